From an optimization exercise on the open Yosys and OpenROAD flow, aimed at small area and a short achievable clock period; shortcuts taken in it are not production practice.
The RTL was checked by simulation tests, not by an equivalence proof against the original design.
Runs are listed by start time; runs that overlapped did not see each other's results, and the first one shown may already differ from the original design.
The series may have gaps, and a smaller design here may also do less where the tests do not look.

<file path="flow/design.v">
package defines;
parameter FLOAT32_EXP_WIDTH = 8;
parameter FLOAT32_SIG_WIDTH = 23;
typedef struct packed {
    logic sign;
    logic[FLOAT32_EXP_WIDTH - 1:0] exponent;
    logic[FLOAT32_SIG_WIDTH - 1:0] significand;
} float32_t;
parameter NUM_VECTOR_LANES = 2;
parameter NUM_REGISTERS = 32;
parameter TOTAL_THREADS = 4 * 1;
typedef logic[31:0] scalar_t;
typedef scalar_t[NUM_VECTOR_LANES - 1:0] vector_t;
typedef logic[$clog2(4) - 1:0] local_thread_idx_t;
typedef logic[4 - 1:0] local_thread_bitmap_t;  
typedef logic[4:0] register_idx_t;
typedef logic[(NUM_VECTOR_LANES > 1 ? $clog2(NUM_VECTOR_LANES) : 1) - 1:0] subcycle_t;
typedef logic[NUM_VECTOR_LANES - 1:0] vector_mask_t;
typedef logic[14:0] syscall_index_t;
parameter CORE_ID_WIDTH = $clog2(1);
typedef logic[3:0] core_id_t;
parameter CORE_PERF_EVENTS = 14;
parameter L2_PERF_EVENTS = 3;
parameter INSTRUCTION_NOP = 32'd0;
parameter REG_RA = register_idx_t'(31);
typedef enum logic[5:0] {
    OP_OR                   = 6'b000000,     
    OP_AND                  = 6'b000001,     
    OP_SYSCALL              = 6'b000010,     
    OP_XOR                  = 6'b000011,     
    OP_ADD_I                = 6'b000101,     
    OP_SUB_I                = 6'b000110,     
    OP_MULL_I               = 6'b000111,     
    OP_MULH_U               = 6'b001000,     
    OP_ASHR                 = 6'b001001,     
    OP_SHR                  = 6'b001010,     
    OP_SHL                  = 6'b001011,     
    OP_CLZ                  = 6'b001100,     
    OP_SHUFFLE              = 6'b001101,     
    OP_CTZ                  = 6'b001110,     
    OP_MOVE                 = 6'b001111,
    OP_CMPEQ_I              = 6'b010000,     
    OP_CMPNE_I              = 6'b010001,     
    OP_CMPGT_I              = 6'b010010,     
    OP_CMPGE_I              = 6'b010011,     
    OP_CMPLT_I              = 6'b010100,     
    OP_CMPLE_I              = 6'b010101,     
    OP_CMPGT_U              = 6'b010110,     
    OP_CMPGE_U              = 6'b010111,     
    OP_CMPLT_U              = 6'b011000,     
    OP_CMPLE_U              = 6'b011001,     
    OP_GETLANE              = 6'b011010,     
    OP_FTOI                 = 6'b011011,     
    OP_RECIPROCAL           = 6'b011100,     
    OP_SEXT8                = 6'b011101,     
    OP_SEXT16               = 6'b011110,     
    OP_MULH_I               = 6'b011111,     
    OP_ADD_F                = 6'b100000,     
    OP_SUB_F                = 6'b100001,     
    OP_MUL_F                = 6'b100010,     
    OP_ITOF                 = 6'b101010,     
    OP_CMPGT_F              = 6'b101100,     
    OP_CMPLT_F              = 6'b101110,     
    OP_CMPGE_F              = 6'b101101,     
    OP_CMPLE_F              = 6'b101111,     
    OP_CMPEQ_F              = 6'b110000,     
    OP_CMPNE_F              = 6'b110001,     
    OP_BREAKPOINT           = 6'b111110
} alu_op_t;
typedef enum logic[3:0] {
    MEM_B                   = 4'b0000,   
    MEM_BX                  = 4'b0001,   
    MEM_S                   = 4'b0010,   
    MEM_SX                  = 4'b0011,   
    MEM_L                   = 4'b0100,   
    MEM_SYNC                = 4'b0101,   
    MEM_CONTROL_REG         = 4'b0110,   
    MEM_BLOCK               = 4'b0111,   
    MEM_BLOCK_M             = 4'b1000,
    MEM_SCGATH              = 4'b1101,   
    MEM_SCGATH_M            = 4'b1110
} memory_op_t;
typedef enum logic[2:0] {
    CACHE_DTLB_INSERT       = 3'b000,
    CACHE_DINVALIDATE       = 3'b001,
    CACHE_DFLUSH            = 3'b010,
    CACHE_IINVALIDATE       = 3'b011,
    CACHE_MEMBAR            = 3'b100,
    CACHE_TLB_INVAL         = 3'b101,
    CACHE_TLB_INVAL_ALL     = 3'b110,
    CACHE_ITLB_INSERT       = 3'b111
} cache_op_t;
typedef enum logic[2:0] {
    BRANCH_REGISTER         = 3'b000,
    BRANCH_ZERO             = 3'b001,
    BRANCH_NOT_ZERO         = 3'b010,
    BRANCH_ALWAYS           = 3'b011,
    BRANCH_CALL_OFFSET      = 3'b100,
    BRANCH_CALL_REGISTER    = 3'b110,
    BRANCH_ERET             = 3'b111
} branch_type_t;
typedef enum logic [4:0] {
    CR_THREAD_ID            = 5'd0,
    CR_TRAP_HANDLER         = 5'd1,
    CR_TRAP_PC              = 5'd2,
    CR_TRAP_CAUSE           = 5'd3,
    CR_FLAGS                = 5'd4,
    CR_TRAP_ADDRESS         = 5'd5,
    CR_CYCLE_COUNT          = 5'd6,
    CR_TLB_MISS_HANDLER     = 5'd7,
    CR_SAVED_FLAGS          = 5'd8,
    CR_CURRENT_ASID         = 5'd9,
    CR_PAGE_DIR             = 5'd10,
    CR_SCRATCHPAD0          = 5'd11,
    CR_SCRATCHPAD1          = 5'd12,
    CR_SUBCYCLE             = 5'd13,
    CR_INTERRUPT_ENABLE     = 5'd14,
    CR_INTERRUPT_ACK        = 5'd15,
    CR_INTERRUPT_PENDING    = 5'd16,
    CR_INTERRUPT_TRIGGER    = 5'd17,
    CR_JTAG_DATA            = 5'd18,
    CR_SYSCALL_INDEX        = 5'd19,
    CR_SUSPEND_THREAD       = 5'd20,
    CR_RESUME_THREAD        = 5'd21,
    CR_PERF_EVENT_SELECT0   = 5'd22,
    CR_PERF_EVENT_SELECT1   = 5'd23,
    CR_PERF_EVENT_COUNT0_L  = 5'd24,
    CR_PERF_EVENT_COUNT0_H  = 5'd25,
    CR_PERF_EVENT_COUNT1_L  = 5'd26,
    CR_PERF_EVENT_COUNT1_H  = 5'd27
} control_register_t;
typedef enum logic[3:0] {
    TT_RESET                = 4'd0,
    TT_ILLEGAL_INSTRUCTION  = 4'd1,
    TT_PRIVILEGED_OP        = 4'd2,
    TT_INTERRUPT            = 4'd3,
    TT_SYSCALL              = 4'd4,
    TT_UNALIGNED_ACCESS     = 4'd5,
    TT_PAGE_FAULT           = 4'd6,
    TT_TLB_MISS             = 4'd7,
    TT_ILLEGAL_STORE        = 4'd8,
    TT_SUPERVISOR_ACCESS    = 4'd9,
    TT_NOT_EXECUTABLE       = 4'd10,
    TT_BREAKPOINT           = 4'd11
} trap_type_t;
typedef enum logic [1:0] {
    MASK_SRC_SCALAR1,
    MASK_SRC_SCALAR2,
    MASK_SRC_ALL_ONES
} mask_src_t;
typedef enum logic {
    OP1_SRC_VECTOR1,
    OP1_SRC_SCALAR1
} op1_src_t;
typedef enum logic [1:0] {
    OP2_SRC_SCALAR2,
    OP2_SRC_VECTOR2,
    OP2_SRC_IMMEDIATE
} op2_src_t;
typedef enum logic [1:0] {
    PIPE_MEM,
    PIPE_INT_ARITH,
    PIPE_FLOAT_ARITH
} pipeline_sel_t;
typedef struct packed {
    logic dcache;
    logic store;
    trap_type_t trap_type;
} trap_cause_t;
typedef logic[3:0] interrupt_id_t;
typedef struct packed {
    scalar_t pc;
    logic injected;
    logic has_trap;
    trap_cause_t trap_cause;
    logic has_scalar1;
    register_idx_t scalar_sel1;
    logic has_scalar2;
    register_idx_t scalar_sel2;
    logic has_vector1;
    register_idx_t vector_sel1;
    logic has_vector2;
    register_idx_t vector_sel2;
    logic has_dest;
    logic dest_vector;
    register_idx_t dest_reg;
    alu_op_t alu_op;
    mask_src_t mask_src;
    op1_src_t op1_src;
    op2_src_t op2_src;
    logic store_value_vector;
    scalar_t immediate_value;
    logic branch;
    branch_type_t branch_type;
    logic call;
    pipeline_sel_t pipeline_sel;
    logic memory_access;
    memory_op_t memory_access_type;
    logic load;
    logic compare;
    subcycle_t last_subcycle;  
    control_register_t creg_index;
    logic cache_control;
    cache_op_t cache_control_op;
} decoded_instruction_t;
parameter PAGE_SIZE = 'h1000;
parameter PAGE_NUM_BITS  = 32 - $clog2(PAGE_SIZE);
parameter ASID_WIDTH = 8;
parameter CACHE_LINE_BYTES = NUM_VECTOR_LANES * 4;  
parameter CACHE_LINE_BITS = CACHE_LINE_BYTES * 8;
parameter CACHE_LINE_WORDS = CACHE_LINE_BYTES / 4;
parameter CACHE_LINE_OFFSET_WIDTH = $clog2(CACHE_LINE_BYTES);     
parameter ICACHE_TAG_BITS = 32 - (CACHE_LINE_OFFSET_WIDTH + $clog2(64));
parameter DCACHE_TAG_BITS = 32 - (CACHE_LINE_OFFSET_WIDTH + $clog2(64));
typedef logic[CACHE_LINE_BITS - 1:0] cache_line_data_t;
typedef logic[PAGE_NUM_BITS - 1:0] page_index_t;
typedef struct packed {
    logic[PAGE_NUM_BITS - 1:0] ppage_idx;
    logic[32 - (PAGE_NUM_BITS + 5) - 1:0] unused;
    logic global_map;
    logic supervisor;
    logic executable;
    logic writable;
    logic present;
} tlb_entry_t;
typedef logic[$clog2(4) - 1:0] l1d_way_idx_t;
typedef logic[$clog2(64) - 1:0] l1d_set_idx_t;
typedef logic[DCACHE_TAG_BITS - 1:0] l1d_tag_t;
typedef struct packed {
    l1d_tag_t tag;
    l1d_set_idx_t set_idx;
    logic[CACHE_LINE_OFFSET_WIDTH - 1:0] offset;
} l1d_addr_t;
typedef logic[$clog2(4) - 1:0] l1i_way_idx_t;
typedef logic[$clog2(64) - 1:0] l1i_set_idx_t;
typedef logic[ICACHE_TAG_BITS - 1:0] l1i_tag_t;
typedef struct packed {
    l1i_tag_t tag;
    l1i_set_idx_t set_idx;
    logic[CACHE_LINE_OFFSET_WIDTH - 1:0] offset;
} l1i_addr_t;
typedef logic[$clog2(8) - 1:0] l2_way_idx_t;
typedef logic[$clog2(256) - 1:0] l2_set_idx_t;
typedef logic[(31 - (CACHE_LINE_OFFSET_WIDTH + $clog2(256))):0] l2_tag_t;
typedef struct packed {
    l2_tag_t tag;
    l2_set_idx_t set_idx;
} l2_addr_t;
typedef logic[31 - CACHE_LINE_OFFSET_WIDTH:0] cache_line_index_t;
typedef enum logic {
    CT_ICACHE,
    CT_DCACHE
} cache_type_t;
typedef logic[$clog2(4) - 1:0] l1_miss_entry_idx_t;
typedef enum logic[2:0] {
    L2REQ_LOAD,
    L2REQ_LOAD_SYNC,
    L2REQ_STORE,
    L2REQ_STORE_SYNC,
    L2REQ_FLUSH,
    L2REQ_IINVALIDATE,
    L2REQ_DINVALIDATE
} l2req_packet_type_t;
typedef struct packed {
    core_id_t core;
    l1_miss_entry_idx_t id;
    l2req_packet_type_t packet_type;
    cache_type_t cache_type;
    l2_addr_t address;
    logic[CACHE_LINE_BYTES - 1:0] store_mask;
    cache_line_data_t data;
} l2req_packet_t;
typedef enum logic[2:0] {
    L2RSP_LOAD_ACK,
    L2RSP_STORE_ACK,
    L2RSP_FLUSH_ACK,
    L2RSP_IINVALIDATE_ACK,
    L2RSP_DINVALIDATE_ACK
} l2rsp_packet_type_t;
typedef struct packed {
    logic status;
    core_id_t core;
    l1_miss_entry_idx_t id;
    l2rsp_packet_type_t packet_type;
    cache_type_t cache_type;
    l2_addr_t address;
    cache_line_data_t data;
} l2rsp_packet_t;
typedef struct packed {
    logic store;
    local_thread_idx_t thread_idx;
    scalar_t address;
    scalar_t value;
} ioreq_packet_t;
typedef struct packed {
    core_id_t core;
    local_thread_idx_t thread_idx;
    scalar_t read_value;
} iorsp_packet_t;
parameter AXI_ADDR_WIDTH = 32;
endpackage : defines
module fp_execute_stage1(
    input                                           clk,
    input                                           reset,
    input logic                                     wb_rollback_en,
    input defines::local_thread_idx_t                        wb_rollback_thread_idx,
    input defines::scalar_t[defines::NUM_VECTOR_LANES - 1:0]                                  of_operand1,
    input defines::scalar_t[defines::NUM_VECTOR_LANES - 1:0]                                  of_operand2,
    input defines::vector_mask_t                             of_mask_value,
    input                                           of_instruction_valid,
    input defines::decoded_instruction_t                     of_instruction,
    input defines::local_thread_idx_t                        of_thread_idx,
    input defines::subcycle_t                                of_subcycle,
    output logic                                    fx1_instruction_valid,
    output defines::decoded_instruction_t                    fx1_instruction,
    output defines::vector_mask_t                            fx1_mask_value,
    output defines::local_thread_idx_t                       fx1_thread_idx,
    output defines::subcycle_t                               fx1_subcycle,
    output logic[defines::NUM_VECTOR_LANES - 1:0]            fx1_result_inf,
    output logic[defines::NUM_VECTOR_LANES - 1:0]            fx1_result_nan,
    output logic[defines::NUM_VECTOR_LANES - 1:0]            fx1_equal,
    output logic[defines::NUM_VECTOR_LANES - 1:0][5:0]       fx1_ftoi_lshift,
    output defines::scalar_t[defines::NUM_VECTOR_LANES - 1:0]         fx1_significand_le,   
    output defines::scalar_t[defines::NUM_VECTOR_LANES - 1:0]         fx1_significand_se,   
    output logic[defines::NUM_VECTOR_LANES - 1:0][5:0]       fx1_se_align_shift,
    output logic[defines::NUM_VECTOR_LANES - 1:0][7:0]       fx1_add_exponent,
    output logic[defines::NUM_VECTOR_LANES - 1:0]            fx1_logical_subtract,
    output logic[defines::NUM_VECTOR_LANES - 1:0]            fx1_add_result_sign,
    output logic[defines::NUM_VECTOR_LANES - 1:0][31:0]      fx1_multiplicand,
    output logic[defines::NUM_VECTOR_LANES - 1:0][31:0]      fx1_multiplier,
    output logic[defines::NUM_VECTOR_LANES - 1:0][7:0]       fx1_mul_exponent,
    output logic[defines::NUM_VECTOR_LANES - 1:0]            fx1_mul_underflow,
    output logic[defines::NUM_VECTOR_LANES - 1:0]            fx1_mul_sign);
    logic fmul;
    logic imul;
    logic ftoi;
    logic itof;
    logic compare;
    assign fmul = of_instruction.alu_op == defines::OP_MUL_F;
    assign imul = of_instruction.alu_op == defines::OP_MULL_I || of_instruction.alu_op == defines::OP_MULH_U
        || of_instruction.alu_op == defines::OP_MULH_I;
    assign ftoi = of_instruction.alu_op == defines::OP_FTOI;
    assign itof = of_instruction.alu_op == defines::OP_ITOF;
    assign compare = of_instruction.alu_op == defines::OP_CMPGT_F
        || of_instruction.alu_op == defines::OP_CMPLT_F
        || of_instruction.alu_op == defines::OP_CMPGE_F
        || of_instruction.alu_op == defines::OP_CMPLE_F
        || of_instruction.alu_op == defines::OP_CMPEQ_F
        || of_instruction.alu_op == defines::OP_CMPNE_F;
    genvar lane_idx;
    generate
        for (lane_idx = 0; lane_idx < defines::NUM_VECTOR_LANES; lane_idx++)
        begin : lane_logic_gen
            defines::float32_t fop1;
            defines::float32_t fop2;
            logic[defines::FLOAT32_SIG_WIDTH:0] full_significand1;     
            logic[defines::FLOAT32_SIG_WIDTH:0] full_significand2;
            logic op1_hidden_bit;
            logic op2_hidden_bit;
            logic op1_larger;
            logic[defines::FLOAT32_EXP_WIDTH - 1:0] exp_difference;
            logic subtract;
            logic[defines::FLOAT32_EXP_WIDTH - 1:0] mul_exponent;
            logic fop1_inf;
            logic fop1_nan;
            logic fop2_inf;
            logic fop2_nan;
            logic logical_subtract;
            logic result_nan;
            logic equal;
            logic mul_exponent_underflow;
            logic mul_exponent_carry;
            logic[5:0] ftoi_rshift;
            logic[5:0] ftoi_lshift_nxt;
            assign fop1 = of_operand1[lane_idx];
            assign fop2 = of_operand2[lane_idx];
            assign op1_hidden_bit = fop1.exponent != 0;     
            assign op2_hidden_bit = fop2.exponent != 0;
            assign full_significand1 = {op1_hidden_bit, fop1.significand};
            assign full_significand2 = {op2_hidden_bit, fop2.significand};
            assign subtract = of_instruction.alu_op != defines::OP_ADD_F;     
            assign fop1_inf = fop1.exponent == 8'hff && fop1.significand == 0;
            assign fop1_nan = fop1.exponent == 8'hff && fop1.significand != 0;
            assign fop2_inf = fop2.exponent == 8'hff && fop2.significand == 0;
            assign fop2_nan = fop2.exponent == 8'hff && fop2.significand != 0;
            always_comb
            begin
                if (fop2.exponent < 8'd118)
                begin
                    ftoi_rshift = 6'd32;     
                    ftoi_lshift_nxt = 0;
                end
                else if (fop2.exponent < 8'd150)
                begin
                    ftoi_rshift = 6'(8'd150 - fop2.exponent);   
                    ftoi_lshift_nxt = 0;
                end
                else
                begin
                    ftoi_rshift = 6'd0;     
                    ftoi_lshift_nxt = 6'(fop2.exponent - 8'd150);
                end
            end
            always_comb
            begin
                if (itof)
                    logical_subtract = of_operand2[lane_idx][31];  
                else if (ftoi)
                    logical_subtract = fop2.sign;  
                else
                    logical_subtract = fop1.sign ^ fop2.sign ^ subtract;
            end
            always_comb
            begin
                if (itof)
                    result_nan = 0;
                else if (fmul)
                    result_nan = fop1_nan || fop2_nan || (fop1_inf && of_operand2[lane_idx] == 0)
                        || (fop2_inf && of_operand1[lane_idx] == 0);
                else if (ftoi)
                    result_nan = fop2_nan || fop2_inf || fop2.exponent >= 8'd159;
                else if (compare)
                    result_nan = fop1_nan || fop2_nan;
                else
                    result_nan = fop1_nan || fop2_nan || (fop1_inf && fop2_inf && logical_subtract);
            end
            assign equal = (fop1_inf && fop2_inf && fop1.sign == fop2.sign)
                || (!fop1_inf && !fop2_inf && fop1 == fop2);
            assign {mul_exponent_underflow, mul_exponent_carry, mul_exponent}
                =  {2'd0, fop1.exponent} + {2'd0, fop2.exponent} - 10'd127;
            assign op1_larger = fop1.exponent > fop2.exponent
                    || (fop1.exponent == fop2.exponent && full_significand1 >= full_significand2);
            assign exp_difference = op1_larger ? fop1.exponent - fop2.exponent
                : fop2.exponent - fop1.exponent;
            always_ff @(posedge clk)
            begin
                fx1_result_nan[lane_idx] <= result_nan;
                fx1_result_inf[lane_idx] <= !itof && !result_nan && (fop1_inf || fop2_inf
                    || (fmul && mul_exponent_carry && !mul_exponent_underflow));
                fx1_equal[lane_idx] <= equal;
                fx1_mul_underflow[lane_idx] <= mul_exponent_underflow;
                if (op1_larger || ftoi || itof)
                begin
                    if (ftoi || itof)
                        fx1_significand_le[lane_idx] <= 0;
                    else
                        fx1_significand_le[lane_idx] <= defines::scalar_t'(full_significand1);
                    if (itof)
                    begin
                        fx1_significand_se[lane_idx] <= of_operand2[lane_idx];
                        fx1_add_exponent[lane_idx] <= 8'd127 + 8'd23;
                        fx1_add_result_sign[lane_idx] <= of_operand2[lane_idx][31];
                    end
                    else
                    begin
                        fx1_significand_se[lane_idx] <= defines::scalar_t'(full_significand2);
                        fx1_add_exponent[lane_idx] <= fop1.exponent;
                        fx1_add_result_sign[lane_idx] <= fop1.sign;     
                    end
                end
                else
                begin
                    fx1_significand_le[lane_idx] <= defines::scalar_t'(full_significand2);
                    fx1_significand_se[lane_idx] <= defines::scalar_t'(full_significand1);
                    fx1_add_exponent[lane_idx] <= fop2.exponent;
                    fx1_add_result_sign[lane_idx] <= fop2.sign ^ subtract;
                end
                fx1_logical_subtract[lane_idx] <= logical_subtract;
                if (itof)
                    fx1_se_align_shift[lane_idx] <= 0;
                else if (ftoi)
                begin
                    fx1_se_align_shift[lane_idx] <= ftoi_rshift[5:0];
                end
                else
                begin
                    fx1_se_align_shift[lane_idx] <= exp_difference < 8'd27 ? 6'(exp_difference) : 6'd27;
                end
                fx1_ftoi_lshift[lane_idx] <= ftoi_lshift_nxt;
                if (imul)
                begin
                    fx1_multiplicand[lane_idx] <= of_operand1[lane_idx];
                    fx1_multiplier[lane_idx] <= of_operand2[lane_idx];
                end
                else
                begin
                    fx1_multiplicand[lane_idx] <= defines::scalar_t'(full_significand1);
                    fx1_multiplier[lane_idx] <= defines::scalar_t'(full_significand2);
                end
                fx1_mul_exponent[lane_idx] <= mul_exponent;
                fx1_mul_sign[lane_idx] <= fop1.sign ^ fop2.sign;
            end
        end
    endgenerate
    always_ff @(posedge clk)
    begin
        fx1_instruction <= of_instruction;
        fx1_mask_value <= of_mask_value;
        fx1_thread_idx <= of_thread_idx;
        fx1_subcycle <= of_subcycle;
    end
    always_ff @(posedge clk, posedge reset)
    begin
        if (reset)
            fx1_instruction_valid <= '0;
        else
        begin
            fx1_instruction_valid <= of_instruction_valid
                && (!wb_rollback_en || wb_rollback_thread_idx != of_thread_idx)
                && of_instruction.pipeline_sel == defines::PIPE_FLOAT_ARITH;
        end
    end
endmodule
module fp_execute_stage2(
    input                                       clk,
    input                                       reset,
    input logic                                 wb_rollback_en,
    input defines::local_thread_idx_t                    wb_rollback_thread_idx,
    input defines::pipeline_sel_t                        wb_rollback_pipeline,
    input defines::vector_mask_t                         fx1_mask_value,
    input                                       fx1_instruction_valid,
    input defines::decoded_instruction_t                 fx1_instruction,
    input defines::local_thread_idx_t                    fx1_thread_idx,
    input defines::subcycle_t                            fx1_subcycle,
    input [defines::NUM_VECTOR_LANES - 1:0]              fx1_result_inf,
    input [defines::NUM_VECTOR_LANES - 1:0]              fx1_result_nan,
    input [defines::NUM_VECTOR_LANES - 1:0]              fx1_equal,
    input [defines::NUM_VECTOR_LANES - 1:0][5:0]         fx1_ftoi_lshift,
    input defines::scalar_t[defines::NUM_VECTOR_LANES - 1:0]      fx1_significand_le,
    input defines::scalar_t[defines::NUM_VECTOR_LANES - 1:0]      fx1_significand_se,
    input [defines::NUM_VECTOR_LANES - 1:0]              fx1_logical_subtract,
    input [defines::NUM_VECTOR_LANES - 1:0][5:0]         fx1_se_align_shift,
    input [defines::NUM_VECTOR_LANES - 1:0][7:0]         fx1_add_exponent,
    input [defines::NUM_VECTOR_LANES - 1:0]              fx1_add_result_sign,
    input [defines::NUM_VECTOR_LANES - 1:0][7:0]         fx1_mul_exponent,
    input [defines::NUM_VECTOR_LANES - 1:0]              fx1_mul_sign,
    input [defines::NUM_VECTOR_LANES - 1:0][31:0]        fx1_multiplicand,
    input [defines::NUM_VECTOR_LANES - 1:0][31:0]        fx1_multiplier,
    input [defines::NUM_VECTOR_LANES - 1:0]              fx1_mul_underflow,
    output logic                                fx2_instruction_valid,
    output defines::decoded_instruction_t                fx2_instruction,
    output defines::vector_mask_t                        fx2_mask_value,
    output defines::local_thread_idx_t                   fx2_thread_idx,
    output defines::subcycle_t                           fx2_subcycle,
    output logic[defines::NUM_VECTOR_LANES - 1:0]        fx2_result_inf,
    output logic[defines::NUM_VECTOR_LANES - 1:0]        fx2_result_nan,
    output logic[defines::NUM_VECTOR_LANES - 1:0]        fx2_equal,
    output logic[defines::NUM_VECTOR_LANES - 1:0][5:0]   fx2_ftoi_lshift,
    output logic[defines::NUM_VECTOR_LANES - 1:0]        fx2_logical_subtract,
    output logic[defines::NUM_VECTOR_LANES - 1:0]        fx2_add_result_sign,
    output defines::scalar_t[defines::NUM_VECTOR_LANES - 1:0]     fx2_significand_le,
    output defines::scalar_t[defines::NUM_VECTOR_LANES - 1:0]     fx2_significand_se,
    output logic[defines::NUM_VECTOR_LANES - 1:0][7:0]   fx2_add_exponent,
    output logic[defines::NUM_VECTOR_LANES - 1:0]        fx2_guard,
    output logic[defines::NUM_VECTOR_LANES - 1:0]        fx2_round,
    output logic[defines::NUM_VECTOR_LANES - 1:0]        fx2_sticky,
    output logic[defines::NUM_VECTOR_LANES - 1:0][63:0]  fx2_significand_product,
    output logic[defines::NUM_VECTOR_LANES - 1:0][7:0]   fx2_mul_exponent,
    output logic[defines::NUM_VECTOR_LANES - 1:0]        fx2_mul_underflow,
    output logic[defines::NUM_VECTOR_LANES - 1:0]        fx2_mul_sign);
    logic imulhs;
    assign imulhs = fx1_instruction.alu_op == defines::OP_MULH_I;
    genvar lane_idx;
    generate
        for (lane_idx = 0; lane_idx < defines::NUM_VECTOR_LANES; lane_idx++)
        begin : lane_logic_gen
            defines::scalar_t aligned_significand;
            logic guard;
            logic round;
            logic[24:0] sticky_bits;
            logic sticky;
            logic[63:0] sext_multiplicand;
            logic[63:0] sext_multiplier;
            assign {aligned_significand, guard, round, sticky_bits} = {fx1_significand_se[lane_idx], 27'd0} >>
                fx1_se_align_shift[lane_idx];
            assign sticky = |sticky_bits;
            assign sext_multiplicand = {{32{fx1_multiplicand[lane_idx][31] && imulhs}},
                fx1_multiplicand[lane_idx]};
            assign sext_multiplier = {{32{fx1_multiplier[lane_idx][31] && imulhs}},
                fx1_multiplier[lane_idx]};
            always_ff @(posedge clk)
            begin
                fx2_significand_le[lane_idx] <= fx1_significand_le[lane_idx];
                fx2_significand_se[lane_idx] <= aligned_significand;
                fx2_add_exponent[lane_idx] <= fx1_add_exponent[lane_idx];
                fx2_logical_subtract[lane_idx] <= fx1_logical_subtract[lane_idx];
                fx2_add_result_sign[lane_idx] <= fx1_add_result_sign[lane_idx];
                fx2_guard[lane_idx] <= guard;
                fx2_round[lane_idx] <= round;
                fx2_sticky[lane_idx] <= sticky;
                fx2_mul_exponent[lane_idx] <= fx1_mul_exponent[lane_idx];
                fx2_mul_underflow[lane_idx] <= fx1_mul_underflow[lane_idx];
                fx2_mul_sign[lane_idx] <= fx1_mul_sign[lane_idx];
                fx2_result_inf[lane_idx] <= fx1_result_inf[lane_idx];
                fx2_result_nan[lane_idx] <= fx1_result_nan[lane_idx];
                fx2_equal[lane_idx] <= fx1_equal[lane_idx];
                fx2_ftoi_lshift[lane_idx] <= fx1_ftoi_lshift[lane_idx];
                fx2_significand_product[lane_idx] <= sext_multiplicand * sext_multiplier;
            end
        end
    endgenerate
    always_ff @(posedge clk)
    begin
        fx2_instruction <= fx1_instruction;
        fx2_mask_value <= fx1_mask_value;
        fx2_thread_idx <= fx1_thread_idx;
        fx2_subcycle <= fx1_subcycle;
    end
    always_ff @(posedge clk, posedge reset)
    begin
        if (reset)
            fx2_instruction_valid <= '0;
        else
        begin
            fx2_instruction_valid <= fx1_instruction_valid
                && (!wb_rollback_en || wb_rollback_thread_idx != fx1_thread_idx
                || wb_rollback_pipeline != defines::PIPE_MEM);
        end
    end
endmodule
module fp_execute_stage3(
    input                                       clk,
    input                                       reset,
    input defines::vector_mask_t                         fx2_mask_value,
    input                                       fx2_instruction_valid,
    input defines::decoded_instruction_t                 fx2_instruction,
    input defines::local_thread_idx_t                    fx2_thread_idx,
    input defines::subcycle_t                            fx2_subcycle,
    input [defines::NUM_VECTOR_LANES - 1:0]              fx2_result_inf,
    input [defines::NUM_VECTOR_LANES - 1:0]              fx2_result_nan,
    input [defines::NUM_VECTOR_LANES - 1:0]              fx2_equal,
    input [defines::NUM_VECTOR_LANES - 1:0][5:0]         fx2_ftoi_lshift,
    input defines::scalar_t[defines::NUM_VECTOR_LANES - 1:0]      fx2_significand_le,
    input defines::scalar_t[defines::NUM_VECTOR_LANES - 1:0]      fx2_significand_se,
    input[defines::NUM_VECTOR_LANES - 1:0]               fx2_logical_subtract,
    input[defines::NUM_VECTOR_LANES - 1:0][7:0]          fx2_add_exponent,
    input[defines::NUM_VECTOR_LANES - 1:0]               fx2_add_result_sign,
    input[defines::NUM_VECTOR_LANES - 1:0]               fx2_guard,
    input[defines::NUM_VECTOR_LANES - 1:0]               fx2_round,
    input[defines::NUM_VECTOR_LANES - 1:0]               fx2_sticky,
    input [defines::NUM_VECTOR_LANES - 1:0][63:0]        fx2_significand_product,
    input [defines::NUM_VECTOR_LANES - 1:0][7:0]         fx2_mul_exponent,
    input [defines::NUM_VECTOR_LANES - 1:0]              fx2_mul_underflow,
    input [defines::NUM_VECTOR_LANES - 1:0]              fx2_mul_sign,
    output logic                                fx3_instruction_valid,
    output defines::decoded_instruction_t                fx3_instruction,
    output defines::vector_mask_t                        fx3_mask_value,
    output defines::local_thread_idx_t                   fx3_thread_idx,
    output defines::subcycle_t                           fx3_subcycle,
    output logic[defines::NUM_VECTOR_LANES - 1:0]        fx3_result_inf,
    output logic[defines::NUM_VECTOR_LANES - 1:0]        fx3_result_nan,
    output logic[defines::NUM_VECTOR_LANES - 1:0]        fx3_equal,
    output logic[defines::NUM_VECTOR_LANES - 1:0][5:0]   fx3_ftoi_lshift,
    output defines::scalar_t[defines::NUM_VECTOR_LANES - 1:0]     fx3_add_significand,
    output logic[defines::NUM_VECTOR_LANES - 1:0][7:0]   fx3_add_exponent,
    output logic[defines::NUM_VECTOR_LANES - 1:0]        fx3_add_result_sign,
    output logic[defines::NUM_VECTOR_LANES - 1:0]        fx3_logical_subtract,
    output logic[defines::NUM_VECTOR_LANES - 1:0][63:0]  fx3_significand_product,
    output logic[defines::NUM_VECTOR_LANES - 1:0][7:0]   fx3_mul_exponent,
    output logic[defines::NUM_VECTOR_LANES - 1:0]        fx3_mul_underflow,
    output logic[defines::NUM_VECTOR_LANES - 1:0]        fx3_mul_sign);
    logic ftoi;
    assign ftoi = fx2_instruction.alu_op == defines::OP_FTOI;
    genvar lane_idx;
    generate
        for (lane_idx = 0; lane_idx < defines::NUM_VECTOR_LANES; lane_idx++)
        begin : lane_logic_gen
            logic carry_in;
            defines::scalar_t unnormalized_sum;
            logic sum_odd;
            logic round_up;
            logic round_tie;
            logic do_round;
            logic _unused;
            assign sum_odd = fx2_significand_le[lane_idx][0] ^ fx2_significand_se[lane_idx][0];
            assign round_tie = (fx2_guard[lane_idx] && !(fx2_round[lane_idx] || fx2_sticky[lane_idx]));
            assign round_up = (fx2_guard[lane_idx] && (fx2_round[lane_idx] || fx2_sticky[lane_idx]));
            assign do_round = (round_up || (sum_odd && round_tie));
            assign carry_in = fx2_logical_subtract[lane_idx] ^ (do_round && !ftoi);
            assign {unnormalized_sum, _unused} = {fx2_significand_le[lane_idx], 1'b1}
                + {(fx2_significand_se[lane_idx] ^ {32{fx2_logical_subtract[lane_idx]}}), carry_in};
            always_ff @(posedge clk)
            begin
                fx3_result_inf[lane_idx] <= fx2_result_inf[lane_idx];
                fx3_result_nan[lane_idx] <= fx2_result_nan[lane_idx];
                fx3_equal[lane_idx] <= fx2_equal[lane_idx];
                fx3_equal[lane_idx] <= fx2_equal[lane_idx];
                fx3_ftoi_lshift[lane_idx] <= fx2_ftoi_lshift[lane_idx];
                fx3_add_significand[lane_idx] <= unnormalized_sum;
                fx3_add_exponent[lane_idx] <= fx2_add_exponent[lane_idx];
                fx3_logical_subtract[lane_idx] <= fx2_logical_subtract[lane_idx];
                fx3_add_result_sign[lane_idx] <= fx2_add_result_sign[lane_idx];
                fx3_significand_product[lane_idx] <= fx2_significand_product[lane_idx];
                fx3_mul_exponent[lane_idx] <= fx2_mul_exponent[lane_idx];
                fx3_mul_underflow[lane_idx] <= fx2_mul_underflow[lane_idx];
                fx3_mul_sign[lane_idx] <= fx2_mul_sign[lane_idx];
            end
        end
    endgenerate
    always_ff @(posedge clk)
    begin
        fx3_instruction <= fx2_instruction;
        fx3_mask_value <= fx2_mask_value;
        fx3_thread_idx <= fx2_thread_idx;
        fx3_subcycle <= fx2_subcycle;
    end
    always_ff @(posedge clk, posedge reset)
    begin
        if (reset)
            fx3_instruction_valid <= '0;
        else
            fx3_instruction_valid <= fx2_instruction_valid;
    end
endmodule
module fp_execute_stage4(
    input                                       clk,
    input                                       reset,
    input defines::vector_mask_t                         fx3_mask_value,
    input                                       fx3_instruction_valid,
    input defines::decoded_instruction_t                 fx3_instruction,
    input defines::local_thread_idx_t                    fx3_thread_idx,
    input defines::subcycle_t                            fx3_subcycle,
    input [defines::NUM_VECTOR_LANES - 1:0]              fx3_result_inf,
    input [defines::NUM_VECTOR_LANES - 1:0]              fx3_result_nan,
    input [defines::NUM_VECTOR_LANES - 1:0]              fx3_equal,
    input [defines::NUM_VECTOR_LANES - 1:0][5:0]         fx3_ftoi_lshift,
    input defines::scalar_t[defines::NUM_VECTOR_LANES - 1:0]      fx3_add_significand,
    input[defines::NUM_VECTOR_LANES - 1:0][7:0]          fx3_add_exponent,
    input[defines::NUM_VECTOR_LANES - 1:0]               fx3_add_result_sign,
    input[defines::NUM_VECTOR_LANES - 1:0]               fx3_logical_subtract,
    input [defines::NUM_VECTOR_LANES - 1:0][63:0]        fx3_significand_product,
    input [defines::NUM_VECTOR_LANES - 1:0][7:0]         fx3_mul_exponent,
    input [defines::NUM_VECTOR_LANES - 1:0]              fx3_mul_underflow,
    input [defines::NUM_VECTOR_LANES - 1:0]              fx3_mul_sign,
    output logic                                fx4_instruction_valid,
    output defines::decoded_instruction_t                fx4_instruction,
    output defines::vector_mask_t                        fx4_mask_value,
    output defines::local_thread_idx_t                   fx4_thread_idx,
    output defines::subcycle_t                           fx4_subcycle,
    output logic [defines::NUM_VECTOR_LANES - 1:0]       fx4_result_inf,
    output logic [defines::NUM_VECTOR_LANES - 1:0]       fx4_result_nan,
    output logic [defines::NUM_VECTOR_LANES - 1:0]       fx4_equal,
    output logic[defines::NUM_VECTOR_LANES - 1:0][7:0]   fx4_add_exponent,
    output logic[defines::NUM_VECTOR_LANES - 1:0][31:0]  fx4_add_significand,
    output logic[defines::NUM_VECTOR_LANES - 1:0]        fx4_add_result_sign,
    output logic[defines::NUM_VECTOR_LANES - 1:0]        fx4_logical_subtract,
    output logic[defines::NUM_VECTOR_LANES - 1:0][5:0]   fx4_norm_shift,
    output logic[defines::NUM_VECTOR_LANES - 1:0][63:0]  fx4_significand_product,
    output logic[defines::NUM_VECTOR_LANES - 1:0][7:0]   fx4_mul_exponent,
    output logic[defines::NUM_VECTOR_LANES - 1:0]        fx4_mul_underflow,
    output logic[defines::NUM_VECTOR_LANES - 1:0]        fx4_mul_sign);
    logic ftoi;
    assign ftoi = fx3_instruction.alu_op == defines::OP_FTOI;
    genvar lane_idx;
    generate
        for (lane_idx = 0; lane_idx < defines::NUM_VECTOR_LANES; lane_idx++)
        begin : lane_logic_gen
            logic[5:0] leading_zeroes;
            always_comb
            begin
                leading_zeroes = 0;
                unique casez (fx3_add_significand[lane_idx])
                    32'b1???????????????????????????????: leading_zeroes = 0;
                    32'b01??????????????????????????????: leading_zeroes = 1;
                    32'b001?????????????????????????????: leading_zeroes = 2;
                    32'b0001????????????????????????????: leading_zeroes = 3;
                    32'b00001???????????????????????????: leading_zeroes = 4;
                    32'b000001??????????????????????????: leading_zeroes = 5;
                    32'b0000001?????????????????????????: leading_zeroes = 6;
                    32'b00000001????????????????????????: leading_zeroes = 7;
                    32'b000000001???????????????????????: leading_zeroes = 8;
                    32'b0000000001??????????????????????: leading_zeroes = 9;
                    32'b00000000001?????????????????????: leading_zeroes = 10;
                    32'b000000000001????????????????????: leading_zeroes = 11;
                    32'b0000000000001???????????????????: leading_zeroes = 12;
                    32'b00000000000001??????????????????: leading_zeroes = 13;
                    32'b000000000000001?????????????????: leading_zeroes = 14;
                    32'b0000000000000001????????????????: leading_zeroes = 15;
                    32'b00000000000000001???????????????: leading_zeroes = 16;
                    32'b000000000000000001??????????????: leading_zeroes = 17;
                    32'b0000000000000000001?????????????: leading_zeroes = 18;
                    32'b00000000000000000001????????????: leading_zeroes = 19;
                    32'b000000000000000000001???????????: leading_zeroes = 20;
                    32'b0000000000000000000001??????????: leading_zeroes = 21;
                    32'b00000000000000000000001?????????: leading_zeroes = 22;
                    32'b000000000000000000000001????????: leading_zeroes = 23;
                    32'b0000000000000000000000001???????: leading_zeroes = 24;
                    32'b00000000000000000000000001??????: leading_zeroes = 25;
                    32'b000000000000000000000000001?????: leading_zeroes = 26;
                    32'b0000000000000000000000000001????: leading_zeroes = 27;
                    32'b00000000000000000000000000001???: leading_zeroes = 28;
                    32'b000000000000000000000000000001??: leading_zeroes = 29;
                    32'b0000000000000000000000000000001?: leading_zeroes = 30;
                    32'b00000000000000000000000000000001: leading_zeroes = 31;
                    32'b00000000000000000000000000000000: leading_zeroes = 32;
                    default: leading_zeroes = 0;
                endcase
            end
            always_ff @(posedge clk)
            begin
                fx4_add_significand[lane_idx] <= fx3_add_significand[lane_idx];
                fx4_norm_shift[lane_idx] <= ftoi ? fx3_ftoi_lshift[lane_idx] : leading_zeroes;
                fx4_add_exponent[lane_idx] <= fx3_add_exponent[lane_idx];
                fx4_add_result_sign[lane_idx] <= fx3_add_result_sign[lane_idx];
                fx4_logical_subtract[lane_idx] <= fx3_logical_subtract[lane_idx];
                fx4_significand_product[lane_idx] <= fx3_significand_product[lane_idx];
                fx4_mul_exponent[lane_idx] <= fx3_mul_exponent[lane_idx];
                fx4_mul_underflow[lane_idx] <= fx3_mul_underflow[lane_idx];
                fx4_mul_sign[lane_idx] <= fx3_mul_sign[lane_idx];
                fx4_result_inf[lane_idx] <= fx3_result_inf[lane_idx];
                fx4_result_nan[lane_idx] <= fx3_result_nan[lane_idx];
                fx4_equal[lane_idx] <= fx3_equal[lane_idx];
            end
        end
    endgenerate
    always_ff @(posedge clk)
    begin
        fx4_instruction <= fx3_instruction;
        fx4_mask_value <= fx3_mask_value;
        fx4_thread_idx <= fx3_thread_idx;
        fx4_subcycle <= fx3_subcycle;
    end
    always_ff @(posedge clk, posedge reset)
    begin
        if (reset)
            fx4_instruction_valid <= '0;
        else
            fx4_instruction_valid <= fx3_instruction_valid;
    end
endmodule
module fp_execute_stage5(
    input                                   clk,
    input                                   reset,
    input defines::vector_mask_t                     fx4_mask_value,
    input                                   fx4_instruction_valid,
    input defines::decoded_instruction_t             fx4_instruction,
    input defines::local_thread_idx_t                fx4_thread_idx,
    input defines::subcycle_t                        fx4_subcycle,
    input [defines::NUM_VECTOR_LANES - 1:0]          fx4_result_inf,
    input [defines::NUM_VECTOR_LANES - 1:0]          fx4_result_nan,
    input [defines::NUM_VECTOR_LANES - 1:0]          fx4_equal,
    input [defines::NUM_VECTOR_LANES - 1:0][7:0]     fx4_add_exponent,
    input defines::scalar_t[defines::NUM_VECTOR_LANES - 1:0]  fx4_add_significand,
    input [defines::NUM_VECTOR_LANES - 1:0]          fx4_add_result_sign,
    input [defines::NUM_VECTOR_LANES - 1:0]          fx4_logical_subtract,
    input [defines::NUM_VECTOR_LANES - 1:0][5:0]     fx4_norm_shift,
    input [defines::NUM_VECTOR_LANES - 1:0][63:0]    fx4_significand_product,
    input [defines::NUM_VECTOR_LANES - 1:0][7:0]     fx4_mul_exponent,
    input [defines::NUM_VECTOR_LANES - 1:0]          fx4_mul_underflow,
    input [defines::NUM_VECTOR_LANES - 1:0]          fx4_mul_sign,
    output logic                            fx5_instruction_valid,
    output defines::decoded_instruction_t            fx5_instruction,
    output defines::vector_mask_t                    fx5_mask_value,
    output defines::local_thread_idx_t               fx5_thread_idx,
    output defines::subcycle_t                       fx5_subcycle,
    output defines::scalar_t[defines::NUM_VECTOR_LANES - 1:0]                         fx5_result);
    logic fmul;
    logic imull;
    logic imulh;
    logic ftoi;
    assign fmul = fx4_instruction.alu_op == defines::OP_MUL_F;
    assign imull = fx4_instruction.alu_op == defines::OP_MULL_I;
    assign imulh = fx4_instruction.alu_op == defines::OP_MULH_U || fx4_instruction.alu_op == defines::OP_MULH_I;
    assign ftoi = fx4_instruction.alu_op == defines::OP_FTOI;
    genvar lane_idx;
    generate
        for (lane_idx = 0; lane_idx < defines::NUM_VECTOR_LANES; lane_idx++)
        begin : lane_logic_gen
            logic[22:0] add_result_significand;
            logic[7:0] add_result_exponent;
            logic[7:0] adjusted_add_exponent;
            defines::scalar_t shifted_significand;
            logic add_subnormal;
            defines::scalar_t add_result;
            logic add_round;
            logic add_overflow;
            logic mul_normalize_shift;
            logic[22:0] mul_normalized_significand;
            logic[22:0] mul_rounded_significand;
            defines::scalar_t fmul_result;
            logic[7:0] mul_exponent;
            logic mul_guard;
            logic mul_round;
            logic[21:0] mul_sticky_bits;
            logic mul_sticky;
            logic mul_round_tie;
            logic mul_round_up;
            logic mul_do_round;
            logic compare_result;
            logic sum_zero;
            logic mul_hidden_bit;
            logic mul_round_overflow;
            assign adjusted_add_exponent = fx4_add_exponent[lane_idx]
                - defines::FLOAT32_EXP_WIDTH'(fx4_norm_shift[lane_idx]) + defines::FLOAT32_EXP_WIDTH'(8);
            assign add_subnormal = fx4_add_exponent[lane_idx] == 0 || fx4_add_significand[lane_idx] == 0;
            assign shifted_significand = fx4_add_significand[lane_idx] << fx4_norm_shift[lane_idx];
            assign add_round = shifted_significand[7] && shifted_significand[8] && !fx4_logical_subtract[lane_idx];
            assign add_result_significand = add_subnormal ? fx4_add_significand[lane_idx][22:0]
                : (shifted_significand[30:8] + defines::FLOAT32_SIG_WIDTH'(add_round));     
            assign add_result_exponent = add_subnormal ? '0 : adjusted_add_exponent;
            assign add_overflow = add_result_exponent == 8'hFF && !fx4_result_nan[lane_idx];
            always_comb
            begin
                if (fx4_result_inf[lane_idx] || add_overflow)
                    add_result = {fx4_add_result_sign[lane_idx], 8'hff, 23'd0};
                else if (fx4_result_nan[lane_idx])
                    add_result = {32'h7fffffff};
                else if (add_result_significand == 0 && add_subnormal)
                begin
                    add_result = 0;
                end
                else
                    add_result = {fx4_add_result_sign[lane_idx], add_result_exponent, add_result_significand};
            end
            assign sum_zero = add_subnormal && add_result_significand == 0;
            always_comb
            begin
                unique case (fx4_instruction.alu_op)
                    defines::OP_CMPGT_F: compare_result = !fx4_add_result_sign[lane_idx] && !fx4_equal[lane_idx] && !fx4_result_nan[lane_idx];
                    defines::OP_CMPGE_F: compare_result = (!fx4_add_result_sign[lane_idx] || fx4_equal[lane_idx]) && !fx4_result_nan[lane_idx];
                    defines::OP_CMPLT_F: compare_result = fx4_add_result_sign[lane_idx] && !fx4_equal[lane_idx] && !fx4_result_nan[lane_idx];
                    defines::OP_CMPLE_F: compare_result = (fx4_add_result_sign[lane_idx] || fx4_equal[lane_idx]) && !fx4_result_nan[lane_idx];
                    defines::OP_CMPEQ_F: compare_result = fx4_equal[lane_idx] && !fx4_result_nan[lane_idx];
                    defines::OP_CMPNE_F: compare_result = !fx4_equal[lane_idx] || fx4_result_nan[lane_idx];
                    default: compare_result = 0;
                endcase
            end
            assign mul_normalize_shift = !fx4_significand_product[lane_idx][47];
            assign {mul_normalized_significand, mul_guard, mul_round, mul_sticky_bits} = mul_normalize_shift
                ? {fx4_significand_product[lane_idx][45:0], 1'b0}
                : fx4_significand_product[lane_idx][46:0];
            assign mul_sticky = |mul_sticky_bits;
            assign mul_round_tie = mul_guard && !(mul_round || mul_sticky);
            assign mul_round_up = mul_guard && (mul_round || mul_sticky);
            assign mul_do_round = mul_round_up || (mul_round_tie && mul_normalized_significand[0]);
            assign mul_rounded_significand = mul_normalized_significand + defines::FLOAT32_SIG_WIDTH'(mul_do_round);
            assign mul_hidden_bit = mul_normalize_shift ? fx4_significand_product[lane_idx][46] : 1'b1;
            assign mul_round_overflow = mul_do_round && mul_rounded_significand == 0;
            always_comb
            begin
                if (!mul_hidden_bit)
                    mul_exponent = 0;     
                else if (mul_normalize_shift && !mul_round_overflow)
                    mul_exponent = fx4_mul_exponent[lane_idx];
                else
                    mul_exponent = fx4_mul_exponent[lane_idx] + defines::FLOAT32_EXP_WIDTH'(1);
            end
            always_comb
            begin
                if (fx4_result_inf[lane_idx])
                    fmul_result = {fx4_mul_sign[lane_idx], 8'hff, 23'd0};
                else if (fx4_result_nan[lane_idx])
                    fmul_result = {32'h7fffffff};
                else
                    fmul_result = {fx4_mul_sign[lane_idx], mul_exponent, mul_rounded_significand};
            end
            always_ff @(posedge clk)
            begin
                if (ftoi)
                begin
                    if (fx4_result_nan[lane_idx])
                        fx5_result[lane_idx] <= 32'h80000000;     
                    else
                        fx5_result[lane_idx] <= shifted_significand;
                end
                else if (fx4_instruction.compare)
                    fx5_result[lane_idx] <= defines::scalar_t'(compare_result);
                else if (imull)
                    fx5_result[lane_idx] <= fx4_significand_product[lane_idx][31:0];
                else if (imulh)
                    fx5_result[lane_idx] <= fx4_significand_product[lane_idx][63:32];
                else if (fmul)
                    fx5_result[lane_idx] <= fx4_mul_underflow[lane_idx] ? 32'h00000000 : fmul_result;
                else
                    fx5_result[lane_idx] <= add_result;
            end
        end
    endgenerate
    always_ff @(posedge clk)
    begin
        fx5_instruction <= fx4_instruction;
        fx5_mask_value <= fx4_mask_value;
        fx5_thread_idx <= fx4_thread_idx;
        fx5_subcycle <= fx4_subcycle;
    end
    always_ff @(posedge clk, posedge reset)
    begin
        if (reset)
            fx5_instruction_valid <= '0;
        else
            fx5_instruction_valid <= fx4_instruction_valid;
    end
endmodule
module fp_pipeline(
    input                                   clk,
    input                                   reset,
    input                                   in_valid,
    input [5:0]                             in_op,
    input [defines::NUM_VECTOR_LANES * 32 - 1:0]     in_a,
    input [defines::NUM_VECTOR_LANES * 32 - 1:0]     in_b,
    output logic                            out_valid,
    output logic [defines::NUM_VECTOR_LANES * 32 - 1:0] out_result);
    defines::decoded_instruction_t of_instruction;
    defines::scalar_t[defines::NUM_VECTOR_LANES - 1:0] of_operand1;
    defines::scalar_t[defines::NUM_VECTOR_LANES - 1:0] of_operand2;
    defines::alu_op_t op;
    assign op = defines::alu_op_t'(in_op);
    assign of_operand1 = in_a;
    assign of_operand2 = in_b;
    always_comb
    begin
        of_instruction = '0;
        of_instruction.alu_op = op;
        of_instruction.pipeline_sel = defines::PIPE_FLOAT_ARITH;
        of_instruction.compare = op == defines::OP_CMPGT_F || op == defines::OP_CMPLT_F || op == defines::OP_CMPGE_F
            || op == defines::OP_CMPLE_F || op == defines::OP_CMPEQ_F || op == defines::OP_CMPNE_F;
    end
    logic fx1_instruction_valid;
    defines::decoded_instruction_t fx1_instruction;
    defines::vector_mask_t fx1_mask_value;
    defines::local_thread_idx_t fx1_thread_idx;
    defines::subcycle_t fx1_subcycle;
    logic[defines::NUM_VECTOR_LANES - 1:0] fx1_result_inf;
    logic[defines::NUM_VECTOR_LANES - 1:0] fx1_result_nan;
    logic[defines::NUM_VECTOR_LANES - 1:0] fx1_equal;
    logic[defines::NUM_VECTOR_LANES - 1:0][5:0] fx1_ftoi_lshift;
    defines::scalar_t[defines::NUM_VECTOR_LANES - 1:0] fx1_significand_le;
    defines::scalar_t[defines::NUM_VECTOR_LANES - 1:0] fx1_significand_se;
    logic[defines::NUM_VECTOR_LANES - 1:0][5:0] fx1_se_align_shift;
    logic[defines::NUM_VECTOR_LANES - 1:0][7:0] fx1_add_exponent;
    logic[defines::NUM_VECTOR_LANES - 1:0] fx1_logical_subtract;
    logic[defines::NUM_VECTOR_LANES - 1:0] fx1_add_result_sign;
    logic[defines::NUM_VECTOR_LANES - 1:0][31:0] fx1_multiplicand;
    logic[defines::NUM_VECTOR_LANES - 1:0][31:0] fx1_multiplier;
    logic[defines::NUM_VECTOR_LANES - 1:0][7:0] fx1_mul_exponent;
    logic[defines::NUM_VECTOR_LANES - 1:0] fx1_mul_underflow;
    logic[defines::NUM_VECTOR_LANES - 1:0] fx1_mul_sign;
    logic fx2_instruction_valid;
    defines::decoded_instruction_t fx2_instruction;
    defines::vector_mask_t fx2_mask_value;
    defines::local_thread_idx_t fx2_thread_idx;
    defines::subcycle_t fx2_subcycle;
    logic[defines::NUM_VECTOR_LANES - 1:0] fx2_result_inf;
    logic[defines::NUM_VECTOR_LANES - 1:0] fx2_result_nan;
    logic[defines::NUM_VECTOR_LANES - 1:0] fx2_equal;
    logic[defines::NUM_VECTOR_LANES - 1:0][5:0] fx2_ftoi_lshift;
    logic[defines::NUM_VECTOR_LANES - 1:0] fx2_logical_subtract;
    logic[defines::NUM_VECTOR_LANES - 1:0] fx2_add_result_sign;
    defines::scalar_t[defines::NUM_VECTOR_LANES - 1:0] fx2_significand_le;
    defines::scalar_t[defines::NUM_VECTOR_LANES - 1:0] fx2_significand_se;
    logic[defines::NUM_VECTOR_LANES - 1:0][7:0] fx2_add_exponent;
    logic[defines::NUM_VECTOR_LANES - 1:0] fx2_guard;
    logic[defines::NUM_VECTOR_LANES - 1:0] fx2_round;
    logic[defines::NUM_VECTOR_LANES - 1:0] fx2_sticky;
    logic[defines::NUM_VECTOR_LANES - 1:0][63:0] fx2_significand_product;
    logic[defines::NUM_VECTOR_LANES - 1:0][7:0] fx2_mul_exponent;
    logic[defines::NUM_VECTOR_LANES - 1:0] fx2_mul_underflow;
    logic[defines::NUM_VECTOR_LANES - 1:0] fx2_mul_sign;
    logic fx3_instruction_valid;
    defines::decoded_instruction_t fx3_instruction;
    defines::vector_mask_t fx3_mask_value;
    defines::local_thread_idx_t fx3_thread_idx;
    defines::subcycle_t fx3_subcycle;
    logic[defines::NUM_VECTOR_LANES - 1:0] fx3_result_inf;
    logic[defines::NUM_VECTOR_LANES - 1:0] fx3_result_nan;
    logic[defines::NUM_VECTOR_LANES - 1:0] fx3_equal;
    logic[defines::NUM_VECTOR_LANES - 1:0][5:0] fx3_ftoi_lshift;
    defines::scalar_t[defines::NUM_VECTOR_LANES - 1:0] fx3_add_significand;
    logic[defines::NUM_VECTOR_LANES - 1:0][7:0] fx3_add_exponent;
    logic[defines::NUM_VECTOR_LANES - 1:0] fx3_add_result_sign;
    logic[defines::NUM_VECTOR_LANES - 1:0] fx3_logical_subtract;
    logic[defines::NUM_VECTOR_LANES - 1:0][63:0] fx3_significand_product;
    logic[defines::NUM_VECTOR_LANES - 1:0][7:0] fx3_mul_exponent;
    logic[defines::NUM_VECTOR_LANES - 1:0] fx3_mul_underflow;
    logic[defines::NUM_VECTOR_LANES - 1:0] fx3_mul_sign;
    logic fx4_instruction_valid;
    defines::decoded_instruction_t fx4_instruction;
    defines::vector_mask_t fx4_mask_value;
    defines::local_thread_idx_t fx4_thread_idx;
    defines::subcycle_t fx4_subcycle;
    logic[defines::NUM_VECTOR_LANES - 1:0] fx4_result_inf;
    logic[defines::NUM_VECTOR_LANES - 1:0] fx4_result_nan;
    logic[defines::NUM_VECTOR_LANES - 1:0] fx4_equal;
    logic[defines::NUM_VECTOR_LANES - 1:0][7:0] fx4_add_exponent;
    logic[defines::NUM_VECTOR_LANES - 1:0][31:0] fx4_add_significand;
    logic[defines::NUM_VECTOR_LANES - 1:0] fx4_add_result_sign;
    logic[defines::NUM_VECTOR_LANES - 1:0] fx4_logical_subtract;
    logic[defines::NUM_VECTOR_LANES - 1:0][5:0] fx4_norm_shift;
    logic[defines::NUM_VECTOR_LANES - 1:0][63:0] fx4_significand_product;
    logic[defines::NUM_VECTOR_LANES - 1:0][7:0] fx4_mul_exponent;
    logic[defines::NUM_VECTOR_LANES - 1:0] fx4_mul_underflow;
    logic[defines::NUM_VECTOR_LANES - 1:0] fx4_mul_sign;
    defines::decoded_instruction_t fx5_instruction;
    defines::vector_mask_t fx5_mask_value;
    defines::local_thread_idx_t fx5_thread_idx;
    defines::subcycle_t fx5_subcycle;
    defines::scalar_t[defines::NUM_VECTOR_LANES - 1:0] fx5_result;
    fp_execute_stage1 fp_execute_stage1(
        .clk(clk),
        .reset(reset),
        .wb_rollback_en(1'b0),
        .wb_rollback_thread_idx('0),
        .of_operand1(of_operand1),
        .of_operand2(of_operand2),
        .of_mask_value('0),
        .of_instruction_valid(in_valid),
        .of_instruction(of_instruction),
        .of_thread_idx('0),
        .of_subcycle('0),
        .fx1_instruction_valid(fx1_instruction_valid),
        .fx1_instruction(fx1_instruction),
        .fx1_mask_value(fx1_mask_value),
        .fx1_thread_idx(fx1_thread_idx),
        .fx1_subcycle(fx1_subcycle),
        .fx1_result_inf(fx1_result_inf),
        .fx1_result_nan(fx1_result_nan),
        .fx1_equal(fx1_equal),
        .fx1_ftoi_lshift(fx1_ftoi_lshift),
        .fx1_significand_le(fx1_significand_le),
        .fx1_significand_se(fx1_significand_se),
        .fx1_se_align_shift(fx1_se_align_shift),
        .fx1_add_exponent(fx1_add_exponent),
        .fx1_logical_subtract(fx1_logical_subtract),
        .fx1_add_result_sign(fx1_add_result_sign),
        .fx1_multiplicand(fx1_multiplicand),
        .fx1_multiplier(fx1_multiplier),
        .fx1_mul_exponent(fx1_mul_exponent),
        .fx1_mul_underflow(fx1_mul_underflow),
        .fx1_mul_sign(fx1_mul_sign));
    fp_execute_stage2 fp_execute_stage2(
        .clk(clk),
        .reset(reset),
        .wb_rollback_en(1'b0),
        .wb_rollback_thread_idx('0),
        .wb_rollback_pipeline(defines::PIPE_MEM),
        .fx1_mask_value(fx1_mask_value),
        .fx1_instruction_valid(fx1_instruction_valid),
        .fx1_instruction(fx1_instruction),
        .fx1_thread_idx(fx1_thread_idx),
        .fx1_subcycle(fx1_subcycle),
        .fx1_result_inf(fx1_result_inf),
        .fx1_result_nan(fx1_result_nan),
        .fx1_equal(fx1_equal),
        .fx1_ftoi_lshift(fx1_ftoi_lshift),
        .fx1_significand_le(fx1_significand_le),
        .fx1_significand_se(fx1_significand_se),
        .fx1_logical_subtract(fx1_logical_subtract),
        .fx1_se_align_shift(fx1_se_align_shift),
        .fx1_add_exponent(fx1_add_exponent),
        .fx1_add_result_sign(fx1_add_result_sign),
        .fx1_mul_exponent(fx1_mul_exponent),
        .fx1_mul_sign(fx1_mul_sign),
        .fx1_multiplicand(fx1_multiplicand),
        .fx1_multiplier(fx1_multiplier),
        .fx1_mul_underflow(fx1_mul_underflow),
        .fx2_instruction_valid(fx2_instruction_valid),
        .fx2_instruction(fx2_instruction),
        .fx2_mask_value(fx2_mask_value),
        .fx2_thread_idx(fx2_thread_idx),
        .fx2_subcycle(fx2_subcycle),
        .fx2_result_inf(fx2_result_inf),
        .fx2_result_nan(fx2_result_nan),
        .fx2_equal(fx2_equal),
        .fx2_ftoi_lshift(fx2_ftoi_lshift),
        .fx2_logical_subtract(fx2_logical_subtract),
        .fx2_add_result_sign(fx2_add_result_sign),
        .fx2_significand_le(fx2_significand_le),
        .fx2_significand_se(fx2_significand_se),
        .fx2_add_exponent(fx2_add_exponent),
        .fx2_guard(fx2_guard),
        .fx2_round(fx2_round),
        .fx2_sticky(fx2_sticky),
        .fx2_significand_product(fx2_significand_product),
        .fx2_mul_exponent(fx2_mul_exponent),
        .fx2_mul_underflow(fx2_mul_underflow),
        .fx2_mul_sign(fx2_mul_sign));
    fp_execute_stage3 fp_execute_stage3(
        .clk(clk),
        .reset(reset),
        .fx2_mask_value(fx2_mask_value),
        .fx2_instruction_valid(fx2_instruction_valid),
        .fx2_instruction(fx2_instruction),
        .fx2_thread_idx(fx2_thread_idx),
        .fx2_subcycle(fx2_subcycle),
        .fx2_result_inf(fx2_result_inf),
        .fx2_result_nan(fx2_result_nan),
        .fx2_equal(fx2_equal),
        .fx2_ftoi_lshift(fx2_ftoi_lshift),
        .fx2_significand_le(fx2_significand_le),
        .fx2_significand_se(fx2_significand_se),
        .fx2_logical_subtract(fx2_logical_subtract),
        .fx2_add_exponent(fx2_add_exponent),
        .fx2_add_result_sign(fx2_add_result_sign),
        .fx2_guard(fx2_guard),
        .fx2_round(fx2_round),
        .fx2_sticky(fx2_sticky),
        .fx2_significand_product(fx2_significand_product),
        .fx2_mul_exponent(fx2_mul_exponent),
        .fx2_mul_underflow(fx2_mul_underflow),
        .fx2_mul_sign(fx2_mul_sign),
        .fx3_instruction_valid(fx3_instruction_valid),
        .fx3_instruction(fx3_instruction),
        .fx3_mask_value(fx3_mask_value),
        .fx3_thread_idx(fx3_thread_idx),
        .fx3_subcycle(fx3_subcycle),
        .fx3_result_inf(fx3_result_inf),
        .fx3_result_nan(fx3_result_nan),
        .fx3_equal(fx3_equal),
        .fx3_ftoi_lshift(fx3_ftoi_lshift),
        .fx3_add_significand(fx3_add_significand),
        .fx3_add_exponent(fx3_add_exponent),
        .fx3_add_result_sign(fx3_add_result_sign),
        .fx3_logical_subtract(fx3_logical_subtract),
        .fx3_significand_product(fx3_significand_product),
        .fx3_mul_exponent(fx3_mul_exponent),
        .fx3_mul_underflow(fx3_mul_underflow),
        .fx3_mul_sign(fx3_mul_sign));
    fp_execute_stage4 fp_execute_stage4(
        .clk(clk),
        .reset(reset),
        .fx3_mask_value(fx3_mask_value),
        .fx3_instruction_valid(fx3_instruction_valid),
        .fx3_instruction(fx3_instruction),
        .fx3_thread_idx(fx3_thread_idx),
        .fx3_subcycle(fx3_subcycle),
        .fx3_result_inf(fx3_result_inf),
        .fx3_result_nan(fx3_result_nan),
        .fx3_equal(fx3_equal),
        .fx3_ftoi_lshift(fx3_ftoi_lshift),
        .fx3_add_significand(fx3_add_significand),
        .fx3_add_exponent(fx3_add_exponent),
        .fx3_add_result_sign(fx3_add_result_sign),
        .fx3_logical_subtract(fx3_logical_subtract),
        .fx3_significand_product(fx3_significand_product),
        .fx3_mul_exponent(fx3_mul_exponent),
        .fx3_mul_underflow(fx3_mul_underflow),
        .fx3_mul_sign(fx3_mul_sign),
        .fx4_instruction_valid(fx4_instruction_valid),
        .fx4_instruction(fx4_instruction),
        .fx4_mask_value(fx4_mask_value),
        .fx4_thread_idx(fx4_thread_idx),
        .fx4_subcycle(fx4_subcycle),
        .fx4_result_inf(fx4_result_inf),
        .fx4_result_nan(fx4_result_nan),
        .fx4_equal(fx4_equal),
        .fx4_add_exponent(fx4_add_exponent),
        .fx4_add_significand(fx4_add_significand),
        .fx4_add_result_sign(fx4_add_result_sign),
        .fx4_logical_subtract(fx4_logical_subtract),
        .fx4_norm_shift(fx4_norm_shift),
        .fx4_significand_product(fx4_significand_product),
        .fx4_mul_exponent(fx4_mul_exponent),
        .fx4_mul_underflow(fx4_mul_underflow),
        .fx4_mul_sign(fx4_mul_sign));
    fp_execute_stage5 fp_execute_stage5(
        .clk(clk),
        .reset(reset),
        .fx4_mask_value(fx4_mask_value),
        .fx4_instruction_valid(fx4_instruction_valid),
        .fx4_instruction(fx4_instruction),
        .fx4_thread_idx(fx4_thread_idx),
        .fx4_subcycle(fx4_subcycle),
        .fx4_result_inf(fx4_result_inf),
        .fx4_result_nan(fx4_result_nan),
        .fx4_equal(fx4_equal),
        .fx4_add_exponent(fx4_add_exponent),
        .fx4_add_significand(fx4_add_significand),
        .fx4_add_result_sign(fx4_add_result_sign),
        .fx4_logical_subtract(fx4_logical_subtract),
        .fx4_norm_shift(fx4_norm_shift),
        .fx4_significand_product(fx4_significand_product),
        .fx4_mul_exponent(fx4_mul_exponent),
        .fx4_mul_underflow(fx4_mul_underflow),
        .fx4_mul_sign(fx4_mul_sign),
        .fx5_instruction_valid(out_valid),
        .fx5_instruction(fx5_instruction),
        .fx5_mask_value(fx5_mask_value),
        .fx5_thread_idx(fx5_thread_idx),
        .fx5_subcycle(fx5_subcycle),
        .fx5_result(fx5_result));
    assign out_result = fx5_result;
endmodule
</file>
<file path="flow/run.sh">
#!/bin/bash
# synth_recipe.tcl (not shown) runs the flow's synth.tcl, then flattens the netlist and writes it again
# the make line also repeats each setting of config.mk as NAME=value (left out here)
make -C /OpenROAD-flow-scripts/flow DESIGN_CONFIG=/design/flow/config.mk WORK_HOME=/design/flow/orfs CLKGATE_MAP_FILE= SYNTH_SCRIPT=/design/flow/synth_recipe.tcl finish
</file>
<file path="flow/config.mk">
export PLATFORM = sky130hd
export DESIGN_NAME = fp_pipeline
export DESIGN_NICKNAME = fp_pipeline
export VERILOG_FILES = /design/flow/design.v
export SDC_FILE = /design/flow/constraint.sdc
export NUM_CORES = 4
export LEC_CHECK = 0
export CAP_MARGIN = 20
export CORE_MARGIN = 2
export CORE_UTILIZATION = 45
export PLACE_DENSITY = 0.6
export SLEW_MARGIN = 20
</file>
<file path="flow/constraint.sdc">
create_clock -name core_clock -period 10.0 [get_ports {clk}]
set_input_delay 2.0000 -clock core_clock [delete_from_list [all_inputs] [get_ports {clk}]]
set_output_delay 2.0000 -clock core_clock [all_outputs]
set_load 0.01 [all_outputs]
</file>
==> results.py, run 1 <==
metrics = {
    "sta": {
        "setup_viol": 0,
        "maxSlewViolCount": 0,
        "hold_viol": 0,
        "fmax_mhz": 108,
        "slew_headroom_pct": 26.4,
        "fin_skew_ns": 0.0517,
        "grt_setup_unrepaired": "false",
        "worst_slew_pin_slew_ns": 1.10,
        "min_period_over_period_pct": 92.8,
        "setup_tns_ns": 0,
        "min_period_ns": 9.28,
    },
    "synth": {
        "synthCells": 13600,
        "synth-seq-cells": 1211,
        "yosysTopAreaCell": "fa_1",
        "yosys_warnings": 6,
        "async_flop_share_pct": 0.413,
        "yosys-top-cells-area": "fa_1, dfxtp_1, inv_1",
        "syn_area_um2": 127000,
        "ys_seq_area_share_pct": 19.2,
        "synth-edff-count": 0,
        "synth_most_common_cell": "inv_1",
        "yosysTopAreaCellShare_pct": 35.8,
        "ys.flop_type": "dfxtp_1",
        "syn_area_per_cell_um2": 9.31,
        "synth_commonest_cells": "inv_1, fa_1, nand2_1, dfxtp_1, and2_1",
        "ys_types": 122,
        "syn_nets": 16600,
    },
    "run": {
        "cap_violations": 0,
    },
    "final_layout": {
        "finalInstanceArea_um2": 136000,
        "syn_to_final_growth_pct": 7.67,
        "nets": 16500,
        "drive_gt1_share_pct": 5.41,
        "post-route-util_pct": 48.8,
    },
    "global_route": {
        "grt_pass1_wl_mm": 583,
        "antenna_found_initial": 46,
        "first_global_vias": 94600,
        "grtUsageTotal_pct": 26.5,
        "grt.overflow.total": 0,
        "grt_start_max_net_pins": 61,
    },
    "floorplanning": {
        "io-pin-count": 202,
        "fp.coreArea_um2": 279000,
        "core.rowCount": 194,
        "initial_core_util_pct": 45.3,
        "die_height_um": 534,
        "die-area_um2": 285000,
        "die_w_um": 534,
    },
    "critical_path": {
        "cpMostUsedCell": "fa_1",
        "cp_num_buf_inv": 4,
        "worstPathRequired_ns": 10.63,
        "worstRegToRegCells": 26,
        "critPathSlowestCell": "dfxtp_1",
        "worstPathMaxFanout": 19,
        "cpPeakStageDelay_ns": 1.01,
        "crit_family": "adder cells",
        "worstSetupPathType": "reg2reg",
        "cp_num_cells": 26,
        "start_kind": "flip-flop",
        "crit_path_end_kind": "flip-flop",
        "critPathArrivalTime_ns": 9.91,
    },
    "placement": {
        "place_area_um2": 132000,
        "gp_congestion": 0.980,
        "hpwl_mm": 308,
        "portBuffers": 201,
    },
    "cts": {
        "cts_tree": "yes",
        "clk_latency_ns": 0.77,
        "cts_resized": 0,
        "cts_inserted_buffers": 110,
        "cts_setup_buffers": 0,
        "clockBufferDepth": 3,
        "htreeDepth": 3,
        "clk_pin_slew_ns": 0.08,
        "cts_root_buf": "clkbuf_16",
        "clock-sinks": 1211,
        "holdBufCountCts": 0,
    },
    "route": {
        "wl_mm": 373,
        "ant_nets": 0,
        "drtIter0Drc": 7807,
        "wire_per_inst_um": 21.6,
        "drt_pass1_iterations": 6,
        "vias_per_cell": 5.37,
        "vias": 92800,
        "drc": 0,
    },
    "worst_hold_path": {
        "hold_path_depth": 0,
        "hold_path_class": "reg2reg",
    },
    "outcome": {
        "outcome": "complete, no violations",
    },
}
[metal layers]
| layer | up-vias | global-route usage, % | part of all wire (%) |
|---|---|---|---|
| met2 | 3331 | 40.4 | 44 |
| met1 | 46900 | 38.1 | 45 |
| met5 | - | 0 | 0.027 |
| met3 | 636 | 3.40 | 6.7 |
| met4 | 10 | 10.6 | 4.5 |
| li1 | 41900 | - | - |
[worst paths after layout]
| kind | from | to | slack (ns) |
|---|---|---|---|
| max in group asynchronous | reset | fp_execute_stage1.fx1_instruction_valid | 8.39 |
| min in group asynchronous | reset | fp_execute_stage4.fx4_instruction_valid | 1.44 |
| worst min register to register | fp_execute_stage2.fx2_result_nan[0] | fp_execute_stage3.fx3_result_nan[0] | 0.30 |
| worst max register to register | fp_execute_stage1.fx1_multiplicand[9] | fp_execute_stage2.fx2_significand_product[60] | 0.72 |
| worst min-delay path | fp_execute_stage2.fx2_result_nan[0] | fp_execute_stage3.fx3_result_nan[0] | 0.30 |
| worst max-delay path | fp_execute_stage1.fx1_multiplicand[9] | fp_execute_stage2.fx2_significand_product[60] | 0.72 |
[sequential cells by signal, summed over array words and instances (netlist names), 16 cells and up]
name                                       count
fp_execute_stage2.fx2_significand_product    128
fp_execute_stage3.fx3_significand_product    128
fp_execute_stage4.fx4_significand_product    128
fp_execute_stage1.fx1_multiplicand            64
fp_execute_stage1.fx1_multiplier              64
fp_execute_stage1.fx1_significand_se          64
fp_execute_stage2.fx2_significand_se          64
fp_execute_stage3.fx3_add_significand         64
fp_execute_stage4.fx4_add_significand         64
fp_execute_stage5.fx5_result                  64
fp_execute_stage1.fx1_significand_le          48
fp_execute_stage2.fx2_significand_le          48
fp_execute_stage1.fx1_add_exponent            16
fp_execute_stage1.fx1_mul_exponent            16
fp_execute_stage2.fx2_add_exponent            16
fp_execute_stage2.fx2_mul_exponent            16
fp_execute_stage3.fx3_add_exponent            16
fp_execute_stage3.fx3_mul_exponent            16
fp_execute_stage4.fx4_add_exponent            16
fp_execute_stage4.fx4_mul_exponent            16
[placed cells by master (no fill, tap or decap), types with 26 or more instances in the layout]
cell / synthesis / layout
inv_1: 2453 / 2453
fa_1: 2260 / 2260
nand2_1: 2051 / 2050
dfxtp_1: 1206 / 1190
and2_1: 652 / 652
ha_1: 614 / 614
nor2_1: 533 / 531
a21oi_1: 448 / 447
o21ai_0: 342 / 340
xnor2_1: 262 / 262
buf_4: 10 / 251
clkdlybuf4s50_1: 0 / 201
mux2i_1: 168 / 168
a21o_1: 166 / 166
xor2_1: 150 / 150
nand3_1: 125 / 125
clkbuf_16: 0 / 111
nor3_1: 105 / 105
mux4_2: 87 / 87
and3_1: 86 / 86
nor4_1: 85 / 82
mux2_2: 76 / 76
nor2b_1: 76 / 75
a211oi_1: 72 / 72
nand4_1: 70 / 70
nand2b_1: 51 / 51
a31oi_1: 48 / 47
o22ai_1: 41 / 41
o21a_1: 41 / 40
or2_2: 38 / 38
o21bai_1: 36 / 36
o211ai_1: 33 / 33
a221oi_1: 32 / 32
or3_1: 26 / 26
[stage by stage]
step / cells / hold slack [ns] / worst slack, ns
after detailed placement: 17100 / 0.312 / 0.862
after global routing: 17300 / 0.301 / 0.267
after floorplan: 13600 / 0.310 / 1.39
after global placement: 17100 / 0.310 / 0.877
after CTS: 17300 / 0.285 / 0.828
final: 17300 / 0.297 / 0.718
[cell type report]
type / instances / area (µm²)
tap: 3724 / 4660
clock buffer: 144 / 3050
sequential: 1211 / 24300
inverter: 2463 / 9250
antenna: 23 / 57.6
fill: 26300 / 143000
timing repair buffer: 453 / 3920
clock inverter: 58 / 800
multi-input combinational: 9209 / 90200
[worst register-to-register path, delay by kind of cell, from the launching register on]
kind,cells,cell delay [ns]
AND/OR/NAND/NOR,5,1.31
XOR/XNOR,1,0.17
flip-flops,1,1.01
adder cells (fa/ha/maj),9,4.44
AO/OA/AOI/OAI,7,1.68
buffers and inverters,4,0.57
[kinds of logic after synthesis]
logic type | count (synthesis) | share of synthesized area, %
xor gates and xnor gates | 412 | 2.85
and+or+nand+nor | 4005 | 14.7
muxes | 344 | 3.80
adders and majority gates | 2874 | 41.8
AOI/OAI and AO/OA | 1574 | 8.02
buffers and inverters | 3162 | 9.58
DFF | 1211 | 19.2
Power of run 1 is not shown: the default activity estimate is doubtful for this run.
--- run 2: outline of the changes from run 1 ---
flow/design.v: 1282 -> 2296 lines; modules unchanged: 0
  booth_tree33: new, 1621 lines, shown in part
  fp_pipeline: edited, 289 -> 374 lines
  removed: fp_execute_stage1, fp_execute_stage2, fp_execute_stage3, fp_execute_stage4, fp_execute_stage5
==> module booth_tree33 as of run 2, first 64 of 1621 lines <==
module booth_tree33(
    input  [32:0] x,
    input  [16:0] bneg,
    input  [16:0] bone,
    input  [16:0] btwo,
    output [63:0] s,
    output [63:0] c,
    output [63:0] t,
    output [63:0] u);
    wire [34:0] xe = {x[32], x, 1'b0};
    wire neg0 = bneg[0];
    wire one0 = bone[0];
    wire two0 = btwo[0];
    wire [33:0] pp0;
    genvar j0;
    for (j0 = 0; j0 < 34; j0++) begin : g0
        assign pp0[j0] = ((one0 & xe[j0+1]) | (two0 & xe[j0])) ^ neg0;
    end
    wire neg1 = bneg[1];
    wire one1 = bone[1];
    wire two1 = btwo[1];
    wire [33:0] pp1;
    genvar j1;
    for (j1 = 0; j1 < 34; j1++) begin : g1
        assign pp1[j1] = ((one1 & xe[j1+1]) | (two1 & xe[j1])) ^ neg1;
    end
    wire neg2 = bneg[2];
    wire one2 = bone[2];
    wire two2 = btwo[2];
    wire [33:0] pp2;
    genvar j2;
    for (j2 = 0; j2 < 34; j2++) begin : g2
        assign pp2[j2] = ((one2 & xe[j2+1]) | (two2 & xe[j2])) ^ neg2;
    end
    wire neg3 = bneg[3];
    wire one3 = bone[3];
    wire two3 = btwo[3];
    wire [33:0] pp3;
    genvar j3;
    for (j3 = 0; j3 < 34; j3++) begin : g3
        assign pp3[j3] = ((one3 & xe[j3+1]) | (two3 & xe[j3])) ^ neg3;
    end
    wire neg4 = bneg[4];
    wire one4 = bone[4];
    wire two4 = btwo[4];
    wire [33:0] pp4;
    genvar j4;
    for (j4 = 0; j4 < 34; j4++) begin : g4
        assign pp4[j4] = ((one4 & xe[j4+1]) | (two4 & xe[j4])) ^ neg4;
    end
    wire neg5 = bneg[5];
    wire one5 = bone[5];
    wire two5 = btwo[5];
    wire [33:0] pp5;
    genvar j5;
    for (j5 = 0; j5 < 34; j5++) begin : g5
        assign pp5[j5] = ((one5 & xe[j5+1]) | (two5 & xe[j5])) ^ neg5;
    end
    wire neg6 = bneg[6];
    wire one6 = bone[6];
    wire two6 = btwo[6];
    wire [33:0] pp6;
    genvar j6;
    for (j6 = 0; j6 < 34; j6++) begin : g6
==> module fp_pipeline as of run 2 <==
module fp_pipeline(
    input                   clk,
    input                   reset,
    input                   in_valid,
    input [5:0]             in_op,
    input [63:0]            in_a,
    input [63:0]            in_b,
    output logic            out_valid,
    output logic [63:0]     out_result);
    localparam logic[5:0] OP_ADD_F = 6'b100000;
    localparam logic[5:0] OP_SUB_F = 6'b100001;
    localparam logic[5:0] OP_MUL_F = 6'b100010;
    localparam logic[5:0] OP_ITOF = 6'b101010;
    localparam logic[5:0] OP_FTOI = 6'b011011;
    localparam logic[5:0] OP_CMPGT_F = 6'b101100;
    localparam logic[5:0] OP_CMPLT_F = 6'b101110;
    localparam logic[5:0] OP_CMPGE_F = 6'b101101;
    localparam logic[5:0] OP_CMPLE_F = 6'b101111;
    localparam logic[5:0] OP_CMPEQ_F = 6'b110000;
    localparam logic[5:0] OP_CMPNE_F = 6'b110001;
    localparam logic[5:0] OP_MULL_I = 6'b000111;
    localparam logic[5:0] OP_MULH_U = 6'b001000;
    localparam logic[5:0] OP_MULH_I = 6'b011111;
    function automatic logic[5:0] clz32(input logic[31:0] v);
        logic[1:0] c2[16];
        logic z2a[16];
        logic[2:0] c4[8];
        logic z4[8];
        logic[3:0] c8[4];
        logic z8[4];
        logic[4:0] c16[2];
        logic z16[2];
        for (int i = 0; i < 16; i++)
        begin
            z2a[i] = !v[2 * i + 1] && !v[2 * i];
            c2[i] = {1'b0, !v[2 * i + 1]};
        end
        for (int i = 0; i < 8; i++)
        begin
            z4[i] = z2a[2 * i + 1] && z2a[2 * i];
            c4[i] = z2a[2 * i + 1] ? {1'b1, c2[2 * i][0]} : {1'b0, c2[2 * i + 1][0]};
        end
        for (int i = 0; i < 4; i++)
        begin
            z8[i] = z4[2 * i + 1] && z4[2 * i];
            c8[i] = z4[2 * i + 1] ? {1'b1, c4[2 * i][1:0]} : {1'b0, c4[2 * i + 1][1:0]};
        end
        for (int i = 0; i < 2; i++)
        begin
            z16[i] = z8[2 * i + 1] && z8[2 * i];
            c16[i] = z8[2 * i + 1] ? {2'b01, c8[2 * i][2:0]} : {2'b00, c8[2 * i + 1][2:0]};
        end
        if (z16[1] && z16[0])
            clz32 = 6'd32;
        else if (z16[1])
            clz32 = {2'b01, c16[0][3:0]};
        else
            clz32 = {2'b00, c16[1][3:0]};
    endfunction
    logic s0_itof, s0_ftoi, s0_imul, s0_mulhs;
    assign s0_itof = in_op == OP_ITOF;
    assign s0_ftoi = in_op == OP_FTOI;
    assign s0_imul = in_op == OP_MULL_I || in_op == OP_MULH_U || in_op == OP_MULH_I;
    assign s0_mulhs = in_op == OP_MULH_I;
    logic r1_valid, r2_valid, r3_valid;
    logic r1_add, r1_fmul, r1_itof, r1_ftoi, r1_cmp;
    logic r1_cmpgt, r1_cmplt, r1_cmpge, r1_cmple, r1_cmpeq, r1_cmpne;
    logic r1_mull, r1_mulh, r1_addres;
    logic r2_fmul, r2_ftoi, r2_cmp, r2_mull, r2_mulh, r2_addres;
    logic r3_fmul, r3_ftoi, r3_cmp, r3_mull, r3_mulh, r3_addres;
    always_ff @(posedge clk)
    begin
        r1_add <= in_op == OP_ADD_F;
        r1_fmul <= in_op == OP_MUL_F;
        r1_itof <= s0_itof;
        r1_ftoi <= s0_ftoi;
        r1_mull <= in_op == OP_MULL_I;
        r1_mulh <= in_op == OP_MULH_U || in_op == OP_MULH_I;
        r1_addres <= in_op == OP_ADD_F || in_op == OP_SUB_F || in_op == OP_ITOF;
        r1_cmpgt <= in_op == OP_CMPGT_F;
        r1_cmplt <= in_op == OP_CMPLT_F;
        r1_cmpge <= in_op == OP_CMPGE_F;
        r1_cmple <= in_op == OP_CMPLE_F;
        r1_cmpeq <= in_op == OP_CMPEQ_F;
        r1_cmpne <= in_op == OP_CMPNE_F;
        r1_cmp <= in_op == OP_CMPGT_F || in_op == OP_CMPLT_F || in_op == OP_CMPGE_F
            || in_op == OP_CMPLE_F || in_op == OP_CMPEQ_F || in_op == OP_CMPNE_F;
        r2_fmul <= r1_fmul;
        r2_ftoi <= r1_ftoi;
        r2_cmp <= r1_cmp;
        r2_mull <= r1_mull;
        r2_mulh <= r1_mulh;
        r2_addres <= r1_addres;
        r3_fmul <= r2_fmul;
        r3_ftoi <= r2_ftoi;
        r3_cmp <= r2_cmp;
        r3_mull <= r2_mull;
        r3_mulh <= r2_mulh;
        r3_addres <= r2_addres;
    end
    always_ff @(posedge clk, posedge reset)
    begin
        if (reset)
        begin
            r1_valid <= 1'b0;
            r2_valid <= 1'b0;
            r3_valid <= 1'b0;
            out_valid <= 1'b0;
        end
        else
        begin
            r1_valid <= in_valid;
            r2_valid <= r1_valid;
            r3_valid <= r2_valid;
            out_valid <= r3_valid;
        end
    end
    genvar lane;
    generate
        for (lane = 0; lane < 2; lane++)
        begin : lane_gen
            logic[31:0] a, b;
            logic[7:0] ea, eb;
            logic[8:0] dab, dba;
            logic[32:0] mx, my;
            logic[34:0] ye;
            logic[16:0] bneg, bone, btwo;
            assign a = in_a[lane * 32+:32];
            assign b = in_b[lane * 32+:32];
            assign ea = a[30:23];
            assign eb = b[30:23];
            assign dab = {1'b0, ea} - {1'b0, eb};
            assign dba = {1'b0, eb} - {1'b0, ea};
            assign mx = s0_imul ? {s0_mulhs && a[31], a} : {9'd0, ea != 0, a[22:0]};
            assign my = s0_imul ? {s0_mulhs && b[31], b} : {9'd0, eb != 0, b[22:0]};
            assign ye = {my[32], my, 1'b0};
            for (genvar i = 0; i < 17; i++)
            begin : booth_gen
                assign bneg[i] = ye[2 * i + 2];
                assign bone[i] = ye[2 * i + 1] ^ ye[2 * i];
                assign btwo[i] = (ye[2 * i + 2] && !ye[2 * i + 1] && !ye[2 * i])
                    || (!ye[2 * i + 2] && ye[2 * i + 1] && ye[2 * i]);
            end
            logic[31:0] r1_a, r1_b;
            logic r1_swap;
            logic[7:0] r1_diff;
            logic[9:0] r1_mxh;
            logic[16:0] r1_bneg, r1_bone, r1_btwo;
            always_ff @(posedge clk)
            begin
                r1_a <= a;
                r1_b <= b;
                r1_swap <= !(s0_itof || s0_ftoi) && a[30:0] < b[30:0];
                r1_diff <= dab[8] ? dba[7:0] : dab[7:0];
                r1_mxh <= mx[32:23];
                r1_bneg <= bneg;
                r1_bone <= bone;
                r1_btwo <= btwo;
            end
            logic[31:0] l, s;
            logic[7:0] el, es;
            logic hid_l, hid_s;
            logic l_inf, l_nan, s_inf, s_nan;
            logic sub;
            logic ls;
            logic res_sign;
            logic[7:0] add_exp;
            logic[5:0] ftoi_rshift;
            logic[5:0] shamt;
            logic[23:0] le;
            logic[31:0] se;
            logic[31:0] aligned;
            logic guard, round;
            logic[24:0] sticky_bits;
            logic[9:0] mexp_full;
            logic munder, mcarry;
            logic nan, inf, equal, cmp_res;
            logic[63:0] ms, mc, mt, mu;
            assign l = r1_swap ? r1_b : r1_a;
            assign s = r1_swap ? r1_a : r1_b;
            assign el = l[30:23];
            assign es = s[30:23];
            assign hid_l = el != 0;
            assign hid_s = es != 0;
            assign l_inf = el == 8'hff && l[22:0] == 0;
            assign l_nan = el == 8'hff && l[22:0] != 0;
            assign s_inf = es == 8'hff && s[22:0] == 0;
            assign s_nan = es == 8'hff && s[22:0] != 0;
            assign sub = !r1_add;
            assign ls = (r1_itof || r1_ftoi) ? s[31] : l[31] ^ s[31] ^ sub;
            assign res_sign = r1_itof ? s[31] : (r1_swap ? l[31] ^ sub : l[31]);
            assign add_exp = r1_itof ? 8'd150 : el;
            always_comb
            begin
                if (es < 8'd118)
                    ftoi_rshift = 6'd32;
                else if (es < 8'd150)
                    ftoi_rshift = 6'(8'd150 - es);
                else
                    ftoi_rshift = 6'd0;
                if (r1_itof)
                    shamt = 6'd0;
                else if (r1_ftoi)
                    shamt = ftoi_rshift;
                else
                    shamt = r1_diff < 8'd27 ? 6'(r1_diff) : 6'd27;
            end
            assign le = (r1_itof || r1_ftoi) ? 24'd0 : {hid_l, l[22:0]};
            assign se = r1_itof ? s : {8'd0, hid_s, s[22:0]};
            assign {aligned, guard, round, sticky_bits} = {se, 27'd0} >> shamt;
            assign mexp_full = {2'd0, el} + {2'd0, es} - 10'd127;
            assign munder = mexp_full[9];
            assign mcarry = mexp_full[8];
            always_comb
            begin
                if (r1_itof)
                    nan = 1'b0;
                else if (r1_fmul)
                    nan = l_nan || s_nan || (l_inf && s == 0) || (s_inf && l == 0);
                else if (r1_ftoi)
                    nan = s_nan || s_inf || es >= 8'd159;
                else if (r1_cmp)
                    nan = l_nan || s_nan;
                else
                    nan = l_nan || s_nan || (l_inf && s_inf && ls);
            end
            assign inf = !r1_itof && !nan && (l_inf || s_inf || (r1_fmul && mcarry && !munder));
            assign equal = (l_inf && s_inf && l[31] == s[31])
                || (!l_inf && !s_inf && r1_a == r1_b);
            assign cmp_res = (r1_cmpgt && !res_sign && !equal && !nan)
                || (r1_cmpge && (!res_sign || equal) && !nan)
                || (r1_cmplt && res_sign && !equal && !nan)
                || (r1_cmple && (res_sign || equal) && !nan)
                || (r1_cmpeq && equal && !nan)
                || (r1_cmpne && (!equal || nan));
            booth_tree33 mul(
                .x({r1_mxh, r1_a[22:0]}),
                .bneg(r1_bneg),
                .bone(r1_bone),
                .btwo(r1_btwo),
                .s(ms),
                .c(mc),
                .t(mt),
                .u(mu));
            logic[63:0] r2_ms, r2_mc, r2_mt, r2_mu;
            logic[31:0] r2_aligned;
            logic[23:0] r2_le;
            logic r2_guard, r2_rs;
            logic[7:0] r2_exp;
            logic r2_sign, r2_ls, r2_nan, r2_inf, r2_under;
            always_ff @(posedge clk)
            begin
                r2_ms <= ms;
                r2_mc <= mc;
                r2_mt <= mt;
                r2_mu <= mu;
                r2_aligned <= aligned;
                r2_le <= le;
                r2_guard <= guard;
                r2_rs <= round || |sticky_bits;
                r2_exp <= r1_fmul ? mexp_full[7:0] : (r1_ftoi ? (es >= 8'd150 ? es - 8'd150 : 8'd0) : add_exp);
                r2_sign <= r1_fmul ? l[31] ^ s[31] : res_sign;
                r2_ls <= r1_cmp ? cmp_res : ls;
                r2_nan <= nan;
                r2_inf <= inf;
                r2_under <= munder;
            end
            logic[63:0] p;
            logic do_round, carry_in;
            logic[31:0] sum;
            logic sum_unused;
            logic[21:0] zlow;
            logic[63:0] qs, qc, ps, pc;
            assign qs = r2_ms ^ r2_mc ^ r2_mt;
            assign qc = {(r2_ms[62:0] & r2_mc[62:0]) | (r2_ms[62:0] & r2_mt[62:0]) | (r2_mc[62:0] & r2_mt[62:0]), 1'b0};
            assign ps = qs ^ qc ^ r2_mu;
            assign pc = {(qs[62:0] & qc[62:0]) | (qs[62:0] & r2_mu[62:0]) | (qc[62:0] & r2_mu[62:0]), 1'b0};
            assign p = ps + pc;
            assign do_round = r2_guard && (r2_rs || (r2_le[0] ^ r2_aligned[0]));
            assign carry_in = r2_ls ^ (do_round && !r2_ftoi);
            assign {sum, sum_unused} = {8'd0, r2_le, 1'b1} + {r2_aligned ^ {32{r2_ls}}, carry_in};
            assign zlow[0] = !(ps[0] ^ pc[0]);
            for (genvar k = 1; k < 22; k++)
            begin : zlow_gen
                assign zlow[k] = (ps[k] ^ pc[k]) == (ps[k - 1] | pc[k - 1]);
            end
            logic[5:0] lz;
            assign lz = clz32(sum);
            logic[63:0] r3_p;
            logic[5:0] r3_nshift;
            logic[7:0] r3_exp;
            logic r3_subn;
            logic r3_sign, r3_ls, r3_nan, r3_inf, r3_under, r3_z21, r3_z22;
            always_ff @(posedge clk)
            begin
                r3_p <= {p[63:32], (r2_fmul || r2_mull || r2_mulh) ? p[31:0] : sum};
                r3_nshift <= r2_ftoi ? r2_exp[5:0] : lz;
                r3_exp <= r2_exp;
                r3_subn <= r2_exp == 0 || lz[5];
                r3_sign <= r2_sign;
                r3_ls <= r2_ls;
                r3_nan <= r2_nan;
                r3_inf <= r2_inf;
                r3_under <= r2_under;
                r3_z21 <= &zlow[20:0];
                r3_z22 <= &zlow[21:0];
            end
            logic mnorm;
            logic[22:0] msig, msig_r, msig_inc0, msig_inc1;
            logic mguard, mround, msticky, mdo_round, mhidden, movf;
            logic[21:0] msticky_bits;
            logic[7:0] mexp;
            logic[31:0] fmul_res;
            logic[31:0] asum;
            logic[31:0] shifted;
            logic[7:0] rexp;
            logic subn, around;
            logic[22:0] rsig;
            logic[31:0] add_res;
            logic[31:0] result;
            assign mnorm = !r3_p[47];
            assign {msig, mguard, mround, msticky_bits} = mnorm ? {r3_p[45:0], 1'b0} : r3_p[46:0];
            assign msticky = mnorm ? !r3_z21 : !r3_z22;
            assign mdo_round = mguard && (mround || msticky || msig[0]);
            assign msig_inc0 = r3_p[45:23] + 23'd1;
            assign msig_inc1 = r3_p[46:24] + 23'd1;
            assign msig_r = mdo_round ? (mnorm ? msig_inc0 : msig_inc1) : msig;
            assign mhidden = mnorm ? r3_p[46] : 1'b1;
            assign movf = mdo_round && (mnorm ? &r3_p[45:23] : &r3_p[46:24]);
            always_comb
            begin
                if (!mhidden)
                    mexp = 8'd0;
                else if (mnorm && !movf)
                    mexp = r3_exp;
                else
                    mexp = r3_exp + 8'd1;
                if (r3_under)
                    fmul_res = 32'd0;
                else if (r3_inf)
                    fmul_res = {r3_sign, 8'hff, 23'd0};
                else if (r3_nan)
                    fmul_res = 32'h7fffffff;
                else
                    fmul_res = {r3_sign, mexp, msig_r};
            end
            assign asum = r3_p[31:0];
            assign shifted = asum << r3_nshift;
            assign subn = r3_subn;
            assign around = shifted[7] && shifted[8] && !r3_ls;
            assign rsig = subn ? asum[22:0] : shifted[30:8] + 23'(around);
            assign rexp = subn ? 8'd0 : r3_exp - {2'd0, r3_nshift} + 8'd8;
            always_comb
            begin
                if (r3_inf || (rexp == 8'hff && !r3_nan))
                    add_res = {r3_sign, 8'hff, 23'd0};
                else if (r3_nan)
                    add_res = 32'h7fffffff;
                else if (rsig == 0 && subn)
                    add_res = 32'd0;
                else
                    add_res = {r3_sign, rexp, rsig};
            end
            assign result = ({32{r3_ftoi}} & (r3_nan ? 32'h80000000 : shifted))
                | ({32{r3_cmp}} & {31'd0, r3_ls})
                | ({32{r3_mull}} & r3_p[31:0])
                | ({32{r3_mulh}} & r3_p[63:32])
                | ({32{r3_fmul}} & fmul_res)
                | ({32{r3_addres}} & add_res);
            always_ff @(posedge clk)
                out_result[lane * 32+:32] <= result;
        end
    endgenerate
endmodule
removed: flow/run.sh
==> flow/flow/run.sh (new file) <==
#!/bin/bash
set -e
export SETUP_SLACK_MARGIN=6
bash standard.sh > standard.log 2>&1
==> flow/standard.sh (new file) <==
#!/bin/bash
# synth_recipe.tcl (not shown) runs the flow's synth.tcl, then flattens the netlist and writes it again
# the make line also repeats each setting of config.mk as NAME=value (left out here)
make -C /OpenROAD-flow-scripts/flow DESIGN_CONFIG=/design/flow/config.mk WORK_HOME=/design/flow/orfs CLKGATE_MAP_FILE= SYNTH_SCRIPT=/design/flow/synth_recipe.tcl "${@:-finish}"
--- a/flow/config.mk
+++ b/flow/config.mk
@@ -5,6 +5,7 @@
 export SDC_FILE = /design/flow/constraint.sdc
 export NUM_CORES = 4
 export LEC_CHECK = 0
+export ABC_AREA = 1
 export CAP_MARGIN = 20
 export CORE_MARGIN = 2
 export CORE_UTILIZATION = 45
==> run 2 against run 1 <==
Effect of this change: still clean; sequential share of layout area grew 2.3 points; non-clock buffer count grew 84; area after synthesis shrank 20%; first-iteration DRC count grew 56%; synthesized cell count shrank 5.0%; largest cell class unchanged.
==> results.py, run 2 <==
metrics = {
    "cts": {
        "holdBufCountCts": 0,
        "clk_pin_slew_ns": 0.06,
        "htreeDepth": 4,
        "clockBufferDepth": 3,
        "cts_tree": "yes",
        "cts_inserted_buffers": 139,
        "clock-sinks": 1134,
        "clk_latency_ns": 0.87,
        "cts_root_buf": "clkbuf_16",
    },
    "synth": {
        "synthMuxAreaShare_pct": 0.268,
        "yosysTopAreaCell": "dfxtp_1",
        "ys.flop_type": "dfxtp_1",
        "synth_xor_xnor_area_share_pct": 12.4,
        "synth-compound-area-share_pct": 14.5,
        "yosysTopAreaCellShare_pct": 22.3,
        "yosys_warnings": 17,
        "synth-simple-area-share_pct": 16.6,
        "syn_nets": 14400,
        "synth_commonest_cells": "nand2_1, inv_1, xor2_1, dfxtp_1, o22ai_1",
        "ys_types": 81,
        "syn_area_um2": 101000,
        "synthCells": 12900,
        "async_flop_share_pct": 0.353,
        "synth_top_family_by_area": "adder cells",
        "synth-seq-cells": 1134,
        "syn_area_per_cell_um2": 7.86,
        "yosys.area_share.adder_pct": 24.2,
        "ys_seq_area_share_pct": 22.4,
        "synth_most_common_cell": "nand2_1",
        "yosys-top-cells-area": "dfxtp_1, fa_1, xor2_1",
        "synth-edff-count": 0,
    },
    "critical_path": {
        "worstRegToRegCells": 9,
        "worstPathRequired_ns": 10.71,
        "start_kind": "flip-flop",
        "crit_path_end_kind": "flip-flop",
        "worstSetupPathType": "reg2reg",
        "critPathArrivalTime_ns": 4.70,
        "rrSetupSlack_ns": 6.01,
        "worstPathMaxFanout": 32,
    },
    "route": {
        "wire_per_inst_um": 28.2,
        "drtIter0Drc": 12200,
        "met3_length_mm": 66.1,
        "drt_pass1_iterations": 9,
        "routed.top_layer": "met5",
        "drc": 0,
        "wl_mm": 449,
        "drt-met1-wl_mm": 186,
        "vias_per_cell": 6.05,
        "met2_wirelength_mm": 175,
        "ant_nets": 0,
        "vias": 96400,
    },
    "run": {
        "cap_violations": 0,
    },
    "global_route": {
        "first_global_vias": 94600,
        "grt.overflow.total": 0,
        "grt_pass1_wl_mm": 644,
        "antenna_found_initial": 42,
        "grtUsageTotal_pct": 38.0,
        "grt_start_max_net_pins": 108,
    },
    "final_layout": {
        "nets": 14400,
        "finalNonFillerCells": 15900,
        "largestRegisters": "lane_gen.r2_ms (128), lane_gen.r3_p (128), lane_gen.r2_mc (126)",
        "final_common_cell": "nand2_1",
        "syn_to_final_growth_pct": 11.6,
        "drive_gt1_share_pct": 8.28,
        "layout_common_cells": "nand2_1, inv_1, xor2_1, dfxtp_1, o22ai_1",
        "post-route-util_pct": 50.4,
    },
    "worst_hold_path": {
        "hold_path_depth": 0,
        "hold_path_class": "reg2reg",
    },
    "sta": {
        "min_period_over_period_pct": 39.9,
        "slew_headroom_pct": 8.64,
        "setup_tns_ns": 0,
        "holdWs_ns": 0.328,
        "maxSlewViolCount": 0,
        "fin_skew_ns": 0.0486,
        "grt_setup_unrepaired": "true",
        "min_period_ns": 3.99,
        "hold_viol": 0,
        "worst_slew_pin_slew_ns": 1.37,
        "fmax_mhz": 251,
        "setup_viol": 0,
    },
    "placement": {
        "hpwl_mm": 338,
        "portBuffers": 201,
        "gp_congestion": 1.03,
        "dp_cells": 15600,
    },
    "floorplanning": {
        "die_height_um": 478,
        "fp.coreArea_um2": 224000,
        "die-area_um2": 229000,
        "io-pin-count": 202,
        "die_w_um": 478,
        "initial_core_util_pct": 45.2,
        "core.rowCount": 174,
    },
    "outcome": {
        "outcome": "complete, no violations",
    },
}
run 2: changes by cell type in the layout (fill, tap and decap cells not counted), moves of 647 or more:
| cell | before | now |
|---|---|---|
| and2_1 | 652 | 5 |
| o22ai_1 | 41 | 1067 |
| fa_1 | 2260 | 913 |
| xor2_1 | 150 | 1326 |
| nand3_1 | 125 | 816 |
| inv_1 | 2453 | 1630 |
run 2: routing by layer:
layer  track usage [%]  vias to the layer above
li1                  -                    42100
met2              51.5                     6582
met5             0.483                        -
met1              52.1                    46400
met4              15.9                       38
met3              16.6                     1313
run 2: kinds of logic after synthesis:
logic type / after synthesis
buffers and inverters: 2504
adders and majority gates: 1404
and+or+nand+nor: 3924
DFF: 1134
muxes: 26
xor gates and xnor gates: 1429
AOI/OAI and AO/OA: 2476
run 2: final timing paths:
check / from / to
min reg2reg: r1_addres / r2_addres
max: lane_gen[0].r1_a[11] / lane_gen[0].r2_ms[34]
max in group asynchronous: reset / out_valid
min: r1_addres / r2_addres
max reg2reg: lane_gen[0].r1_a[11] / lane_gen[0].r2_ms[34]
min in group asynchronous: reset / r3_valid
run 2: layout make-up:
cell class	count	area [µm²]
antenna	15	37.5
clock buffer	176	3830
sequential	1134	22800
tap	2992	3740
clock inverter	77	1040
inverter	1754	6720
timing repair inverter	3	23.8
multi-input combinational	9260	70100
timing repair buffer	537	4770
fill	21700	111000
run 2: repair_timing:
| item | CTS | global route |
|---|---|---|
| pin swaps | 35 | 54 |
| cloned | 2 | 6 |
| gates resized for setup | 170 | 222 |
| buffers inserted | 30 | 65 |
| endpoints found under the setup margin | 188 | 161 |
run 2: metrics by stage:
step	setup WS (ns)	area (µm²)
finish	6.01	113000
global route	5.95	113000
CTS	5.96	111000
detailed placement	4.75	106000
global placement	4.71	106000
floorplan	6.03	101000
run 2: worst max-delay path, cell delays in order (launching register included):
cell,delay [ns]
dfxtp_1,0.52
inv_1,0.16
buf_4,0.47
o22ai_1,0.22
xor2_1,0.21
fa_1,0.51
fa_1,0.52
fa_1,0.60
inv_1,0.08
fa_1,0.48
Power of run 2 is not shown: the default activity estimate is doubtful for this run.
==> run 3: changes to the inputs <==
--- a/flow/design.v
+++ b/flow/design.v
@@ -1979,6 +1979,47 @@
         else
             clz32 = {2'b00, c16[1][3:0]};
     endfunction
+    function automatic logic[32:0] add32c(input logic[31:0] x, input logic[31:0] y, input logic cin);
+        logic[31:0] g, p, gg, pp, c0, c1;
+        g = x & y;
+        p = x ^ y;
+        gg = g;
+        pp = p;
+        for (int l = 0; l < 5; l++)
+            for (int i = 0; i < 32; i++)
+                if (((i >> l) & 1) != 0)
+                begin
+                    gg[i] = gg[i] | (pp[i] & gg[((i >> l) << l) - 1]);
+                    pp[i] = pp[i] & pp[((i >> l) << l) - 1];
+                end
+        c0 = {gg[30:0], 1'b0};
+        c1 = {gg[30:0] | pp[30:0], 1'b1};
+        add32c = cin ? {gg[31] | pp[31], p ^ c1} : {gg[31], p ^ c0};
+    endfunction
+    function automatic logic[63:0] add64(input logic[63:0] x, input logic[63:0] y);
+        logic[63:0] g, p, gg, pp;
+        g = x & y;
+        p = x ^ y;
+        gg = g;
+        pp = p;
+        for (int l = 0; l < 6; l++)
+            for (int i = 0; i < 64; i++)
+                if (((i >> l) & 1) != 0)
+                begin
+                    gg[i] = gg[i] | (pp[i] & gg[((i >> l) << l) - 1]);
+                    pp[i] = pp[i] & pp[((i >> l) << l) - 1];
+                end
+        add64 = p ^ {gg[62:0], 1'b0};
+    endfunction
+    function automatic logic[22:0] inc23(input logic[22:0] x);
+        logic[22:0] pp;
+        pp = x;
+        for (int l = 0; l < 5; l++)
+            for (int i = 0; i < 23; i++)
+                if (((i >> l) & 1) != 0)
+                    pp[i] = pp[i] & pp[((i >> l) << l) - 1];
+        inc23 = x ^ {pp[21:0], 1'b1};
+    endfunction
     logic s0_itof, s0_ftoi, s0_imul, s0_mulhs;
     assign s0_itof = in_op == OP_ITOF;
     assign s0_ftoi = in_op == OP_FTOI;
@@ -2045,39 +2086,47 @@
             logic[7:0] ea, eb;
             logic[8:0] dab, dba;
             logic[32:0] mx, my;
-            logic[34:0] ye;
-            logic[16:0] bneg, bone, btwo;
             assign a = in_a[lane * 32+:32];
             assign b = in_b[lane * 32+:32];
             assign ea = a[30:23];
             assign eb = b[30:23];
             assign dab = {1'b0, ea} - {1'b0, eb};
             assign dba = {1'b0, eb} - {1'b0, ea};
+            logic[7:0] diff;
+            logic[5:0] ftoi_rshift;
+            logic[5:0] shamt0;
+            assign diff = dab[8] ? dba[7:0] : dab[7:0];
+            always_comb
+            begin
+                if (eb < 8'd118)
+                    ftoi_rshift = 6'd32;
+                else if (eb < 8'd150)
+                    ftoi_rshift = 6'(8'd150 - eb);
+                else
+                    ftoi_rshift = 6'd0;
+                if (s0_itof)
+                    shamt0 = 6'd0;
+                else if (s0_ftoi)
+                    shamt0 = ftoi_rshift;
+                else
+                    shamt0 = diff < 8'd27 ? 6'(diff) : 6'd27;
+            end
             assign mx = s0_imul ? {s0_mulhs && a[31], a} : {9'd0, ea != 0, a[22:0]};
             assign my = s0_imul ? {s0_mulhs && b[31], b} : {9'd0, eb != 0, b[22:0]};
-            assign ye = {my[32], my, 1'b0};
-            for (genvar i = 0; i < 17; i++)
-            begin : booth_gen
-                assign bneg[i] = ye[2 * i + 2];
-                assign bone[i] = ye[2 * i + 1] ^ ye[2 * i];
-                assign btwo[i] = (ye[2 * i + 2] && !ye[2 * i + 1] && !ye[2 * i])
-                    || (!ye[2 * i + 2] && ye[2 * i + 1] && ye[2 * i]);
-            end
             logic[31:0] r1_a, r1_b;
             logic r1_swap;
-            logic[7:0] r1_diff;
-            logic[9:0] r1_mxh;
-            logic[16:0] r1_bneg, r1_bone, r1_btwo;
+            logic[5:0] r1_shamt;
+            logic[9:0] r1_mxh, r1_myh;
+            logic r1_eq;
             always_ff @(posedge clk)
             begin
                 r1_a <= a;
                 r1_b <= b;
                 r1_swap <= !(s0_itof || s0_ftoi) && a[30:0] < b[30:0];
-                r1_diff <= dab[8] ? dba[7:0] : dab[7:0];
+                r1_shamt <= shamt0;
                 r1_mxh <= mx[32:23];
-                r1_bneg <= bneg;
-                r1_bone <= bone;
-                r1_btwo <= btwo;
+                r1_myh <= my[32:23];
+                r1_eq <= a == b;
             end
             logic[31:0] l, s;
             logic[7:0] el, es;
@@ -2087,13 +2136,11 @@
             logic ls;
             logic res_sign;
             logic[7:0] add_exp;
-            logic[5:0] ftoi_rshift;
             logic[5:0] shamt;
             logic[23:0] le;
             logic[31:0] se;
             logic[31:0] aligned;
             logic guard, round;
-            logic[24:0] sticky_bits;
             logic[9:0] mexp_full;
             logic munder, mcarry;
             logic nan, inf, equal, cmp_res;
@@ -2112,24 +2159,15 @@
             assign ls = (r1_itof || r1_ftoi) ? s[31] : l[31] ^ s[31] ^ sub;
             assign res_sign = r1_itof ? s[31] : (r1_swap ? l[31] ^ sub : l[31]);
             assign add_exp = r1_itof ? 8'd150 : el;
-            always_comb
-            begin
-                if (es < 8'd118)
-                    ftoi_rshift = 6'd32;
-                else if (es < 8'd150)
-                    ftoi_rshift = 6'(8'd150 - es);
-                else
-                    ftoi_rshift = 6'd0;
-                if (r1_itof)
-                    shamt = 6'd0;
-                else if (r1_ftoi)
-                    shamt = ftoi_rshift;
-                else
-                    shamt = r1_diff < 8'd27 ? 6'(r1_diff) : 6'd27;
-            end
+            assign shamt = r1_shamt;
             assign le = (r1_itof || r1_ftoi) ? 24'd0 : {hid_l, l[22:0]};
             assign se = r1_itof ? s : {8'd0, hid_s, s[22:0]};
-            assign {aligned, guard, round, sticky_bits} = {se, 27'd0} >> shamt;
+            logic[31:0] sticky_mask;
+            assign {aligned, guard, round} = {se, 2'd0} >> shamt;
+            for (genvar k = 0; k < 32; k++)
+            begin : sticky_mask_gen
+                assign sticky_mask[k] = shamt >= 6'(k + 3);
+            end
             assign mexp_full = {2'd0, el} + {2'd0, es} - 10'd127;
             assign munder = mexp_full[9];
             assign mcarry = mexp_full[8];
@@ -2148,18 +2186,28 @@
             end
             assign inf = !r1_itof && !nan && (l_inf || s_inf || (r1_fmul && mcarry && !munder));
             assign equal = (l_inf && s_inf && l[31] == s[31])
-                || (!l_inf && !s_inf && r1_a == r1_b);
+                || (!l_inf && !s_inf && r1_eq);
             assign cmp_res = (r1_cmpgt && !res_sign && !equal && !nan)
                 || (r1_cmpge && (!res_sign || equal) && !nan)
                 || (r1_cmplt && res_sign && !equal && !nan)
                 || (r1_cmple && (res_sign || equal) && !nan)
                 || (r1_cmpeq && equal && !nan)
                 || (r1_cmpne && (!equal || nan));
+            logic[34:0] ye;
+            logic[16:0] bneg, bone, btwo;
+            assign ye = {r1_myh[9], r1_myh, r1_b[22:0], 1'b0};
+            for (genvar i = 0; i < 17; i++)
+            begin : booth_gen
+                assign bneg[i] = ye[2 * i + 2];
+                assign bone[i] = ye[2 * i + 1] ^ ye[2 * i];
+                assign btwo[i] = (ye[2 * i + 2] && !ye[2 * i + 1] && !ye[2 * i])
+                    || (!ye[2 * i + 2] && ye[2 * i + 1] && ye[2 * i]);
+            end
             booth_tree33 mul(
                 .x({r1_mxh, r1_a[22:0]}),
-                .bneg(r1_bneg),
-                .bone(r1_bone),
-                .btwo(r1_btwo),
+                .bneg(bneg),
+                .bone(bone),
+                .btwo(btwo),
                 .s(ms),
                 .c(mc),
                 .t(mt),
@@ -2179,7 +2227,7 @@
                 r2_aligned <= aligned;
                 r2_le <= le;
                 r2_guard <= guard;
-                r2_rs <= round || |sticky_bits;
+                r2_rs <= round || |(se & sticky_mask);
                 r2_exp <= r1_fmul ? mexp_full[7:0] : (r1_ftoi ? (es >= 8'd150 ? es - 8'd150 : 8'd0) : add_exp);
                 r2_sign <= r1_fmul ? l[31] ^ s[31] : res_sign;
                 r2_ls <= r1_cmp ? cmp_res : ls;
@@ -2197,10 +2245,10 @@
             assign qc = {(r2_ms[62:0] & r2_mc[62:0]) | (r2_ms[62:0] & r2_mt[62:0]) | (r2_mc[62:0] & r2_mt[62:0]), 1'b0};
             assign ps = qs ^ qc ^ r2_mu;
             assign pc = {(qs[62:0] & qc[62:0]) | (qs[62:0] & r2_mu[62:0]) | (qc[62:0] & r2_mu[62:0]), 1'b0};
-            assign p = ps + pc;
+            assign p = add64(ps, pc);
             assign do_round = r2_guard && (r2_rs || (r2_le[0] ^ r2_aligned[0]));
             assign carry_in = r2_ls ^ (do_round && !r2_ftoi);
-            assign {sum, sum_unused} = {8'd0, r2_le, 1'b1} + {r2_aligned ^ {32{r2_ls}}, carry_in};
+            assign {sum_unused, sum} = add32c({8'd0, r2_le}, r2_aligned ^ {32{r2_ls}}, carry_in);
             assign zlow[0] = !(ps[0] ^ pc[0]);
             for (genvar k = 1; k < 22; k++)
             begin : zlow_gen
@@ -2228,7 +2276,7 @@
                 r3_z22 <= &zlow[21:0];
             end
             logic mnorm;
-            logic[22:0] msig, msig_r, msig_inc0, msig_inc1;
+            logic[22:0] msig, msig_r;
             logic mguard, mround, msticky, mdo_round, mhidden, movf;
             logic[21:0] msticky_bits;
             logic[7:0] mexp;
@@ -2244,9 +2292,7 @@
             assign {msig, mguard, mround, msticky_bits} = mnorm ? {r3_p[45:0], 1'b0} : r3_p[46:0];
             assign msticky = mnorm ? !r3_z21 : !r3_z22;
             assign mdo_round = mguard && (mround || msticky || msig[0]);
-            assign msig_inc0 = r3_p[45:23] + 23'd1;
-            assign msig_inc1 = r3_p[46:24] + 23'd1;
-            assign msig_r = mdo_round ? (mnorm ? msig_inc0 : msig_inc1) : msig;
+            assign msig_r = mdo_round ? inc23(msig) : msig;
             assign mhidden = mnorm ? r3_p[46] : 1'b1;
             assign movf = mdo_round && (mnorm ? &r3_p[45:23] : &r3_p[46:24]);
             always_comb
@@ -2270,7 +2316,7 @@
             assign shifted = asum << r3_nshift;
             assign subn = r3_subn;
             assign around = shifted[7] && shifted[8] && !r3_ls;
-            assign rsig = subn ? asum[22:0] : shifted[30:8] + 23'(around);
+            assign rsig = subn ? asum[22:0] : (around ? inc23(shifted[30:8]) : shifted[30:8]);
             assign rexp = subn ? 8'd0 : r3_exp - {2'd0, r3_nshift} + 8'd8;
             always_comb
             begin
@@ -2278,7 +2324,7 @@
                     add_res = {r3_sign, 8'hff, 23'd0};
                 else if (r3_nan)
                     add_res = 32'h7fffffff;
-                else if (rsig == 0 && subn)
+                else if (subn && asum[22:0] == 0)
                     add_res = 32'd0;
                 else
                     add_res = {r3_sign, rexp, rsig};
==> run 3 against run 2 <==
Effect of this change: still clean; area after synthesis fell by 2.6%; global-route usage is 1.3 points lower; via count decreased by 1.4%; die area is 2.5% lower; critical path type unchanged; critical endpoint is now lane_gen[0].r3_p[38].
==> results.py, run 3 <==
metrics = {
    "outcome": {
        "outcome": "complete, no violations",
    },
    "critical_path": {
        "cpPeakStageDelay_ns": 0.52,
        "worstPathRequired_ns": 10.65,
        "worstSetupPathType": "reg2reg",
        "critPathArrivalTime_ns": 4.68,
        "cp-startpoint": "lane_gen[0].r2_ms[4]",
        "crit_family": "adder cells",
        "crit_path_end_kind": "flip-flop",
        "cp_num_cells": 19,
        "worstPathMaxFanout": 6,
        "r2r_start": "lane_gen[0].r2_ms[4]",
        "worstRegToRegCells": 19,
        "start_kind": "flip-flop",
        "endpoint": "lane_gen[0].r3_p[38]",
        "r2r_end": "lane_gen[0].r3_p[38]",
        "critPathSlowestCell": "fa_1",
        "cpMostUsedCell": "nand2_2",
        "crit_chain": "fa_1, inv_1, fa_1, ha_1, nand3_2, nand2_1, nand2_2, nand2_2, nand2_2, nand2_2, a21oi_4, o21ai_4, a21o_1, nand2_2, nand2_4, buf_12, nand3_2, o211ai_1, xor2_2",
        "cp_num_buf_inv": 2,
        "rrSetupSlack_ns": 5.97,
    },
    "final_layout": {
        "post-route-util_pct": 51.6,
        "largestRegisters": "lane_gen.r2_ms (128), lane_gen.r3_p (128), lane_gen.r2_mc (126)",
        "finalNonFillerCells": 15600,
        "drive_gt1_share_pct": 8.43,
        "nets": 14200,
        "syn_to_final_growth_pct": 13.7,
        "layout_common_cells": "nand2_1, inv_1, xor2_1, o22ai_1, dfxtp_1",
        "final_common_cell": "nand2_1",
    },
    "floorplanning": {
        "initial_core_util_pct": 45.4,
        "die-area_um2": 223000,
        "die_w_um": 472,
        "die_height_um": 472,
        "fp.coreArea_um2": 218000,
        "io-pin-count": 202,
        "core.rowCount": 171,
    },
    "cts": {
        "clock-sinks": 1076,
        "clockBufferDepth": 3,
        "cts_tree": "yes",
        "clk_latency_ns": 0.84,
        "clk_pin_slew_ns": 0.06,
        "cts_inserted_buffers": 132,
        "htreeDepth": 4,
        "cts_root_buf": "clkbuf_16",
    },
    "global_route": {
        "grt_pass1_wl_mm": 611,
        "grt.overflow.total": 0,
        "grt_start_max_net_pins": 120,
        "first_global_vias": 92600,
        "grtUsageTotal_pct": 36.8,
        "antenna_found_initial": 36,
    },
    "synth": {
        "yosysTopAreaCell": "dfxtp_1",
        "syn_nets": 14200,
        "synthMuxAreaShare_pct": 0.368,
        "yosys_warnings": 17,
        "yosys-top-cells-area": "dfxtp_1, fa_1, xor2_1",
        "synth-simple-area-share_pct": 16.2,
        "synth-edff-count": 0,
        "yosys.area_share.adder_pct": 25.1,
        "syn_area_um2": 98700,
        "synth_xor_xnor_area_share_pct": 10.9,
        "ys_types": 81,
        "ys.flop_type": "dfxtp_1",
        "synth_most_common_cell": "nand2_1",
        "synthCells": 12600,
        "ys_seq_area_share_pct": 21.8,
        "synth-compound-area-share_pct": 15.8,
        "synth_commonest_cells": "nand2_1, inv_1, xor2_1, dfxtp_1, o22ai_1",
        "async_flop_share_pct": 0.372,
        "syn_area_per_cell_um2": 7.80,
        "yosysTopAreaCellShare_pct": 21.7,
        "synth_top_family_by_area": "adder cells",
        "synth-seq-cells": 1076,
    },
    "sta": {
        "min_period_ns": 4.03,
        "setup_viol": 0,
        "grt_setup_unrepaired": "true",
        "slew_headroom_pct": 14.5,
        "hold_viol": 0,
        "maxSlewViolCount": 0,
        "worst_slew_pin_slew_ns": 1.27,
        "setup_tns_ns": 0,
        "fin_skew_ns": 0.0447,
        "fmax_mhz": 248,
        "min_period_over_period_pct": 40.3,
    },
    "placement": {
        "hpwl_mm": 302,
        "dp_cells": 15100,
        "gp_congestion": 0.999,
        "portBuffers": 201,
    },
    "route": {
        "wire_per_inst_um": 27.7,
        "drc": 0,
        "wl_mm": 431,
        "drtIter0Drc": 13000,
        "drt_pass1_iterations": 12,
        "vias_per_cell": 6.10,
        "ant_nets": 0,
        "vias": 95100,
    },
    "worst_hold_path": {
        "hold_path_class": "reg2reg",
    },
    "run": {
        "cap_violations": 0,
    },
}
run 3: repair_timing:
action	in CTS	in global routing
hold buffers	0	0
endpoints found under the hold margin	0	0
gates cloned	12	26
pin swaps	28	68
gates resized for setup	308	371
endpoints found under the setup margin	358	219
setup buffers	62	77
run 3: worst register-to-register path, delay by kind of cell (launching register included):
family,cells,cell delay (ns)
fa+ha+maj,3,1.38
simple gates,9,0.78
compound gates,4,0.71
xor+xnor,1,0.45
flops,1,0.32
buf+inv,2,0.22
run 3: cells by family (layout without fill, tap and decap cells):
| family | Yosys count | in the layout |
|---|---|---|
| simple gates | 3762 | 3765 |
| compound gates | 2628 | 2635 |
| buf+inv | 2494 | 2545 |
| fa+ha+maj | 1422 | 1422 |
| xor+xnor | 1230 | 1230 |
| flops | 1076 | 1076 |
| mux | 36 | 36 |
| other cells | 0 | 15 |
run 3: worst min path at each step:
stage,startpoint,slack [ns],depth (start not counted),end
floorplan,lane_gen[0].r2_inf,0.31,0,lane_gen[0].r3_inf
global placement,lane_gen[0].r2_sign,0.32,0,lane_gen[0].r3_sign
detailed placement,lane_gen[1].r2_sign,0.32,0,lane_gen[1].r3_sign
CTS,lane_gen[0].r2_nan,0.33,0,lane_gen[0].r3_nan
global route,lane_gen[1].r2_under,0.34,0,lane_gen[1].r3_under
finish,lane_gen[0].r2_nan,0.33,0,lane_gen[0].r3_nan
run 3: cell type report:
type,instances,area [µm²]
well taps,2854,3570
repair inverters,1,5.00
inverters,1707,6600
multi-input cells,9088,69100
clock inverters,77,1050
fillers,20600,105000
clock buffers,165,3660
diodes,15,37.5
flip-flops and latches,1076,21600
repair buffers,595,6550
run 3: routing by layer:
| layer | track usage (%) | vias to the layer above | wire length [µm] | share of wire, % |
|---|---|---|---|---|
| li1 | - | 41400 | - | - |
| met1 | 50.1 | 45300 | 175000 | 40 |
| met2 | 49.6 | 6718 | 164000 | 38 |
| met3 | 16.1 | 1583 | 67800 | 16 |
| met4 | 16.2 | 30 | 23800 | 5.5 |
| met5 | 0.541 | - | 1030 | 0.24 |
run 3: stage by stage:
step / cell area, µm² / hold slack, ns / setup WS, ns
after CTS: 110000 / 0.332 / 5.96
after global placement: 103000 / 0.315 / 4.86
final: 112000 / 0.330 / 5.97
after global routing: 112000 / 0.337 / 5.90
after detailed placement: 103000 / 0.316 / 4.87
after floorplan: 98700 / 0.310 / 6.04
Power of run 3 is not shown: the default activity estimate is doubtful for this run.
==> run 4: changes to the inputs <==
--- a/flow/design.v
+++ b/flow/design.v
@@ -1979,47 +1979,6 @@
         else
             clz32 = {2'b00, c16[1][3:0]};
     endfunction
-    function automatic logic[32:0] add32c(input logic[31:0] x, input logic[31:0] y, input logic cin);
-        logic[31:0] g, p, gg, pp, c0, c1;
-        g = x & y;
-        p = x ^ y;
-        gg = g;
-        pp = p;
-        for (int l = 0; l < 5; l++)
-            for (int i = 0; i < 32; i++)
-                if (((i >> l) & 1) != 0)
-                begin
-                    gg[i] = gg[i] | (pp[i] & gg[((i >> l) << l) - 1]);
-                    pp[i] = pp[i] & pp[((i >> l) << l) - 1];
-                end
-        c0 = {gg[30:0], 1'b0};
-        c1 = {gg[30:0] | pp[30:0], 1'b1};
-        add32c = cin ? {gg[31] | pp[31], p ^ c1} : {gg[31], p ^ c0};
-    endfunction
-    function automatic logic[63:0] add64(input logic[63:0] x, input logic[63:0] y);
-        logic[63:0] g, p, gg, pp;
-        g = x & y;
-        p = x ^ y;
-        gg = g;
-        pp = p;
-        for (int l = 0; l < 6; l++)
-            for (int i = 0; i < 64; i++)
-                if (((i >> l) & 1) != 0)
-                begin
-                    gg[i] = gg[i] | (pp[i] & gg[((i >> l) << l) - 1]);
-                    pp[i] = pp[i] & pp[((i >> l) << l) - 1];
-                end
-        add64 = p ^ {gg[62:0], 1'b0};
-    endfunction
-    function automatic logic[22:0] inc23(input logic[22:0] x);
-        logic[22:0] pp;
-        pp = x;
-        for (int l = 0; l < 5; l++)
-            for (int i = 0; i < 23; i++)
-                if (((i >> l) & 1) != 0)
-                    pp[i] = pp[i] & pp[((i >> l) << l) - 1];
-        inc23 = x ^ {pp[21:0], 1'b1};
-    endfunction
     logic s0_itof, s0_ftoi, s0_imul, s0_mulhs;
     assign s0_itof = in_op == OP_ITOF;
     assign s0_ftoi = in_op == OP_FTOI;
@@ -2086,47 +2045,39 @@
             logic[7:0] ea, eb;
             logic[8:0] dab, dba;
             logic[32:0] mx, my;
+            logic[34:0] ye;
+            logic[16:0] bneg, bone, btwo;
             assign a = in_a[lane * 32+:32];
             assign b = in_b[lane * 32+:32];
             assign ea = a[30:23];
             assign eb = b[30:23];
             assign dab = {1'b0, ea} - {1'b0, eb};
             assign dba = {1'b0, eb} - {1'b0, ea};
-            logic[7:0] diff;
-            logic[5:0] ftoi_rshift;
-            logic[5:0] shamt0;
-            assign diff = dab[8] ? dba[7:0] : dab[7:0];
-            always_comb
-            begin
-                if (eb < 8'd118)
-                    ftoi_rshift = 6'd32;
-                else if (eb < 8'd150)
-                    ftoi_rshift = 6'(8'd150 - eb);
-                else
-                    ftoi_rshift = 6'd0;
-                if (s0_itof)
-                    shamt0 = 6'd0;
-                else if (s0_ftoi)
-                    shamt0 = ftoi_rshift;
-                else
-                    shamt0 = diff < 8'd27 ? 6'(diff) : 6'd27;
-            end
             assign mx = s0_imul ? {s0_mulhs && a[31], a} : {9'd0, ea != 0, a[22:0]};
             assign my = s0_imul ? {s0_mulhs && b[31], b} : {9'd0, eb != 0, b[22:0]};
+            assign ye = {my[32], my, 1'b0};
+            for (genvar i = 0; i < 17; i++)
+            begin : booth_gen
+                assign bneg[i] = ye[2 * i + 2];
+                assign bone[i] = ye[2 * i + 1] ^ ye[2 * i];
+                assign btwo[i] = (ye[2 * i + 2] && !ye[2 * i + 1] && !ye[2 * i])
+                    || (!ye[2 * i + 2] && ye[2 * i + 1] && ye[2 * i]);
+            end
             logic[31:0] r1_a, r1_b;
             logic r1_swap;
-            logic[5:0] r1_shamt;
-            logic[9:0] r1_mxh, r1_myh;
-            logic r1_eq;
+            logic[7:0] r1_diff;
+            logic[9:0] r1_mxh;
+            logic[16:0] r1_bneg, r1_bone, r1_btwo;
             always_ff @(posedge clk)
             begin
                 r1_a <= a;
                 r1_b <= b;
                 r1_swap <= !(s0_itof || s0_ftoi) && a[30:0] < b[30:0];
-                r1_shamt <= shamt0;
+                r1_diff <= dab[8] ? dba[7:0] : dab[7:0];
                 r1_mxh <= mx[32:23];
-                r1_myh <= my[32:23];
-                r1_eq <= a == b;
+                r1_bneg <= bneg;
+                r1_bone <= bone;
+                r1_btwo <= btwo;
             end
             logic[31:0] l, s;
             logic[7:0] el, es;
@@ -2136,11 +2087,13 @@
             logic ls;
             logic res_sign;
             logic[7:0] add_exp;
+            logic[5:0] ftoi_rshift;
             logic[5:0] shamt;
             logic[23:0] le;
             logic[31:0] se;
             logic[31:0] aligned;
             logic guard, round;
+            logic[24:0] sticky_bits;
             logic[9:0] mexp_full;
             logic munder, mcarry;
             logic nan, inf, equal, cmp_res;
@@ -2159,15 +2112,24 @@
             assign ls = (r1_itof || r1_ftoi) ? s[31] : l[31] ^ s[31] ^ sub;
             assign res_sign = r1_itof ? s[31] : (r1_swap ? l[31] ^ sub : l[31]);
             assign add_exp = r1_itof ? 8'd150 : el;
-            assign shamt = r1_shamt;
+            always_comb
+            begin
+                if (es < 8'd118)
+                    ftoi_rshift = 6'd32;
+                else if (es < 8'd150)
+                    ftoi_rshift = 6'(8'd150 - es);
+                else
+                    ftoi_rshift = 6'd0;
+                if (r1_itof)
+                    shamt = 6'd0;
+                else if (r1_ftoi)
+                    shamt = ftoi_rshift;
+                else
+                    shamt = r1_diff < 8'd27 ? 6'(r1_diff) : 6'd27;
+            end
             assign le = (r1_itof || r1_ftoi) ? 24'd0 : {hid_l, l[22:0]};
             assign se = r1_itof ? s : {8'd0, hid_s, s[22:0]};
-            logic[31:0] sticky_mask;
-            assign {aligned, guard, round} = {se, 2'd0} >> shamt;
-            for (genvar k = 0; k < 32; k++)
-            begin : sticky_mask_gen
-                assign sticky_mask[k] = shamt >= 6'(k + 3);
-            end
+            assign {aligned, guard, round, sticky_bits} = {se, 27'd0} >> shamt;
             assign mexp_full = {2'd0, el} + {2'd0, es} - 10'd127;
             assign munder = mexp_full[9];
             assign mcarry = mexp_full[8];
@@ -2186,28 +2148,18 @@
             end
             assign inf = !r1_itof && !nan && (l_inf || s_inf || (r1_fmul && mcarry && !munder));
             assign equal = (l_inf && s_inf && l[31] == s[31])
-                || (!l_inf && !s_inf && r1_eq);
+                || (!l_inf && !s_inf && r1_a == r1_b);
             assign cmp_res = (r1_cmpgt && !res_sign && !equal && !nan)
                 || (r1_cmpge && (!res_sign || equal) && !nan)
                 || (r1_cmplt && res_sign && !equal && !nan)
                 || (r1_cmple && (res_sign || equal) && !nan)
                 || (r1_cmpeq && equal && !nan)
                 || (r1_cmpne && (!equal || nan));
-            logic[34:0] ye;
-            logic[16:0] bneg, bone, btwo;
-            assign ye = {r1_myh[9], r1_myh, r1_b[22:0], 1'b0};
-            for (genvar i = 0; i < 17; i++)
-            begin : booth_gen
-                assign bneg[i] = ye[2 * i + 2];
-                assign bone[i] = ye[2 * i + 1] ^ ye[2 * i];
-                assign btwo[i] = (ye[2 * i + 2] && !ye[2 * i + 1] && !ye[2 * i])
-                    || (!ye[2 * i + 2] && ye[2 * i + 1] && ye[2 * i]);
-            end
             booth_tree33 mul(
                 .x({r1_mxh, r1_a[22:0]}),
-                .bneg(bneg),
-                .bone(bone),
-                .btwo(btwo),
+                .bneg(r1_bneg),
+                .bone(r1_bone),
+                .btwo(r1_btwo),
                 .s(ms),
                 .c(mc),
                 .t(mt),
@@ -2227,7 +2179,7 @@
                 r2_aligned <= aligned;
                 r2_le <= le;
                 r2_guard <= guard;
-                r2_rs <= round || |(se & sticky_mask);
+                r2_rs <= round || |sticky_bits;
                 r2_exp <= r1_fmul ? mexp_full[7:0] : (r1_ftoi ? (es >= 8'd150 ? es - 8'd150 : 8'd0) : add_exp);
                 r2_sign <= r1_fmul ? l[31] ^ s[31] : res_sign;
                 r2_ls <= r1_cmp ? cmp_res : ls;
@@ -2245,10 +2197,10 @@
             assign qc = {(r2_ms[62:0] & r2_mc[62:0]) | (r2_ms[62:0] & r2_mt[62:0]) | (r2_mc[62:0] & r2_mt[62:0]), 1'b0};
             assign ps = qs ^ qc ^ r2_mu;
             assign pc = {(qs[62:0] & qc[62:0]) | (qs[62:0] & r2_mu[62:0]) | (qc[62:0] & r2_mu[62:0]), 1'b0};
-            assign p = add64(ps, pc);
+            assign p = ps + pc;
             assign do_round = r2_guard && (r2_rs || (r2_le[0] ^ r2_aligned[0]));
             assign carry_in = r2_ls ^ (do_round && !r2_ftoi);
-            assign {sum_unused, sum} = add32c({8'd0, r2_le}, r2_aligned ^ {32{r2_ls}}, carry_in);
+            assign {sum, sum_unused} = {8'd0, r2_le, 1'b1} + {r2_aligned ^ {32{r2_ls}}, carry_in};
             assign zlow[0] = !(ps[0] ^ pc[0]);
             for (genvar k = 1; k < 22; k++)
             begin : zlow_gen
@@ -2276,7 +2228,7 @@
                 r3_z22 <= &zlow[21:0];
             end
             logic mnorm;
-            logic[22:0] msig, msig_r;
+            logic[22:0] msig, msig_r, msig_inc0, msig_inc1;
             logic mguard, mround, msticky, mdo_round, mhidden, movf;
             logic[21:0] msticky_bits;
             logic[7:0] mexp;
@@ -2292,7 +2244,9 @@
             assign {msig, mguard, mround, msticky_bits} = mnorm ? {r3_p[45:0], 1'b0} : r3_p[46:0];
             assign msticky = mnorm ? !r3_z21 : !r3_z22;
             assign mdo_round = mguard && (mround || msticky || msig[0]);
-            assign msig_r = mdo_round ? inc23(msig) : msig;
+            assign msig_inc0 = r3_p[45:23] + 23'd1;
+            assign msig_inc1 = r3_p[46:24] + 23'd1;
+            assign msig_r = mdo_round ? (mnorm ? msig_inc0 : msig_inc1) : msig;
             assign mhidden = mnorm ? r3_p[46] : 1'b1;
             assign movf = mdo_round && (mnorm ? &r3_p[45:23] : &r3_p[46:24]);
             always_comb
@@ -2316,7 +2270,7 @@
             assign shifted = asum << r3_nshift;
             assign subn = r3_subn;
             assign around = shifted[7] && shifted[8] && !r3_ls;
-            assign rsig = subn ? asum[22:0] : (around ? inc23(shifted[30:8]) : shifted[30:8]);
+            assign rsig = subn ? asum[22:0] : shifted[30:8] + 23'(around);
             assign rexp = subn ? 8'd0 : r3_exp - {2'd0, r3_nshift} + 8'd8;
             always_comb
             begin
==> flow/flow/run.sh (replaced) <==
#!/bin/bash
set -e
export SETUP_SLACK_MARGIN=6
export BUFFER_PORTS_ARGS="-buffer_cell sky130_fd_sc_hd__buf_2"
bash standard.sh > standard.log 2>&1
--- a/flow/config.mk
+++ b/flow/config.mk
@@ -9,5 +9,7 @@
 export CAP_MARGIN = 20
 export CORE_MARGIN = 2
 export CORE_UTILIZATION = 45
+export CTS_CLUSTER_DIAMETER = 150
+export CTS_CLUSTER_SIZE = 18
 export PLACE_DENSITY = 0.6
 export SLEW_MARGIN = 20
==> run 4 against run 3 <==
Effect of this change: sequential share of layout area rose by 1.8 points; critical path type unchanged; hold slack barely moved; maximum frequency rose by 1.1%; first-iteration DRC count rose by 2.9%; global-route usage rose by 1.1 points; clock-buffer cell count fell by 84; die area rose by 2.7%; setup slack improved by 0.043 ns; critical path depth fell by 10; area after synthesis rose by 2.7%; cell area fell by 3.7%.
==> results.py, run 4 <==
metrics = {
    "outcome": {
        "outcome": "complete, no violations",
    },
    "synth": {
        "yosys-top-cells-area": "dfxtp_1, fa_1, xor2_1",
        "ys.flop_type": "dfxtp_1",
        "syn_nets": 14500,
        "yosysTopAreaCell": "dfxtp_1",
        "synth_commonest_cells": "nand2_1, inv_1, xor2_1, dfxtp_1, o22ai_1",
        "yosysTopAreaCellShare_pct": 22.3,
        "ys_types": 77,
        "synth_most_common_cell": "nand2_1",
        "synth-seq-cells": 1134,
        "synthCells": 12900,
        "async_flop_share_pct": 0.353,
        "synth-edff-count": 0,
        "syn_area_um2": 101000,
        "syn_area_per_cell_um2": 7.84,
        "ys_seq_area_share_pct": 22.4,
        "yosys_warnings": 17,
    },
    "critical_path": {
        "cp_num_buf_inv": 3,
        "worstPathMaxFanout": 24,
        "cpPeakStageDelay_ns": 0.61,
        "worstSetupPathType": "reg2reg",
        "critPathSlowestCell": "fa_1",
        "crit_path_end_kind": "flip-flop",
        "worstPathRequired_ns": 10.60,
        "crit_family": "adder cells",
        "critPathArrivalTime_ns": 4.59,
        "start_kind": "flip-flop",
        "crit_chain": "inv_2, buf_4, o22ai_1, xor2_1, fa_1, fa_1, fa_1, inv_1, fa_1",
        "cpMostUsedCell": "fa_1",
    },
    "cts": {
        "cts_inserted_buffers": 74,
        "clockBufferDepth": 3,
        "cts_tree": "yes",
        "clk_latency_ns": 0.79,
        "htreeDepth": 3,
        "clk_pin_slew_ns": 0.09,
        "clock-sinks": 1134,
        "cts_root_buf": "clkbuf_16",
    },
    "placement": {
        "gp_congestion": 1.09,
        "portBuffers": 201,
        "hpwl_mm": 333,
    },
    "sta": {
        "worst_slew_pin_slew_ns": 1.29,
        "fmax_mhz": 251,
        "hold_viol": 0,
        "maxSlewViolCount": 0,
        "grt_setup_unrepaired": "true",
        "slew_headroom_pct": 13.9,
        "fin_skew_ns": 0.0697,
        "setup_tns_ns": 0,
        "setup_viol": 0,
        "min_period_ns": 3.98,
        "min_period_over_period_pct": 39.8,
    },
    "global_route": {
        "grt_start_max_net_pins": 96,
        "antenna_found_initial": 37,
        "grt.overflow.total": 0,
        "grt_pass1_wl_mm": 642,
        "first_global_vias": 94100,
        "grtUsageTotal_pct": 37.9,
    },
    "final_layout": {
        "largestRegisters": "lane_gen.r2_ms (128), lane_gen.r3_p (128), lane_gen.r2_mc (126)",
        "fill_cells": 22200,
        "drive_gt1_share_pct": 7.09,
        "layout_common_cells": "nand2_1, inv_1, xor2_1, dfxtp_1, o22ai_1",
        "seq_area_um2": 22800,
        "syn_to_final_growth_pct": 6.51,
        "multiInputGateArea_um2": 69600,
        "final_common_cell": "nand2_1",
        "nets": 14300,
    },
    "route": {
        "vias_per_cell": 6.16,
        "drc": 0,
        "ant_nets": 0,
        "wl_mm": 450,
        "drtIter0Drc": 13300,
        "drt_pass1_iterations": 9,
        "vias": 97000,
        "wire_per_inst_um": 28.6,
    },
    "floorplanning": {
        "fp.coreArea_um2": 224000,
        "die_height_um": 479,
        "initial_core_util_pct": 45.2,
        "die_w_um": 479,
        "core.rowCount": 174,
        "io-pin-count": 202,
        "die-area_um2": 229000,
    },
    "run": {
        "cap_violations": 0,
    },
    "worst_hold_path": {
        "hold_path_class": "reg2reg",
    },
}
==> run 4: final timing paths <==
path / startpoint / to / slack [ns] / cells after the start
min in group asynchronous: reset / r1_valid / 1.13 / 2
setup reg to reg: lane_gen[0].r1_a[14] / lane_gen[0].r2_ms[30] / 6.02 / 9
hold / removal: lane_gen[0].r2_nan / lane_gen[0].r3_nan / 0.33 / 0
hold reg to reg: lane_gen[0].r2_nan / lane_gen[0].r3_nan / 0.33 / 0
setup / recovery: lane_gen[0].r1_a[14] / lane_gen[0].r2_ms[30] / 6.02 / 9
max in group asynchronous: reset / out_valid / 8.73 / 2
==> run 4: logic make-up after synthesis <==
logic type,Yosys count,synth area share [%]
mux,20,0.205
buf+inv,2528,9.60
flops,1134,22.4
simple gates,3747,15.7
compound gates,2661,15.4
fa+ha+maj,1404,24.2
xor+xnor,1438,12.4
==> run 4: stage by stage <==
stage	area [µm²]	util, %	cells	worst slack [ns]	hold WS (ns)
global route	108000	48.1	15700	5.85	0.326
global placement	105000	46.7	15600	5.20	0.313
detailed placement	105000	46.7	15600	5.19	0.322
floorplan	101000	-	12900	6.00	0.310
CTS	107000	47.8	15700	5.83	0.321
finish	108000	48.1	15700	6.02	0.330
==> run 4: what timing repair did <==
item / in CTS / in global routing
endpoints found under the setup margin: 179 / 180
cloned: 0 / 2
setup buffers: 16 / 18
gates resized for setup: 43 / 151
pin swaps: 5 / 13
hold buffers: 0 / 0
==> run 4: area by class of cell <==
cell class                 count  share of cell area [%]
inverter                    1771                    6.21
antenna                       19                  0.0440
clock buffer                  81                    1.80
clock inverter                 9                   0.123
sequential                  1134                    21.1
tap                         2992                    3.47
multi-input combinational   9270                    64.4
timing repair buffer         465                    2.88
timing repair inverter         1                 0.00695
==> run 4: worst reg2reg max path: cells and delay by family (launching register included) <==
kind,cells,cell delay (ns)
XOR/XNOR,1,0.20
buffers and inverters,3,0.91
flip-flops,1,0.32
AO/OA/AOI/OAI,1,0.19
adder cells (fa/ha/maj),4,2.20
==> run 4: metal layers <==
metal	wire [µm]	up-vias	GRT usage [%]
li1	-	41900	-
met2	169000	7094	49.9
met4	24400	28	16.6
met1	183000	46400	51.1
met5	303	-	0.331
met3	72900	1542	19.1
Power of run 4 is not shown: the default activity estimate is doubtful for this run.
==> run 5: changes to the inputs <==
--- a/flow/config.mk
+++ b/flow/config.mk
@@ -9,7 +9,5 @@
 export CAP_MARGIN = 20
 export CORE_MARGIN = 2
 export CORE_UTILIZATION = 45
-export CTS_CLUSTER_DIAMETER = 150
-export CTS_CLUSTER_SIZE = 18
 export PLACE_DENSITY = 0.6
 export SLEW_MARGIN = 20
==> run 5 against run 4 <==
Effect of this change: critical path type unchanged; cell count rose by 0.98%; maximum frequency fell by 0.94%; cell area rose by 2.6%; first-iteration DRC count rose by 1.6%; utilization rose by 1.2 points; via count rose by 0.69%; critical path depth did not move; sequential share of layout area fell by 0.53 points; hold slack improved by 0.0032 ns; register-to-register slack got worse by 0.04 ns.
==> results.py, run 5 <==
metrics = {
    "floorplanning": {
        "core.rowCount": 174,
        "io-pin-count": 202,
        "die_w_um": 479,
        "fp.coreArea_um2": 224000,
        "die_height_um": 479,
        "initial_core_util_pct": 45.2,
        "die-area_um2": 229000,
    },
    "cts": {
        "htreeDepth": 4,
        "clk_pin_slew_ns": 0.07,
        "holdBufCountCts": 0,
        "cts_root_buf": "clkbuf_16",
        "clock-sinks": 1134,
        "cts_inserted_buffers": 138,
        "clk_latency_ns": 0.84,
        "clockBufferDepth": 3,
        "cts_tree": "yes",
    },
    "global_route": {
        "grt_pass1_wl_mm": 644,
        "antenna_found_initial": 41,
        "grtUsageTotal_pct": 38.0,
        "grt.overflow.total": 0,
        "grt_start_max_net_pins": 96,
        "first_global_vias": 94700,
    },
    "critical_path": {
        "cp_num_buf_inv": 3,
        "crit_family": "adder cells",
        "worstSetupPathType": "reg2reg",
        "crit_chain": "clkinvlp_4, buf_4, o22ai_1, xor2_1, fa_1, fa_1, fa_1, inv_1, fa_1",
        "worstPathRequired_ns": 10.66,
        "worstRegToRegCells": 9,
        "critPathArrivalTime_ns": 4.68,
        "cp_num_cells": 9,
        "crit_path_end_kind": "flip-flop",
        "critPathSlowestCell": "fa_1",
        "rrSetupSlack_ns": 5.98,
        "cpPeakStageDelay_ns": 0.63,
        "start_kind": "flip-flop",
        "r2r_end": "lane_gen[0].r2_mu[29]",
        "cpMostUsedCell": "fa_1",
        "r2r_start": "lane_gen[0].r1_bone[5]",
        "worstPathMaxFanout": 20,
    },
    "worst_hold_path": {
        "hold_end": "lane_gen[0].r3_nan",
        "hold_start": "lane_gen[0].r2_nan",
        "hold_path_depth": 0,
        "hold_path_class": "reg2reg",
    },
    "synth": {
        "synth_most_common_cell": "nand2_1",
        "syn_area_per_cell_um2": 7.84,
        "ys.flop_type": "dfxtp_1",
        "syn_area_um2": 101000,
        "yosysTopAreaCellShare_pct": 22.3,
        "yosysTopAreaCell": "dfxtp_1",
        "async_flop_share_pct": 0.353,
        "synth_commonest_cells": "nand2_1, inv_1, xor2_1, dfxtp_1, o22ai_1",
        "ys_seq_area_share_pct": 22.4,
        "yosys-top-cells-area": "dfxtp_1, fa_1, xor2_1",
        "yosys_warnings": 17,
        "synth-edff-count": 0,
        "ys_types": 77,
        "synth-seq-cells": 1134,
        "syn_nets": 14500,
        "synthCells": 12900,
    },
    "route": {
        "drtIter0Drc": 13600,
        "drc": 0,
        "vias_per_cell": 6.14,
        "ant_nets": 0,
        "wire_per_inst_um": 28.4,
        "wl_mm": 451,
        "drt_pass1_iterations": 10,
        "vias": 97700,
    },
    "sta": {
        "min_period_over_period_pct": 40.2,
        "grt_setup_unrepaired": "true",
        "hold_viol": 0,
        "fin_skew_ns": 0.0465,
        "min_period_ns": 4.02,
        "setup_tns_ns": 0,
        "slew_headroom_pct": 11.5,
        "worst_slew_pin_slew_ns": 1.31,
        "maxSlewViolCount": 0,
        "setup_viol": 0,
        "fmax_mhz": 249,
        "setup_ws_ns": 5.98,
    },
    "final_layout": {
        "syn_to_final_growth_pct": 9.23,
        "layout_common_cells": "nand2_1, inv_1, xor2_1, dfxtp_1, o22ai_1",
        "drive_gt1_share_pct": 7.98,
        "nets": 14300,
        "final_common_cell": "nand2_1",
        "largestRegisters": "lane_gen.r2_ms (128), lane_gen.r3_p (128), lane_gen.r2_mc (126)",
    },
    "outcome": {
        "outcome": "complete, no violations",
    },
    "placement": {
        "gp_congestion": 1.09,
        "hpwl_mm": 333,
        "dp_slack_ns": 5.19,
        "portBuffers": 201,
    },
    "run": {
        "cap_violations": 0,
    },
}
-- run 5: worst reg2reg max path, delay by kind of cell (launching register included) --
kind / cells / cell delay, ns
buffers and inverters: 3 / 0.77
flip-flops: 1 / 0.56
adder cells (fa/ha/maj): 4 / 2.19
AO/OA/AOI/OAI: 1 / 0.21
XOR/XNOR: 1 / 0.12
-- run 5: what timing repair did --
action	in CTS	in global routing
resized for setup	42	150
gates cloned	0	2
buffers inserted	11	20
pin swaps	4	15
setup endpoints to repair	162	232
-- run 5: how the worst max path moves through the flow --
| stage | from | endpoint | slack (ns) |
|---|---|---|---|
| after floorplan | in_a[23] | lane_gen[0].r1_diff[7] | 6.00 |
| after global placement | in_op[1] | lane_gen[0].r1_btwo[11] | 5.20 |
| after detailed placement | in_op[1] | lane_gen[0].r1_btwo[11] | 5.19 |
| after CTS | lane_gen[1].r1_swap | lane_gen[1].r2_rs | 5.83 |
| after global routing | lane_gen[1].r1_swap | lane_gen[1].r2_rs | 5.85 |
| final | lane_gen[0].r1_bone[5] | lane_gen[0].r2_mu[29] | 5.98 |
-- run 5: through the flow --
step / std cells / instance area [µm²] / hold WS (ns) / util, %
floorplan: 12900 / 101000 / 0.310 / -
global placement: 15600 / 105000 / 0.313 / 46.7
detailed placement: 15600 / 105000 / 0.322 / 46.7
CTS: 15900 / 110000 / 0.334 / 49.0
global route: 15900 / 111000 / 0.341 / 49.3
finish: 15900 / 111000 / 0.333 / 49.3
-- run 5: final cells by class --
cell class / count / area (µm²)
multi-input combinational: 9270 / 69600
tap: 2992 / 3740
clock inverter: 63 / 997
timing repair buffer: 460 / 3070
clock buffer: 188 / 3880
timing repair inverter: 1 / 7.51
sequential: 1134 / 22800
inverter: 1771 / 6710
fill: 21900 / 114000
antenna: 17 / 42.5
-- run 5: layer usage --
layer | vias up | wire [µm] | global-route usage (%)
met5 | - | 283 | 0.518
met4 | 32 | 24900 | 17.1
met3 | 1573 | 72700 | 18.9
met2 | 7300 | 169000 | 49.8
met1 | 46700 | 184000 | 51.6
li1 | 42100 | - | -
-- run 5: kinds of logic after synthesis --
family | synth area share [%]
xor gates and xnor gates | 12.4
DFF | 22.4
muxes | 0.205
and+or+nand+nor | 15.7
AOI/OAI and AO/OA | 15.4
buffers and inverters | 9.60
adders and majority gates | 24.2
Power of run 5 is not shown: the default activity estimate is doubtful for this run.
==> run 6: changes to the inputs <==
==> flow/flow/run.sh (replaced) <==
#!/bin/bash
set -e
export SETUP_SLACK_MARGIN=6.1
export BUFFER_PORTS_ARGS="-buffer_cell sky130_fd_sc_hd__buf_2"
bash standard.sh > standard.log 2>&1
--- a/flow/config.mk
+++ b/flow/config.mk
@@ -9,5 +9,7 @@
 export CAP_MARGIN = 20
 export CORE_MARGIN = 2
 export CORE_UTILIZATION = 45
+export CTS_CLUSTER_DIAMETER = 150
+export CTS_CLUSTER_SIZE = 18
 export PLACE_DENSITY = 0.6
 export SLEW_MARGIN = 20
==> run 6 against run 5 <==
Effect of this change: register-to-register slack better by 0.07 ns; non-clock buffer count increased by 32; global-route usage rose by 1.1 points; flip-flop and latch count stayed put; maximum frequency is 1.7% higher; utilization down 0.94 points; clock skew is 0.0086 ns higher; synthesized cell count unchanged; setup slack better by 0.066 ns; still clean on timing, DRC and antenna; clock-buffer cell count is 106 lower; sequential share of layout area rose by 0.41 points; hold slack worse by 0.0026 ns.
==> results.py, run 6 <==
metrics = {
    "outcome": {
        "outcome": "complete, no violations",
    },
    "sta": {
        "fin_skew_ns": 0.0551,
        "slew_headroom_pct": 13.2,
        "worst_slew_pin_slew_ns": 1.30,
        "hold_viol": 0,
        "min_period_over_period_pct": 39.6,
        "maxSlewViolCount": 0,
        "min_period_ns": 3.96,
        "setup_ws_ns": 6.04,
        "fmax_mhz": 253,
        "setup_tns_ns": 0,
        "grt_setup_unrepaired": "true",
        "setup_viol": 0,
    },
    "critical_path": {
        "crit_path_end_kind": "flip-flop",
        "critPathArrivalTime_ns": 4.55,
        "worstPathRequired_ns": 10.60,
        "critPathSlowestCell": "a21oi_2",
        "crit_family": "adder cells",
        "cpMostUsedCell": "fa_1",
        "cp_num_buf_inv": 0,
        "cpPeakStageDelay_ns": 0.86,
        "worstPathMaxFanout": 4,
        "start_kind": "flip-flop",
        "crit_chain": "fa_1, fa_1, ha_1, a21oi_2, o221ai_1, a221oi_1, nand2_1, xor2_1",
        "worstSetupPathType": "reg2reg",
    },
    "synth": {
        "yosys-top-cells-area": "dfxtp_1, fa_1, xor2_1",
        "ys_seq_area_share_pct": 22.4,
        "syn_area_um2": 101000,
        "synthCells": 12900,
        "synth_most_common_cell": "nand2_1",
        "yosys_warnings": 17,
        "ys.flop_type": "dfxtp_1",
        "synth-seq-cells": 1134,
        "yosysTopAreaCell": "dfxtp_1",
        "syn_nets": 14500,
        "ys_types": 77,
        "yosysTopAreaCellShare_pct": 22.3,
        "async_flop_share_pct": 0.353,
        "syn_area_per_cell_um2": 7.84,
        "synth-edff-count": 0,
        "synth_commonest_cells": "nand2_1, inv_1, xor2_1, dfxtp_1, o22ai_1",
    },
    "final_layout": {
        "finalNonFillerCells": 15800,
        "drive_gt1_share_pct": 7.87,
        "nets": 14300,
        "syn_to_final_growth_pct": 7.16,
        "final_common_cell": "nand2_1",
        "layout_common_cells": "nand2_1, inv_1, xor2_1, dfxtp_1, o22ai_1",
        "largestRegisters": "lane_gen.r2_ms (128), lane_gen.r3_p (128), lane_gen.r2_mc (126)",
        "fill_cells": 22300,
    },
    "cts": {
        "clk_latency_ns": 0.77,
        "cts_root_buf": "clkbuf_16",
        "clockBufferDepth": 3,
        "cts_inserted_buffers": 75,
        "cts_tree": "yes",
        "htreeDepth": 3,
        "clock-sinks": 1134,
        "clk_pin_slew_ns": 0.08,
        "holdBufCountCts": 0,
    },
    "floorplanning": {
        "fp.coreArea_um2": 224000,
        "initial_core_util_pct": 45.2,
        "io-pin-count": 202,
        "die_height_um": 479,
        "die-area_um2": 229000,
        "core.rowCount": 174,
        "die_w_um": 479,
    },
    "placement": {
        "dp_slack_ns": 5.28,
        "dp_cells": 15600,
        "gp_congestion": 1.02,
        "hpwl_mm": 347,
        "portBuffers": 201,
    },
    "route": {
        "wl_mm": 464,
        "drt_pass1_iterations": 9,
        "wire_per_inst_um": 29.4,
        "vias": 96400,
        "vias_per_cell": 6.11,
        "drc": 0,
        "ant_nets": 0,
        "drtIter0Drc": 12200,
    },
    "global_route": {
        "antenna_found_initial": 31,
        "grtUsageTotal_pct": 39.2,
        "grt_pass1_wl_mm": 658,
        "grt.overflow.total": 0,
        "first_global_vias": 94400,
        "grt_start_max_net_pins": 87,
    },
    "run": {
        "cap_violations": 0,
    },
    "worst_hold_path": {
        "hold_path_class": "reg2reg",
    },
}
[run 6: cell counts after synthesis]
No cell type changed its count.
[run 6: worst reg2reg max path, delay by kind of cell, from the launching register on]
kind                     cells  cell delay, ns
AND/OR/NAND/NOR              1            0.15
AO/OA/AOI/OAI                3            1.47
adder cells (fa/ha/maj)      3            1.69
XOR/XNOR                     1            0.16
flip-flops                   1            0.32
[run 6: cell families (layout without fill, tap and decap cells)]
family	after synthesis	after routing	synth area share [%]
multiplexers	20	20	0.205
adder cells (fa/ha/maj)	1404	1404	24.2
AND/OR/NAND/NOR	3747	3747	15.7
AO/OA/AOI/OAI	2661	2661	15.4
flip-flops	1134	1134	22.4
XOR/XNOR	1438	1438	12.4
buffers and inverters	2528	2354	9.60
other	0	19	0
[run 6: worst paths after layout]
check,start,endpoint,slack [ns],cells after the start
min in group asynchronous,reset,r1_valid,1.13,2
min reg2reg,lane_gen[0].r2_nan,lane_gen[0].r3_nan,0.33,0
max in group asynchronous,reset,r2_valid,8.73,2
min,lane_gen[0].r2_nan,lane_gen[0].r3_nan,0.33,0
max,lane_gen[0].r2_ms[59],lane_gen[0].r3_p[62],6.04,8
max reg2reg,lane_gen[0].r2_ms[59],lane_gen[0].r3_p[62],6.04,8
[run 6: final cells by class]
class                      instances  area, µm²  share of cell area, %
clock buffer                      82       1980                   1.82
antenna                           19       47.5                 0.0438
multi-input combinational       9270      69900                   64.3
timing repair inverter             2       12.5                 0.0115
sequential                      1134      22800                   21.0
inverter                        1771       6750                   6.21
clock inverter                     7       86.3                 0.0794
tap                             2992       3740                   3.44
timing repair buffer             492       3420                   3.15
[run 6: layer usage]
layer	wire, µm	GRT usage [%]	up-vias
li1	-	-	41900
met3	69700	18.1	1289
met5	724	0.829	-
met4	24600	18.1	28
met2	177000	51.9	6458
met1	192000	53.2	46700
[run 6: through the flow]
| stage | area (µm²) | utilization (%) | hold slack [ns] |
|---|---|---|---|
| global route | 109000 | 48.4 | 0.344 |
| detailed placement | 105000 | 46.7 | 0.313 |
| CTS | 107000 | 47.8 | 0.331 |
| floorplan | 101000 | - | 0.310 |
| finish | 109000 | 48.4 | 0.331 |
| global placement | 105000 | 46.7 | 0.313 |
[run 6: repair_timing]
item	4_1_cts	5_1_grt
buffers inserted	15	47
pin swaps	7	34
resized for setup	94	236
endpoints found under the setup margin	176	187
cloned	2	2
Power of run 6 is not shown: the default activity estimate is doubtful for this run.

port drivers added, routing unchanged:
The results above use ideal ports. As a check the final layouts listed here were re-extracted and re-timed, cells and wires unchanged. Step 1 assumes that a clkbuf_16 drives the clock port and a buf_2 every other input. Step 2 adds t to the input delays and takes it off the output delays; t is the mean of the earliest and latest rising clock arrival at the registers after step 1. Input paths then give back, and output paths get back, about the clock's delay inside the block. a / b / c = no drivers / after step 1 / after step 2; a / b = the first two.
run | t (ns) | slack for setup (ns) | clock arrival spread, ns | worst data-port slew with drivers (ns) | cell pins on the clock port's net
run 1 | 0.829 | 0.718 / 0.718 / 0.718 | 0.057 / 0.058 | 0.25 | 1
run 2 | 0.927 | 6.010 / 6.010 / 5.225 | 0.048 / 0.049 | 0.13 | 1
run 3 | 0.909 | 5.972 / 5.972 / 5.286 | 0.045 / 0.045 | 0.06 | 1
run 4 | 0.852 | 6.015 / 6.015 / 5.286 | 0.084 / 0.085 | 0.06 | 1
run 5 | 0.923 | 5.977 / 5.977 / 5.368 | 0.053 / 0.053 | 0.06 | 1
run 6 | 0.837 | 6.043 / 6.043 / 5.446 | 0.063 / 0.062 | 0.10 | 1
After both steps every run listed still meets setup and hold. The setup slack of run 2, which loses most, moves by 0.000 ns with the drivers and by -0.785 ns with both steps.
